This is an optimization exercise on Yosys and OpenROAD, whose aim is small area, a short achievable clock period and few clock cycles per item, not a production implementation.
At most, simulation tests tie the RTL to the original design; equivalence was not proved.
Runs are listed by start time; runs that overlapped did not see each other's results, and the first one shown may already differ from the original design.
Some runs may be left out. An edit can pass the tests and still lose a function that they never use.
No functional check of the RTL was part of runs 2 to 4 and 14.
No activity file was given, so power comes from the tool's default toggle rates.

**config.mk**
```make
export PLATFORM = sky130hd
export DESIGN_NAME = skinny_top
export DESIGN_NICKNAME = skinny_top
export VERILOG_FILES = /design/flow/design.v
export SDC_FILE = /design/flow/constraint.sdc
export NUM_CORES = 4
export LEC_CHECK = 0
export CAP_MARGIN = 20
export CORE_MARGIN = 2
export CORE_UTILIZATION = 40
export SLEW_MARGIN = 20
```
**design.v**
```verilog
module skinny_top ( 
   cipher_o, done_o,
   input_i, key_i, tweak1_i, tweak2_i, clk_i, rst_i, start_i
   ) ;
   output [127:0] cipher_o;
   output reg 	  done_o;
   input [127:0]  input_i, key_i, tweak1_i, tweak2_i;
   input 	  clk_i, rst_i, start_i;
   reg [127:0] 	  state;
   reg [127:0] 	  key;
	wire [127:0]     next_key;
   reg [127:0] 	  tweak1;
	wire [127:0]     next_tweak1;
   reg [127:0] 	  tweak2;
	wire [127:0]     next_tweak2;
   reg [5:0] 	  constant;
   wire [127:0]   sb, atk, shr, mxc, rkey; 
	assign cipher_o = state;
   always @ (posedge clk_i) begin
      if (!rst_i) begin
	 done_o <= 1;
	 constant <= 6'h01;
      end
      else if (start_i) begin
	 constant <= 6'h01;
	 state <= input_i;
	 key <= key_i;
	 tweak1 <= tweak1_i;
	 tweak2 <= tweak2_i;	 
	 done_o <= 0;	 
      end
      else if (done_o == 0) begin
	 constant <= {constant[4:0],constant[5]^constant[4]^1'b1};
	 state <= mxc;
	 key <= next_key;
	 tweak1 <= next_tweak1;
	 tweak2 <= next_tweak2;
	 if (constant == 6'h1a) begin
	    done_o <= 1;	    
	 end
      end
   end  
   key_expansion tk3 (.ko(next_key), .ki(key));
   tweak2_expansion tk2 (.ko(next_tweak2), .ki(tweak2));
   tweak1_expansion tk1 (.ko(next_tweak1), .ki(tweak1));
   assign rkey = {key[127:64],64'h0} ^ {tweak1[127:64],64'h0} ^ {tweak2[127:64],64'h0}^
		 {4'h0,constant[3:0],24'h0,6'h0,constant[5:4],24'h0,8'h02,56'h0};
   skinny_sbox8_logic sbox00 (.so(sb[  7:  0]), .si(state[  7:  0]));
   skinny_sbox8_logic sbox01 (.so(sb[ 15:  8]), .si(state[ 15:  8]));
   skinny_sbox8_logic sbox02 (.so(sb[ 23: 16]), .si(state[ 23: 16]));
   skinny_sbox8_logic sbox03 (.so(sb[ 31: 24]), .si(state[ 31: 24]));
   skinny_sbox8_logic sbox04 (.so(sb[ 39: 32]), .si(state[ 39: 32]));
   skinny_sbox8_logic sbox05 (.so(sb[ 47: 40]), .si(state[ 47: 40]));
   skinny_sbox8_logic sbox06 (.so(sb[ 55: 48]), .si(state[ 55: 48]));
   skinny_sbox8_logic sbox07 (.so(sb[ 63: 56]), .si(state[ 63: 56]));
   skinny_sbox8_logic sbox08 (.so(sb[ 71: 64]), .si(state[ 71: 64]));
   skinny_sbox8_logic sbox09 (.so(sb[ 79: 72]), .si(state[ 79: 72]));
   skinny_sbox8_logic sbox10 (.so(sb[ 87: 80]), .si(state[ 87: 80]));
   skinny_sbox8_logic sbox11 (.so(sb[ 95: 88]), .si(state[ 95: 88]));
   skinny_sbox8_logic sbox12 (.so(sb[103: 96]), .si(state[103: 96]));
   skinny_sbox8_logic sbox13 (.so(sb[111:104]), .si(state[111:104]));
   skinny_sbox8_logic sbox14 (.so(sb[119:112]), .si(state[119:112]));
   skinny_sbox8_logic sbox15 (.so(sb[127:120]), .si(state[127:120]));
   assign atk = rkey ^ sb;
   assign shr[127:96] =  atk[127:96];
   assign shr[ 95:64] = {atk[ 71:64],atk[95:72]};
   assign shr[ 63:32] = {atk[ 47:32],atk[63:48]};
   assign shr[ 31: 0] = {atk[ 23: 0],atk[31:24]};
   assign mxc[ 95:64] = shr[127:96];
   assign mxc[ 63:32] = shr[ 95:64] ^ shr[63:32];
   assign mxc[ 31: 0] = shr[127:96] ^ shr[63:32];
   assign mxc[127:96] = shr[ 31: 0] ^ mxc[31: 0]; 
endmodule  
module key_expansion ( 
   ko,
   ki
   ) ;
   output [127:0] ko;
   input  [127:0] ki;
   wire [127:0]   kp;
   assign kp[127:120] = ki[ 55: 48];
   assign kp[119:112] = ki[  7:  0];
   assign kp[111:104] = ki[ 63: 56];
   assign kp[103: 96] = ki[ 23: 16];
   assign kp[ 95: 88] = ki[ 47: 40];
   assign kp[ 87: 80] = ki[ 15:  8];
   assign kp[ 79: 72] = ki[ 31: 24];
   assign kp[ 71: 64] = ki[ 39: 32];
   assign kp[ 63: 56] = ki[127:120];
   assign kp[ 55: 48] = ki[119:112];
   assign kp[ 47: 40] = ki[111:104];
   assign kp[ 39: 32] = ki[103: 96];
   assign kp[ 31: 24] = ki[ 95: 88];
   assign kp[ 23: 16] = ki[ 87: 80];
   assign kp[ 15:  8] = ki[ 79: 72];
   assign kp[  7:  0] = ki[ 71: 64];
   assign ko[127:120] = {kp[120]^kp[126],kp[127:121]};
   assign ko[119:112] = {kp[112]^kp[118],kp[119:113]};
   assign ko[111:104] = {kp[104]^kp[110],kp[111:105]};
   assign ko[103: 96] = {kp[ 96]^kp[102],kp[103: 97]};
   assign ko[ 95: 88] = {kp[ 88]^kp[ 94],kp[ 95: 89]};
   assign ko[ 87: 80] = {kp[ 80]^kp[ 86],kp[ 87: 81]};
   assign ko[ 79: 72] = {kp[ 72]^kp[ 78],kp[ 79: 73]};
   assign ko[ 71: 64] = {kp[ 64]^kp[ 70],kp[ 71: 65]};
   assign ko[ 63:  0] = kp[ 63:  0];
endmodule  
module tweak2_expansion ( 
   ko,
   ki
   ) ;
   output [127:0] ko;
   input  [127:0] ki;
   wire [127:0]   kp;
   assign kp[127:120] = ki[ 55: 48];
   assign kp[119:112] = ki[  7:  0];
   assign kp[111:104] = ki[ 63: 56];
   assign kp[103: 96] = ki[ 23: 16];
   assign kp[ 95: 88] = ki[ 47: 40];
   assign kp[ 87: 80] = ki[ 15:  8];
   assign kp[ 79: 72] = ki[ 31: 24];
   assign kp[ 71: 64] = ki[ 39: 32];
   assign kp[ 63: 56] = ki[127:120];
   assign kp[ 55: 48] = ki[119:112];
   assign kp[ 47: 40] = ki[111:104];
   assign kp[ 39: 32] = ki[103: 96];
   assign kp[ 31: 24] = ki[ 95: 88];
   assign kp[ 23: 16] = ki[ 87: 80];
   assign kp[ 15:  8] = ki[ 79: 72];
   assign kp[  7:  0] = ki[ 71: 64];
   assign ko[127:120] = {kp[126:120],kp[127]^kp[125]};   
   assign ko[119:112] = {kp[118:112],kp[119]^kp[117]};   
   assign ko[111:104] = {kp[110:104],kp[111]^kp[109]};   
   assign ko[103: 96] = {kp[102: 96],kp[103]^kp[101]};   
   assign ko[ 95: 88] = {kp[ 94: 88],kp[ 95]^kp[ 93]};   
   assign ko[ 87: 80] = {kp[ 86: 80],kp[ 87]^kp[ 85]};   
   assign ko[ 79: 72] = {kp[ 78: 72],kp[ 79]^kp[ 77]};   
   assign ko[ 71: 64] = {kp[ 70: 64],kp[ 71]^kp[ 69]};   
   assign ko[ 63:  0] = kp[ 63:  0];
endmodule  
module tweak1_expansion ( 
   ko,
   ki
   ) ;
   output [127:0] ko;
   input  [127:0] ki;
   wire [127:0]   kp;
   assign kp[127:120] = ki[ 55: 48];
   assign kp[119:112] = ki[  7:  0];
   assign kp[111:104] = ki[ 63: 56];
   assign kp[103: 96] = ki[ 23: 16];
   assign kp[ 95: 88] = ki[ 47: 40];
   assign kp[ 87: 80] = ki[ 15:  8];
   assign kp[ 79: 72] = ki[ 31: 24];
   assign kp[ 71: 64] = ki[ 39: 32];
   assign kp[ 63: 56] = ki[127:120];
   assign kp[ 55: 48] = ki[119:112];
   assign kp[ 47: 40] = ki[111:104];
   assign kp[ 39: 32] = ki[103: 96];
   assign kp[ 31: 24] = ki[ 95: 88];
   assign kp[ 23: 16] = ki[ 87: 80];
   assign kp[ 15:  8] = ki[ 79: 72];
   assign kp[  7:  0] = ki[ 71: 64];
   assign ko = kp;
endmodule  
module skinny_sbox8_logic (
                     so,
                     si
                     ) ;
   output [7:0] so;
   input [7:0]  si;
   wire [7:0]   a;
   skinny_sbox8_cfn b764 (a[0],si[7],si[6],si[4]);
   skinny_sbox8_cfn b320 (a[1],si[3],si[2],si[0]);
   skinny_sbox8_cfn b216 (a[2],si[2],si[1],si[6]);
   skinny_sbox8_cfn b015 (a[3], a[0], a[1],si[5]);
   skinny_sbox8_cfn b131 (a[4], a[1],si[3],si[1]);
   skinny_sbox8_cfn b237 (a[5], a[2], a[3],si[7]);
   skinny_sbox8_cfn b303 (a[6], a[3], a[0],si[3]);
   skinny_sbox8_cfn b452 (a[7], a[4], a[5],si[2]);
   assign so[6] = a[0];
   assign so[5] = a[1];
   assign so[2] = a[2];
   assign so[7] = a[3];
   assign so[3] = a[4];
   assign so[1] = a[5];
   assign so[4] = a[6];
   assign so[0] = a[7];
endmodule  
module skinny_sbox8_cfn (
                         f,
                         x, y, z
                         ) ;
   output f;
   input  x, y, z;
   assign f = ((~x) & (~y)) ^ z;
endmodule  
```
**run.sh**
```bash
#!/bin/bash
# synth_recipe.tcl (not shown) runs the flow's synth.tcl, then flattens the netlist and writes it again
# the make line also repeats each setting of config.mk as NAME=value (left out here)
make -C /OpenROAD-flow-scripts/flow DESIGN_CONFIG=/design/flow/config.mk WORK_HOME=/design/flow/orfs CLKGATE_MAP_FILE= SYNTH_SCRIPT=/design/flow/synth_recipe.tcl finish
```
**constraint.sdc**
```tcl
create_clock -name core_clock -period 10.0 [get_ports {clk_i}]
set_input_delay 2.0000 -clock core_clock [delete_from_list [all_inputs] [get_ports {clk_i}]]
set_output_delay 2.0000 -clock core_clock [all_outputs]
set_load 0.01 [all_outputs]
```
==> results of run 1 <==
-- worst max-delay path: cells and delay by family --
family,cells,cell delay (ns)
buf+inv,4,2.60
mux,1,0.42
-- routing by layer --
metal | GRT usage, % | vias to the layer above | wire (um) | part of all wire, %
met5 | 0 | - | 308 | 0.30
met4 | 7.971 | 48 | 2712 | 2.7
met3 | 6.878 | 144 | 7743 | 7.6
met2 | 47.88 | 725 | 50400 | 50
met1 | 34.64 | 9240 | 40510 | 40
li1 | - | 8436 | - | -
-- registers in the layout, summed over array words and instances, names as in the netlist --
register,count
state,128
tweak1,128
constant,6
key,128
done_o,1
tweak2,128
-- cell usage after synthesis, drive strengths merged, types with 3 or more instances --
cell / n / area share (%)
o22ai: 5 / 0.11
mux2i: 21 / 0.76
dfxtp: 7 / 0.51
clkbuf: 63 / 0.89
a211oi: 5 / 0.14
nor2: 43 / 0.58
buf: 141 / 3.7
a21oi: 6 / 0.11
o21a: 10 / 0.27
and2: 27 / 0.61
xnor3: 8 / 0.65
edfxtp: 512 / 55
o21ai: 136 / 2.5
xnor2: 315 / 10
nand3b: 15 / 0.41
nand3: 18 / 0.33
nor4: 4 / 0.14
inv: 3 / 0.041
nor3: 10 / 0.18
or3: 38 / 0.87
nand2: 213 / 2.9
mux2: 385 / 16
nand4: 11 / 0.25
xor2: 85 / 2.7
-- power by group through the flow --
stage / clock network (mW) / registers (mW) / logic (mW)
2_1_floorplan: 0 / 2.99 / 1.96
3_3_place_gp: 0 / 3.14 / 2.85
3_5_place_dp: 0 / 3.14 / 2.87
4_1_cts: 2.11 / 3.10 / 2.89
5_1_grt: 2.19 / 3.12 / 3.07
6_report: 2.08 / 3.10 / 2.87
-- how the worst max path moves through the flow --
stage          startpoint  depth (start not counted)         end
2_1_floorplan     start_i                          4      key[0]
3_3_place_gp      start_i                          5  tweak2[76]
6_report          start_i                          5     key[35]
3_5_place_dp      start_i                          5     key[27]
5_1_grt           start_i                          5  tweak2[74]
4_1_cts           start_i                          5     key[27]
-- final cells by class --
type,instances,area [um^2]
Fill cell,5915,32550
Sequential cell,519,15510
Multi-Input combinational cell,1366,10920
Timing Repair Buffer,653,6581
Clock buffer,70,1518
Tap cell,931,1165
Clock inverter,35,282.8
Antenna cell,12,30.03
Inverter,4,27.53
-- logic make-up (layout without fill, tap and decap cells) --
logic type               Yosys count  count (layout)  synth area share (%)
flip-flops                       519             519                 55.98
XOR/XNOR                         408             408                 13.29
multiplexers                     406             406                 16.40
AND/OR/NAND/NOR                  384             384                 6.388
buffers and inverters            208             762                 4.655
AO/OA/AOI/OAI                    167             167                 3.237
adder cells (fa/ha/maj)            1               1               0.04514
other                              0              12                     0
==> flow_summary.yaml, run 1 <==
cts:
  clock_path_buffers: 3
  postCtsHoldBufs: 0
  clkTransAtPathRegs_ns: 0.06
  cts.htree.levels: 2
  cts_resized: 0
  postCtsSetupRepairBufs: 0
  tritoncts: "built"
  cts_root_buffer: "clkbuf_16"
  clock-sinks: 519
  numCtsBuffers: 58
  clk_latency_ns: 0.64
routing:
  wl_per_cell_um: 28.32
  via_count: 18590
  ant_nets: 0
  drt-total-wl_um: 101700
  dr.pass1.iters: 8
  drtIter0Drc: 1692
  route.detailed.drc: 0
  via_per_inst: 5.179
worst_hold_path:
  min_to: "tweak1[108]"
  min_from: "tweak1[60]"
  hold_path_class: "register to register"
  hold_depth: 1
place:
  placed_area_um2: 34170
  post-place-ws_ns: 4.265
  placement.io_buffers: 643
  gp_congestion: 0.9144
  hpwl_um: 81420
  dp.cells: 3472
timing:
  fmax_mhz: 206.1
  skew_ns: 0.03157
  min_period_over_period_pct: 48.53
  maxSlewViolCount: 0
  rsz0062_at_grt: "false"
  setup_tns_ns: 0
  whs_ns: 0.5411
  finalCriticalPeriod_ns: 4.853
  setup_viol: 0
  finalHoldViolations: 0
  maxSlewHeadroom_pct: 22.03
  setup_ws_ns: 5.147
  worst_pin_slew_ns: 1.170
floorplan:
  core_area_um2: 68590
  dieWidth_um: 267.2
  die_y_um: 267.2
  dieArea_um2: 71410
  io_pins: 644
  fp-row-count: 96
  floorplan.initialDensity_pct: 40.41
layout:
  fin_area_um2: 36040
  final_nets: 3118
  drive_gt1_share_pct: 18.32
  syn_to_final_growth_pct: 30.04
  final_cell_mix: "clkdlybuf4s50_1, edfxtp_1, mux2_2, xnor2_1, nand2_1"
  fin_util_pct: 52.55
  final_common_cell: "clkdlybuf4s50_1"
  final_cell_count_no_fill: 3590
critical_path:
  required_ns: 10.39
  crit_chain: "buf_8 > buf_4 > buf_4 > buf_6 > mux2_2"
  cp-end-kind: "register"
  crit_type: "input pin to register"
  cp_slowest_stage_delay_ns: 0.79
  crit_top_cell: "buf_4"
  crit_slowest_cell: "buf_4"
  arrival_ns: 5.24
  r2r_cells: 7
  r2r_end: "state[48]"
  r2r_slack_ns: 6.48
  r2r-start: "state[39]"
  critPathMaxFanout: 95
  startpoint_type: "input pin"
synth:
  synthCells: 2093
  ys_seq_area_share_pct: 55.98
  yosysWarnings: 1
  syn_avg_cell_area_um2: 13.24
  synthesis.area_um2: 27710
  synth.distinct_cells: 43
  syn-num-nets: 2609
  async_reset_ff_share_pct: 0
  ys.flop_type: "edfxtp_1"
  synth-seq-cells: 519
  synth_edf_count: 512
power_and_ir_drop:
  power_density_nw_per_um2: 223.2
  switching_power_mw: 2.712
  finalPower_mw: 8.042
  p_int_mw: 5.331
  p_seq_share_pct: 38.5
  clock_power_share_pct: 25.8
  power_switching_share_pct: 33.72
  combPwrFrac_pct: 35.7
  vdd_ir_drop_max_mv: 0.1572
  p_leak_nw: 12.29
outcome:
  outcome: "timing/DRC/antenna clean"
global_routing:
  grt-ovfl-total: 0
  grt_max_degree: 200
  antenna_found_initial: 34
  grt.total_usage_pct: 27.84
  grt_pass1_wl_um: 137900
  grt_pass1_vias: 18730
flow_run:
  cap_violations: 0
Testbench counts, summed over its fixed seeds: cycles 10,504, items 256.
==> inputs of run 2 (changes only) <==
==> design.v (replaced) <==
module skinny_top (
   output [127:0] cipher_o,
   output reg     done_o,
   input  [127:0] input_i, key_i, tweak1_i, tweak2_i,
   input          clk_i, rst_i, start_i
   ) ;
   reg [127:0] state, tk1, tk2, tk3;
   reg [5:0]   rc;
   wire [127:0] s  [0:2];
   wire [127:0] t1 [0:2];
   wire [127:0] t2 [0:2];
   wire [127:0] t3 [0:2];
   wire [5:0]   c  [0:2];
   assign cipher_o = state;
   assign s[0] = state;
   assign t1[0] = tk1;
   assign t2[0] = tk2;
   assign t3[0] = tk3;
   assign c[0] = rc;
   genvar g;
   generate for (g = 0; g < 2; g = g + 1) begin : rnd
      skinny_round r (.so(s[g+1]), .si(s[g]), .t1(t1[g]), .t2(t2[g]), .t3(t3[g]), .rc(c[g]));
      skinny_tks ts (.t1o(t1[g+1]), .t2o(t2[g+1]), .t3o(t3[g+1]), .t1(t1[g]), .t2(t2[g]), .t3(t3[g]));
      assign c[g+1] = {c[g][4:0], c[g][5]^c[g][4]^1'b1};
   end endgenerate
   always @(posedge clk_i) begin
      if (!rst_i) begin
         done_o <= 1'b1;
         rc <= 6'h01;
      end else if (start_i) begin
         done_o <= 1'b0;
         rc <= 6'h01;
      end else begin
         rc <= c[2];
         if (rc == 6'h2d) done_o <= 1'b1;
      end
   end
   always @(posedge clk_i) begin
      if (start_i) state <= input_i;
      else if (!done_o) state <= s[2];
   end
   always @(posedge clk_i) begin
      if (start_i) begin
         tk1 <= tweak1_i;
         tk2 <= tweak2_i;
         tk3 <= key_i;
      end else begin
         tk1 <= t1[2];
         tk2 <= t2[2];
         tk3 <= t3[2];
      end
   end
endmodule
module skinny_round (
   output [127:0] so,
   input  [127:0] si, t1, t2, t3,
   input  [5:0]   rc
   ) ;
   wire [127:0] sb, atk;
   wire [31:0]  r0, r1, r2, r3, x02;
   genvar i;
   generate for (i = 0; i < 16; i = i + 1) begin : sbl
      skinny_sbox8_logic sb8 (.so(sb[8*i+7:8*i]), .si(si[8*i+7:8*i]));
   end endgenerate
   assign atk = sb ^ {t1[127:64] ^ t2[127:64] ^ t3[127:64], 64'h0} ^
                {4'h0, rc[3:0], 24'h0, 6'h0, rc[5:4], 24'h0, 8'h02, 56'h0};
   assign r0 = atk[127:96];
   assign r1 = {atk[71:64], atk[95:72]};
   assign r2 = {atk[47:32], atk[63:48]};
   assign r3 = {atk[23:0],  atk[31:24]};
   assign x02 = r0 ^ r2;
   assign so = {x02 ^ r3, r0, r1 ^ r2, x02};
endmodule
module skinny_tks (
   output [127:0] t1o, t2o, t3o,
   input  [127:0] t1, t2, t3
   ) ;
   wire [127:0] p1, p2, p3;
   skinny_perm pm1 (.ko(p1), .ki(t1));
   skinny_perm pm2 (.ko(p2), .ki(t2));
   skinny_perm pm3 (.ko(p3), .ki(t3));
   assign t1o = p1;
   genvar i;
   generate for (i = 8; i < 16; i = i + 1) begin : lf
      assign t2o[8*i+7:8*i] = {p2[8*i+6:8*i], p2[8*i+7] ^ p2[8*i+5]};
      assign t3o[8*i+7:8*i] = {p3[8*i] ^ p3[8*i+6], p3[8*i+7:8*i+1]};
   end endgenerate
   assign t2o[63:0] = p2[63:0];
   assign t3o[63:0] = p3[63:0];
endmodule
module skinny_perm (
   output [127:0] ko,
   input  [127:0] ki
   ) ;
   assign ko = {ki[ 55: 48], ki[  7:  0], ki[ 63: 56], ki[ 23: 16],
                ki[ 47: 40], ki[ 15:  8], ki[ 31: 24], ki[ 39: 32],
                ki[127:120], ki[119:112], ki[111:104], ki[103: 96],
                ki[ 95: 88], ki[ 87: 80], ki[ 79: 72], ki[ 71: 64]};
endmodule
module skinny_sbox8_logic (
   output [7:0] so,
   input  [7:0] si
   ) ;
   wire [7:0] a;
   assign a[0] = ~(si[7] | si[6]) ^ si[4];
   assign a[1] = ~(si[3] | si[2]) ^ si[0];
   assign a[2] = ~(si[2] | si[1]) ^ si[6];
   assign a[3] = ~(a[0]  | a[1])  ^ si[5];
   assign a[4] = ~(a[1]  | si[3]) ^ si[1];
   assign a[5] = ~(a[2]  | a[3])  ^ si[7];
   assign a[6] = ~(a[3]  | a[0])  ^ si[3];
   assign a[7] = ~(a[4]  | a[5])  ^ si[2];
   assign so = {a[3], a[0], a[1], a[6], a[4], a[2], a[5], a[7]};
endmodule
--- a/config.mk
+++ b/config.mk
@@ -8,4 +8,5 @@
 export CAP_MARGIN = 20
 export CORE_MARGIN = 2
 export CORE_UTILIZATION = 40
+export SETUP_SLACK_MARGIN = 5
 export SLEW_MARGIN = 20
==> run 2 against run 1 <==
  * Final cell count grew 22%
  * Largest cell class is now multi-input gates
  * Critical endpoint is now state[24]
  * Hold slack worse by 0.043 ns
  * Still clean
  * Via count increased by 26%
==> flow_summary.yaml, run 2 <==
routing:
  route.detailed.drc: 0
  wl_per_cell_um: 31.11
  drtIter0Drc: 2355
  drt-total-wl_um: 136400
  dr.pass1.iters: 6
  via_count: 23510
  via_per_inst: 5.362
  ant_nets: 0
timing:
  maxSlewViolCount: 0
  worst_pin_slew_ns: 1.205
  finalCriticalPeriod_ns: 4.927
  setup_viol: 0
  rsz0062_at_grt: "true"
  setup_tns_ns: 0
  min_period_over_period_pct: 49.27
  maxSlewHeadroom_pct: 19.66
  finalHoldViolations: 0
  skew_ns: 0.07409
  fmax_mhz: 203.0
critical_path:
  critPathMaxFanout: 7
  required_ns: 10.37
  arrival_ns: 5.30
  cp-end-kind: "register"
  crit_type: "register to register"
  startpoint_type: "register"
floorplan:
  fp-row-count: 99
  die_y_um: 275.3
  dieArea_um2: 75810
  core_area_um2: 72960
  dieWidth_um: 275.3
  floorplan.initialDensity_pct: 40.36
  io_pins: 644
global_routing:
  grt_max_degree: 188
  grt_pass1_wl_um: 180600
  antenna_found_initial: 14
  grt.total_usage_pct: 34.82
  grt-ovfl-total: 0
  grt_pass1_vias: 23200
outcome:
  outcome: "timing/DRC/antenna clean"
synth:
  ys.flop_type: "dfxtp_1"
  async_reset_ff_share_pct: 0
  yosysMostFrequentCell: "xnor2_1"
  synth_edf_count: 128
  ys_seq_area_share_pct: 39.63
  synthTopCellsByCount: "xnor2_1, mux2_2, dfxtp_1"
  synth_top_area_share_pct: 26.58
  synthesis.area_um2: 29450
  yosys-top-cells-area: "dfxtp_1, xnor2_1, mux2_2, edfxtp_1, xor2_1"
  synth.distinct_cells: 92
  synthCells: 2736
  syn_avg_cell_area_um2: 10.76
  yosysWarnings: 1
  synth-seq-cells: 519
  synth_top_cell_by_area: "dfxtp_1"
  syn-num-nets: 3252
cts:
  postCtsHoldBufs: 0
  cts.htree.levels: 2
  cts_root_buffer: "clkbuf_16"
  tritoncts: "built"
  clock_path_buffers: 3
  clkTransAtPathRegs_ns: 0.06
  clock-sinks: 519
  numCtsBuffers: 57
  clk_latency_ns: 0.68
layout:
  multi_input_area_um2: 17890
  final_cell_mix: "clkdlybuf4s50_1, xnor2_1, mux2_2, dfxtp_1, nand2_1"
  regArea_um2: 11670
  syn_to_final_growth_pct: 33.60
  final_common_cell: "clkdlybuf4s50_1"
  final_nets: 3892
  fill_cells: 6456
  drive_gt1_share_pct: 18.33
place:
  hpwl_um: 114900
  gp_congestion: 0.9960
  placement.io_buffers: 643
worst_hold_path:
  hold_path_class: "register to register"
flow_run:
  cap_violations: 0
-- run 2: changes by cell type after synthesis, sizes merged, moves of 19 or more --
cell / change
nor2: +91
xor2: +122
xnor2: +263
xnor3: +36
dfxtp: +384
edfxtp: -384
mux2: +23
nor2b: +19
buf: -132
a21oi: +21
-- run 2: critical path, cell delays in order (launching register included) --
cell       delay (ns)
edfxtp_1         0.54
nor2_1           0.26
xnor2_2          0.22
a2111oi_4        0.45
mux2i_1          0.33
xnor2_2          0.18
xnor3_2          0.59
mux2i_1          0.31
xnor2_2          0.20
nand2_1          0.12
nand2_1          0.06
a2111oi_1        0.47
a22oi_2          0.21
buf_4            0.20
xnor2_1          0.20
mux2_2           0.31
-- run 2: layout make-up --
cell class / instances / share of cell area (%)
multi-input cells: 2112 / 45.46
inverters: 19 / 0.1845
flip-flops and latches: 519 / 29.67
clock buffers: 81 / 4.188
repair buffers: 667 / 16.87
well taps: 959 / 3.050
diodes: 4 / 0.02544
clock inverters: 23 / 0.5534
-- run 2: layer usage --
layer	vias to the layer above	wire [um]	global-route usage, %
li1	10700	-	-
met1	11580	56050	44.06
met2	1022	65400	59.74
met3	196	9872	6.594
met4	12	5022	11.24
met5	-	67	0
-- run 2: final timing paths --
| kind | startpoint | end | slack (ns) | cells after the start |
|---|---|---|---|---|
| min reg2reg | tk2[114] | tk2[123] | 0.50 | 1 |
| max | state[63] | state[24] | 5.07 | 15 |
| max reg2reg | state[63] | state[24] | 5.07 | 15 |
| min | tk2[114] | tk2[123] | 0.50 | 1 |
-- run 2: logic make-up after synthesis --
| family | after synthesis | synth area share [%] |
|---|---|---|
| flip-flops | 519 | 39.63 |
| AND/OR/NAND/NOR | 584 | 9.649 |
| AO/OA/AOI/OAI | 264 | 5.710 |
| XOR/XNOR | 830 | 27.14 |
| buffers and inverters | 105 | 1.377 |
| multiplexers | 433 | 16.45 |
| adder cells (fa/ha/maj) | 1 | 0.04248 |
-- run 2: timing repair --
action,4_1_cts,5_1_grt
setup endpoints to repair,20,25
setup buffers,0,13
pin swaps,0,9
resized for setup,26,46
-- run 2: per-stage QoR --
step,cell area (um^2),setup slack (ns),util [%],hold slack (ns),std cells
floorplan,29450,5.274,-,0.4598,2736
global placement,36860,4.407,50.52,0.4753,4263
detailed placement,36860,4.302,50.52,0.4806,4263
CTS,38910,4.859,53.34,0.4933,4367
global route,39340,4.913,53.92,0.5014,4382
finish,39340,5.073,53.92,0.4985,4384
Power of run 2 is not shown: default switching activity piles up to over one toggle a cycle in this logic, so the estimate is an artifact.
==> inputs of run 3 (changes only) <==
--- a/design.v
+++ b/design.v
@@ -6,11 +6,11 @@
    ) ;
    reg [127:0] state, tk1, tk2, tk3;
    reg [5:0]   rc;
-   wire [127:0] s  [0:2];
-   wire [127:0] t1 [0:2];
-   wire [127:0] t2 [0:2];
-   wire [127:0] t3 [0:2];
-   wire [5:0]   c  [0:2];
+   wire [127:0] s  [0:1];
+   wire [127:0] t1 [0:1];
+   wire [127:0] t2 [0:1];
+   wire [127:0] t3 [0:1];
+   wire [5:0]   c  [0:1];
    assign cipher_o = state;
    assign s[0] = state;
    assign t1[0] = tk1;
@@ -18,7 +18,7 @@
    assign t3[0] = tk3;
    assign c[0] = rc;
    genvar g;
-   generate for (g = 0; g < 2; g = g + 1) begin : rnd
+   generate for (g = 0; g < 1; g = g + 1) begin : rnd
       skinny_round r (.so(s[g+1]), .si(s[g]), .t1(t1[g]), .t2(t2[g]), .t3(t3[g]), .rc(c[g]));
       skinny_tks ts (.t1o(t1[g+1]), .t2o(t2[g+1]), .t3o(t3[g+1]), .t1(t1[g]), .t2(t2[g]), .t3(t3[g]));
       assign c[g+1] = {c[g][4:0], c[g][5]^c[g][4]^1'b1};
@@ -31,13 +31,13 @@
          done_o <= 1'b0;
          rc <= 6'h01;
       end else begin
-         rc <= c[2];
-         if (rc == 6'h2d) done_o <= 1'b1;
+         rc <= c[1];
+         if (rc == 6'h1a) done_o <= 1'b1;
       end
    end
    always @(posedge clk_i) begin
       if (start_i) state <= input_i;
-      else if (!done_o) state <= s[2];
+      else if (!done_o) state <= s[1];
    end
    always @(posedge clk_i) begin
       if (start_i) begin
@@ -45,9 +45,9 @@
          tk2 <= tweak2_i;
          tk3 <= key_i;
       end else begin
-         tk1 <= t1[2];
-         tk2 <= t2[2];
-         tk3 <= t3[2];
+         tk1 <= t1[1];
+         tk2 <= t2[1];
+         tk3 <= t3[1];
       end
    end
 endmodule
==> run 3 against run 2 <==
  * Critical path depth decreased by 12
  * Critical path type is now input pin to register
  * Still clean on timing, DRC and antenna
  * Synthesized area fell by 23%
  * Routed wire length shrank 33%
  * Clock skew shrank 0.053 ns
  * Worst setup slack gained 0.73 ns
  * Non-clock buffer count shrank 20
==> flow_summary.yaml, run 3 <==
outcome:
  outcome: "timing/DRC/antenna clean"
critical_path:
  arrival_ns: 4.43
  critPathMaxFanout: 137
  startpoint_type: "input pin"
  crit_type: "input pin to register"
  cp-end-kind: "register"
  required_ns: 10.23
power_and_ir_drop:
  clock_power_share_pct: 19.6
  p_seq_share_pct: 31.5
  p_int_mw: 6.831
  p_leak_nw: 11.85
  switching_power_mw: 4.262
  combPwrFrac_pct: 49.0
  power_switching_share_pct: 38.42
  vdd_ir_drop_max_mv: 0.1805
  power_density_nw_per_um2: 347.2
synth:
  synthTopCellsByCount: "mux2_2, dfxtp_1, xnor2_1"
  synthAdderAreaFrac_pct: 0.05483
  yosysWarnings: 1
  yosys-top-cells-area: "dfxtp_1, mux2_2, edfxtp_1, xnor2_1, xor2_1"
  synth_edf_count: 128
  synthCells: 1888
  synthesis.area_um2: 22820
  syn_avg_cell_area_um2: 12.09
  synth.distinct_cells: 34
  synth_top_area_share_pct: 34.30
  yosys.area_share.simple_pct: 6.750
  ys.flop_type: "dfxtp_1"
  synth-seq-cells: 519
  synth_top_cell_by_area: "dfxtp_1"
  synthMuxAreaShare_pct: 21.24
  async_reset_ff_share_pct: 0
  yosysMostFrequentCell: "mux2_2"
  syn-num-nets: 2404
  ys_seq_area_share_pct: 51.15
  synth_xor_area_share_pct: 16.10
  synth_compound_area_share_pct: 3.449
  synth_top_family_by_area: "multiplexers"
global_routing:
  grt_pass1_wl_um: 125000
  grt_max_degree: 208
  antenna_found_initial: 32
  grt-ovfl-total: 0
  grt.total_usage_pct: 29.96
  grt_pass1_vias: 17150
layout:
  final_cell_mix: "clkdlybuf4s50_1, mux2_2, dfxtp_1, xnor2_1, o21ai_0"
  fin_area_um2: 31960
  syn_to_final_growth_pct: 40.04
  final_common_cell: "clkdlybuf4s50_1"
  final_nets: 3037
  fin_util_pct: 56.67
  drive_gt1_share_pct: 20.37
timing:
  maxSlewViolCount: 0
  maxSlewHeadroom_pct: 26.24
  skew_ns: 0.02141
  setup_tns_ns: 0
  min_period_over_period_pct: 41.98
  setup_viol: 0
  finalCriticalPeriod_ns: 4.198
  rsz0062_at_grt: "false"
  finalHoldViolations: 0
  fmax_mhz: 238.2
  worst_pin_slew_ns: 1.106
floorplan:
  fp-row-count: 87
  dieWidth_um: 242.9
  io_pins: 644
  core_area_um2: 56390
  floorplan.initialDensity_pct: 40.47
  die_y_um: 242.9
  dieArea_um2: 58980
cts:
  cts_root_buffer: "clkbuf_16"
  clock-sinks: 519
  postCtsHoldBufs: 0
  cts.htree.levels: 2
  clock_path_buffers: 3
  numCtsBuffers: 56
  cts_resized: 0
  clkTransAtPathRegs_ns: 0.06
  tritoncts: "built"
  postCtsSetupRepairBufs: 0
  clk_latency_ns: 0.62
routing:
  wl_per_cell_um: 27.44
  drt-total-wl_um: 91460
  drtIter0Drc: 1192
  via_per_inst: 5.060
  ant_nets: 0
  dr.pass1.iters: 5
  route.detailed.drc: 0
  via_count: 16870
place:
  gp_congestion: 0.9431
  placement.io_buffers: 643
  hpwl_um: 75390
  placed_area_um2: 29990
worst_hold_path:
  hold_path_class: "register to register"
flow_run:
  cap_violations: 0
==> run 3: changes by cell type in the layout (fill, tap and decap cells not counted), sizes merged, moves of 15 or more <==
cell / change
xnor2: -271
xor2: -116
nor2: -101
nand2: -74
xnor3: -36
a21oi: -27
buf: -20
nand3: -19
nor2b: -18
inv: -16
nor3: -16
nand2b: -15
==> run 3: path summary, 6_finish.rpt <==
path | startpoint | end | slack [ns] | cells after the start
worst max-delay path | start_i | state[87] | 5.80 | 3
worst min-delay path | tk2[2] | tk2[115] | 0.44 | 1
worst max register to register | state[34] | state[48] | 6.56 | 7
worst min register to register | tk2[2] | tk2[115] | 0.44 | 1
==> run 3: cells by family (layout without fill, tap and decap cells) <==
group | after synthesis | after routing
flip-flops | 519 | 519
AND/OR/NAND/NOR | 304 | 304
multiplexers | 432 | 432
adder cells (fa/ha/maj) | 1 | 1
buffers and inverters | 75 | 750
AO/OA/AOI/OAI | 151 | 151
other | 0 | 14
XOR/XNOR | 406 | 406
==> run 3: critical path, stage by stage <==
cell and delay, ns:
buf_8 0.62, nand2b_4 0.91, buf_4 0.79
==> run 3: routing by layer <==
| layer | wire length, um | up-vias | track usage [%] |
|---|---|---|---|
| met5 | 267 | - | 0 |
| met4 | 2149 | 40 | 7.218 |
| li1 | - | 7830 | - |
| met2 | 45630 | 651 | 53.01 |
| met1 | 36770 | 8205 | 36.05 |
| met3 | 6640 | 139 | 8.038 |
==> run 3: layout make-up <==
type                       count  area (um^2)
fill                        4976        24430
sequential                   519        11670
multi-input combinational   1294        10870
timing repair buffer         647         6496
clock buffer                  82         1710
tap                          756        945.9
clock inverter                18        219.0
antenna                       14        35.03
inverter                       3        11.26
==> run 3: per-stage QoR <==
| stage | cells | hold WS, ns | power (mW) | setup WS, ns |
|---|---|---|---|---|
| after floorplan | 1888 | 0.4340 | 6.767 | 5.371 |
| after global routing | 3329 | 0.4605 | 11.63 | 5.631 |
| after detailed placement | 3219 | 0.4413 | 8.952 | 5.127 |
| final | 3333 | 0.4378 | 11.09 | 5.802 |
| after CTS | 3319 | 0.4447 | 11.13 | 5.770 |
| after global placement | 3219 | 0.4382 | 8.880 | 5.202 |
==> run 3: power groups by stage <==
stage / clock network, mW / logic, mW / registers (mW)
global placement: 0 / 5.37 / 3.51
floorplan: 0 / 3.45 / 3.31
finish: 2.17 / 5.43 / 3.49
detailed placement: 0 / 5.43 / 3.52
global route: 2.29 / 5.81 / 3.53
CTS: 2.20 / 5.45 / 3.48
==> inputs of run 4 (changes only) <==
--- a/design.v
+++ b/design.v
@@ -6,11 +6,11 @@
    ) ;
    reg [127:0] state, tk1, tk2, tk3;
    reg [5:0]   rc;
-   wire [127:0] s  [0:1];
-   wire [127:0] t1 [0:1];
-   wire [127:0] t2 [0:1];
-   wire [127:0] t3 [0:1];
-   wire [5:0]   c  [0:1];
+   wire [127:0] s  [0:2];
+   wire [127:0] t1 [0:2];
+   wire [127:0] t2 [0:2];
+   wire [127:0] t3 [0:2];
+   wire [5:0]   c  [0:2];
    assign cipher_o = state;
    assign s[0] = state;
    assign t1[0] = tk1;
@@ -18,7 +18,7 @@
    assign t3[0] = tk3;
    assign c[0] = rc;
    genvar g;
-   generate for (g = 0; g < 1; g = g + 1) begin : rnd
+   generate for (g = 0; g < 2; g = g + 1) begin : rnd
       skinny_round r (.so(s[g+1]), .si(s[g]), .t1(t1[g]), .t2(t2[g]), .t3(t3[g]), .rc(c[g]));
       skinny_tks ts (.t1o(t1[g+1]), .t2o(t2[g+1]), .t3o(t3[g+1]), .t1(t1[g]), .t2(t2[g]), .t3(t3[g]));
       assign c[g+1] = {c[g][4:0], c[g][5]^c[g][4]^1'b1};
@@ -31,13 +31,13 @@
          done_o <= 1'b0;
          rc <= 6'h01;
       end else begin
-         rc <= c[1];
-         if (rc == 6'h1a) done_o <= 1'b1;
+         rc <= c[2];
+         if (rc == 6'h2d) done_o <= 1'b1;
       end
    end
    always @(posedge clk_i) begin
       if (start_i) state <= input_i;
-      else if (!done_o) state <= s[1];
+      else if (!done_o) state <= s[2];
    end
    always @(posedge clk_i) begin
       if (start_i) begin
@@ -45,9 +45,9 @@
          tk2 <= tweak2_i;
          tk3 <= key_i;
       end else begin
-         tk1 <= t1[1];
-         tk2 <= t2[1];
-         tk3 <= t3[1];
+         tk1 <= t1[2];
+         tk2 <= t2[2];
+         tk3 <= t3[2];
       end
    end
 endmodule
==> flow/run.sh (new file) <==
#!/bin/bash
set -euo pipefail
export BUFFER_PORTS_ARGS="-buffer_cell sky130_fd_sc_hd__buf_1"
bash standard.sh SETUP_SLACK_MARGIN=6 finish > make_finish.log 2>&1
==> standard.sh (new file) <==
#!/bin/bash
# synth_recipe.tcl (not shown) runs the flow's synth.tcl, then flattens the netlist and writes it again
# the make line also repeats each setting of config.mk as NAME=value (left out here)
make -C /OpenROAD-flow-scripts/flow DESIGN_CONFIG=/design/flow/config.mk WORK_HOME=/design/flow/orfs CLKGATE_MAP_FILE= SYNTH_SCRIPT=/design/flow/synth_recipe.tcl "${@:-finish}"
--- a/config.mk
+++ b/config.mk
@@ -8,5 +8,4 @@
 export CAP_MARGIN = 20
 export CORE_MARGIN = 2
 export CORE_UTILIZATION = 40
-export SETUP_SLACK_MARGIN = 5
 export SLEW_MARGIN = 20
removed: run.sh
==> run 4 against run 3 <==
  * Still clean
  * Via count increased by 48%
  * Clock-buffer cell count grew 4
  * Critical path depth rose by 11
  * Non-clock buffer count grew 312
  * Hold slack improved by 0.050 ns
  * Final cell count increased by 41%
  * Clock skew increased by 0.022 ns
  * Critical path type is now register to register
  * Highest routed layer unchanged
==> flow_summary.yaml, run 4 <==
outcome:
  outcome: "timing/DRC/antenna clean"
layout:
  final_common_cell: "buf_1"
  fill_cells: 6574
  final_cell_mix: "buf_1, xnor2_1, mux2_2, dfxtp_1, buf_4"
  multi_input_area_um2: 20630
  regArea_um2: 11680
  drive_gt1_share_pct: 32.84
  syn_to_final_growth_pct: 37.82
  final_nets: 4186
critical_path:
  r2r_slack_ns: 5.42
  arrival_ns: 4.92
  r2r_cells: 14
  cp-end-kind: "register"
  r2r_end: "state[112]"
  required_ns: 10.34
  startpoint_type: "register"
  critPathMaxFanout: 5
  r2r-start: "state[115]"
  crit_type: "register to register"
global_routing:
  grt_pass1_wl_um: 177900
  grt-ovfl-total: 0
  grt_util_met1_pct: 40.89
  use_met3_pct: 7.838
  grt_max_degree: 183
  grt.total_usage_pct: 33.83
  grtUsageMet2_pct: 56.76
  antenna_found_initial: 22
  busiest_layer: "met2"
  grt_pass1_vias: 24240
synth:
  yosysMostFrequentCell: "xnor2_1"
  synthesis.area_um2: 29450
  yosysWarnings: 1
  synth_top_area_share_pct: 26.58
  synthCells: 2736
  synth_edf_count: 128
  synth.distinct_cells: 92
  async_reset_ff_share_pct: 0
  synth-seq-cells: 519
  synthTopCellsByCount: "xnor2_1, mux2_2, dfxtp_1"
  synth_top_cell_by_area: "dfxtp_1"
  syn-num-nets: 3252
  yosys-top-cells-area: "dfxtp_1, xnor2_1, mux2_2, edfxtp_1, xor2_1"
  ys_seq_area_share_pct: 39.63
  ys.flop_type: "dfxtp_1"
  syn_avg_cell_area_um2: 10.76
routing:
  via_per_inst: 5.334
  ant_nets: 0
  drtIter0Drc: 2072
  drt-total-wl_um: 133500
  dr.pass1.iters: 6
  via_count: 24980
  route.detailed.drc: 0
  wl_per_cell_um: 28.51
floorplan:
  dieWidth_um: 275.3
  fp-row-count: 99
  core_area_um2: 72960
  floorplan.initialDensity_pct: 40.36
  dieArea_um2: 75810
  io_pins: 644
  die_y_um: 275.3
worst_hold_path:
  min_from: "tk3[117]"
  hold_depth: 1
  hold_path_class: "register to register"
  min_to: "tk3[124]"
timing:
  maxSlewViolCount: 0
  maxSlewHeadroom_pct: 16.96
  fmax_mhz: 218.4
  setup_tns_ns: 0
  setup_viol: 0
  finalHoldViolations: 0
  worst_pin_slew_ns: 1.246
  min_period_over_period_pct: 45.78
  rsz0062_at_grt: "true"
  skew_ns: 0.04381
  finalCriticalPeriod_ns: 4.578
cts:
  clk_latency_ns: 0.65
  clock_path_buffers: 3
  cts.htree.levels: 2
  numCtsBuffers: 59
  postCtsHoldBufs: 0
  clock-sinks: 519
  clkTransAtPathRegs_ns: 0.06
  cts_root_buffer: "clkbuf_16"
  tritoncts: "built"
flow_run:
  cap_violations: 0
place:
  hpwl_um: 107200
  gp_congestion: 1.015
  placement.io_buffers: 643
## run 4: changes by cell type after synthesis, sizes merged, moves of 18 or more
cell	delta
xnor2	+271
xor2	+116
nor2	+101
nand2	+74
xnor3	+36
a21oi	+27
nand3	+19
nor2b	+18
## run 4: worst max-delay path by stage
stage / slack (ns) / startpoint / endpoint
CTS: 5.59 / state[14] / state[112]
detailed placement: 4.49 / state[90] / state[96]
global placement: 4.51 / state[90] / state[96]
floorplan: 5.78 / tk3[114] / state[112]
global route: 5.35 / state[115] / state[112]
finish: 5.42 / state[115] / state[112]
## run 4: per-stage QoR
| step | util [%] | setup slack [ns] | hold slack [ns] | cells | cell area, um^2 |
|---|---|---|---|---|---|
| after global placement | 45.29 | 4.512 | 0.4603 | 4259 | 33040 |
| final | 55.63 | 5.422 | 0.4882 | 4684 | 40590 |
| after detailed placement | 45.29 | 4.494 | 0.4638 | 4259 | 33040 |
| after global routing | 55.62 | 5.349 | 0.4993 | 4680 | 40580 |
| after CTS | 53.24 | 5.585 | 0.4815 | 4585 | 38840 |
| after floorplan | - | 5.782 | 0.4534 | 2736 | 29670 |
## run 4: critical path, stage by stage, from the launching register on
cell and delay, ns:
edfxtp_1 0.48, or3_4 0.41, nand4_1 0.19, mux2i_2 0.33
mux2i_2 0.31, xnor2_2 0.15, xor2_2 0.23, or4_4 0.55
a31oi_4 0.33, o31ai_4 0.12, nor3b_4 0.19, xnor2_2 0.32
xor2_2 0.14, and3_1 0.17, o31a_1 0.37
## run 4: logic make-up after synthesis
family	share of synthesized area, %
buf+inv	1.377
mux	16.45
xor+xnor	27.14
compound gates	5.710
simple gates	9.649
fa+ha+maj	0.04248
flops	39.63
## run 4: per-layer routing
metal,part of all wire (%),wire length [um]
met1,38,51100
met2,47,63320
met3,8.5,11290
met4,5.8,7754
met5,0.049,66
## run 4: timing repair
action | 4_1_cts | 5_1_grt
endpoints found under the setup margin | 223 | 87
endpoints found under the hold margin | 0 | 0
gates resized for setup | 329 | 179
buffers inserted | 220 | 89
pin swaps | 133 | 109
## run 4: final cells by class
type                    instances  area share [%]
diodes                         10         0.06166
clock inverters                20          0.5888
well taps                     959           2.956
clock buffers                  86           4.341
flip-flops and latches        519           28.78
multi-input cells            2112           50.82
inverters                      19          0.1819
repair buffers                959           12.26
Power of run 4 is not shown: default switching activity piles up to over one toggle a cycle in this logic, so the estimate is an artifact.
==> inputs of run 5 (changes only) <==
--- a/design.v
+++ b/design.v
@@ -6,6 +6,7 @@
    ) ;
    reg [127:0] state, tk1, tk2, tk3;
    reg [5:0]   rc;
+   reg         busy;    
    wire [127:0] s  [0:2];
    wire [127:0] t1 [0:2];
    wire [127:0] t2 [0:2];
@@ -26,29 +27,31 @@
    always @(posedge clk_i) begin
       if (!rst_i) begin
          done_o <= 1'b1;
+         busy <= 1'b0;
          rc <= 6'h01;
       end else if (start_i) begin
          done_o <= 1'b0;
+         busy <= 1'b1;
          rc <= 6'h01;
       end else begin
          rc <= c[2];
-         if (rc == 6'h2d) done_o <= 1'b1;
+         if (rc == 6'h2d) begin
+            done_o <= 1'b1;
+            busy <= 1'b0;
+         end
       end
    end
+   wire [127:0] ld   = {128{start_i}};
+   wire [127:0] run  = {128{busy}};
+   wire [127:0] idle = {128{done_o}};
+   wire [127:0] hold = {128{done_o & ~start_i}};
    always @(posedge clk_i) begin
-      if (start_i) state <= input_i;
-      else if (!done_o) state <= s[2];
+      state <= (ld & input_i) | (run & s[2]) | (hold & state);
    end
    always @(posedge clk_i) begin
-      if (start_i) begin
-         tk1 <= tweak1_i;
-         tk2 <= tweak2_i;
-         tk3 <= key_i;
-      end else begin
-         tk1 <= t1[2];
-         tk2 <= t2[2];
-         tk3 <= t3[2];
-      end
+      tk1 <= (idle & tweak1_i) | (run & t1[2]);
+      tk2 <= (idle & tweak2_i) | (run & t2[2]);
+      tk3 <= (idle & key_i)    | (run & t3[2]);
    end
 endmodule
 module skinny_round (
==> flow/run.sh (replaced) <==
#!/bin/bash
set -euo pipefail
export BUFFER_PORTS_ARGS="-buffer_cell sky130_fd_sc_hd__buf_1"
bash standard.sh SETUP_SLACK_MARGIN=0 finish > make_finish.log 2>&1
==> run 5 against run 4 <==
  * Still clean on timing, DRC and antenna
  * Sequential share of layout area grew 2.7 points
  * Worst setup slack got worse by 0.65 ns
  * Final cell count shrank 6.1%
  * Non-clock buffer count is 306 lower
  * Design area decreased by 18%
  * Synthesized cell count increased by 3.7%
  * Hold slack worse by 0.014 ns
  * Synthesized area down 4.8%
  * Utilization fell by 8.1 points
  * Fmax shrank 12%
  * Critical path type unchanged
==> flow_summary.yaml, run 5 <==
outcome:
  outcome: "timing/DRC/antenna clean"
floorplan:
  io_pins: 644
  dieWidth_um: 268.7
  die_y_um: 268.7
  dieArea_um2: 72220
  floorplan.initialDensity_pct: 40.24
  core_area_um2: 69660
  fp-row-count: 97
synth:
  synth-seq-cells: 520
  ys.flop_type: "dfxtp_1"
  syn_avg_cell_area_um2: 9.879
  yosysWarnings: 1
  ys_seq_area_share_pct: 37.13
  synth_edf_count: 0
  synthesis.area_um2: 28040
  syn-num-nets: 3354
  yosys-top-cells-area: "dfxtp_1, xnor2_1, a22o_1, xor2_1, a222oi_1"
  synthCells: 2838
  synth.distinct_cells: 88
  synth_top_cell_by_area: "dfxtp_1"
  synthTopCellsByCount: "xnor2_1, dfxtp_1, a22o_1"
  async_reset_ff_share_pct: 0
  yosysMostFrequentCell: "xnor2_1"
  synth_top_area_share_pct: 37.13
flow_run:
  cap_violations: 0
cts:
  postCtsHoldBufs: 0
  clkTransAtPathRegs_ns: 0.06
  clk_latency_ns: 0.65
  cts.htree.levels: 2
  numCtsBuffers: 57
  tritoncts: "built"
  clock_path_buffers: 3
  clock-sinks: 520
  cts_resized: 0
  postCtsSetupRepairBufs: 0
  cts_root_buffer: "clkbuf_16"
critical_path:
  arrival_ns: 5.72
  cp-end-kind: "register"
  crit_type: "register to register"
  startpoint_type: "register"
  r2r_slack_ns: 4.77
  required_ns: 10.49
  critPathMaxFanout: 7
timing:
  rsz0062_at_grt: "false"
  finalCriticalPeriod_ns: 5.227
  fmax_mhz: 191.3
  setup_viol: 0
  skew_ns: 0.04722
  setup_tns_ns: 0
  finalHoldViolations: 0
  maxSlewHeadroom_pct: 24.01
  worst_pin_slew_ns: 1.140
  maxSlewViolCount: 0
  min_period_over_period_pct: 52.27
global_routing:
  grt_pass1_wl_um: 175400
  grt-ovfl-total: 0
  grt_max_degree: 211
  grt_pass1_vias: 23300
  grt.total_usage_pct: 34.84
  antenna_found_initial: 16
worst_hold_path:
  hold_path_class: "register to register"
routing:
  ant_nets: 0
  wl_met3_um: 11860
  wl_met1_um: 52780
  dr.pass1.iters: 10
  wl_met2_um: 59920
  via_count: 24780
  route.detailed.drc: 0
  top_layer_used: "met5"
  drtIter0Drc: 3380
  drt-total-wl_um: 130400
  via_per_inst: 5.634
  wl_per_cell_um: 29.65
layout:
  final_nets: 3914
  drive_gt1_share_pct: 5.080
  fill_cells: 6865
  final_cell_mix: "buf_1, xnor2_1, dfxtp_1, a22o_1, xor2_1"
  multi_input_area_um2: 16590
  regArea_um2: 10420
  fin_area_um2: 33120
  syn_to_final_growth_pct: 18.12
  final_common_cell: "buf_1"
place:
  gp_congestion: 1.008
  placement.io_buffers: 643
  hpwl_um: 106700
  placed_area_um2: 31160
[run 5: cell count changes after synthesis, sizes merged, moves of 16 or more]
cell	before	now
nand2	205	104
nor2	134	118
a222oi	1	88
a22o	1	370
dfxtp	391	520
inv	19	119
mux2	408	5
clkbuf	77	142
edfxtp	128	0
a22oi	7	39
o21ai	139	104
[run 5: logic make-up after synthesis]
logic type,Yosys count,share of synthesized area [%]
simple gates,454,8.346
flops,520,37.13
xor+xnor,835,28.75
fa+ha+maj,1,0.04462
mux,17,0.6561
buf+inv,272,3.735
compound gates,739,21.33
[run 5: cell type report]
type / instances / share of cell area, %
flip-flops and latches: 520 / 31.46
diodes: 13 / 0.09824
clock buffers: 89 / 5.275
inverters: 120 / 1.360
repair buffers: 653 / 7.640
clock inverters: 17 / 0.5327
well taps: 940 / 3.552
multi-input cells: 2046 / 50.09
[run 5: metal layers]
| metal | vias up | GRT usage [%] |
|---|---|---|
| met5 | - | 0 |
| met4 | 6 | 14.95 |
| met3 | 205 | 6.630 |
| met2 | 1319 | 56.48 |
| met1 | 11980 | 45.25 |
| li1 | 11270 | - |
[run 5: through the flow]
step	hold slack [ns]	std cells	util [%]	setup WS, ns
2_1_floorplan	0.4411	2838	-	6.003
6_report	0.4738	4398	47.54	4.773
4_1_cts	0.4796	4385	47.49	4.930
3_3_place_gp	0.4650	4279	44.73	4.981
3_5_place_dp	0.4651	4279	44.73	4.964
5_1_grt	0.4958	4391	47.51	4.598
[run 5: path summary, 6_finish.rpt]
path	start	cells after the start	endpoint
max	state[66]	14	state[105]
max reg2reg	state[66]	14	state[105]
min reg2reg	tk1[112]	1	tk1[120]
min	tk1[112]	1	tk1[120]
[run 5: worst max-delay path: stages (launching register included)]
cell	delay [ns]
dfxtp_1	0.41
or3_1	0.43
nand4_1	0.11
xor2_1	0.31
xnor2_1	0.15
xnor2_1	0.51
nor2_1	0.11
xnor2_1	0.65
nor2_1	0.15
a211oi_2	0.79
nand2_1	0.14
xnor2_1	0.58
xor2_1	0.20
xnor2_1	0.40
o21ai_0	0.14
Testbench counts for the RTL of run 5, summed over its fixed seeds: cycles 5,384, items 256.
Power of run 5 is left out for the same reason.
==> inputs of run 6 (changes only) <==
==> flow/run.sh (replaced) <==
#!/bin/bash
set -euo pipefail
export BUFFER_PORTS_ARGS="-buffer_cell sky130_fd_sc_hd__buf_1"
bash standard.sh SETUP_SLACK_MARGIN=5 finish > make_finish.log 2>&1
==> run 6 against run 5 <==
  * Fmax grew 6.8%
  * Clock-buffer cell count stayed put
  * Hold slack lost 0.0024 ns
  * Critical path depth did not move
  * First-iteration DRC count increased by 4.6%
  * Sequential share of layout area down 0.052 points
  * Highest routed layer unchanged
==> flow_summary.yaml, run 6 <==
layout:
  final_cell_mix: "buf_1, xnor2_1, dfxtp_1, a22o_1, xor2_1"
  regArea_um2: 10420
  drive_gt1_share_pct: 5.254
  multi_input_area_um2: 16640
  syn_to_final_growth_pct: 18.32
  final_nets: 3914
  final_common_cell: "buf_1"
  final_cell_count_no_fill: 4399
  fill_cells: 6857
outcome:
  outcome: "timing/DRC/antenna clean"
synth:
  synth_top_cell_by_area: "dfxtp_1"
  synthCells: 2838
  ys_seq_area_share_pct: 37.13
  synth_top_area_share_pct: 37.13
  yosys-top-cells-area: "dfxtp_1, xnor2_1, a22o_1, xor2_1, a222oi_1"
  yosysWarnings: 1
  async_reset_ff_share_pct: 0
  syn-num-nets: 3354
  synthesis.area_um2: 28040
  syn_avg_cell_area_um2: 9.879
  synth_edf_count: 0
  synth-seq-cells: 520
  synth.distinct_cells: 88
  yosysMostFrequentCell: "xnor2_1"
  synthTopCellsByCount: "xnor2_1, dfxtp_1, a22o_1"
  ys.flop_type: "dfxtp_1"
timing:
  maxSlewViolCount: 0
  skew_ns: 0.05024
  finalHoldViolations: 0
  maxSlewHeadroom_pct: 21.12
  setup_ws_ns: 5.104
  min_period_over_period_pct: 48.96
  setup_tns_ns: 0
  whs_ns: 0.4714
  setup_viol: 0
  fmax_mhz: 204.2
  worst_pin_slew_ns: 1.183
  rsz0062_at_grt: "true"
  finalCriticalPeriod_ns: 4.896
place:
  placement.io_buffers: 643
  hpwl_um: 106700
  post-place-ws_ns: 4.964
  gp_congestion: 1.008
  dp.cells: 4279
cts:
  clock-sinks: 520
  postCtsHoldBufs: 0
  cts.htree.levels: 2
  postCtsSetupRepairBufs: 0
  cts_root_buffer: "clkbuf_16"
  tritoncts: "built"
  clock_path_buffers: 3
  clkTransAtPathRegs_ns: 0.06
  numCtsBuffers: 57
  clk_latency_ns: 0.65
critical_path:
  arrival_ns: 5.36
  cp-end-kind: "register"
  crit_top_cell: "xnor2_1"
  cp_slowest_stage_delay_ns: 0.71
  critPathMaxFanout: 10
  crit_slowest_cell: "xor2_1"
  crit_type: "register to register"
  startpoint_type: "register"
  cp_top_family: "XOR/XNOR gates"
  required_ns: 10.47
  crit_chain: "or3_1 > nand4_1 > xor2_2 > nand2_1 > a41oi_2 > nor2_2 > xnor2_2 > xor2_1 > a211oi_4 > nor2b_1 > xnor2_1 > xnor2_1 > xnor2_1 > o21ai_0"
  r2r_slack_ns: 5.10
  critPathBufInv: 0
floorplan:
  dieArea_um2: 72220
  fp-row-count: 97
  dieWidth_um: 268.7
  io_pins: 644
  floorplan.initialDensity_pct: 40.24
  core_area_um2: 69660
  die_y_um: 268.7
routing:
  wl_met2_um: 60070
  ant_nets: 0
  drt-total-wl_um: 130500
  via_count: 24860
  wl_per_cell_um: 29.67
  wl_met1_um: 52740
  route.detailed.drc: 0
  via_per_inst: 5.652
  drtIter0Drc: 3536
  wl_met3_um: 11790
  dr.pass1.iters: 13
  top_layer_used: "met5"
global_routing:
  grt_pass1_wl_um: 175400
  grt-ovfl-total: 0
  grt_max_degree: 211
  antenna_found_initial: 16
  grt.total_usage_pct: 34.83
  grt_pass1_vias: 23330
flow_run:
  cap_violations: 0
worst_hold_path:
  hold_path_class: "register to register"
==> run 6: cell families (layout without fill, tap and decap cells) <==
group	after synthesis	in the layout	synth area share (%)
fa+ha+maj	1	1	0.04462
xor+xnor	835	835	28.75
compound gates	739	739	21.33
simple gates	454	454	8.346
buf+inv	272	879	3.735
other cells	0	14	0
flops	520	520	37.13
mux	17	17	0.6561
==> run 6: layout make-up <==
| cell class | count | area share [%] |
|---|---|---|
| repair buffers | 653 | 7.627 |
| multi-input cells | 2046 | 50.16 |
| flip-flops and latches | 520 | 31.41 |
| diodes | 14 | 0.1056 |
| clock inverters | 17 | 0.5319 |
| clock buffers | 89 | 5.266 |
| inverters | 120 | 1.358 |
| well taps | 940 | 3.546 |
==> run 6: path summary, 6_finish.rpt <==
kind,startpoint,endpoint,depth (start not counted)
hold / removal,tk1[112],tk1[120],1
setup reg to reg,state[42],state[108],14
hold reg to reg,tk1[112],tk1[120],1
setup / recovery,state[42],state[108],14
==> run 6: metal layers <==
| metal | vias up | GRT usage, % |
|---|---|---|
| met5 | - | 0 |
| met3 | 210 | 6.475 |
| met2 | 1325 | 56.53 |
| met1 | 12030 | 45.25 |
| met4 | 8 | 14.95 |
| li1 | 11290 | - |
==> run 6: through the flow <==
stage          instance area, um^2  utilization [%]
2_1_floorplan                28040                -
5_1_grt                      33150            47.59
3_3_place_gp                 31160            44.73
6_report                     33170            47.61
4_1_cts                      33090            47.50
3_5_place_dp                 31160            44.73
==> run 6: timing repair <==
action                     in CTS  in global routing
resized for setup               1                  7
hold endpoints to repair        0                  0
setup endpoints to repair       1                 11
cloned                          0                  0
==> run 6: worst register-to-register path, cell delays in order (launching register included) <==
cell and delay (ns):
dfxtp_1 0.41, or3_1 0.42, nand4_1 0.14, xor2_2 0.38
nand2_1 0.13, a41oi_2 0.35, nor2_2 0.12, xnor2_2 0.37
xor2_1 0.71, a211oi_4 0.27, nor2b_1 0.23, xnor2_1 0.46
xnor2_1 0.23, xnor2_1 0.38, o21ai_0 0.12
Power of run 6 is left out for the same reason.
==> inputs of run 7 (changes only) <==
==> flow/run.sh (replaced) <==
#!/bin/bash
set -euo pipefail
export BUFFER_PORTS_ARGS="-buffer_cell sky130_fd_sc_hd__buf_1"
bash standard.sh SETUP_SLACK_MARGIN=0 finish > make_finish.log 2>&1
--- a/config.mk
+++ b/config.mk
@@ -5,6 +5,7 @@
 export SDC_FILE = /design/flow/constraint.sdc
 export NUM_CORES = 4
 export LEC_CHECK = 0
+export ABC_AREA = 1
 export CAP_MARGIN = 20
 export CORE_MARGIN = 2
 export CORE_UTILIZATION = 40
==> run 7 against run 6 <==
  * First-iteration DRC count fell by 7.7%
  * Fmax rose by 17%
  * Worst setup slack improved by 0.71 ns
  * Synthesized area rose by 7.5%
  * Critical path depth fell by 2
  * Flip-flop and latch count did not move
  * Sequential share of layout area fell by 2.1 points
  * Clock-buffer cell count fell by 10
  * Final cell count rose by 26%
  * Synthesized cell count rose by 39%
==> flow_summary.yaml, run 7 <==
cts:
  cts_root_buffer: "clkbuf_16"
  postCtsSetupRepairBufs: 0
  cts.htree.levels: 2
  clock_path_buffers: 3
  clk_latency_ns: 0.65
  clock-sinks: 520
  postCtsHoldBufs: 0
  cts_resized: 0
  numCtsBuffers: 58
  tritoncts: "built"
  clkTransAtPathRegs_ns: 0.06
critical_path:
  arrival_ns: 4.68
  required_ns: 10.49
  crit_chain: "nor3_1 > nor2_1 > nand3_1 > nand2_1 > nand3b_2 > nand3_1 > nand2_1 > nand2_2 > xnor2_1 > xor2_1 > xnor2_1 > o221ai_1"
  crit_type: "register to register"
  cp-end-kind: "register"
  startpoint_type: "register"
  cp_slowest_stage_delay_ns: 0.66
  crit_slowest_cell: "xnor2_1"
  critPathMaxFanout: 6
layout:
  final_nets: 5054
  final_common_cell: "nand2_1"
  fin_area_um2: 35500
  syn_to_final_growth_pct: 17.77
  final_cell_mix: "nand2_1, buf_1, dfxtp_1, nand3_1, inv_1"
  final_cell_count_no_fill: 5560
  drive_gt1_share_pct: 9.404
flow_run:
  cap_violations: 0
synth:
  synth-seq-cells: 520
  synth_top_area_share_pct: 34.53
  ys_seq_area_share_pct: 34.53
  synthesis.area_um2: 30140
  synth_edf_count: 0
  yosysWarnings: 1
  ys.flop_type: "dfxtp_1"
  syn_avg_cell_area_um2: 7.637
  synthTopCellsByCount: "nand2_1, dfxtp_1, nand3_1"
  synthCells: 3947
  synth_top_cell_by_area: "dfxtp_1"
  syn-num-nets: 4463
  yosysMostFrequentCell: "nand2_1"
  synth.distinct_cells: 46
  yosys-top-cells-area: "dfxtp_1, nand2_1, a22o_1, xor2_1, xnor2_1"
  async_reset_ff_share_pct: 0
timing:
  rsz0062_at_grt: "false"
  maxSlewHeadroom_pct: 24.89
  fmax_mhz: 239.1
  setup_tns_ns: 0
  setup_ws_ns: 5.817
  maxSlewViolCount: 0
  setup_viol: 0
  worst_pin_slew_ns: 1.127
  skew_ns: 0.04531
  finalHoldViolations: 0
  finalCriticalPeriod_ns: 4.183
  min_period_over_period_pct: 41.83
global_routing:
  grt_pass1_wl_um: 202600
  antenna_found_initial: 14
  grt-ovfl-total: 0
  grt.total_usage_pct: 36.93
  grt_pass1_vias: 27920
  grt_max_degree: 102
place:
  hpwl_um: 125000
  placement.io_buffers: 643
  gp_congestion: 1.035
  placed_area_um2: 33410
  post-place-ws_ns: 5.844
  dp.cells: 5447
routing:
  drt-total-wl_um: 148600
  dr.pass1.iters: 6
  via_count: 30320
  drtIter0Drc: 3262
  wl_per_cell_um: 26.72
  route.detailed.drc: 0
  ant_nets: 0
  via_per_inst: 5.454
floorplan:
  core_area_um2: 74570
  floorplan.initialDensity_pct: 40.42
  fp-row-count: 100
  io_pins: 644
  dieArea_um2: 77570
  dieWidth_um: 278.5
  die_y_um: 278.5
outcome:
  outcome: "timing/DRC/antenna clean"
worst_hold_path:
  hold_path_class: "register to register"
run 7: through the flow:
step,hold WS (ns),util (%)
floorplan,0.4328,-
global placement,0.4491,44.81
detailed placement,0.4524,44.81
CTS,0.4563,47.58
global route,0.4839,47.60
finish,0.4614,47.61
run 7: kinds of logic after synthesis:
group / synth area share (%)
AND/OR/NAND/NOR: 28.81
AO/OA/AOI/OAI: 13.69
XOR/XNOR: 16.76
flip-flops: 34.53
buffers and inverters: 6.160
adder cells (fa/ha/maj): 0.04150
run 7: final timing paths:
| kind | start | end | slack [ns] | depth (start not counted) |
|---|---|---|---|---|
| worst max-delay path | state[3] | state[110] | 5.82 | 12 |
| worst min-delay path | tk3[109] | tk3[92] | 0.46 | 2 |
| worst max register to register | state[3] | state[110] | 5.82 | 12 |
| worst min register to register | tk3[109] | tk3[92] | 0.46 | 2 |
run 7: critical path: cells and delay by family (launching register included):
kind | cells | cell delay [ns]
compound gates | 1 | 0.18
simple gates | 8 | 1.63
xor+xnor | 3 | 1.61
flops | 1 | 0.64
run 7: routing by layer:
layer	wire [um]	global-route usage, %	vias up
met5	66	0	-
met4	8976	19.20	10
met3	11370	5.902	290
met2	66670	59.50	1428
met1	61490	47.64	14400
li1	-	-	14200
run 7: layout make-up:
type	count	area (um^2)
clock inverters	26	387.9
diodes	8	20.02
flip-flops and latches	520	10420
inverters	364	1374
fillers	7667	39070
well taps	969	1212
repair buffers	658	2530
clock buffers	79	1680
multi-input cells	2936	17880
Power of run 7 is left out for the same reason.
==> inputs of run 8 (changes only) <==
==> flow/run.sh (replaced) <==
#!/bin/bash
set -euo pipefail
export BUFFER_PORTS_ARGS="-buffer_cell sky130_fd_sc_hd__buf_1"
bash standard.sh SETUP_SLACK_MARGIN=5.5 finish > make_finish.log 2>&1
--- a/config.mk
+++ b/config.mk
@@ -5,7 +5,6 @@
 export SDC_FILE = /design/flow/constraint.sdc
 export NUM_CORES = 4
 export LEC_CHECK = 0
-export ABC_AREA = 1
 export CAP_MARGIN = 20
 export CORE_MARGIN = 2
 export CORE_UTILIZATION = 40
==> run 8 against run 7 <==
  * Still clean on timing, DRC and antenna
  * Hold slack improved by 0.013 ns
  * First-iteration DRC count up 2.5%
  * Synthesized cell count fell by 28%
  * Critical path depth up 1
==> flow_summary.yaml, run 8 <==
floorplan:
  dieWidth_um: 268.7
  die_y_um: 268.7
  floorplan.initialDensity_pct: 40.24
  io_pins: 644
  fp-row-count: 97
  core_area_um2: 69660
  dieArea_um2: 72220
global_routing:
  grt_max_degree: 211
  grt_pass1_wl_um: 175700
  antenna_found_initial: 15
  grt_pass1_vias: 23410
  grt.total_usage_pct: 34.89
  grt-ovfl-total: 0
synth:
  yosys.area_share.simple_pct: 8.346
  synthAdderAreaFrac_pct: 0.04463
  synth_top_cell_by_area: "dfxtp_1"
  synth_top_area_share_pct: 37.13
  synthesis.area_um2: 28040
  synthMuxAreaShare_pct: 0.6560
  synth_edf_count: 0
  yosys-top-cells-area: "dfxtp_1, xnor2_1, a22o_1, xor2_1, a222oi_1"
  syn-num-nets: 3354
  ys.flop_type: "dfxtp_1"
  async_reset_ff_share_pct: 0
  synth_top_family_by_area: "XOR/XNOR gates"
  ys_seq_area_share_pct: 37.13
  synth-seq-cells: 520
  synth_xor_area_share_pct: 28.75
  synthCells: 2838
  yosysMostFrequentCell: "xnor2_1"
  synthTopCellsByCount: "xnor2_1, dfxtp_1, a22o_1"
  synth_compound_area_share_pct: 21.33
  synth.distinct_cells: 88
  syn_avg_cell_area_um2: 9.879
  yosysWarnings: 1
timing:
  setup_tns_ns: 0
  setup_viol: 0
  fmax_mhz: 221.4
  maxSlewViolCount: 0
  skew_ns: 0.05019
  finalCriticalPeriod_ns: 4.516
  worst_pin_slew_ns: 1.177
  finalHoldViolations: 0
  maxSlewHeadroom_pct: 21.54
  rsz0062_at_grt: "true"
  min_period_over_period_pct: 45.16
layout:
  final_common_cell: "buf_1"
  final_cell_mix: "buf_1, xnor2_1, dfxtp_1, a22o_1, xor2_1"
  drive_gt1_share_pct: 8.672
  final_nets: 3940
  fill_cells: 6801
  final_cell_count_no_fill: 4426
  syn_to_final_growth_pct: 21.60
flow_run:
  cap_violations: 0
cts:
  clk_latency_ns: 0.65
  cts.htree.levels: 2
  clock_path_buffers: 3
  clock-sinks: 520
  cts_root_buffer: "clkbuf_16"
  numCtsBuffers: 57
  clkTransAtPathRegs_ns: 0.06
  tritoncts: "built"
routing:
  dr.pass1.iters: 13
  via_count: 24960
  ant_nets: 0
  route.detailed.drc: 0
  drtIter0Drc: 3345
  drt-total-wl_um: 131300
  wl_per_cell_um: 29.67
  via_per_inst: 5.640
outcome:
  outcome: "timing/DRC/antenna clean"
critical_path:
  startpoint_type: "register"
  r2r_cells: 13
  critPathMaxFanout: 5
  required_ns: 10.46
  cp-end-kind: "register"
  crit_type: "register to register"
  arrival_ns: 4.98
worst_hold_path:
  hold_path_class: "register to register"
  hold_depth: 1
place:
  hpwl_um: 106700
  dp.cells: 4279
  placement.io_buffers: 643
  gp_congestion: 1.008
-- run 8: changes by cell type in the layout (fill, tap and decap cells not counted), moves of 84 or more --
cell      previous run  this run
nand2_1           1111       104
nand3_1            380        25
xnor2_1            237       527
inv_1              319       119
nand2_2            124         0
a222oi_1             0        88
a22o_1             286       370
-- run 8: logic make-up after synthesis --
logic type      after synthesis
xor+xnor                    835
fa+ha+maj                     1
simple gates                454
flops                       520
buf+inv                     272
mux                          17
compound gates              739
-- run 8: layout make-up --
| type | count | area (um^2) | area share [%] |
|---|---|---|---|
| Clock inverter | 17 | 176.4 | 0.5175 |
| Antenna cell | 15 | 37.54 | 0.1101 |
| Clock buffer | 89 | 1747 | 5.124 |
| Timing Repair Buffer | 679 | 2738 | 8.030 |
| Sequential cell | 520 | 10440 | 30.61 |
| Inverter | 120 | 450.4 | 1.321 |
| Tap cell | 940 | 1176 | 3.450 |
| Multi-Input combinational cell | 2046 | 17330 | 50.84 |
-- run 8: metrics by stage --
stage                     util [%]  setup WS (ns)  area [um^2]  hold WS, ns
final                        48.94          5.484        34090       0.4747
after global routing         48.90          5.456        34070       0.4958
after CTS                    47.92          5.449        33380       0.4796
after detailed placement     44.73          4.964        31160       0.4651
after global placement       44.73          4.981        31160       0.4650
after floorplan                  -          6.003        28040       0.4411
-- run 8: what timing repair did --
item | 4_1_cts | 5_1_grt
pin swaps | 4 | 20
resized for setup | 36 | 89
endpoints found under the setup margin | 33 | 49
buffers inserted | 6 | 20
hold buffers | 0 | 0
-- run 8: worst paths after layout --
path                                   to  startpoint  slack (ns)
worst min register to register   tk1[120]    tk1[112]        0.47
worst max register to register  state[32]  state[110]        5.48
worst min-delay path             tk1[120]    tk1[112]        0.47
worst max-delay path            state[32]  state[110]        5.48
-- run 8: per-layer routing --
metal  routed length (um)  global-route usage [%]
met5                   35                       0
met4                 6523                   15.93
met3                12040                   6.274
met2                59900                   56.12
met1                52800                   45.54
-- run 8: worst max-delay path, stage by stage (launching register included) --
cell	delay, ns
dfxtp_2	0.38
or3_1	0.41
and2_1	0.22
xnor2_1	0.48
a211oi_1	0.18
xnor2_1	0.68
nor2_1	0.14
xnor2_1	0.62
nand2_1	0.13
xor2_1	0.51
nor2_1	0.11
xnor2_1	0.16
xnor2_1	0.23
o21ai_0	0.11
Power of run 8 is left out for the same reason.
==> inputs of run 9 (changes only) <==
==> flow/run.sh (replaced) <==
#!/bin/bash
set -euo pipefail
export BUFFER_PORTS_ARGS="-buffer_cell sky130_fd_sc_hd__buf_1"
bash standard.sh SETUP_SLACK_MARGIN=6 finish > make_finish.log 2>&1
--- a/config.mk
+++ b/config.mk
@@ -5,6 +5,7 @@
 export SDC_FILE = /design/flow/constraint.sdc
 export NUM_CORES = 4
 export LEC_CHECK = 0
+export ABC_AREA = 1
 export CAP_MARGIN = 20
 export CORE_MARGIN = 2
 export CORE_UTILIZATION = 40
==> run 9 against run 8 <==
  * Hold slack got worse by 0.016 ns
  * Critical path type unchanged
  * Still clean on timing, DRC and antenna
  * Die area increased by 7.4%
  * Register-to-register slack improved by 0.57 ns
  * Design area increased by 4.7%
  * Clock skew decreased by 0.012 ns
  * Worst setup slack improved by 0.57 ns
  * Global-route usage increased by 2.1 points
  * Sequential share of layout area decreased by 1.4 points
  * First-iteration DRC count decreased by 5.9%
  * Critical endpoint is now state[33]
==> flow_summary.yaml, run 9 <==
routing:
  wl_met2_um: 66890
  drtIter0Drc: 3148
  wl_met3_um: 11970
  wl_met1_um: 61180
  route.detailed.drc: 0
  via_count: 30620
  top_layer_used: "met5"
  wl_per_cell_um: 26.79
  drt-total-wl_um: 149000
  ant_nets: 0
  dr.pass1.iters: 7
  via_per_inst: 5.503
layout:
  syn_to_final_growth_pct: 18.41
  final_nets: 5057
  final_common_cell: "nand2_1"
  final_cell_mix: "nand2_1, buf_1, dfxtp_1, nand3_1, inv_1"
  drive_gt1_share_pct: 10.18
  final_cell_count_no_fill: 5564
synth:
  ys_seq_area_share_pct: 34.53
  synthAdderAreaFrac_pct: 0.04151
  synth_top_family_by_area: "simple AND/OR/NAND/NOR gates"
  syn-num-nets: 4463
  synth_top_cell_by_area: "dfxtp_1"
  synth_compound_area_share_pct: 13.69
  async_reset_ff_share_pct: 0
  yosys.area_share.simple_pct: 28.81
  yosysWarnings: 1
  synth.distinct_cells: 46
  synthCells: 3947
  synth_top_area_share_pct: 34.53
  yosysMostFrequentCell: "nand2_1"
  synthMuxAreaShare_pct: 0
  synth_xor_area_share_pct: 16.76
  synth_edf_count: 0
  yosys-top-cells-area: "dfxtp_1, nand2_1, a22o_1, xor2_1, xnor2_1"
  syn_avg_cell_area_um2: 7.637
  ys.flop_type: "dfxtp_1"
  synth-seq-cells: 520
  synthesis.area_um2: 30140
  synthTopCellsByCount: "nand2_1, dfxtp_1, nand3_1"
flow_run:
  cap_violations: 0
critical_path:
  crit_type: "register to register"
  critPathMaxFanout: 8
  crit_path_end: "state[33]"
  r2r_end: "state[33]"
  arrival_ns: 4.45
  required_ns: 10.50
  crit_start: "state[111]"
  cp-end-kind: "register"
  r2r_slack_ns: 6.06
  r2r_cells: 17
  r2r-start: "state[111]"
  startpoint_type: "register"
timing:
  maxSlewHeadroom_pct: 23.61
  finalCriticalPeriod_ns: 3.943
  setup_tns_ns: 0
  whs_ns: 0.4584
  fmax_mhz: 253.6
  skew_ns: 0.03841
  min_period_over_period_pct: 39.43
  setup_viol: 0
  worst_pin_slew_ns: 1.146
  finalHoldViolations: 0
  rsz0062_at_grt: "true"
  maxSlewViolCount: 0
place:
  placement.io_buffers: 643
  gp_congestion: 1.035
  hpwl_um: 125000
  dp.cells: 5447
global_routing:
  antenna_found_initial: 15
  grt_pass1_wl_um: 203000
  grt-ovfl-total: 0
  grt.total_usage_pct: 37.01
  grt_pass1_vias: 27960
  grt_max_degree: 102
floorplan:
  floorplan.initialDensity_pct: 40.42
  die_y_um: 278.5
  io_pins: 644
  dieWidth_um: 278.5
  dieArea_um2: 77570
  core_area_um2: 74570
  fp-row-count: 100
cts:
  clock-sinks: 520
  clkTransAtPathRegs_ns: 0.06
  cts_root_buffer: "clkbuf_16"
  tritoncts: "built"
  clock_path_buffers: 3
  clk_latency_ns: 0.65
  numCtsBuffers: 58
  cts.htree.levels: 2
worst_hold_path:
  hold_path_class: "register to register"
  min_from: "tk3[109]"
outcome:
  outcome: "timing/DRC/antenna clean"
run 9: how the worst min path moves through the flow:
stage / depth (start not counted) / to
after floorplan: 2 / tk1[71]
after global placement: 2 / tk3[92]
after detailed placement: 2 / tk1[19]
after CTS: 2 / tk3[92]
after global routing: 2 / tk1[43]
final: 2 / tk3[92]
run 9: cell families after synthesis:
| family | after synthesis |
|---|---|
| flops | 520 |
| compound gates | 543 |
| fa+ha+maj | 1 |
| xor+xnor | 529 |
| simple gates | 1863 |
| buf+inv | 491 |
run 9: timing repair:
| action | in CTS | in global routing |
|---|---|---|
| setup endpoints to repair | 2 | 38 |
| hold buffers | 0 | 0 |
| pin swaps | 0 | 2 |
| resized for setup | 1 | 36 |
| setup buffers | 1 | 2 |
run 9: final cells by class:
cell class | count | area, um^2
antenna | 9 | 22.52
clock buffer | 79 | 1680
clock inverter | 26 | 387.9
fill | 7648 | 38880
inverter | 364 | 1374
multi-input combinational | 2936 | 18020
sequential | 520 | 10430
tap | 969 | 1212
timing repair buffer | 661 | 2569
run 9: layer usage:
layer,up-vias,GRT usage [%]
met4,12,19.16
met5,-,0
met1,14550,48.11
met2,1567,59.63
li1,14200,-
met3,293,5.390
run 9: stage by stage:
stage | setup slack, ns | util (%) | cell area (um^2)
floorplan | 7.074 | - | 30140
global placement | 5.810 | 44.81 | 33410
detailed placement | 5.844 | 44.81 | 33410
CTS | 6.004 | 47.61 | 35500
global route | 5.855 | 47.85 | 35680
finish | 6.057 | 47.86 | 35690
run 9: critical path, stage by stage (launching register included):
cell and delay (ns):
dfxtp_1 0.49, inv_2 0.11, nand3_1 0.09, nand2_1 0.29, nand3_4 0.27, nand3_1 0.12
nand2_1 0.09, nand2_1 0.11, xnor2_1 0.72, nand2_1 0.15, xor2_1 0.42, nand2_1 0.17
xor2_2 0.20, xor2_1 0.17, nor2_1 0.12, nor2_1 0.05, nand2_1 0.15, nand3_1 0.07
Power of run 9 is left out for the same reason.
==> inputs of run 10 (changes only) <==
==> flow/run.sh (replaced) <==
#!/bin/bash
set -euo pipefail
export BUFFER_PORTS_ARGS="-buffer_cell sky130_fd_sc_hd__buf_1"
bash standard.sh SETUP_SLACK_MARGIN=0 finish > make_finish.log 2>&1
--- a/config.mk
+++ b/config.mk
@@ -8,5 +8,6 @@
 export ABC_AREA = 1
 export CAP_MARGIN = 20
 export CORE_MARGIN = 2
-export CORE_UTILIZATION = 40
+export CORE_UTILIZATION = 55
+export CTS_BUF_LIST = sky130_fd_sc_hd__clkbuf_2 sky130_fd_sc_hd__clkbuf_4 sky130_fd_sc_hd__clkbuf_8
 export SLEW_MARGIN = 20
==> run 10 against run 9 <==
  * Clock-buffer cell count grew 53
  * Flip-flop and latch count is the same
  * Sequential share of layout area grew 0.61 points
  * Routed wire length shrank 7.1%
  * Via count grew 2.6%
  * First-iteration DRC count grew 24%
  * Design area shrank 2.1%
  * Critical path type unchanged
  * Worst setup slack lost 0.37 ns
==> flow_summary.yaml, run 10 <==
critical_path:
  crit_slowest_cell: "xor2_1"
  crit_chain: "inv_1 > nand3_1 > nand2_1 > nand2_2 > nand2_4 > nand2_2 > nand2_4 > nand2_4 > nand2_2 > nand2_1 > nand2_1 > xor2_1 > nand4_1 > nand2_1 > nand3b_1 > nand2_1 > nand2_1 > nand2_1 > nand2_1 > inv_1 > nand2_1 > nand3_1 > nand2_1"
  r2r_slack_ns: 5.69
  cp_top_family: "simple AND/OR/NAND/NOR gates"
  required_ns: 10.58
  critPathMaxFanout: 7
  startpoint_type: "register"
  crit_top_cell: "nand2_1"
  crit_type: "register to register"
  cp_slowest_stage_delay_ns: 0.84
  critPathBufInv: 2
  cp-end-kind: "register"
  arrival_ns: 4.89
cts:
  clk_latency_ns: 0.73
  cts_resized: 0
  clkTransAtPathRegs_ns: 0.06
  cts_root_buffer: "clkbuf_8"
  postCtsSetupRepairBufs: 0
  clock-sinks: 520
  tritoncts: "built"
  postCtsHoldBufs: 0
  numCtsBuffers: 86
  cts.htree.levels: 3
  clock_path_buffers: 3
timing:
  rsz0062_at_grt: "false"
  maxSlewHeadroom_pct: 26.37
  finalCriticalPeriod_ns: 4.308
  worst_pin_slew_ns: 1.097
  min_period_over_period_pct: 43.08
  setup_tns_ns: 0
  maxSlewViolCount: 0
  setup_viol: 0
  skew_ns: 0.03328
  finalHoldViolations: 0
  fmax_mhz: 232.1
routing:
  ant_nets: 0
  dr.pass1.iters: 6
  via_per_inst: 5.893
  route.detailed.drc: 0
  via_count: 31400
  drt-total-wl_um: 138500
  drtIter0Drc: 3900
  wl_per_cell_um: 25.99
synth:
  yosysWarnings: 1
  synthTopCellsByCount: "nand2_1, dfxtp_1, nand3_1"
  synth_edf_count: 0
  ys.flop_type: "dfxtp_1"
  synth-seq-cells: 520
  yosys-top-cells-area: "dfxtp_1, nand2_1, a22o_1, xor2_1, xnor2_1"
  ys_seq_area_share_pct: 34.53
  synth.distinct_cells: 46
  synth_top_cell_by_area: "dfxtp_1"
  synthesis.area_um2: 30140
  async_reset_ff_share_pct: 0
  yosysMostFrequentCell: "nand2_1"
  synthCells: 3947
  synth_top_area_share_pct: 34.53
  syn-num-nets: 4463
  syn_avg_cell_area_um2: 7.637
worst_hold_path:
  hold_path_class: "register to register"
floorplan:
  core_area_um2: 54030
  fp-row-count: 85
  floorplan.initialDensity_pct: 55.79
  io_pins: 644
  dieWidth_um: 238.1
  die_y_um: 238.1
  dieArea_um2: 56700
flow_run:
  cap_violations: 0
layout:
  final_cell_mix: "nand2_1, buf_1, dfxtp_1, nand3_1, inv_1"
  drive_gt1_share_pct: 10.40
  multi_input_area_um2: 17880
  final_cell_count_no_fill: 5328
  final_nets: 5080
  regArea_um2: 10420
  final_common_cell: "nand2_1"
  fill_cells: 4928
  syn_to_final_growth_pct: 15.88
global_routing:
  grt_max_degree: 216
  grt-ovfl-total: 0
  antenna_found_initial: 5
  grt_pass1_vias: 27800
  grt_pass1_wl_um: 189500
  grt.total_usage_pct: 47.09
place:
  gp_congestion: 1.072
  dp.cells: 5171
  placement.io_buffers: 643
  hpwl_um: 114800
outcome:
  outcome: "timing/DRC/antenna clean"
-- run 10: through the flow --
step	instance area, um^2	utilization [%]	hold WS (ns)	setup WS [ns]
final	34930	64.65	0.4471	5.692
after global placement	33060	61.20	0.4457	5.928
after detailed placement	33060	61.20	0.4500	5.898
after floorplan	30140	-	0.4328	7.074
after CTS	34890	64.58	0.4308	5.871
after global routing	34930	64.65	0.4629	5.630
-- run 10: path summary, 6_finish.rpt --
check / start / to / cells past startpoint
min: tk1[1] / tk1[49] / 2
max reg2reg: state[127] / state[96] / 23
max: state[127] / state[96] / 23
min reg2reg: tk1[1] / tk1[49] / 2
-- run 10: cells by family after synthesis --
kind of cell               count (synthesis)  share of synthesized area [%]
AOI/OAI and AO/OA                        543                          13.69
xor gates and xnor gates                 529                          16.76
adders and majority gates                  1                        0.04150
buffers and inverters                    491                          6.160
DFF                                      520                          34.53
and+or+nand+nor                         1863                          28.81
-- run 10: layer usage --
metal	global-route usage [%]	up-vias	wire length (um)
li1	-	14270	-
met1	61.23	14670	53620
met2	70.55	2079	58430
met3	11.13	386	16310
met4	29.38	2	10120
met5	0	-	13
-- run 10: tightest hold or removal path, cell delays in order (launching register included) --
cell and delay [ns]:
dfxtp_1 0.32, nand2_1 0.07, nand2_1 0.05
-- run 10: area by class of cell --
type	count	share of cell area, %
diodes	5	0.03582
clock buffers	132	4.664
clock inverters	19	0.5731
inverters	364	3.933
multi-input cells	2936	51.19
flip-flops and latches	520	29.82
well taps	696	2.493
repair buffers	656	7.293
Power of run 10 is left out for the same reason.
==> inputs of run 11 (changes only) <==
==> flow/run.sh (replaced) <==
#!/bin/bash
set -euo pipefail
export BUFFER_PORTS_ARGS="-buffer_cell sky130_fd_sc_hd__buf_1"
bash standard.sh SETUP_SLACK_MARGIN=7 finish > make_finish.log 2>&1
--- a/config.mk
+++ b/config.mk
@@ -8,6 +8,5 @@
 export ABC_AREA = 1
 export CAP_MARGIN = 20
 export CORE_MARGIN = 2
-export CORE_UTILIZATION = 55
-export CTS_BUF_LIST = sky130_fd_sc_hd__clkbuf_2 sky130_fd_sc_hd__clkbuf_4 sky130_fd_sc_hd__clkbuf_8
+export CORE_UTILIZATION = 40
 export SLEW_MARGIN = 20
==> run 11 against run 10 <==
  * Highest routed layer unchanged
  * Largest cell class unchanged
  * Clock-buffer cell count decreased by 53
  * Synthesized cell count unchanged
  * Critical endpoint is now state[33]
  * Die area increased by 37%
==> flow_summary.yaml, run 11 <==
synth:
  synth-seq-cells: 520
  yosysWarnings: 1
  yosysMostFrequentCell: "nand2_1"
  ys_seq_area_share_pct: 34.53
  synth_edf_count: 0
  synth.distinct_cells: 46
  synth_top_area_share_pct: 34.53
  async_reset_ff_share_pct: 0
  syn-num-nets: 4463
  syn_avg_cell_area_um2: 7.637
  synth_top_cell_by_area: "dfxtp_1"
  synthCells: 3947
  ys.flop_type: "dfxtp_1"
  synthesis.area_um2: 30140
  synthTopCellsByCount: "nand2_1, dfxtp_1, nand3_1"
  yosys-top-cells-area: "dfxtp_1, nand2_1, a22o_1, xor2_1, xnor2_1"
layout:
  final_common_cell: "nand2_1"
  drive_gt1_share_pct: 39.83
  final_cell_mix: "nand2_1, buf_1, dfxtp_1, buf_4, nand2_2"
  final_nets: 5500
  syn_to_final_growth_pct: 55.28
critical_path:
  startpoint_type: "register"
  critPathBufInv: 2
  arrival_ns: 3.78
  crit_type: "register to register"
  required_ns: 10.50
  cp_top_family: "simple AND/OR/NAND/NOR gates"
  cp-end-kind: "register"
  cp_slowest_stage_delay_ns: 0.36
  crit_top_cell: "nand2_2"
  crit_slowest_cell: "dfxtp_4"
  crit_chain: "buf_6 > nor2_4 > nor2_4 > nor2_8 > nand2_2 > nand2_4 > nand4_1 > nand2_2 > nand3_2 > nand2_4 > buf_12 > xor2_4 > nand2_2 > xor2_4 > nand2_2 > xor2_2 > xor2_1 > nor2_1 > nor2_1 > nand2_1 > nand3_1"
  critPathMaxFanout: 8
floorplan:
  fp-row-count: 100
  dieArea_um2: 77570
  dieWidth_um: 278.5
  die_y_um: 278.5
  io_pins: 644
  core_area_um2: 74570
  floorplan.initialDensity_pct: 40.42
timing:
  setup_tns_ns: 0
  worst_pin_slew_ns: 1.154
  finalHoldViolations: 0
  skew_ns: 0.05002
  fmax_mhz: 305.0
  min_period_over_period_pct: 32.79
  maxSlewHeadroom_pct: 22.54
  finalCriticalPeriod_ns: 3.279
  maxSlewViolCount: 0
  rsz0062_at_grt: "true"
  setup_viol: 0
cts:
  cts_root_buffer: "clkbuf_16"
  clkTransAtPathRegs_ns: 0.07
  clk_latency_ns: 0.65
  tritoncts: "built"
  clock-sinks: 520
  cts.htree.levels: 2
  clock_path_buffers: 3
  numCtsBuffers: 58
  postCtsHoldBufs: 0
place:
  placement.io_buffers: 643
  hpwl_um: 125000
  gp_congestion: 1.035
global_routing:
  grt_pass1_wl_um: 213300
  grt.total_usage_pct: 38.67
  antenna_found_initial: 12
  grt_pass1_vias: 30330
  grt_max_degree: 102
  grt-ovfl-total: 0
routing:
  wl_per_cell_um: 26.97
  route.detailed.drc: 0
  via_count: 33640
  drt-total-wl_um: 162000
  dr.pass1.iters: 5
  via_per_inst: 5.600
  drtIter0Drc: 3484
  ant_nets: 0
flow_run:
  cap_violations: 0
outcome:
  outcome: "timing/DRC/antenna clean"
worst_hold_path:
  hold_path_class: "register to register"
==> run 11: stage by stage <==
step | cells | worst slack [ns] | utilization (%) | hold WS, ns | area, um^2
2_1_floorplan | 3947 | 7.074 | - | 0.4328 | 30140
3_3_place_gp | 5447 | 5.810 | 44.81 | 0.4491 | 33410
3_5_place_dp | 5447 | 5.844 | 44.81 | 0.4524 | 33410
4_1_cts | 5815 | 6.718 | 56.09 | 0.4650 | 41830
5_1_grt | 6005 | 6.612 | 62.76 | 0.4839 | 46800
6_report | 6007 | 6.721 | 62.77 | 0.4665 | 46810
==> run 11: area by class of cell <==
| type | count | area [um^2] |
|---|---|---|
| Multi-Input combinational cell | 2937 | 23810 |
| Timing Repair Buffer | 1103 | 7417 |
| Clock inverter | 26 | 387.9 |
| Inverter | 364 | 1455 |
| Antenna cell | 9 | 22.52 |
| Sequential cell | 520 | 10820 |
| Tap cell | 969 | 1212 |
| Clock buffer | 79 | 1680 |
| Fill cell | 6409 | 27760 |
==> run 11: final timing paths <==
kind | startpoint | to | slack (ns) | depth (start not counted)
worst min register to register | tk1[11] | tk1[19] | 0.47 | 2
worst min-delay path | tk1[11] | tk1[19] | 0.47 | 2
worst max-delay path | state[107] | state[33] | 6.72 | 21
worst max register to register | state[107] | state[33] | 6.72 | 21
==> run 11: kinds of logic after synthesis <==
kind of cell | synth area share, %
simple gates | 28.81
fa+ha+maj | 0.04150
xor+xnor | 16.76
flops | 34.53
buf+inv | 6.160
compound gates | 13.69
==> run 11: metal layers <==
metal	wire (um)	vias up	global-route usage [%]
met5	52	-	0
met4	12200	8	22.97
met3	14500	417	6.615
met2	73200	1862	62.26
met1	62070	16280	48.64
li1	-	15070	-
==> run 11: tightest hold or removal path: stages (launching register included) <==
cell and delay (ns):
dfxtp_1 0.32, nand2_1 0.06, nand2_1 0.05
==> run 11: what timing repair did <==
item,CTS,global route
setup buffers,261,183
pin swaps,146,378
cloned,2,0
gates resized for setup,1052,799
setup endpoints to repair,418,236
Power of run 11 is left out for the same reason.
==> inputs of run 12 (changes only) <==
==> flow/run.sh (replaced) <==
#!/bin/bash
set -euo pipefail
export BUFFER_PORTS_ARGS="-buffer_cell sky130_fd_sc_hd__buf_1"
bash standard.sh SETUP_SLACK_MARGIN=6.8 finish > make_finish.log 2>&1
==> run 12 against run 11 <==
  * Largest cell class unchanged
  * Still clean on timing, DRC and antenna
  * Worst setup slack about the same
  * Die area unchanged
  * Final cell count decreased by 3.5%
  * Via count decreased by 4.3%
  * Synthesized area unchanged
==> flow_summary.yaml, run 12 <==
cts:
  cts_root_buffer: "clkbuf_16"
  clock_path_buffers: 3
  cts.htree.levels: 2
  numCtsBuffers: 58
  clkTransAtPathRegs_ns: 0.07
  clock-sinks: 520
  postCtsHoldBufs: 0
  tritoncts: "built"
  clk_latency_ns: 0.65
synth:
  yosysMostFrequentCell: "nand2_1"
  synth.distinct_cells: 46
  synthesis.area_um2: 30140
  yosysWarnings: 1
  synthTopCellsByCount: "nand2_1, dfxtp_1, nand3_1"
  async_reset_ff_share_pct: 0
  ys.flop_type: "dfxtp_1"
  synth-seq-cells: 520
  synthCells: 3947
  syn_avg_cell_area_um2: 7.637
  synth_edf_count: 0
  syn-num-nets: 4463
  synth_top_cell_by_area: "dfxtp_1"
  ys_seq_area_share_pct: 34.53
  synth_top_area_share_pct: 34.53
  yosys-top-cells-area: "dfxtp_1, nand2_1, a22o_1, xor2_1, xnor2_1"
place:
  placement.io_buffers: 643
  dp.cells: 5447
  hpwl_um: 125000
  gp_congestion: 1.035
timing:
  min_period_over_period_pct: 32.79
  rsz0062_at_grt: "true"
  finalHoldViolations: 0
  worst_pin_slew_ns: 1.100
  skew_ns: 0.04330
  maxSlewViolCount: 0
  maxSlewHeadroom_pct: 26.13
  setup_tns_ns: 0
  fmax_mhz: 305.0
  finalCriticalPeriod_ns: 3.279
  setup_viol: 0
routing:
  ant_nets: 0
  dr.pass1.iters: 8
  route.detailed.drc: 0
  wl_per_cell_um: 26.79
  drtIter0Drc: 3303
  via_count: 32180
  drt-total-wl_um: 155300
  via_per_inst: 5.549
floorplan:
  die_y_um: 278.5
  core_area_um2: 74570
  io_pins: 644
  floorplan.initialDensity_pct: 40.42
  fp-row-count: 100
  dieWidth_um: 278.5
  dieArea_um2: 77570
critical_path:
  critPathMaxFanout: 2
  cp-end-kind: "primary output"
  required_ns: 8.00
  startpoint_type: "register"
  crit_type: "register to primary output"
  arrival_ns: 1.28
global_routing:
  grt-ovfl-total: 0
  grt_max_degree: 102
  grt_pass1_wl_um: 207100
  grt.total_usage_pct: 37.73
  grt_pass1_vias: 28890
  antenna_found_initial: 16
layout:
  drive_gt1_share_pct: 28.62
  syn_to_final_growth_pct: 38.45
  final_cell_mix: "nand2_1, buf_1, dfxtp_1, inv_1, nand3_1"
  final_common_cell: "nand2_1"
  final_nets: 5292
  final_cell_count_no_fill: 5798
outcome:
  outcome: "timing/DRC/antenna clean"
worst_hold_path:
  hold_path_class: "register to register"
flow_run:
  cap_violations: 0
## run 12: cell type report
cell class                 instances  area (um^2)
antenna                            8        20.02
inverter                         364         1406
clock inverter                    26        387.9
multi-input combinational       2938        21530
fill                            7096        32840
timing repair buffer             894         4791
sequential                       520        10710
clock buffer                      79         1680
tap                              969         1212
## run 12: logic make-up (layout without fill, tap and decap cells)
family	count (synthesis)	in the layout	share of synthesized area, %
fa+ha+maj	1	1	0.04150
xor+xnor	529	529	16.76
compound gates	543	543	13.69
other cells	0	8	0
buf+inv	491	1363	6.160
flops	520	520	34.53
simple gates	1863	1865	28.81
## run 12: what timing repair did
action                     4_1_cts  5_1_grt
pin swaps                       58      220
setup endpoints to repair      258      110
cloned                           1        3
buffers inserted                80      154
gates resized for setup        580      477
## run 12: metal layers
layer	vias to the layer above	part of all wire (%)	GRT usage (%)
met2	1664	45	61.09
met4	12	7.0	20.33
li1	14640	-	-
met3	389	8.4	6.179
met1	15470	40	48.13
met5	-	0.050	0
## run 12: metrics by stage
| step | setup WS (ns) | util (%) | instance area [um^2] | hold WS, ns |
|---|---|---|---|---|
| floorplan | 7.074 | - | 30140 | 0.4328 |
| global placement | 5.810 | 44.81 | 33410 | 0.4491 |
| finish | 6.721 | 55.97 | 41740 | 0.4703 |
| global route | 6.621 | 55.96 | 41730 | 0.4839 |
| CTS | 6.525 | 51.42 | 38340 | 0.4563 |
| detailed placement | 5.844 | 44.81 | 33410 | 0.4524 |
## run 12: final timing paths
kind                            startpoint      endpoint  slack (ns)  cells after the start
worst max-delay path             state[91]  cipher_o[91]        6.72                      2
worst min-delay path               tk1[43]       tk1[27]        0.47                      2
worst max register to register  state[122]     state[53]        6.74                     14
worst min register to register     tk1[43]       tk1[27]        0.47                      2
## run 12: worst max-delay path: stages (launching register included)
cell and delay [ns]:
dfxtp_4 0.36, buf_8 0.14, buf_6 0.12
Power of run 12 is left out for the same reason.
==> inputs of run 13 (changes only) <==
==> flow/run.sh (replaced) <==
#!/bin/bash
set -euo pipefail
export BUFFER_PORTS_ARGS="-buffer_cell sky130_fd_sc_hd__buf_1"
bash standard.sh SETUP_SLACK_MARGIN=6.5 finish > make_finish.log 2>&1
==> run 13 against run 12 <==
  * Still clean
  * Utilization shrank 6.1 points
  * Worst setup slack lost 0.21 ns
  * Critical path depth grew 14
  * Clock-buffer cell count is the same
  * Synthesized cell count is the same
  * Routed wire length shrank 3.4%
  * Flip-flop and latch count is the same
  * Via count shrank 4.6%
  * Critical path type is now register to register
  * Critical endpoint is now state[97]
==> flow_summary.yaml, run 13 <==
global_routing:
  grt_max_degree: 102
  antenna_found_initial: 17
  grt-ovfl-total: 0
  grt.total_usage_pct: 37.10
  grt_pass1_wl_um: 203500
  grt_pass1_vias: 28040
synth:
  synth.distinct_cells: 46
  ys.flop_type: "dfxtp_1"
  synth-seq-cells: 520
  synthesis.area_um2: 30140
  ys_seq_area_share_pct: 34.53
  synth_top_cell_by_area: "dfxtp_1"
  syn-num-nets: 4463
  yosysWarnings: 1
  yosysMostFrequentCell: "nand2_1"
  synth_top_area_share_pct: 34.53
  async_reset_ff_share_pct: 0
  synth_edf_count: 0
  syn_avg_cell_area_um2: 7.637
  synthTopCellsByCount: "nand2_1, dfxtp_1, nand3_1"
  synthCells: 3947
  yosys-top-cells-area: "dfxtp_1, nand2_1, a22o_1, xor2_1, xnor2_1"
cts:
  clkTransAtPathRegs_ns: 0.06
  numCtsBuffers: 58
  tritoncts: "built"
  cts.htree.levels: 2
  clock-sinks: 520
  clk_latency_ns: 0.65
  clock_path_buffers: 3
  cts_root_buffer: "clkbuf_16"
critical_path:
  crit_type: "register to register"
  critPathMaxFanout: 4
  startpoint_type: "register"
  required_ns: 10.52
  arrival_ns: 4.01
  cp-end-kind: "register"
timing:
  rsz0062_at_grt: "true"
  maxSlewHeadroom_pct: 24.68
  whs_ns: 0.4548
  worst_pin_slew_ns: 1.122
  skew_ns: 0.04250
  setup_ws_ns: 6.512
  min_period_over_period_pct: 34.88
  finalHoldViolations: 0
  maxSlewViolCount: 0
  setup_viol: 0
  finalCriticalPeriod_ns: 3.488
  setup_tns_ns: 0
  fmax_mhz: 286.7
layout:
  syn_to_final_growth_pct: 23.47
  drive_gt1_share_pct: 15.17
  final_cell_count_no_fill: 5604
  final_nets: 5098
  final_common_cell: "nand2_1"
  final_cell_mix: "nand2_1, buf_1, dfxtp_1, nand3_1, inv_1"
routing:
  dr.pass1.iters: 6
  drt-total-wl_um: 150100
  wl_per_cell_um: 26.79
  drtIter0Drc: 3060
  via_count: 30710
  ant_nets: 0
  via_per_inst: 5.479
  route.detailed.drc: 0
floorplan:
  die_y_um: 278.5
  core_area_um2: 74570
  floorplan.initialDensity_pct: 40.42
  io_pins: 644
  fp-row-count: 100
  dieArea_um2: 77570
  dieWidth_um: 278.5
place:
  dp.cells: 5447
  placement.io_buffers: 643
  gp_congestion: 1.035
  post-place-ws_ns: 5.844
  hpwl_um: 125000
worst_hold_path:
  hold_path_class: "register to register"
flow_run:
  cap_violations: 0
outcome:
  outcome: "timing/DRC/antenna clean"
==> run 13: cell counts after synthesis <==
Identical to the previous run, type by type.
==> run 13: path summary, 6_finish.rpt <==
path	startpoint	slack (ns)	end	cells after the start
worst max-delay path	tk2[101]	6.51	state[97]	16
worst min-delay path	tk3[109]	0.45	tk3[92]	2
worst max register to register	tk2[101]	6.51	state[97]	16
worst min register to register	tk3[109]	0.45	tk3[92]	2
==> run 13: timing repair <==
| item | in CTS | in global routing |
|---|---|---|
| gates resized for setup | 113 | 188 |
| endpoints found under the setup margin | 75 | 67 |
| hold buffers | 0 | 0 |
| pin swaps | 4 | 44 |
| setup buffers | 7 | 36 |
==> run 13: cell type report <==
type | instances | area, um^2
tap | 969 | 1212
inverter | 364 | 1379
sequential | 520 | 10510
timing repair buffer | 702 | 2912
clock inverter | 26 | 387.9
clock buffer | 79 | 1680
multi-input combinational | 2936 | 19120
antenna | 8 | 20.02
fill | 7544 | 37350
==> run 13: through the flow <==
stage / utilization [%] / area, um^2
6_report: 49.91 / 37220
5_1_grt: 49.91 / 37220
4_1_cts: 48.37 / 36070
3_5_place_dp: 44.81 / 33410
3_3_place_gp: 44.81 / 33410
2_1_floorplan: - / 30140
==> run 13: kinds of logic after synthesis <==
kind of cell,count (synthesis),synth area share (%)
simple gates,1863,28.81
compound gates,543,13.69
xor+xnor,529,16.76
flops,520,34.53
buf+inv,491,6.160
fa+ha+maj,1,0.04150
==> run 13: layer usage <==
| layer | global-route usage, % | routed length [um] | share of wire, % | vias to the layer above |
|---|---|---|---|---|
| li1 | - | - | - | 14250 |
| met1 | 48.13 | 61500 | 41 | 14690 |
| met2 | 59.88 | 68130 | 45 | 1470 |
| met3 | 5.440 | 11500 | 7.7 | 294 |
| met4 | 19.27 | 8924 | 5.9 | 10 |
| met5 | 0 | 72 | 0.048 | - |
==> run 13: critical path: stages, from the launching register on <==
cell     delay [ns]
dfxtp_1        0.34
xnor2_1        0.30
xor2_2         0.37
xor2_2         0.43
xor2_2         0.40
xnor2_1        0.23
nand4_1        0.19
nand2_4        0.18
nand3_1        0.12
nand2_1        0.12
nand2_1        0.11
nand2_4        0.12
nand2_1        0.08
nand2_2        0.08
nand2_1        0.08
nand3_4        0.15
nand2_1        0.06
Power of run 13 is left out for the same reason.
==> inputs of run 14 (changes only) <==
--- a/design.v
+++ b/design.v
@@ -6,7 +6,6 @@
    ) ;
    reg [127:0] state, tk1, tk2, tk3;
    reg [5:0]   rc;
-   reg         busy;    
    wire [127:0] s  [0:2];
    wire [127:0] t1 [0:2];
    wire [127:0] t2 [0:2];
@@ -24,34 +23,39 @@
       skinny_tks ts (.t1o(t1[g+1]), .t2o(t2[g+1]), .t3o(t3[g+1]), .t1(t1[g]), .t2(t2[g]), .t3(t3[g]));
       assign c[g+1] = {c[g][4:0], c[g][5]^c[g][4]^1'b1};
    end endgenerate
+   localparam NCP = 8;
+   reg [NCP-1:0] idle, busy;
+   wire last = (rc == 6'h2d);
    always @(posedge clk_i) begin
       if (!rst_i) begin
          done_o <= 1'b1;
-         busy <= 1'b0;
          rc <= 6'h01;
       end else if (start_i) begin
          done_o <= 1'b0;
-         busy <= 1'b1;
          rc <= 6'h01;
       end else begin
          rc <= c[2];
-         if (rc == 6'h2d) begin
-            done_o <= 1'b1;
-            busy <= 1'b0;
-         end
+         if (last) done_o <= 1'b1;
       end
    end
-   wire [127:0] ld   = {128{start_i}};
-   wire [127:0] run  = {128{busy}};
-   wire [127:0] idle = {128{done_o}};
-   wire [127:0] hold = {128{done_o & ~start_i}};
    always @(posedge clk_i) begin
-      state <= (ld & input_i) | (run & s[2]) | (hold & state);
+      idle <= {NCP{~rst_i}} | ({NCP{~start_i}} & (idle | {NCP{last}}));
+      busy <= {NCP{rst_i}} & ({NCP{start_i}} | (busy & {NCP{~last}}));
+   end
+   wire [127:0] run, idl;
+   genvar j;
+   generate for (j = 0; j < 128; j = j + 1) begin : sel
+      assign run[j] = busy[j/16];
+      assign idl[j] = idle[j/16];
+   end endgenerate
+   wire [127:0] nxt = (run & s[2]) | (idl & state);
+   always @(posedge clk_i) begin
+      state <= start_i ? input_i : nxt;
    end
    always @(posedge clk_i) begin
-      tk1 <= (idle & tweak1_i) | (run & t1[2]);
-      tk2 <= (idle & tweak2_i) | (run & t2[2]);
-      tk3 <= (idle & key_i)    | (run & t3[2]);
+      tk1 <= (idl & tweak1_i) | (run & t1[2]);
+      tk2 <= (idl & tweak2_i) | (run & t2[2]);
+      tk3 <= (idl & key_i)    | (run & t3[2]);
    end
 endmodule
 module skinny_round (
@@ -108,10 +112,10 @@
    assign a[0] = ~(si[7] | si[6]) ^ si[4];
    assign a[1] = ~(si[3] | si[2]) ^ si[0];
    assign a[2] = ~(si[2] | si[1]) ^ si[6];
-   assign a[3] = ~(a[0]  | a[1])  ^ si[5];
-   assign a[4] = ~(a[1]  | si[3]) ^ si[1];
-   assign a[5] = ~(a[2]  | a[3])  ^ si[7];
-   assign a[6] = ~(a[3]  | a[0])  ^ si[3];
-   assign a[7] = ~(a[4]  | a[5])  ^ si[2];
+   assign a[3] = a[1] ? si[5] : ~(a[0] ^ si[5]);
+   assign a[4] = si[3] ? si[1] : ~(a[1] ^ si[1]);
+   assign a[5] = a[3] ? si[7] : ~(a[2] ^ si[7]);
+   assign a[6] = a[0] ? si[3] : ~(a[3] ^ si[3]);
+   assign a[7] = a[5] ? si[2] : ~(a[4] ^ si[2]);
    assign so = {a[3], a[0], a[1], a[6], a[4], a[2], a[5], a[7]};
 endmodule
==> flow/run.sh (replaced) <==
#!/bin/bash
set -euo pipefail
export BUFFER_PORTS_ARGS="-buffer_cell sky130_fd_sc_hd__buf_1"
export MY_ABC_SCRIPT="$PWD/flow/abc_map.script"
bash standard.sh SYNTH_SCRIPT="$PWD/flow/my_synth.tcl" SETUP_SLACK_MARGIN=6.5 finish > make_finish.log 2>&1
==> flow/abc_map.script (new file) <==
strash
dch
map -B 0.9 -D 4500
topo
stime -c
buffer -c
upsize -c
dnsize -c
==> flow/my_synth.tcl (new file) <==
proc synth {args} { yosys synth -nofsm -noshare {*}$args }
# Same as the standard flow's synthesis script, except that ABC's mapping script can be replaced
# by the file named in MY_ABC_SCRIPT.
proc abc {args} {
  if {[info exists ::env(MY_ABC_SCRIPT)] && $::env(MY_ABC_SCRIPT) ne ""} {
    set i [lsearch -exact $args -script]
    if {$i >= 0} { lset args [expr {$i + 1}] $::env(MY_ABC_SCRIPT) }
  }
  yosys abc {*}$args
}
source $::env(SCRIPTS_DIR)/synth.tcl
# left out here: clear keep_hierarchy, flatten, clean up, hide names made inside functions, write 1_2_yosys.v
--- a/config.mk
+++ b/config.mk
@@ -8,5 +8,5 @@
 export ABC_AREA = 1
 export CAP_MARGIN = 20
 export CORE_MARGIN = 2
-export CORE_UTILIZATION = 40
+export CORE_UTILIZATION = 60
 export SLEW_MARGIN = 20
==> run 14 against run 13 <==
  * Still clean
  * Fmax is 0.76% lower
  * Global-route usage grew 13 points
  * Sequential share of layout area increased by 1.2 points
  * Final cell count decreased by 4.8%
  * Critical path type unchanged
  * Largest cell class unchanged
==> flow_summary.yaml, run 14 <==
outcome:
  outcome: "timing/DRC/antenna clean"
cts:
  postCtsHoldBufs: 0
  numCtsBuffers: 54
  clock_path_buffers: 3
  cts.htree.levels: 2
  tritoncts: "built"
  clkTransAtPathRegs_ns: 0.07
  cts_root_buffer: "clkbuf_16"
  clk_latency_ns: 0.63
  clock-sinks: 535
critical_path:
  r2r_slack_ns: 6.49
  crit_path_end: "state[101]"
  critPathBufInv: 2
  cp_slowest_stage_delay_ns: 0.66
  crit_slowest_cell: "dfxtp_1"
  crit_top_cell: "nand2_1"
  r2r_end: "state[101]"
  r2r-start: "tk1[96]"
  crit_type: "register to register"
  critPathMaxFanout: 4
  crit_start: "tk1[96]"
  cp-end-kind: "register"
  cp.depth: 15
  required_ns: 10.53
  crit_chain: "xnor2_1 > xor2_2 > inv_1 > nand2_1 > nand2_2 > nand2_1 > nand2_4 > nand2_1 > nand2_2 > buf_12 > xnor2_2 > xor2_2 > or2_2 > nand3_1 > a21oi_1"
  startpoint_type: "register"
  arrival_ns: 4.05
  r2r_cells: 15
  cp_top_family: "XOR/XNOR gates"
place:
  gp_congestion: 1.086
  placement.io_buffers: 643
  hpwl_um: 106900
floorplan:
  io_pins: 644
  core_area_um2: 49050
  dieWidth_um: 227.3
  die_y_um: 227.3
  dieArea_um2: 51680
  floorplan.initialDensity_pct: 61.01
  fp-row-count: 81
global_routing:
  grt-ovfl-total: 0
  grt_max_degree: 87
  grt.total_usage_pct: 50.18
  antenna_found_initial: 10
  grt_pass1_vias: 28300
  grt_pass1_wl_um: 184800
synth:
  async_reset_ff_share_pct: 0
  yosysMostFrequentCell: "nand2_1"
  ys.flop_type: "dfxtp_1"
  synth_edf_count: 0
  synth_top_cell_by_area: "dfxtp_1"
  synth_top_area_share_pct: 35.79
  yosysWarnings: 1
  synth-seq-cells: 535
  synth.distinct_cells: 46
  syn_avg_cell_area_um2: 7.527
  ys_seq_area_share_pct: 35.79
  synthesis.area_um2: 29930
  synthCells: 3976
  syn-num-nets: 4492
  yosys-top-cells-area: "dfxtp_1, nand2_1, a22o_1, xor2_1, xnor2_1"
  synthTopCellsByCount: "nand2_1, dfxtp_1, a22o_1"
routing:
  drt-total-wl_um: 137200
  wl_per_cell_um: 25.72
  drtIter0Drc: 4362
  route.detailed.drc: 0
  via_count: 32500
  via_per_inst: 6.094
  dr.pass1.iters: 8
  ant_nets: 0
worst_hold_path:
  hold_path_class: "register to register"
layout:
  final_common_cell: "nand2_1"
  drive_gt1_share_pct: 14.47
  final_cell_mix: "nand2_1, buf_1, dfxtp_1, a22o_1, inv_1"
  final_nets: 5136
  syn_to_final_growth_pct: 23.31
timing:
  finalCriticalPeriod_ns: 3.514
  setup_viol: 0
  min_period_over_period_pct: 35.14
  rsz0062_at_grt: "true"
  finalHoldViolations: 0
  maxSlewViolCount: 0
  maxSlewHeadroom_pct: 24.81
  skew_ns: 0.03110
  fmax_mhz: 284.5
  setup_tns_ns: 0
  worst_pin_slew_ns: 1.128
flow_run:
  cap_violations: 0
-- run 14: changes by cell type after synthesis, moves of 33 or more --
cell	delta
nor2_1	+167
o211ai_1	-54
nand2_2	-37
xor2_1	+43
nand3_1	-109
nand4_1	-33
o221ai_1	-36
a21oi_1	+263
nand2_1	-130
-- run 14: cell families after synthesis --
family,share of synthesized area [%]
AND/OR/NAND/NOR,24.48
AO/OA/AOI/OAI,16.09
XOR/XNOR,17.57
flip-flops,35.79
buffers and inverters,6.029
adder cells (fa/ha/maj),0.04180
-- run 14: metal layers --
metal	GRT usage (%)	routed length (um)	vias up
li1	-	-	14240
met1	63.97	49030	15090
met2	74.15	57030	2585
met3	15.04	19940	574
met4	31.71	11120	12
met5	0	71	-
-- run 14: worst register-to-register path, cell delays in order (launching register included) --
cell and delay, ns:
dfxtp_1 0.66, xnor2_1 0.23, xor2_2 0.40, inv_1 0.08, nand2_1 0.14, nand2_2 0.12
nand2_1 0.12, nand2_4 0.10, nand2_1 0.10, nand2_2 0.11, buf_12 0.15, xnor2_2 0.30
xor2_2 0.32, or2_2 0.17, nand3_1 0.18, a21oi_1 0.24
-- run 14: how the worst min path moves through the flow --
stage | startpoint | end | slack (ns) | cells after the start
after global routing | tk1[115] | tk1[123] | 0.47 | 2
after CTS | tk1[20] | tk1[36] | 0.46 | 2
after detailed placement | tk1[20] | tk1[36] | 0.45 | 2
after floorplan | tk1[85] | tk1[101] | 0.44 | 2
after global placement | tk1[20] | tk1[36] | 0.44 | 2
final | tk1[25] | tk1[9] | 0.45 | 2
-- run 14: area by class of cell --
type	instances	area, um^2
clock buffer	79	1577
antenna	4	10.01
tap	664	830.8
fill	3740	12150
inverter	324	1236
multi-input combinational	2974	19000
sequential	535	10850
clock inverter	22	270.3
timing repair buffer	731	3128
-- run 14: per-stage QoR --
step | setup WS (ns) | utilization (%) | instance area, um^2 | cells | hold slack, ns
2_1_floorplan | 6.531 | - | 29930 | 3976 | 0.4385
3_3_place_gp | 5.628 | 66.77 | 32750 | 5159 | 0.4443
3_5_place_dp | 5.574 | 66.77 | 32750 | 5159 | 0.4494
4_1_cts | 6.343 | 71.55 | 35090 | 5264 | 0.4577
5_1_grt | 6.393 | 75.22 | 36900 | 5330 | 0.4743
6_report | 6.486 | 75.23 | 36900 | 5333 | 0.4515
-- run 14: timing repair --
item                       in CTS  in global routing
setup endpoints to repair     113                126
pin swaps                       4                 63
buffers inserted                4                 65
resized for setup              92                286
Power of run 14 is left out for the same reason.
==> inputs of run 15 (changes only) <==
--- a/design.v
+++ b/design.v
@@ -6,6 +6,7 @@
    ) ;
    reg [127:0] state, tk1, tk2, tk3;
    reg [5:0]   rc;
+   reg         busy;    
    wire [127:0] s  [0:2];
    wire [127:0] t1 [0:2];
    wire [127:0] t2 [0:2];
@@ -23,39 +24,33 @@
       skinny_tks ts (.t1o(t1[g+1]), .t2o(t2[g+1]), .t3o(t3[g+1]), .t1(t1[g]), .t2(t2[g]), .t3(t3[g]));
       assign c[g+1] = {c[g][4:0], c[g][5]^c[g][4]^1'b1};
    end endgenerate
-   localparam NCP = 8;
-   reg [NCP-1:0] idle, busy;
-   wire last = (rc == 6'h2d);
    always @(posedge clk_i) begin
       if (!rst_i) begin
          done_o <= 1'b1;
+         busy <= 1'b0;
          rc <= 6'h01;
       end else if (start_i) begin
          done_o <= 1'b0;
+         busy <= 1'b1;
          rc <= 6'h01;
       end else begin
          rc <= c[2];
-         if (last) done_o <= 1'b1;
+         if (rc == 6'h2d) begin
+            done_o <= 1'b1;
+            busy <= 1'b0;
+         end
       end
    end
-   always @(posedge clk_i) begin
-      idle <= {NCP{~rst_i}} | ({NCP{~start_i}} & (idle | {NCP{last}}));
-      busy <= {NCP{rst_i}} & ({NCP{start_i}} | (busy & {NCP{~last}}));
-   end
-   wire [127:0] run, idl;
-   genvar j;
-   generate for (j = 0; j < 128; j = j + 1) begin : sel
-      assign run[j] = busy[j/16];
-      assign idl[j] = idle[j/16];
-   end endgenerate
-   wire [127:0] nxt = (run & s[2]) | (idl & state);
+   wire [127:0] run  = {128{busy}};
+   wire [127:0] idle = {128{done_o}};
+   wire [127:0] nxt = (run & s[2]) | (idle & state);
    always @(posedge clk_i) begin
       state <= start_i ? input_i : nxt;
    end
    always @(posedge clk_i) begin
-      tk1 <= (idl & tweak1_i) | (run & t1[2]);
-      tk2 <= (idl & tweak2_i) | (run & t2[2]);
-      tk3 <= (idl & key_i)    | (run & t3[2]);
+      tk1 <= (idle & tweak1_i) | (run & t1[2]);
+      tk2 <= (idle & tweak2_i) | (run & t2[2]);
+      tk3 <= (idle & key_i)    | (run & t3[2]);
    end
 endmodule
 module skinny_round (
==> flow/abc_map.script (replaced) <==
strash
dch
map -B 0.9
topo
stime -c
buffer -c
upsize -c
dnsize -c
==> run 15 against run 14 <==
  * Still clean on timing, DRC and antenna
  * Clock-buffer cell count decreased by 7
  * Synthesized area rose by 2.6%
  * Synthesized cell count is 7.4% higher
  * Final cell count increased by 4.6%
  * Hold slack gained 0.0075 ns
  * Non-clock buffer count decreased by 44
  * Global-route usage grew 1.2 points
  * Design area decreased by 1.8%
==> flow_summary.yaml, run 15 <==
outcome:
  outcome: "timing/DRC/antenna clean"
synth:
  yosysWarnings: 1
  synth_xor_area_share_pct: 14.24
  synthMuxAreaShare_pct: 0
  synth_compound_area_share_pct: 15.69
  synth.distinct_cells: 47
  ys.flop_type: "dfxtp_1"
  async_reset_ff_share_pct: 0
  synthAdderAreaFrac_pct: 0.04076
  synth_edf_count: 0
  syn-num-nets: 4786
  synthTopCellsByCount: "nand2_1, dfxtp_1, nand3_1"
  syn_avg_cell_area_um2: 7.188
  synthesis.area_um2: 30690
  synth_top_family_by_area: "simple AND/OR/NAND/NOR gates"
  synthCells: 4270
  yosysMostFrequentCell: "nand2_1"
  synth_top_area_share_pct: 33.92
  yosys-top-cells-area: "dfxtp_1, nand2_1, a22o_1, xnor2_1, xor2_1"
  yosys.area_share.simple_pct: 29.82
  synth_top_cell_by_area: "dfxtp_1"
  ys_seq_area_share_pct: 33.92
  synth-seq-cells: 520
critical_path:
  startpoint_type: "register"
  crit_slowest_cell: "xnor2_1"
  r2r_cells: 17
  crit_chain: "xnor2_1 > nand2_1 > nand2_1 > nand2_1 > nand2_1 > inv_1 > nand2_2 > nand2_2 > xor2_2 > or2_1 > nand2_1 > inv_1 > nand2_1 > nand2_1 > xnor2_1 > o21ai_0 > a21oi_1"
  critPathMaxFanout: 4
  crit_top_cell: "nand2_1"
  cp-end-kind: "register"
  crit_type: "register to register"
  cp_slowest_stage_delay_ns: 0.64
  arrival_ns: 3.99
  required_ns: 10.50
routing:
  wl_per_cell_um: 25.57
  via_count: 34160
  drt-total-wl_um: 142600
  route.detailed.drc: 0
  ant_nets: 0
  via_per_inst: 6.126
  dr.pass1.iters: 8
  drtIter0Drc: 4820
timing:
  setup_ws_ns: 6.506
  worst_pin_slew_ns: 1.150
  fmax_mhz: 286.2
  finalCriticalPeriod_ns: 3.494
  setup_viol: 0
  maxSlewHeadroom_pct: 23.33
  rsz0062_at_grt: "true"
  maxSlewViolCount: 0
  setup_tns_ns: 0
  skew_ns: 0.04678
  min_period_over_period_pct: 34.94
  finalHoldViolations: 0
floorplan:
  dieArea_um2: 52980
  dieWidth_um: 230.2
  fp-row-count: 82
  core_area_um2: 50380
  floorplan.initialDensity_pct: 60.93
  die_y_um: 230.2
  io_pins: 644
cts:
  clk_latency_ns: 0.65
  cts_root_buffer: "clkbuf_16"
  clock_path_buffers: 3
  clkTransAtPathRegs_ns: 0.07
  cts.htree.levels: 2
  numCtsBuffers: 54
  clock-sinks: 520
  tritoncts: "built"
worst_hold_path:
  hold_path_class: "register to register"
  hold_depth: 2
place:
  hpwl_um: 112800
  gp_congestion: 1.073
  dp.cells: 5448
  placement.io_buffers: 643
  post-place-ws_ns: 5.854
  placed_area_um2: 33460
layout:
  fin_area_um2: 36230
  drive_gt1_share_pct: 11.16
  syn_to_final_growth_pct: 18.05
  final_nets: 5381
  final_cell_count_no_fill: 5576
  final_cell_mix: "nand2_1, buf_1, dfxtp_1, nand3_1, inv_1"
  final_common_cell: "nand2_1"
global_routing:
  grtUsageMet2_pct: 77.84
  grt_pass1_wl_um: 198000
  use_met3_pct: 13.50
  busiest_layer: "met2"
  grt_pass1_vias: 30600
  grt_max_degree: 228
  grt-ovfl-total: 0
  grt_util_met1_pct: 62.57
  grt.total_usage_pct: 51.36
  antenna_found_initial: 6
flow_run:
  cap_violations: 0
-- run 15: cell types whose count changed after synthesis, sizes merged, moves of 18 or more --
| cell | change |
|---|---|
| a22o | -18 |
| clkbuf | +23 |
| inv | +30 |
| nand2 | +240 |
| nand3 | +136 |
| nor2 | -24 |
| o21bai | +21 |
| xnor2 | -22 |
| xor2 | -69 |
-- run 15: cells by family after synthesis --
| family | after synthesis |
|---|---|
| and+or+nand+nor | 2042 |
| AOI/OAI and AO/OA | 726 |
| DFF | 520 |
| buffers and inverters | 502 |
| xor gates and xnor gates | 479 |
| adders and majority gates | 1 |
-- run 15: critical path: cells and delay by family, from the launching register on --
kind / cells / cell delay [ns]
and+or+nand+nor: 10 / 1.12
xor gates and xnor gates: 3 / 1.02
DFF: 1 / 0.33
AOI/OAI and AO/OA: 2 / 0.73
buffers and inverters: 2 / 0.13
-- run 15: final cells by class --
type                            instances  area, um^2
Inverter                              354        1338
Clock inverter                         20       267.8
Tap cell                              672       840.8
Fill cell                            4021       14140
Clock buffer                           72        1489
Sequential cell                       520       10530
Antenna cell                            3       7.507
Multi-Input combinational cell       3248       18940
Timing Repair Buffer                  687        2820
-- run 15: per-stage QoR --
step	utilization (%)	hold WS [ns]
CTS	70.35	0.4613
detailed placement	66.42	0.4520
floorplan	-	0.4381
global route	71.93	0.4742
finish	71.93	0.4590
global placement	66.42	0.4439
-- run 15: repair_timing --
action,4_1_cts,5_1_grt
endpoints found under the setup margin,154,142
gates resized for setup,37,165
buffers inserted,4,29
pin swaps,3,27
hold buffers,0,0
-- run 15: worst paths after layout --
check | start | endpoint | slack (ns)
min | tk1[27] | tk1[11] | 0.46
max reg2reg | tk2[120] | state[49] | 6.51
max | tk2[120] | state[49] | 6.51
min reg2reg | tk1[27] | tk1[11] | 0.46
-- run 15: layer usage --
metal  vias up  wire (um)
met5         -         13
li1      15170          -
met3       574      19420
met4         2      13080
met1     15750      49880
met2      2659      60170
Testbench counts for the RTL of run 15, summed over its fixed seeds: cycles 5,384, items 256.
Power of run 15 is left out for the same reason.
==> inputs of run 16 (changes only) <==
==> flow/abc_map.script (replaced) <==
strash
dch
map -B 0.9 -D 4500
topo
stime -c
buffer -c
upsize -c
dnsize -c
==> run 16 against run 15 <==
  * Global-route usage decreased by 0.96 points
  * Sequential share of layout area increased by 0.46 points
  * Non-clock buffer count increased by 3
  * Synthesized cell count decreased by 7.5%
  * Register-to-register slack got worse by 0.08 ns
  * Final cell count decreased by 5.8%
  * Hold slack improved by 0.0021 ns
  * Clock-buffer cell count increased by 4
  * Critical path depth decreased by 5
  * Utilization increased by 1.2 points
  * First-iteration DRC count decreased by 8.4%
  * Highest routed layer unchanged
==> flow_summary.yaml, run 16 <==
place:
  hpwl_um: 107800
  placement.io_buffers: 643
  gp_congestion: 1.143
  dp.cells: 5122
routing:
  drt-total-wl_um: 134800
  wl_per_cell_um: 25.66
  dr.pass1.iters: 7
  via_count: 31750
  drtIter0Drc: 4414
  ant_nets: 0
  via_per_inst: 6.042
  route.detailed.drc: 0
timing:
  maxSlewHeadroom_pct: 20.53
  finalHoldViolations: 0
  skew_ns: 0.03598
  whs_ns: 0.4611
  finalCriticalPeriod_ns: 3.575
  setup_viol: 0
  min_period_over_period_pct: 35.75
  maxSlewViolCount: 0
  setup_tns_ns: 0
  rsz0062_at_grt: "true"
  fmax_mhz: 279.7
  worst_pin_slew_ns: 1.192
cts:
  clkTransAtPathRegs_ns: 0.06
  cts_root_buffer: "clkbuf_16"
  tritoncts: "built"
  clk_latency_ns: 0.64
  cts.htree.levels: 2
  clock-sinks: 520
  numCtsBuffers: 52
  clock_path_buffers: 3
critical_path:
  startpoint_type: "register"
  critPathMaxFanout: 4
  cp_slowest_stage_delay_ns: 0.65
  cp_top_family: "XOR/XNOR gates"
  crit_chain: "xnor2_1 > xnor2_1 > o21bai_2 > nand2_4 > xnor2_2 > nand2_1 > xor2_2 > nand3_1 > xnor2_1 > a21oi_1 > o21ai_0 > a21oi_1"
  required_ns: 10.50
  crit_slowest_cell: "xnor2_1"
  cp-end-kind: "register"
  crit_top_cell: "xnor2_1"
  arrival_ns: 4.08
  crit_type: "register to register"
  critPathBufInv: 0
synth:
  synth_top_area_share_pct: 35.22
  ys_seq_area_share_pct: 35.22
  synthesis.area_um2: 29560
  synth_top_cell_by_area: "dfxtp_1"
  syn-num-nets: 4464
  ys.flop_type: "dfxtp_1"
  synthCells: 3948
  synth_edf_count: 0
  async_reset_ff_share_pct: 0
  synthTopCellsByCount: "nand2_1, dfxtp_1, inv_1"
  synth-seq-cells: 520
  syn_avg_cell_area_um2: 7.487
  yosys-top-cells-area: "dfxtp_1, nand2_1, a22o_1, xor2_1, xnor2_1"
  synth.distinct_cells: 43
  yosysMostFrequentCell: "nand2_1"
  yosysWarnings: 1
global_routing:
  grt_pass1_wl_um: 183200
  grt_util_met1_pct: 62.93
  grt_pass1_vias: 27550
  grt.total_usage_pct: 50.40
  grtUsageMet2_pct: 75.10
  antenna_found_initial: 4
  grt-ovfl-total: 0
  use_met3_pct: 11.80
  grt_max_degree: 230
  busiest_layer: "met2"
layout:
  final_cell_mix: "nand2_1, buf_1, dfxtp_1, a22o_1, inv_1"
  syn_to_final_growth_pct: 20.63
  fin_util_pct: 73.14
  drive_gt1_share_pct: 12.38
  final_nets: 5065
  final_cell_count_no_fill: 5254
  final_common_cell: "nand2_1"
floorplan:
  fp-row-count: 81
  floorplan.initialDensity_pct: 60.63
  dieArea_um2: 51050
  core_area_um2: 48750
  dieWidth_um: 226.0
  io_pins: 644
  die_y_um: 226.0
flow_run:
  cap_violations: 0
worst_hold_path:
  hold_path_class: "register to register"
outcome:
  outcome: "timing/DRC/antenna clean"
[run 16: cell types whose count changed in the layout (fill, tap and decap cells not counted), sizes merged, moves of 6 or more]
cell	change
a22o	+16
clkinv	-6
inv	-13
nand2	-243
nand3	-127
nand4	-13
nor2	+14
o21ai	-7
o21bai	-20
xnor2	+26
xor2	+56
[run 16: worst paths after layout]
check	start	slack, ns	to	cells past startpoint
min reg2reg	tk1[25]	0.46	tk1[9]	2
max	tk2[104]	6.42	state[32]	12
min	tk1[25]	0.46	tk1[9]	2
max reg2reg	tk2[104]	6.42	state[32]	12
[run 16: per-stage QoR]
| stage | setup WS, ns | instance area [um^2] |
|---|---|---|
| floorplan | 7.145 | 29560 |
| global placement | 5.782 | 32360 |
| detailed placement | 5.766 | 32360 |
| CTS | 6.478 | 34460 |
| global route | 6.411 | 35650 |
| finish | 6.425 | 35660 |
[run 16: cells by family after synthesis]
logic type | count (synthesis) | share of synthesized area, %
and+or+nand+nor | 1667 | 24.78
DFF | 520 | 35.22
xor gates and xnor gates | 561 | 17.56
buffers and inverters | 483 | 6.168
AOI/OAI and AO/OA | 716 | 16.23
adders and majority gates | 1 | 0.04232
[run 16: repair_timing]
action | in CTS | in global routing
hold buffers | 0 | 0
pin swaps | 3 | 37
gates resized for setup | 63 | 208
buffers inserted | 4 | 33
setup endpoints to repair | 205 | 113
[run 16: metal layers]
layer,share of wire (%),up-vias
met3,13,551
met2,42,2339
met1,36,14780
li1,-,14070
met4,9.7,4
met5,0.016,-
[run 16: worst register-to-register path, stage by stage, from the launching register on]
cell      delay [ns]
dfxtp_1         0.33
xnor2_1         0.65
xnor2_1         0.27
o21bai_2        0.21
nand2_4         0.10
xnor2_2         0.47
nand2_1         0.21
xor2_2          0.46
nand3_1         0.19
xnor2_1         0.26
a21oi_1         0.09
o21ai_0         0.13
a21oi_1         0.09
[run 16: area by class of cell]
type | count | area [um^2]
fillers | 3881 | 13090
well taps | 664 | 830.8
clock inverters | 16 | 212.7
multi-input cells | 2945 | 18430
repair buffers | 690 | 2859
inverters | 340 | 1285
clock buffers | 76 | 1501
diodes | 3 | 7.507
flip-flops and latches | 520 | 10530
Power of run 16 is left out for the same reason.
==> inputs of run 17 (changes only) <==
==> flow/abc_map.script (replaced) <==
strash
dch
map -B 0.9
topo
stime -c
buffer -c
upsize -c
dnsize -c
--- a/config.mk
+++ b/config.mk
@@ -8,5 +8,5 @@
 export ABC_AREA = 1
 export CAP_MARGIN = 20
 export CORE_MARGIN = 2
-export CORE_UTILIZATION = 60
+export CORE_UTILIZATION = 70
 export SLEW_MARGIN = 20
==> run 17 against run 16 <==
  * The run now fails in global routing
  * Synthesized area is 3.8% higher
  * Synthesized cell count is 8.2% higher
==> flow_summary.yaml, run 17 <==
outcome:
  lastStage: "global routing"
  outcome: "stopped before the end"
  error: "[ERROR GRT-0116] Global routing finished with congestion. Check the congestion regions in the DRC Viewer."
synth:
  synthesis.area_um2: 30690
  synth.distinct_cells: 47
  yosys-top-cells-area: "dfxtp_1, nand2_1, a22o_1, xnor2_1, xor2_1"
  synth_top_cell_by_area: "dfxtp_1"
  synth_top_area_share_pct: 33.92
  yosysMostFrequentCell: "nand2_1"
  ys.flop_type: "dfxtp_1"
  synthCells: 4270
  yosysWarnings: 1
  synthTopCellsByCount: "nand2_1, dfxtp_1, nand3_1"
  synth_edf_count: 0
  syn_avg_cell_area_um2: 7.188
  syn-num-nets: 4786
  ys_seq_area_share_pct: 33.92
  synth-seq-cells: 520
  async_reset_ff_share_pct: 0
floorplan:
  floorplan.initialDensity_pct: 71.10
  fp-row-count: 76
  die_y_um: 213.4
  io_pins: 644
  dieWidth_um: 213.4
place:
  hpwl_um: 113500
  placement.io_buffers: 643
  gp_congestion: 1.166
global_routing:
  grt.total_usage_pct: 72.63
  grt_pass1_vias: 36910
  grt-ovfl-total: 14
  grt_pass1_wl_um: 238900
  grt_max_degree: 122
cts:
  postCtsHoldBufs: 0
  numCtsBuffers: 52
  clock-sinks: 520
  cts.htree.levels: 2
  clock_path_buffers: 3
  cts_root_buffer: "clkbuf_16"
[run 17: per-layer routing]
layer,GRT usage [%],GRT overflow
met3,51.65,0
met1,74.32,0
met4,75.74,9
met5,9.914,0
met2,91.70,5
[run 17: how the worst max path moves through the flow]
stage	from	slack, ns	depth (start not counted)	to
3_5_place_dp	start_i	5.93	5	done_o
2_1_floorplan	start_i	7.16	5	done_o
3_3_place_gp	start_i	5.98	5	done_o
4_1_cts	state[107]	6.50	17	state[32]
[run 17: timing repair]
item,CTS
gates cloned,0
setup buffers,5
gates resized for setup,29
endpoints found under the setup margin,30
pin swaps,3
[run 17: kinds of logic after synthesis]
| kind of cell | count (synthesis) | synth area share [%] |
|---|---|---|
| compound gates | 726 | 15.69 |
| xor+xnor | 479 | 14.24 |
| fa+ha+maj | 1 | 0.04076 |
| buf+inv | 502 | 6.286 |
| flops | 520 | 33.92 |
| simple gates | 2042 | 29.82 |
[run 17: through the flow]
step           hold WS (ns)  cells  cell area, um^2  setup WS, ns  utilization (%)
2_1_floorplan        0.4381   4270            30690         7.165                -
3_3_place_gp         0.4430   5363            33350         5.983            77.26
3_5_place_dp         0.4566   5363            33350         5.930            77.26
4_1_cts              0.4682   5465            35300         6.498            81.77
==> inputs of run 18 (changes only) <==
--- a/config.mk
+++ b/config.mk
@@ -8,5 +8,7 @@
 export ABC_AREA = 1
 export CAP_MARGIN = 20
 export CORE_MARGIN = 2
-export CORE_UTILIZATION = 70
+export CORE_UTILIZATION = 60
+export CTS_CLUSTER_DIAMETER = 100
+export CTS_CLUSTER_SIZE = 20
 export SLEW_MARGIN = 20
==> run 18 against run 17 <==
  * Synthesized area stayed put
  * Now clean on timing, DRC and antenna
  * Synthesized cell count stayed put
==> flow_summary.yaml, run 18 <==
synth:
  synthesis.area_um2: 30690
  yosysWarnings: 1
  synth_top_cell_by_area: "dfxtp_1"
  synthCells: 4270
  async_reset_ff_share_pct: 0
  synthTopCellsByCount: "nand2_1, dfxtp_1, nand3_1"
  synthMuxAreaShare_pct: 0
  synth.distinct_cells: 47
  synthAdderAreaFrac_pct: 0.04076
  synth_top_family_by_area: "simple AND/OR/NAND/NOR gates"
  yosysMostFrequentCell: "nand2_1"
  yosys.area_share.simple_pct: 29.82
  synth-seq-cells: 520
  syn-num-nets: 4786
  ys_seq_area_share_pct: 33.92
  synth_top_area_share_pct: 33.92
  yosys-top-cells-area: "dfxtp_1, nand2_1, a22o_1, xnor2_1, xor2_1"
  syn_avg_cell_area_um2: 7.188
  synth_edf_count: 0
  synth_xor_area_share_pct: 14.24
  ys.flop_type: "dfxtp_1"
  synth_compound_area_share_pct: 15.69
critical_path:
  r2r_cells: 17
  r2r_end: "state[49]"
  crit_slowest_cell: "o21ai_0"
  arrival_ns: 4.06
  startpoint_type: "register"
  crit_chain: "xnor2_1 > nand2_1 > nand2_1 > nand2_1 > nand2_1 > inv_1 > nand2_2 > nand2_2 > xor2_2 > or2_1 > nand2_1 > inv_1 > nand2_1 > nand2_1 > xnor2_1 > o21ai_0 > a21oi_1"
  crit_top_cell: "nand2_1"
  required_ns: 10.53
  r2r-start: "tk2[120]"
  cp_top_family: "simple AND/OR/NAND/NOR gates"
  r2r_slack_ns: 6.47
  critPathBufInv: 2
  crit_type: "register to register"
  cp-end-kind: "register"
  cp_slowest_stage_delay_ns: 0.65
  critPathMaxFanout: 4
routing:
  via_per_inst: 6.073
  drtIter0Drc: 4846
  dr.pass1.iters: 8
  via_count: 33520
  route.detailed.drc: 0
  drt-total-wl_um: 138800
  ant_nets: 0
  wl_per_cell_um: 25.15
floorplan:
  floorplan.initialDensity_pct: 60.93
  core_area_um2: 50380
  dieWidth_um: 230.2
  io_pins: 644
  fp-row-count: 82
  dieArea_um2: 52980
  die_y_um: 230.2
place:
  placement.io_buffers: 643
  post-place-ws_ns: 5.854
  hpwl_um: 112800
  gp_congestion: 1.073
timing:
  fmax_mhz: 283.2
  finalHoldViolations: 0
  setup_ws_ns: 6.469
  setup_viol: 0
  worst_pin_slew_ns: 1.160
  setup_tns_ns: 0
  whs_ns: 0.4647
  min_period_over_period_pct: 35.31
  skew_ns: 0.03888
  maxSlewViolCount: 0
  finalCriticalPeriod_ns: 3.531
  rsz0062_at_grt: "true"
  maxSlewHeadroom_pct: 22.66
cts:
  clk_latency_ns: 0.67
  cts.htree.levels: 1
  numCtsBuffers: 31
  clock-sinks: 520
  clock_path_buffers: 3
  clkTransAtPathRegs_ns: 0.08
  tritoncts: "built"
  cts_root_buffer: "clkbuf_16"
global_routing:
  grt-ovfl-total: 0
  grt_pass1_wl_um: 192400
  grt_pass1_vias: 29890
  antenna_found_initial: 3
  grt_max_degree: 228
  grt.total_usage_pct: 49.85
worst_hold_path:
  min_from: "tk1[11]"
  hold_depth: 2
  hold_path_class: "register to register"
  min_to: "tk1[19]"
layout:
  fin_util_pct: 70.14
  syn_to_final_growth_pct: 15.12
  final_cell_mix: "nand2_1, buf_1, dfxtp_1, nand3_1, inv_1"
  drive_gt1_share_pct: 10.26
  final_common_cell: "nand2_1"
  final_nets: 5353
  fill_cells: 4249
flow_run:
  cap_violations: 0
outcome:
  outcome: "timing/DRC/antenna clean"
[run 18: cell counts after synthesis]
No cell type changed its count.
[run 18: per-stage QoR]
step,cells,instance area (um^2)
2_1_floorplan,4270,30690
3_3_place_gp,5448,33460
3_5_place_dp,5448,33460
4_1_cts,5492,34560
5_1_grt,5519,35330
6_report,5519,35330
[run 18: cell type report]
type | instances | area, um^2 | share of cell area (%)
clock buffer | 34 | 807.0 | 2.284
sequential | 520 | 10530 | 29.81
timing repair buffer | 682 | 2758 | 7.805
inverter | 354 | 1338 | 3.786
clock inverter | 6 | 91.34 | 0.2585
antenna | 3 | 7.507 | 0.02125
tap | 672 | 840.8 | 2.380
multi-input combinational | 3248 | 18960 | 53.65
[run 18: how the worst max path moves through the flow]
stage / start / to / slack, ns / cells past startpoint
floorplan: start_i / done_o / 7.16 / 5
global placement: start_i / done_o / 5.87 / 6
detailed placement: start_i / done_o / 5.85 / 6
CTS: state[122] / cipher_o[122] / 6.50 / 1
global route: tk1[106] / state[105] / 6.32 / 25
finish: tk2[120] / state[49] / 6.47 / 17
[run 18: kinds of logic after synthesis]
kind of cell | Yosys count
adders and majority gates | 1
xor gates and xnor gates | 479
DFF | 520
AOI/OAI and AO/OA | 726
buffers and inverters | 502
and+or+nand+nor | 2042
[run 18: what timing repair did]
item                       4_1_cts  5_1_grt
setup buffers                    4       24
hold buffers                     0        0
pin swaps                        2       22
resized for setup               36      171
setup endpoints to repair      152      165
[run 18: metal layers]
layer | up-vias | global-route usage (%) | wire length, um
li1 | 15070 | - | -
met1 | 15480 | 62.52 | 49860
met2 | 2453 | 76.09 | 58810
met3 | 511 | 11.25 | 18120
met4 | 0 | 34.54 | 11990
met5 | - | 0 | 0
[run 18: worst reg2reg max path, delay by kind of cell, from the launching register on]
family | cells | cell delay [ns]
xor gates and xnor gates | 3 | 1.01
DFF | 1 | 0.34
buffers and inverters | 2 | 0.13
and+or+nand+nor | 10 | 1.14
AOI/OAI and AO/OA | 2 | 0.79
Power of run 18 is left out for the same reason.
==> inputs of run 19 (changes only) <==
==> flow/run.sh (replaced) <==
#!/bin/bash
set -euo pipefail
export BUFFER_PORTS_ARGS="-buffer_cell sky130_fd_sc_hd__buf_1"
export MY_ABC_SCRIPT="$PWD/flow/abc_map.script"
bash standard.sh SYNTH_SCRIPT="$PWD/flow/my_synth.tcl" SETUP_SLACK_MARGIN=6.6 finish > make_finish.log 2>&1
==> run 19 against run 18 <==
  * Still clean on timing, DRC and antenna
  * First-iteration DRC count fell by 0.29%
  * Die area is the same
  * Via count increased by 1.1%
  * Synthesized cell count is the same
  * Clock skew about the same
  * Critical path type is now register to primary output
  * Largest cell class unchanged
==> flow_summary.yaml, run 19 <==
routing:
  ant_nets: 0
  wl_per_cell_um: 25.13
  dr.pass1.iters: 10
  drtIter0Drc: 4832
  route.detailed.drc: 0
  via_count: 33870
  via_per_inst: 6.109
  drt-total-wl_um: 139300
timing:
  maxSlewHeadroom_pct: 22.95
  maxSlewViolCount: 0
  setup_ws_ns: 6.570
  min_period_over_period_pct: 34.31
  skew_ns: 0.03857
  setup_tns_ns: 0
  rsz0062_at_grt: "true"
  setup_viol: 0
  finalCriticalPeriod_ns: 3.431
  fmax_mhz: 291.5
  whs_ns: 0.4649
  finalHoldViolations: 0
  worst_pin_slew_ns: 1.147
worst_hold_path:
  hold_path_class: "register to register"
critical_path:
  crit_type: "register to primary output"
  cp_top_family: "flip-flops"
  cp-end-kind: "primary output"
  arrival_ns: 1.43
  critPathBufInv: 1
  startpoint_type: "register"
  critPathMaxFanout: 3
  crit_slowest_cell: "dfxtp_1"
  crit_chain: "buf_1"
  required_ns: 8.00
  cp_slowest_stage_delay_ns: 0.56
synth:
  synth_top_family_by_area: "simple AND/OR/NAND/NOR gates"
  synth_xor_area_share_pct: 14.24
  syn-num-nets: 4786
  yosysWarnings: 1
  synth_compound_area_share_pct: 15.69
  synthMuxAreaShare_pct: 0
  synth_top_cell_by_area: "dfxtp_1"
  syn_avg_cell_area_um2: 7.188
  ys.flop_type: "dfxtp_1"
  synthTopCellsByCount: "nand2_1, dfxtp_1, nand3_1"
  ys_seq_area_share_pct: 33.92
  synthAdderAreaFrac_pct: 0.04076
  yosys.area_share.simple_pct: 29.82
  synth_top_area_share_pct: 33.92
  yosys-top-cells-area: "dfxtp_1, nand2_1, a22o_1, xnor2_1, xor2_1"
  synth_edf_count: 0
  synth.distinct_cells: 47
  synthCells: 4270
  async_reset_ff_share_pct: 0
  yosysMostFrequentCell: "nand2_1"
  synthesis.area_um2: 30690
  synth-seq-cells: 520
layout:
  final_nets: 5378
  syn_to_final_growth_pct: 17.05
  fin_util_pct: 71.32
  final_common_cell: "nand2_1"
  drive_gt1_share_pct: 12.49
  final_cell_mix: "nand2_1, buf_1, dfxtp_1, nand3_1, inv_1"
cts:
  clock-sinks: 520
  tritoncts: "built"
  numCtsBuffers: 31
  clkTransAtPathRegs_ns: 0.09
  cts.htree.levels: 1
  cts_root_buffer: "clkbuf_16"
  clk_latency_ns: 0.67
  clock_path_buffers: 3
place:
  placement.io_buffers: 643
  post-place-ws_ns: 5.854
  hpwl_um: 112800
  gp_congestion: 1.073
floorplan:
  die_y_um: 230.2
  floorplan.initialDensity_pct: 60.93
  fp-row-count: 82
  dieArea_um2: 52980
  io_pins: 644
  dieWidth_um: 230.2
  core_area_um2: 50380
flow_run:
  cap_violations: 0
global_routing:
  grt_pass1_vias: 30040
  grt_pass1_wl_um: 193300
  grt.total_usage_pct: 50.09
  grt_max_degree: 228
  antenna_found_initial: 3
  grt-ovfl-total: 0
outcome:
  outcome: "timing/DRC/antenna clean"
run 19: cell counts after synthesis:
No cell type changed its count.
run 19: timing repair:
item / CTS / global route
endpoints found under the hold margin: 0 / 0
buffers inserted: 13 / 40
endpoints found under the setup margin: 249 / 129
hold buffers: 0 / 0
pin swaps: 8 / 39
gates resized for setup: 98 / 218
run 19: layer usage:
layer / part of all wire, % / vias up / GRT usage [%]
li1: - / 15140 / -
met1: 36 / 15710 / 62.51
met2: 42 / 2529 / 75.77
met3: 13 / 492 / 11.57
met4: 9.0 / 0 / 36.53
met5: 0 / - / 0
run 19: cells by family after synthesis:
| group | Yosys count |
|---|---|
| compound gates | 726 |
| xor+xnor | 479 |
| fa+ha+maj | 1 |
| buf+inv | 502 |
| flops | 520 |
| simple gates | 2042 |
run 19: layout make-up:
type,instances,area [um^2]
clock inverter,6,91.34
multi-input combinational,3248,19280
sequential,520,10580
inverter,354,1338
tap,672,840.8
antenna,3,7.507
timing repair buffer,707,2973
fill,4192,14450
clock buffer,34,807.0
run 19: per-stage QoR:
stage	std cells	cell area, um^2
4_1_cts	5501	34790
2_1_floorplan	4270	30690
3_3_place_gp	5448	33460
6_report	5544	35930
3_5_place_dp	5448	33460
5_1_grt	5544	35930
run 19: final timing paths:
kind / from / endpoint / slack [ns] / depth (start not counted)
worst min-delay path: tk1[11] / tk1[19] / 0.46 / 2
worst max-delay path: state[28] / cipher_o[28] / 6.57 / 1
worst min register to register: tk1[11] / tk1[19] / 0.46 / 2
worst max register to register: tk2[67] / state[104] / 6.61 / 21
Power of run 19 is left out for the same reason.
==> inputs of run 20 (changes only) <==
--- a/config.mk
+++ b/config.mk
@@ -11,4 +11,5 @@
 export CORE_UTILIZATION = 60
 export CTS_CLUSTER_DIAMETER = 100
 export CTS_CLUSTER_SIZE = 20
+export PLACE_DENSITY = 0.72
 export SLEW_MARGIN = 20
==> run 20 against run 19 <==
  * Critical endpoint is now state[111]
  * Register-to-register slack worse by 0.04 ns
  * Via count shrank 1.4%
  * Die area unchanged
  * Worst setup slack better by 0.0027 ns
  * Global-route usage is 0.42 points lower
  * Flip-flop and latch count unchanged
  * Largest cell class unchanged
  * Utilization decreased by 0.61 points
  * Still clean
==> flow_summary.yaml, run 20 <==
global_routing:
  antenna_found_initial: 3
  grt_pass1_wl_um: 190800
  grt.total_usage_pct: 49.67
  grt-ovfl-total: 0
  grt_pass1_vias: 29480
  grt_max_degree: 242
synth:
  synth-seq-cells: 520
  synth_top_cell_by_area: "dfxtp_1"
  synthCells: 4270
  yosys-top-cells-area: "dfxtp_1, nand2_1, a22o_1, xnor2_1, xor2_1"
  synth_top_area_share_pct: 33.92
  synth.distinct_cells: 47
  syn-num-nets: 4786
  yosysWarnings: 1
  synthesis.area_um2: 30690
  syn_avg_cell_area_um2: 7.188
  synth_edf_count: 0
  ys_seq_area_share_pct: 33.92
  yosysMostFrequentCell: "nand2_1"
  ys.flop_type: "dfxtp_1"
  async_reset_ff_share_pct: 0
  synthTopCellsByCount: "nand2_1, dfxtp_1, nand3_1"
layout:
  final_cell_mix: "nand2_1, buf_1, dfxtp_1, nand3_1, inv_1"
  syn_to_final_growth_pct: 16.05
  final_common_cell: "nand2_1"
  drive_gt1_share_pct: 11.75
  fin_util_pct: 70.71
  final_nets: 5372
floorplan:
  floorplan.initialDensity_pct: 60.93
  core_area_um2: 50380
  fp-row-count: 82
  io_pins: 644
  dieWidth_um: 230.2
  die_y_um: 230.2
  dieArea_um2: 52980
critical_path:
  required_ns: 10.59
  startpoint_type: "register"
  crit_slowest_cell: "xor2_2"
  arrival_ns: 4.02
  critPathMaxFanout: 5
  cp-end-kind: "register"
  cp_slowest_stage_delay_ns: 0.42
  crit_chain: "xnor2_1 > xor2_2 > xor2_2 > xnor2_1 > xor2_1 > nand3_1 > nand3_2 > nand2_2 > or2_1 > nand2_1 > nand3_1 > nand3_1 > nand3_1 > a21oi_1"
  crit_type: "register to register"
  r2r-start: "tk2[109]"
  r2r_cells: 14
  crit_top_cell: "nand3_1"
  r2r_end: "state[111]"
  r2r_slack_ns: 6.57
timing:
  setup_tns_ns: 0
  setup_viol: 0
  finalHoldViolations: 0
  maxSlewHeadroom_pct: 15.79
  finalCriticalPeriod_ns: 3.428
  rsz0062_at_grt: "true"
  maxSlewViolCount: 0
  worst_pin_slew_ns: 1.263
  fmax_mhz: 291.7
  skew_ns: 0.02025
  min_period_over_period_pct: 34.28
routing:
  ant_nets: 0
  drtIter0Drc: 4542
  wl_per_cell_um: 24.97
  drt-total-wl_um: 138200
  via_per_inst: 6.036
  via_count: 33410
  dr.pass1.iters: 12
  route.detailed.drc: 0
place:
  gp_congestion: 1.151
  hpwl_um: 112700
  placement.io_buffers: 643
cts:
  postCtsHoldBufs: 0
  clk_latency_ns: 0.67
  clock_path_buffers: 3
  clock-sinks: 520
  clkTransAtPathRegs_ns: 0.10
  tritoncts: "built"
  cts_root_buffer: "clkbuf_16"
  cts.htree.levels: 1
  numCtsBuffers: 30
worst_hold_path:
  hold_depth: 2
  hold_path_class: "register to register"
  min_from: "tk1[36]"
  min_to: "tk1[4]"
flow_run:
  cap_violations: 0
outcome:
  outcome: "timing/DRC/antenna clean"
## run 20: logic make-up (layout without fill, tap and decap cells)
family,Yosys count,in the layout,synth area share [%]
XOR/XNOR,479,479,14.24
other,0,3,0
flip-flops,520,520,33.92
AND/OR/NAND/NOR,2042,2042,29.82
buffers and inverters,502,1092,6.286
adder cells (fa/ha/maj),1,1,0.04076
AO/OA/AOI/OAI,726,726,15.69
## run 20: repair_timing
| item | CTS | global route |
|---|---|---|
| pin swaps | 1 | 37 |
| setup buffers | 3 | 43 |
| setup endpoints to repair | 79 | 195 |
| gates resized for setup | 62 | 209 |
## run 20: per-layer routing
metal	share of wire [%]	track usage, %
met5	0.0094	0
met4	9.1	35.44
met2	42	75.02
met1	36	61.55
met3	14	12.79
## run 20: layout make-up
type / instances / area [um^2]
fill: 4344 / 14760
timing repair buffer: 702 / 2918
sequential: 520 / 10580
tap: 672 / 840.8
clock inverter: 3 / 50.05
clock buffer: 33 / 782.0
inverter: 354 / 1341
multi-input combinational: 3248 / 19100
antenna: 3 / 7.507
## run 20: critical path: cells and delay by family, from the launching register on
kind	cells	cell delay, ns
and+or+nand+nor	8	1.21
xor gates and xnor gates	5	1.58
DFF	1	0.37
AOI/OAI and AO/OA	1	0.19
## run 20: worst max-delay path by stage
stage | to | depth (start not counted) | start
3_5_place_dp | state[26] | 5 | start_i
2_1_floorplan | done_o | 5 | start_i
6_report | state[111] | 14 | tk2[109]
4_1_cts | cipher_o[123] | 1 | state[123]
3_3_place_gp | done_o | 5 | start_i
5_1_grt | state[96] | 26 | state[122]
## run 20: per-stage QoR
stage          cell area, um^2  worst slack (ns)  hold slack [ns]  std cells
6_report                 35620             6.572           0.4622       5535
5_1_grt                  35620             6.467           0.4880       5534
4_1_cts                  34500             6.556           0.4616       5488
3_5_place_dp             33470             6.059           0.4503       5449
3_3_place_gp             33470             6.078           0.4458       5449
2_1_floorplan            30690             7.165           0.4381       4270
Power of run 20 is left out for the same reason.
==> inputs of run 21 (changes only) <==
==> flow/abc_map.script (replaced) <==
strash
dch
map -B 0.9 -D 4500
topo
stime -c
buffer -c
upsize -c
dnsize -c
==> run 21 against run 20 <==
  * Still clean on timing, DRC and antenna
  * Routed wire length is 1.5% lower
  * Critical path depth grew 4
  * Register-to-register slack hardly changed
  * Hold slack got worse by 0.020 ns
  * Critical path type unchanged
==> flow_summary.yaml, run 21 <==
timing:
  finalHoldViolations: 0
  rsz0062_at_grt: "true"
  maxSlewHeadroom_pct: 29.61
  setup_viol: 0
  maxSlewViolCount: 0
  finalCriticalPeriod_ns: 3.434
  setup_tns_ns: 0
  min_period_over_period_pct: 34.34
  worst_pin_slew_ns: 1.048
  fmax_mhz: 291.2
  skew_ns: 0.06453
cts:
  clkTransAtPathRegs_ns: 0.10
  cts.htree.levels: 1
  clock-sinks: 520
  cts_root_buffer: "clkbuf_16"
  clk_latency_ns: 0.68
  tritoncts: "built"
  postCtsHoldBufs: 0
  numCtsBuffers: 31
  clock_path_buffers: 3
synth:
  synth_edf_count: 0
  synthAdderAreaFrac_pct: 0.04233
  synth_xor_area_share_pct: 17.56
  yosysWarnings: 1
  ys.flop_type: "dfxtp_1"
  synthesis.area_um2: 29560
  yosysMostFrequentCell: "nand2_1"
  synth_top_area_share_pct: 35.22
  yosys.area_share.simple_pct: 24.78
  synth_top_family_by_area: "simple AND/OR/NAND/NOR gates"
  synth.distinct_cells: 43
  synthTopCellsByCount: "nand2_1, dfxtp_1, inv_1"
  syn_avg_cell_area_um2: 7.487
  synthCells: 3948
  synth_compound_area_share_pct: 16.23
  async_reset_ff_share_pct: 0
  ys_seq_area_share_pct: 35.22
  yosys-top-cells-area: "dfxtp_1, nand2_1, a22o_1, xor2_1, xnor2_1"
  synth-seq-cells: 520
  synthMuxAreaShare_pct: 0
  synth_top_cell_by_area: "dfxtp_1"
  syn-num-nets: 4464
worst_hold_path:
  hold_path_class: "register to register"
global_routing:
  grt_max_degree: 107
  grt-ovfl-total: 0
  grt_pass1_wl_um: 184200
  grt.total_usage_pct: 50.70
  antenna_found_initial: 6
  grt_pass1_vias: 27580
floorplan:
  io_pins: 644
  fp-row-count: 81
  core_area_um2: 48750
  floorplan.initialDensity_pct: 60.63
  dieWidth_um: 226.0
  die_y_um: 226.0
  dieArea_um2: 51050
critical_path:
  cp-end-kind: "register"
  arrival_ns: 4.01
  crit_chain: "xnor2_1 > xor2_1 > xor2_1 > inv_1 > nand2_1 > nand2_1 > xor2_1 > inv_1 > nand3_2 > nand3_1 > or2_1 > nand2_2 > inv_1 > nand2_1 > nand2_2 > nand2_1 > nand3_1 > a21oi_1"
  cp_slowest_stage_delay_ns: 0.37
  startpoint_type: "register"
  critPathMaxFanout: 4
  required_ns: 10.58
  crit_slowest_cell: "dfxtp_1"
  crit_top_cell: "nand2_1"
  crit_type: "register to register"
layout:
  fill_cells: 3905
  multi_input_area_um2: 18910
  final_common_cell: "nand2_1"
  regArea_um2: 10590
  final_nets: 5087
  final_cell_mix: "nand2_1, buf_1, dfxtp_1, a22o_1, inv_1"
  drive_gt1_share_pct: 14.64
  syn_to_final_growth_pct: 20.60
routing:
  ant_nets: 0
  drt-total-wl_um: 136100
  dr.pass1.iters: 9
  route.detailed.drc: 0
  wl_per_cell_um: 25.94
  via_per_inst: 6.065
  via_count: 31820
  drtIter0Drc: 4265
place:
  placement.io_buffers: 643
  gp_congestion: 1.151
  hpwl_um: 109400
outcome:
  outcome: "timing/DRC/antenna clean"
flow_run:
  cap_violations: 0
==> run 21: repair_timing <==
item,4_1_cts,5_1_grt
buffers inserted,15,61
endpoints found under the setup margin,203,85
pin swaps,7,71
resized for setup,142,276
==> run 21: cell type report <==
type / instances / area share [%]
Multi-Input combinational cell: 2945 / 53.06
Sequential cell: 520 / 29.72
Timing Repair Buffer: 733 / 8.828
Inverter: 340 / 3.633
Tap cell: 664 / 2.331
Clock buffer: 33 / 2.197
Clock inverter: 5 / 0.1966
Antenna cell: 6 / 0.04212
==> run 21: kinds of logic (layout without fill, tap and decap cells) <==
logic type | Yosys count | after routing
AOI/OAI and AO/OA | 716 | 716
xor gates and xnor gates | 561 | 561
adders and majority gates | 1 | 1
buffers and inverters | 483 | 1111
DFF | 520 | 520
other | 0 | 6
and+or+nand+nor | 1667 | 1667
==> run 21: critical path, delay by kind of cell (launching register included) <==
kind	cells	cell delay, ns
AO/OA/AOI/OAI	1	0.22
buffers and inverters	3	0.34
XOR/XNOR	4	1.21
AND/OR/NAND/NOR	10	1.22
flip-flops	1	0.37
==> run 21: path summary, 6_finish.rpt <==
path,slack (ns),end,depth (start not counted),from
worst max-delay path,6.57,state[124],18,tk2[125]
worst min-delay path,0.44,tk1[125],2,tk1[117]
worst max register to register,6.57,state[124],18,tk2[125]
worst min register to register,0.44,tk1[125],2,tk1[117]
==> run 21: routing by layer <==
| metal | routed length, um | track usage (%) | up-vias | share of wire [%] |
|---|---|---|---|---|
| met5 | 15 | 0 | - | 0.011 |
| met4 | 13090 | 38.03 | 2 | 9.6 |
| met3 | 18370 | 12.10 | 605 | 14 |
| met2 | 57740 | 76.81 | 2430 | 42 |
| met1 | 46840 | 62.57 | 14710 | 34 |
| li1 | - | - | 14080 | - |
==> run 21: metrics by stage <==
stage               setup slack, ns  std cells  util (%)  area [um^2]  hold WS, ns
floorplan                     7.145       3948         -        29560       0.4385
global placement              5.880       5126     66.41        32370       0.4437
detailed placement            5.876       5126     66.41        32370       0.4511
CTS                           6.584       5179     69.81        34030       0.4559
global route                  6.412       5244     73.11        35640       0.4719
finish                        6.566       5246     73.12        35650       0.4426
Power of run 21 is left out for the same reason.

what the ideal ports hide:
The results above use ideal ports. As a check the final layouts listed here were re-extracted and re-timed, cells and wires unchanged.
Step 1, drivers: a clkbuf_16 drives clk_i and a buf_2 each remaining input, both assumed.
Step 2 also shifts input and output timing later by t, the mid clock arrival at the registers, as if the neighbouring blocks saw the same clock.
Three values: ideal, step 1, step 2; two values: the first two.
| run | t (ns) | setup slack, ns | worst setup path after step 2 |
|---|---|---|---|
| run 1 | 0.692 | 5.147 / 5.155 / 4.463 | input to register |
| run 2 | 0.715 | 5.073 / 5.073 / 4.647 | input to register |
| run 3 | 0.673 | 5.802 / 5.814 / 5.141 | input to register |
| run 4 | 0.696 | 5.422 / 5.422 / 5.239 | input to register |
| run 5 | 0.690 | 4.773 / 4.773 / 4.773 | register to register |
| run 6 | 0.687 | 5.104 / 5.104 / 5.104 | register to register |
| run 7 | 0.692 | 5.817 / 5.815 / 5.781 | input to register |
| run 8 | 0.684 | 5.484 / 5.484 / 5.484 | register to register |
| run 9 | 0.693 | 6.057 / 6.057 / 5.803 | input to register |
| run 10 | 0.778 | 5.692 / 5.692 / 5.692 | register to register |
| run 11 | 0.694 | 6.721 / 6.656 / 6.331 | input to register |
| run 12 | 0.696 | 6.721 / 6.656 / 6.174 | input to register |
| run 13 | 0.694 | 6.512 / 6.512 / 5.935 | input to register |
| run 14 | 0.676 | 6.486 / 6.486 / 5.963 | input to register |
| run 15 | 0.696 | 6.506 / 6.497 / 6.093 | input to register |
| run 16 | 0.691 | 6.425 / 6.425 / 5.954 | input to register |
| run 18 | 0.716 | 6.469 / 6.424 / 6.127 | input to register |
| run 19 | 0.717 | 6.569 / 6.505 / 6.100 | input to register |
| run 20 | 0.724 | 6.572 / 6.515 / 6.162 | input to register |
| run 21 | 0.707 | 6.566 / 6.511 / 6.021 | input to register |
After both steps setup and hold are still met in every run listed. For run 1, which loses most, drivers alone change the setup slack by +0.008 ns; drivers and shift together by -0.684 ns.
